From an optimization exercise on the open Yosys and OpenROAD flow, aimed at small area; shortcuts taken in it are not production practice. Where RTL was checked, it was by simulation tests only, not by an equivalence proof against the original. Order is by start time. A run may have started before the one above it ended, and the first run may already hold edits. Some runs may be left out. An edit can pass the tests and still lose a function that they never use. For runs 2 to 4, only the layout was checked, not whether the RTL still works.

==> design.v <==
module D_ff(
    input D,
    input clk,
    input reset,
    output reg Q
    );
    always @ (posedge clk or posedge reset) begin
     if(reset==1'b1)begin
        Q <= 1'b0; 
     end
     else begin
       Q <= D; 
     end
    end 
endmodule
module T_FF(
    input T,
    input clk,
    input reset,
    input enable,
    output reg Q
    );
    always @ (posedge clk or posedge reset) begin
     if(reset==1'b1)begin
        Q <= 1'b0; 
     end
     else begin
        if (T == 1'b1 & enable == 1'b1) begin
            Q <= ~Q;
        end
        else begin
            Q <= Q;
        end 
     end
    end 
endmodule
module decoder(
    input [2:0] F,
    output [6:0] O
    );
    assign O[0] = ~F[2] & ~F[1] & ~F[0];
    assign O[1] = ~F[2] & ~F[1] & F[0];
    assign O[2] = ~F[2] & F[1] & ~F[0];
    assign O[3] = ~F[2] & F[1] & F[0];
    assign O[4] = F[2] & ~F[1] & ~F[0];
    assign O[5] = F[2] & ~F[1] & F[0];
    assign O[6] = F[2] & F[1] & ~F[0];
endmodule
module cell_selector(
    input F,
    input E,
    input D,
    input C,
    input B,
    input A,
    output [2:0] X
    );
    assign X[0] = ~F | (~D & E) | (~B & C);
    assign X[1] = (~D & F) | (~A &  B);
    assign X[2] = ~A & D;
endmodule
module cell_fsm(
    input column,
    input cell_,
    input change,
    input player_colour,
    input clk,
    input reset,
    input [1:0] win,
    output [1:0] cell_colour
    );
    wire col_cel_change;
    assign col_cel_change = column & cell_ & change;
    wire D2;
    wire D1;
    assign D2 = col_cel_change | cell_colour[1] | win[1];
    D_ff ff2(D2, clk, reset, cell_colour[1]);
    D_ff ff1(D1, clk, reset, cell_colour[0]);
    assign D1 = (win[1] & win[0]) | (cell_colour[0] & ~win[1]) | (~cell_colour[1] & player_colour & col_cel_change & ~win[1]);
endmodule
module column(
    input column_,
    input player_colour,
    input change,
    input [1:0] win,
    input clk,
    input reset,
    output [11:0] column_vector
    );
    wire [2:0] X;
    wire [6:0] O;
    wire [5:0] cell_occupied;
    assign cell_occupied[5] = column_vector[11];
    assign cell_occupied[4] = column_vector[9];
    assign cell_occupied[3] = column_vector[7];
    assign cell_occupied[2] = column_vector[5];
    assign cell_occupied[1] = column_vector[3];
    assign cell_occupied[0] = column_vector[1];
    cell_fsm c0(column_, O[1], change, player_colour, clk, reset, win, column_vector[1:0]);
    cell_fsm c1(column_, O[2], change, player_colour, clk, reset, win, column_vector[3:2]);
    cell_fsm c2(column_, O[3], change, player_colour, clk, reset, win, column_vector[5:4]);
    cell_fsm c3(column_, O[4], change, player_colour, clk, reset, win, column_vector[7:6]);
    cell_fsm c4(column_, O[5], change, player_colour, clk, reset, win, column_vector[9:8]);
    cell_fsm c5(column_, O[6], change, player_colour, clk, reset, win, column_vector[11:10]);
    cell_selector sel(cell_occupied[0], cell_occupied[1], cell_occupied[2], cell_occupied[3], cell_occupied[4], cell_occupied[5], X);
    decoder d1(X, O);
endmodule
module matrix(
    input [6:0] O,
    input player_colour,
    input change,
    input clk,
    input reset,
    input [1:0] win,
    output [11:0] col1,
    output [11:0] col2,
    output [11:0] col3,
    output [11:0] col4,
    output [11:0] col5,
    output [11:0] col6,
    output [11:0] col7
    );
    column c1(O[0], player_colour, change, win, clk, reset, col1);
    column c2(O[1], player_colour, change, win, clk, reset, col2);
    column c3(O[2], player_colour, change, win, clk, reset, col3);
    column c4(O[3], player_colour, change, win, clk, reset, col4);
    column c5(O[4], player_colour, change, win, clk, reset, col5);
    column c6(O[5], player_colour, change, win, clk, reset, col6);
    column c7(O[6], player_colour, change, win, clk, reset, col7);
endmodule
module column_choosing_FSM(
    input right,
    input left,
    input reset,
    input clk,
    input sel_column,
    output [2:0] A
    );
    wire t0;
    wire t1;
    wire t2;
    assign t0 = (~A[2] & right & ~left) | (~A[1] & right & ~left) | (A[0] & ~right & left) | (A[1] & ~right & left) | (A[2] & ~right & left);
    assign t1 = (~A[0] & ~right & left) | (A[0] & right & ~left) | (A[2] & A[1] & right & ~left);
    assign t2 = (~A[1] & ~A[0] & ~right & left) | (A[1] & A[0] & right & ~left) | (A[2] & A[1] & right & ~left);
    T_FF tff0(t0, clk, reset, sel_column, A[0]);
    T_FF tff1(t1, clk, reset, sel_column, A[1]);
    T_FF tff2(t2, clk, reset, sel_column, A[2]);
endmodule
module cell_check(
    input [1:0] c1,
    input [1:0] c2,
    input [1:0] c3,
    input [1:0] c4,
    output [1:0] win
    );
    wire blue_win;
    wire red_win;
    reg [1:0] win_;
    and g1(red_win, c1[1], c2[1], c3[1], c4[1], c1[0], c2[0], c3[0], c4[0]);
    and g2(blue_win, c1[1], c2[1], c3[1], c4[1], ~c1[0], ~c2[0], ~c3[0], ~c4[0]);
    always @ (*) begin
        if (blue_win) begin
            win_ = 2'b10;  
        end
        else if (red_win) begin
            win_ = 2'b11;
        end
        else begin
            win_ = 2'b00;
        end 
    end
    assign win = win_;
endmodule
module win_check(
    input [11:0] col1,
    input [11:0] col2,
    input [11:0] col3,
    input [11:0] col4,
    input [11:0] col5,
    input [11:0] col6,
    input [11:0] col7,
    input clk,
    output [1:0]win
    );
    wire [1:0] win_c [68:0];
    reg [1:0] m_ [41:0];
    always @ (*) begin
        m_[0] = col1[1:0];
        m_[1] = col1[3:2];
        m_[2] = col1[5:4];
        m_[3] = col1[7:6];
        m_[4] = col1[9:8];
        m_[5] = col1[11:10];
        m_[6] = col2[1:0];
        m_[7] = col2[3:2];
        m_[8] = col2[5:4];
        m_[9] = col2[7:6];
        m_[10] = col2[9:8];
        m_[11] = col2[11:10];
        m_[12] = col3[1:0];
        m_[13] = col3[3:2];
        m_[14] = col3[5:4];
        m_[15] = col3[7:6];
        m_[16] = col3[9:8];
        m_[17] = col3[11:10];
        m_[18] = col4[1:0];
        m_[19] = col4[3:2];
        m_[20] = col4[5:4];
        m_[21] = col4[7:6];
        m_[22] = col4[9:8];
        m_[23] = col4[11:10];
        m_[24] = col5[1:0];
        m_[25] = col5[3:2];
        m_[26] = col5[5:4];
        m_[27] = col5[7:6];
        m_[28] = col5[9:8];
        m_[29] = col5[11:10];
        m_[30] = col6[1:0];
        m_[31] = col6[3:2];
        m_[32] = col6[5:4];
        m_[33] = col6[7:6];
        m_[34] = col6[9:8];
        m_[35] = col6[11:10];
        m_[36] = col7[1:0];
        m_[37] = col7[3:2];
        m_[38] = col7[5:4];
        m_[39] = col7[7:6];
        m_[40] = col7[9:8];
        m_[41] = col7[11:10];
    end
    cell_check m0(m_[0], m_[1], m_[2], m_[3], win_c[0]);
    cell_check m1(m_[1], m_[2], m_[3], m_[4], win_c[1]);
    cell_check m2(m_[2], m_[3], m_[4], m_[5], win_c[2]);
    cell_check m3(m_[6], m_[7], m_[8], m_[9], win_c[3]);
    cell_check m4(m_[7], m_[8], m_[9], m_[10], win_c[4]);
    cell_check m5(m_[8], m_[9], m_[10], m_[11], win_c[5]);
    cell_check m6(m_[12], m_[13], m_[14], m_[15], win_c[6]);
    cell_check m7(m_[13], m_[14], m_[15], m_[16], win_c[7]);
    cell_check m8(m_[14], m_[15], m_[16], m_[17], win_c[8]);
    cell_check m9(m_[18], m_[19], m_[20], m_[21], win_c[9]);
    cell_check m10(m_[19], m_[20], m_[21], m_[22], win_c[10]);
    cell_check m11(m_[20], m_[21], m_[22], m_[23], win_c[11]);
    cell_check m12(m_[24], m_[25], m_[26], m_[27], win_c[12]);
    cell_check m13(m_[25], m_[26], m_[27], m_[28], win_c[13]);
    cell_check m14(m_[26], m_[27], m_[28], m_[29], win_c[14]);
    cell_check m15(m_[30], m_[31], m_[32], m_[33], win_c[15]);
    cell_check m16(m_[31], m_[32], m_[33], m_[34], win_c[16]);
    cell_check m17(m_[32], m_[33], m_[34], m_[35], win_c[17]);
    cell_check m18(m_[36], m_[37], m_[38], m_[39], win_c[18]);
    cell_check m19(m_[37], m_[38], m_[39], m_[40], win_c[19]);
    cell_check m20(m_[38], m_[39], m_[40], m_[41], win_c[20]);
    cell_check m21(m_[0], m_[6], m_[12], m_[18], win_c[21]);
    cell_check m22(m_[6], m_[12], m_[18], m_[24], win_c[22]);
    cell_check m23(m_[12], m_[18], m_[24], m_[30], win_c[23]);
    cell_check m24(m_[18], m_[24], m_[30], m_[36], win_c[24]);
    cell_check m25(m_[1], m_[7], m_[13], m_[19], win_c[25]);
    cell_check m26(m_[7], m_[13], m_[19], m_[25], win_c[26]);
    cell_check m27(m_[13], m_[19], m_[25], m_[31], win_c[27]);
    cell_check m28(m_[19], m_[25], m_[31], m_[37], win_c[28]);
    cell_check m29(m_[2], m_[8], m_[14], m_[20], win_c[29]);
    cell_check m30(m_[8], m_[14], m_[20], m_[26], win_c[30]);
    cell_check m31(m_[14], m_[20], m_[26], m_[32], win_c[31]);
    cell_check m32(m_[20], m_[26], m_[32], m_[38], win_c[32]);
    cell_check m33(m_[3], m_[9], m_[15], m_[21], win_c[33]);
    cell_check m34(m_[9], m_[15], m_[21], m_[27], win_c[34]);
    cell_check m35(m_[15], m_[21], m_[27], m_[33], win_c[35]);
    cell_check m36(m_[21], m_[27], m_[33], m_[39], win_c[36]);
    cell_check m37(m_[4], m_[10], m_[16], m_[22], win_c[37]);
    cell_check m38(m_[10], m_[16], m_[22], m_[28], win_c[38]);
    cell_check m39(m_[16], m_[22], m_[28], m_[34], win_c[39]);
    cell_check m40(m_[22], m_[28], m_[34], m_[40], win_c[40]);
    cell_check m41(m_[5], m_[11], m_[17], m_[23], win_c[41]);
    cell_check m42(m_[11], m_[17], m_[23], m_[29], win_c[42]);
    cell_check m43(m_[17], m_[23], m_[29], m_[35], win_c[43]);
    cell_check m44(m_[23], m_[29], m_[35], m_[41], win_c[44]);
    cell_check m45(m_[2], m_[9], m_[16], m_[23], win_c[45]);
    cell_check m46(m_[1], m_[8], m_[15], m_[22], win_c[46]);
    cell_check m47(m_[8], m_[15], m_[22], m_[29], win_c[47]);
    cell_check m48(m_[0], m_[7], m_[14], m_[21], win_c[48]);
    cell_check m49(m_[7], m_[14], m_[21], m_[28], win_c[49]);
    cell_check m50(m_[14], m_[21], m_[28], m_[35], win_c[50]);
    cell_check m51(m_[6], m_[13], m_[20], m_[27], win_c[51]);
    cell_check m52(m_[13], m_[20], m_[27], m_[34], win_c[52]);
    cell_check m53(m_[20], m_[27], m_[34], m_[41], win_c[53]);
    cell_check m54(m_[12], m_[19], m_[26], m_[33], win_c[54]);
    cell_check m55(m_[19], m_[26], m_[33], m_[40], win_c[55]);
    cell_check m56(m_[18], m_[25], m_[32], m_[39], win_c[56]);
    cell_check m57(m_[3], m_[8], m_[13], m_[18], win_c[57]);
    cell_check m58(m_[4], m_[9], m_[14], m_[19], win_c[58]);
    cell_check m59(m_[9], m_[14], m_[19], m_[24], win_c[59]);
    cell_check m60(m_[5], m_[10], m_[15], m_[20], win_c[60]);
    cell_check m61(m_[10], m_[15], m_[20], m_[25], win_c[61]);
    cell_check m62(m_[15], m_[20], m_[25], m_[30], win_c[62]);
    cell_check m63(m_[11], m_[16], m_[21], m_[26], win_c[63]);
    cell_check m64(m_[16], m_[21], m_[26], m_[31], win_c[64]);
    cell_check m65(m_[21], m_[26], m_[31], m_[36], win_c[65]);
    cell_check m66(m_[17], m_[22], m_[27], m_[32], win_c[66]);
    cell_check m67(m_[22], m_[27], m_[32], m_[37], win_c[67]);
    cell_check m68(m_[23], m_[28], m_[33], m_[38], win_c[68]);
    assign win[0] = win_c[0][0] || 
                    win_c[1][0] || 
                    win_c[2][0] || 
                    win_c[3][0] || 
                    win_c[4][0] || 
                    win_c[5][0] || 
                    win_c[6][0] || 
                    win_c[7][0] || 
                    win_c[8][0] || 
                    win_c[9][0] || 
                    win_c[10][0] || 
                    win_c[11][0] || 
                    win_c[12][0] || 
                    win_c[13][0] || 
                    win_c[14][0] || 
                    win_c[15][0] || 
                    win_c[16][0] || 
                    win_c[17][0] || 
                    win_c[18][0] || 
                    win_c[19][0] || 
                    win_c[20][0] || 
                    win_c[21][0] || 
                    win_c[22][0] || 
                    win_c[23][0] || 
                    win_c[24][0] || 
                    win_c[25][0] || 
                    win_c[26][0] || 
                    win_c[27][0] || 
                    win_c[28][0] || 
                    win_c[29][0] || 
                    win_c[30][0] || 
                    win_c[31][0] || 
                    win_c[32][0] || 
                    win_c[33][0] || 
                    win_c[34][0] || 
                    win_c[35][0] || 
                    win_c[36][0] || 
                    win_c[37][0] || 
                    win_c[38][0] || 
                    win_c[39][0] || 
                    win_c[40][0] || 
                    win_c[41][0] || 
                    win_c[42][0] || 
                    win_c[43][0] || 
                    win_c[44][0] || 
                    win_c[45][0] || 
                    win_c[46][0] || 
                    win_c[47][0] || 
                    win_c[48][0] || 
                    win_c[49][0] || 
                    win_c[50][0] || 
                    win_c[51][0] || 
                    win_c[52][0] || 
                    win_c[53][0] || 
                    win_c[54][0] || 
                    win_c[55][0] || 
                    win_c[56][0] || 
                    win_c[57][0] || 
                    win_c[58][0] || 
                    win_c[59][0] || 
                    win_c[60][0] || 
                    win_c[61][0] || 
                    win_c[62][0] || 
                    win_c[63][0] || 
                    win_c[64][0] || 
                    win_c[65][0] || 
                    win_c[66][0] || 
                    win_c[67][0] || 
                    win_c[68][0];
    assign win[1] = win_c[0][1] || 
                    win_c[1][1] || 
                    win_c[2][1] || 
                    win_c[3][1] || 
                    win_c[4][1] || 
                    win_c[5][1] || 
                    win_c[6][1] || 
                    win_c[7][1] || 
                    win_c[8][1] || 
                    win_c[9][1] || 
                    win_c[10][1] || 
                    win_c[11][1] || 
                    win_c[12][1] || 
                    win_c[13][1] || 
                    win_c[14][1] || 
                    win_c[15][1] || 
                    win_c[16][1] || 
                    win_c[17][1] || 
                    win_c[18][1] || 
                    win_c[19][1] || 
                    win_c[20][1] || 
                    win_c[21][1] || 
                    win_c[22][1] || 
                    win_c[23][1] || 
                    win_c[24][1] || 
                    win_c[25][1] || 
                    win_c[26][1] || 
                    win_c[27][1] || 
                    win_c[28][1] || 
                    win_c[29][1] || 
                    win_c[30][1] || 
                    win_c[31][1] || 
                    win_c[32][1] || 
                    win_c[33][1] || 
                    win_c[34][1] || 
                    win_c[35][1] || 
                    win_c[36][1] || 
                    win_c[37][1] || 
                    win_c[38][1] || 
                    win_c[39][1] || 
                    win_c[40][1] || 
                    win_c[41][1] || 
                    win_c[42][1] || 
                    win_c[43][1] || 
                    win_c[44][1] || 
                    win_c[45][1] || 
                    win_c[46][1] || 
                    win_c[47][1] || 
                    win_c[48][1] || 
                    win_c[49][1] || 
                    win_c[50][1] || 
                    win_c[51][1] || 
                    win_c[52][1] || 
                    win_c[53][1] || 
                    win_c[54][1] || 
                    win_c[55][1] || 
                    win_c[56][1] || 
                    win_c[57][1] || 
                    win_c[58][1] || 
                    win_c[59][1] || 
                    win_c[60][1] || 
                    win_c[61][1] || 
                    win_c[62][1] || 
                    win_c[63][1] || 
                    win_c[64][1] || 
                    win_c[65][1] || 
                    win_c[66][1] || 
                    win_c[67][1] || 
                    win_c[68][1];
endmodule
module update_and_check_win(
    input player_colour,
    input change,
    input sel_column,
    input right,
    input left,
    input clk,
    input reset,
    output [1:0] win,
    output [11:0] col1,
    output [11:0] col2,
    output [11:0] col3,
    output [11:0] col4,
    output [11:0] col5,
    output [11:0] col6,
    output [11:0] col7,
    output [2:0] A
    );
    wire [6:0] O;
    column_choosing_FSM FSM(right, left, reset, clk, sel_column, A);
    decoder d2(A, O);
    matrix m(O, player_colour, change, clk, reset, win, col1, col2, col3, col4, col5, col6, col7);
    win_check wc(col1, col2, col3, col4, col5, col6, col7, clk, win);
endmodule
module game_FSM(
    input clk,
    input reset,
    input enter,
    input [1:0] win,
    output change,
    output sel_column
    );
    wire q2;
    wire q1;
    wire d2;
    wire d1;
    wire won;
    assign won = win[1];
    assign d1 = (~q1 & enter) | (q1 & ~enter) | (q2 & ~q1);
    assign d2 = (~q2 & q1 & enter) | (q2 & ~q1 & won) | (q2 & q1 & ~enter);
    D_ff ff1(d1, clk, reset, q1);
    D_ff ff2(d2, clk, reset, q2);
    assign change = q2 & ~q1;
    assign sel_column = ~q2 & q1;
endmodule
module game(
    input clk,
    input reset,
    input right,
    input left,
    input enter,
    output [11:0] col1,
    output [11:0] col2,
    output [11:0] col3,
    output [11:0] col4,
    output [11:0] col5,
    output [11:0] col6,
    output [11:0] col7,
    output [2:0] A,
    output player_colour,
    output change,
    output sel_column,
    output [1:0] win
    );
    T_FF player(change, clk, reset, change, player_colour);
    game_FSM mainfsm(clk, reset, enter, win, change, sel_column);
    update_and_check_win checker_u(player_colour, change, sel_column, right, left, clk, reset, win, col1, col2, col3, col4, col5, col6, col7, A);
endmodule
module clk_div(clk,reset,pix_en);
  parameter div_value=1;
  input clk;
  input reset;
  output pix_en;
  reg clk_d;
  reg count;
  always @(posedge clk or posedge reset)
    begin
      if (reset)
        count<=0;
      else if (count==div_value)
        count<=0;
      else
        count<=count+1;
    end
  always @(posedge clk or posedge reset)
    begin
      if (reset)
        clk_d<=0;
      else if (count==div_value)
        clk_d<=~clk_d;
    end
  assign pix_en = (count==div_value) & ~clk_d;
endmodule
module Counter_10bit(clk,reset,en,h_count,trig_v);
  input clk;
  input reset;
  input en;
  output [9:0] h_count;
  output trig_v;
  reg [9:0] h_count;
  reg trig_v;
  always @ (posedge clk or posedge reset)
    begin 
      if (reset)
        begin
          h_count<=0;
          trig_v<=0;
        end
      else if (en)
        begin
          if (h_count <799)
            begin
              h_count<=h_count+1;
              trig_v<=0;
            end
          else
            begin
              h_count<=0;
              trig_v<=1;
            end
        end
    end
endmodule
module v_Counter(clk,reset,en,v_enable,v_count);
  input clk;
  input reset;
  input en;
  input v_enable;
  output [9:0] v_count;
  reg [9:0] v_count;
  always @ (posedge clk or posedge reset)
    begin 
      if (reset)
        v_count<=0;
      else if (en && v_enable == 1) 
        begin
          if (v_count<524)
            begin
              v_count<=v_count+1;
            end
          else
            begin
              v_count<=0;
            end
        end
    end
endmodule
module vga_sync(
  input [9:0] h_count,
  input [9:0] v_count,
  output h_sync,
  output v_sync,
  output video_on,
  output [9:0] x_loc,
  output [9:0] y_loc);
  localparam HD = 640;
  localparam HF = 16;
  localparam HB = 48;
  localparam HR = 96;
  localparam VD = 480;
  localparam VF = 10;
  localparam VB = 33;
  localparam VR = 2;
  assign video_on = (h_count<640 && v_count<480);
  assign h_sync = ~(h_count>=656 && h_count<752) ;
  assign v_sync = ~(v_count>=490 && v_count<492) ;
  assign x_loc = h_count;
  assign y_loc = v_count;
endmodule
module pixel_gen(
  input clk,
  input reset,
  input en,
  input [9:0] pixel_x,
  input [9:0] pixel_y,
  input video_on,
  input [11:0] col1,
  input [11:0] col2,
  input [11:0] col3,
  input [11:0] col4,
  input [11:0] col5,
  input [11:0] col6,
  input [11:0] col7,
  input [2:0] A,
  input player_colour,
  output reg [3:0] red,
  output reg [3:0] green,
  output reg [3:0] blue
);
    wire [11:0] col [6:0];
    assign col[6] = col7;
    assign col[5] = col6;
    assign col[4] = col5;
    assign col[3] = col4;
    assign col[2] = col3;
    assign col[1] = col2;
    assign col[0] = col1;
    integer col_num;
    integer row_num1;
    integer row_num2;
    reg occupied;
    reg colour;
    reg [3:0] red_n;
    reg [3:0] green_n;
    reg [3:0] blue_n;
  always @(posedge clk or posedge reset) begin
    if (reset) begin
      red <= 4'h0;
      green <= 4'h0;
      blue <= 4'h0;
    end
    else if (en) begin
      red <= red_n;
      green <= green_n;
      blue <= blue_n;
    end
  end
  always @(*) begin
    occupied = 1'b0;
    colour = 1'b0;
    if (pixel_x >=1 && pixel_x <=90)
        col_num = 0;
    else if (pixel_x >=93 && pixel_x <=181)
        col_num = 1;
    else if (pixel_x >=184 && pixel_x <=273)
        col_num = 2;
    else if (pixel_x >=276 && pixel_x <=364)
        col_num = 3;
    else if (pixel_x >=367 && pixel_x <=456)
        col_num = 4;
    else if (pixel_x >=459 && pixel_x <=547)
        col_num = 5;
    else if (pixel_x >=550 && pixel_x <=638)
        col_num = 6;
    else
        col_num = -1;
    if (pixel_y >=1 && pixel_y <= 67) begin
        row_num1 = 0;
        row_num2 = 1;
    end
    else if (pixel_y >=70 && pixel_y <= 136) begin
        row_num1 = 2;
        row_num2 = 3;
    end
    else if (pixel_y >=139 && pixel_y <= 204) begin
        row_num1 = 4;
        row_num2 = 5;
    end
    else if (pixel_y >=207 && pixel_y <= 273) begin
        row_num1 = 6;
        row_num2 = 7;
    end
    else if (pixel_y >=276 && pixel_y <= 341) begin
        row_num1 = 8;
        row_num2 = 9;
    end
    else if (pixel_y >=344 && pixel_y <= 410) begin
        row_num1 = 10;
        row_num2 = 11;
    end
    else begin
        row_num1 = -1;
        row_num2 = -1;
    end
    if (
    (pixel_x ==0) || (pixel_x ==639) ||
    (((pixel_x ==91) || (pixel_x ==92) ||
    (pixel_x ==182) || (pixel_x ==183) ||
    (pixel_x ==274) || (pixel_x ==275) ||
    (pixel_x ==365) || (pixel_x ==366) ||
    (pixel_x ==457) || (pixel_x ==458) ||
    (pixel_x ==548) || (pixel_x ==549)) && (pixel_y >=69)) ||
    (pixel_y ==0) || (pixel_y ==479) ||
    (pixel_y ==68) || (pixel_y ==69) ||
    (pixel_y ==137) || (pixel_y ==138) ||
    (pixel_y ==205) || (pixel_y ==206) ||
    (pixel_y ==274) || (pixel_y ==275) ||
    (pixel_y ==342) || (pixel_y ==343) ||
    (pixel_y ==411) || (pixel_y ==412)
    ) 
      begin
      	red_n = 4'hF;
      	green_n = 4'hF;
      	blue_n = 4'hF;
      end
    else if (video_on && (col_num >= 0 && row_num1 >= 0 && row_num2 >= 0))
      begin
        occupied = col[col_num][row_num2];
        colour = col[col_num][row_num1];
        if (occupied == 1'b0) begin
            red_n = (4'h0);
            green_n = (4'h0);
            blue_n = (4'h0);
        end
        else if (colour == 1'b0) begin
            red_n = (4'h0);
            green_n = (4'h0);
            blue_n = (4'hF);
        end
        else begin
            red_n = (4'hF);
            green_n = (4'h0);
            blue_n = (4'h0);
        end
      end
    else if ((col_num == 0 && A == 3'd0  || col_num == 1 && A == 3'd1 || col_num == 2 && A == 3'd2 || col_num == 3 && A == 3'd3 || col_num == 4 && A == 3'd4 || col_num == 5 && A == 3'd5 || col_num == 6 && A == 3'd6)&& video_on) begin
        if (player_colour) begin
            red_n = (4'hF);
            green_n = (4'h0);
            blue_n = (4'h0);
        end
        else begin
            red_n = (4'h0);
            green_n = (4'h0);
            blue_n = (4'hF);
        end
    end
    else
      begin
        red_n = (4'h0);
        green_n = (4'h0);
        blue_n = (4'h0);
      end
  end
endmodule
module vga_controller(clk, reset, A, player_colour, col1, col2, col3, col4, col5, col6, col7, h_sync,v_sync,red,green,blue);
  input clk;
  input reset;
  input [2:0] A;
  input player_colour;
  input [11:0] col1;
  input [11:0] col2;
  input [11:0] col3;
  input [11:0] col4;
  input [11:0] col5;
  input [11:0] col6;
  input [11:0] col7;
  output h_sync;
  output v_sync;
  output [3:0] red;
  output [3:0] green;
  output [3:0] blue;
  wire [9:0] h_counts;
  wire [9:0] v_counts;
  wire pix_en;
  wire trig_V;
  wire video_ON;
  wire [9:0] X_loc;
  wire [9:0] Y_loc;
  clk_div clock(.clk(clk),.reset(reset),.pix_en(pix_en));
  Counter_10bit h_ct(.clk(clk),.reset(reset),.en(pix_en),.h_count(h_counts),.trig_v(trig_V));
  v_Counter v1(.clk(clk),.reset(reset),.en(pix_en),.v_enable(trig_V),.v_count(v_counts));
  vga_sync vg(.h_count(h_counts),.v_count(v_counts),.h_sync(h_sync),.v_sync(v_sync),.video_on(video_ON),.x_loc(X_loc),.y_loc(Y_loc));
  pixel_gen p1(.clk(clk),.reset(reset),.en(pix_en),.pixel_x(X_loc),.pixel_y(Y_loc),.video_on(video_ON),.red(red),.green(green),.blue(blue), .col1(col1), .col2(col2), .col3(col3), .col4(col4), .col5(col5), .col6(col6), .col7(col7), .A(A), .player_colour(player_colour));
endmodule
module connect4(
    input clk,
    input reset,
    input right,
    input left,
    input enter,
    output h_sync,
    output v_sync,
    output [3:0] red,
    output [3:0] green,
    output [3:0] blue,
    output [1:0] win
    );
    wire [11:0] col1, col2, col3, col4, col5, col6, col7;
    wire [2:0] A;
    wire player_colour;
    wire change;
    wire sel_column;
    game g(clk, reset, right, left, enter, col1, col2, col3, col4, col5, col6, col7, A, player_colour, change, sel_column, win);
    vga_controller vga(clk, reset, A, player_colour, col1, col2, col3, col4, col5, col6, col7, h_sync, v_sync, red, green, blue);
endmodule
==> run.sh <==
#!/bin/bash
# synth_recipe.tcl (not shown) runs the flow's synth.tcl, then flattens the netlist and writes it again
# the make line also repeats each setting of config.mk as NAME=value (left out here)
make -C /OpenROAD-flow-scripts/flow DESIGN_CONFIG=/design/flow/config.mk WORK_HOME=/design/flow/orfs CLKGATE_MAP_FILE= SYNTH_SCRIPT=/design/flow/synth_recipe.tcl finish
==> config.mk <==
export PLATFORM = sky130hd
export DESIGN_NAME = connect4
export DESIGN_NICKNAME = connect4
export VERILOG_FILES = /design/flow/design.v
export SDC_FILE = /design/flow/constraint.sdc
export NUM_CORES = 4
export LEC_CHECK = 0
export CAP_MARGIN = 20
export CORE_MARGIN = 2
export CORE_UTILIZATION = 40
export SLEW_MARGIN = 20
==> constraint.sdc <==
create_clock -name core_clock -period 10.0 [get_ports {clk}]
set_input_delay 2.0000 -clock core_clock [delete_from_list [all_inputs] [get_ports {clk}]]
set_output_delay 2.0000 -clock core_clock [all_outputs]
set_load 0.01 [all_outputs]
==> results of run 1 <==
-- metal layers --
| layer | GRT usage (%) | share of wire, % | wire (um) |
|---|---|---|---|
| met1 | 44.3 | 44 | 16200 |
| met2 | 45.0 | 41 | 15400 |
| met3 | 9.22 | 11 | 3990 |
| met4 | 12.4 | 4.4 | 1620 |
| met5 | 0.828 | 0 | 0 |
-- path summary, 6_finish.rpt --
check | start | to | slack [ns] | cells after the start
min in group asynchronous | reset | vga.v1.v_count[0] | 1.99 | 2
worst min register to register | vga.clock.clk_d | vga.clock.clk_d | 0.49 | 1
worst min-delay path | vga.clock.clk_d | vga.clock.clk_d | 0.49 | 1
worst max register to register | vga.h_ct.h_count[4] | vga.p1.red[2] | 5.98 | 9
worst max-delay path | g.checker_u.m.c5.c2.ff2.Q | win[1] | 4.47 | 8
max in group asynchronous | reset | g.checker_u.m.c6.c4.ff2.Q | 6.68 | 3
-- metrics by stage --
step | hold WS (ns) | util, % | setup WS (ns) | instance area, um^2 | instances
floorplan | 0.451 | - | 4.93 | 9080 | 1183
global placement | 0.468 | 41.0 | 4.90 | 9190 | 1383
detailed placement | 0.479 | 41.0 | 5.03 | 9190 | 1383
CTS | 0.493 | 43.4 | 4.55 | 9730 | 1413
global route | 0.510 | 43.4 | 4.31 | 9730 | 1413
finish | 0.490 | 43.4 | 4.47 | 9730 | 1413
-- cell families after synthesis --
kind of cell	Yosys count	share of synthesized area, %
AOI/OAI and AO/OA	360	28.5
adders and majority gates	9	1.24
xor gates and xnor gates	7	0.675
DFF	116	32.0
muxes	5	0.689
and+or+nand+nor	526	29.3
buffers and inverters	160	7.59
-- critical path, delay by kind of cell (launching register included) --
kind	cells	cell delay [ns]
buffers and inverters	1	0.51
AND/OR/NAND/NOR	5	1.43
AO/OA/AOI/OAI	2	0.57
flip-flops	1	0.59
-- cell usage after synthesis (19+ instances only) --
| cell | n | area [um^2] |
|---|---|---|
| nor2_1 | 138 | 518 |
| dfrtp_1 | 116 | 2900 |
| nand2_1 | 115 | 432 |
| clkbuf_1 | 84 | 315 |
| o21ai_0 | 75 | 375 |
| a21oi_1 | 58 | 290 |
| nand4_1 | 49 | 307 |
| inv_1 | 47 | 176 |
| nor3_1 | 45 | 225 |
| a211o_1 | 31 | 272 |
| nand3_1 | 31 | 155 |
| nor4_1 | 23 | 144 |
| nor2b_1 | 20 | 125 |
| a31oi_1 | 19 | 119 |
-- layout make-up --
cell class	instances	share of cell area, %
clock buffers	21	4.73
inverters	48	1.88
repair buffers	27	2.60
clock inverters	9	0.848
flip-flops and latches	116	29.8
multi-input cells	907	56.5
well taps	285	3.66
==> flow_summary_export.csv, run 1 <==
group,metric,value,unit
job,cap_violations,0,
critical_path,slowest_stage,"dfrtp_1",
floorplanning,pin_count,21,
sta,timing.final.crit_share,55.3,%
cells_and_area,register_area,2900,um^2
floorplanning,die_w,155,um
yosys,synth_nets,1197,
yosys,ys_warn_count,10,
run_status,status,"timing/DRC/antenna clean",
yosys,synth_seq_cells,116,
placed_design,place_congestion,1.10,
floorplanning,die-height,155,um
route,drt_iter0_drc,1579,
cells_and_area,reg_top3,"vga.h_ct.h_count x10, vga.v1.v_count x10",
global_route,track_usage,31.4,%
cts,cts_buffers,17,
placed_design,io_buffers,20,
floorplanning,rows,55,
cts,cts-hold-fix-buffers,0,
yosys,post_synth.cell_area_avg,7.68,um^2
cts,ctsResizeCount,0,
sta,period_needed,5.53,ns
cells_and_area,layout_common_cells,"nor2_1, dfrtp_1, nand2_1, o21ai_0, a21oi_1",
cts,cts.clk_slew.worst_paths,0.05,ns
yosys,synth_cells,1183,
yosys,postSynth.asyncResetShare,100,%
cts,cts_tree,"yes",
sta,timing.setup.tns,0,ns
critical_path,worstPathRequired,8.00,ns
placed_design,hpwl,26.5,mm
sta,finClkSkew,0.0271,ns
critical_path,max_stage_delay,0.59,ns
cells_and_area,multi_input_area,5500,um^2
route,wl_per_cell,26.4,um
sta,fmax,181,MHz
yosys,synth_edf_count,0,
yosys,synth_ff_type,"dfrtp_1",
cells_and_area,fin_nets,1131,
sta,relSlewSlack,42.1,%
sta,maxSlewViolCount,0,
global_route,antenna_found_initial,0,
critical_path,crit_type,"reg2out",
cts,max-clock-path-buffers,2,
cells_and_area,syn2layout_area_growth,7.15,%
sta,setup_viol,0,
critical_path,cp-start-kind,"flop",
cts,clk_latency,0.44,ns
route,vias_per_cell,6.94,
cells_and_area,nFillCells,2292,
cts,htreeDepth,4,
cts,cts_root_buf,"clkbuf_16",
cts,cts_setup_buffers,0,
cells_and_area,antenna_cells,0,
hold_path,hp-class,"reg2reg",
cts,cts_sinks,116,
route,dr.pass1.iters,7,
floorplanning,core_area,22400,um^2
floorplanning,start_util,40.5,%
global_route,grt_pass1_vias,9350,
route,vias,9806,
route,detail-route-antenna-nets,0,
floorplanning,dieArea,23900,um^2
sta,rsz0062_at_grt,"no",
global_route,grt_pass1_wl,57.6,mm
yosys,synth_area,9080,um^2
critical_path,path_max_fanout,14,
global_route,grt_max_degree,86,
critical_path,worst_ep_arrival_time,3.53,ns
sta,hold_violations,0,
global_route,grt_overflow,0,
sta,tightest_slew,0.847,ns
route,drc,0,
yosys,synth.distinct_cells,85,
cells_and_area,final_layout_size_suffix_gt1_share,4.88,%
cells_and_area,final_common_cell,"nor2_1",
critical_path,setup.worst_path.end_class,"primary output",
route,drt_wl_total,37.2,mm
critical_path,crit_chain,"nand2_1, a2111oi_0, nor3_1, nand4_1, a2111oi_0, nand2_1, or3_2, clkdlybuf4s50_1",
yosys,ys_seq_area_share,32.0,%
Power of run 1 is not shown: the default activity estimate is doubtful for this run.
==> inputs of run 2 (changes only) <==
==> design.v (replaced) <==
module connect4(
    input clk,
    input reset,
    input right,
    input left,
    input enter,
    output h_sync,
    output v_sync,
    output [3:0] red,
    output [3:0] green,
    output [3:0] blue,
    output [1:0] win
    );
    integer c, r;
    reg q1, q2;
    wire change = q2 & ~q1;
    wire sel = ~q2 & q1;
    wire won;
    always @(posedge clk or posedge reset)
        if (reset) begin
            q1 <= 1'b0; q2 <= 1'b0;
        end else begin
            q1 <= (~q1 & enter) | (q1 & ~enter) | (q2 & ~q1);
            q2 <= (~q2 & q1 & enter) | (q2 & ~q1 & won) | (q2 & q1 & ~enter);
        end
    reg player;
    always @(posedge clk or posedge reset)
        if (reset) player <= 1'b0;
        else if (change) player <= ~player;
    reg [2:0] A;
    always @(posedge clk or posedge reset)
        if (reset) A <= 3'd0;
        else if (sel) begin
            if (right & ~left) A <= (A == 3'd6) ? 3'd0 : A + 3'd1;
            else if (left & ~right) A <= (A == 3'd0) ? 3'd6 : A - 3'd1;
        end
    reg [6:0] bd [0:6];
    reg F, W;
    reg [5:0] occ [0:6];
    reg [5:0] M [0:6];
    always @(*)
        for (c = 0; c < 7; c = c + 1)
            for (r = 0; r < 6; r = r + 1) begin
                occ[c][r] = |(bd[c] >> (r + 1));
                M[c][r] = occ[c][r] & (bd[c][r] ^ player);
            end
    wire drop = change & ~F;
    always @(posedge clk or posedge reset)
        if (reset) begin
            for (c = 0; c < 7; c = c + 1) bd[c] <= 7'b0000001;
        end else begin
            for (c = 0; c < 7; c = c + 1)
                if (drop && A == c) begin
                    if (~occ[c][0]) bd[c][0] <= player;
                    for (r = 1; r < 6; r = r + 1)
                        if (~occ[c][r]) bd[c][r] <= bd[c][r] ? player : bd[c][r-1];
                    bd[c][6] <= bd[c][6] | bd[c][5];
                end
        end
    reg wm;
    always @(*) begin
        wm = 1'b0;
        for (c = 0; c < 7; c = c + 1)
            for (r = 0; r < 3; r = r + 1)
                wm = wm | (M[c][r] & M[c][r+1] & M[c][r+2] & M[c][r+3]);
        for (c = 0; c < 4; c = c + 1)
            for (r = 0; r < 6; r = r + 1)
                wm = wm | (M[c][r] & M[c+1][r] & M[c+2][r] & M[c+3][r]);
        for (c = 0; c < 4; c = c + 1)
            for (r = 0; r < 3; r = r + 1) begin
                wm = wm | (M[c][r] & M[c+1][r+1] & M[c+2][r+2] & M[c+3][r+3]);
                wm = wm | (M[c][r+3] & M[c+1][r+2] & M[c+2][r+1] & M[c+3][r]);
            end
    end
    assign won = F | wm;
    assign win = {won, F ? W : (wm & ~player)};
    always @(posedge clk or posedge reset)
        if (reset) begin
            F <= 1'b0; W <= 1'b0;
        end else if (~F) begin
            F <= wm; W <= ~player;
        end
    reg [1:0] s;
    wire pe = ~s[1] & s[0];
    reg [2:0] k;
    reg [6:0] o;
    reg [2:0] j;
    reg [6:0] u;
    wire oz = (o == 7'd0);
    wire uz = (u == 7'd0);
    wire hwrap = (k == 3'd7) & oz;
    reg [6:0] ol, ul;
    always @(*) begin
        case (k)
            3'd7, 3'd1, 3'd3: ol = 7'd91;
            3'd0, 3'd2, 3'd4: ol = 7'd90;
            3'd5: ol = 7'd127;
            default: ol = 7'd122;
        endcase
        case (j)
            3'd7, 3'd0, 3'd2, 3'd4: ul = 7'd68;
            3'd1, 3'd3: ul = 7'd67;
            3'd5: ul = 7'd66;
            default: ul = 7'd45;
        endcase
    end
    always @(posedge clk or posedge reset)
        if (reset) begin
            s <= 2'b00; k <= 3'd7; o <= 7'd0; j <= 3'd7; u <= 7'd1;
        end else begin
            s <= {s[0], ~s[1]};
            if (pe) begin
                if (oz) begin
                    k <= k + 3'd1; o <= ol;
                end else
                    o <= o - 7'd1;
                if (hwrap) begin
                    if (uz) begin
                        j <= j + 3'd1; u <= ul;
                    end else
                        u <= u - 7'd1;
                end
            end
        end
    assign h_sync = ~(((k == 3'd6) & (o <= 7'd21)) | ((k == 3'd7) & (o >= 7'd49)));
    assign v_sync = ~((j == 3'd7) & ((u == 7'd34) | (u == 7'd35)));
    wire cellx = ((k <= 3'd5) & (o >= 7'd2)) | ((k == 3'd6) & (o >= 7'd39));
    wire vl = (k <= 3'd5) & (o <= 7'd1);
    wire xb = ((k == 3'd6) & (o == 7'd38)) | hwrap;
    wire hl = ((j <= 3'd5) & (u <= 7'd1)) | ((j >= 3'd6) & uz);
    wire rowon = (j <= 3'd5) & (u >= 7'd2);
    wire cur = (j == 3'd6) & ~uz;
    wire yg = (j != 3'd0);
    reg selb, selo;
    always @(*) begin
        selb = 1'b0; selo = 1'b0;
        for (c = 0; c < 7; c = c + 1)
            for (r = 0; r < 6; r = r + 1)
                if (k == c && j == r) begin
                    selb = bd[c][r];
                    selo = occ[c][r];
                end
    end
    wire curs = cur & cellx & (k == A);
    wire white = xb | (vl & yg) | hl;
    wire cellon = cellx & rowon;
    wire cred = F ? W : (selo & selb);
    wire cblue = F ? ~W : (selo & ~selb);
    wire nR = white | (cellon & cred) | (curs & player);
    wire nB = white | (cellon & cblue) | (curs & ~player);
    reg cR, cB;
    always @(posedge clk or posedge reset)
        if (reset) begin
            cR <= 1'b0; cB <= 1'b0;
        end else if (pe) begin
            cR <= nR; cB <= nB;
        end
    assign red = {4{cR}};
    assign blue = {4{cB}};
    assign green = {4{cR & cB}};
endmodule
==> flow/run.sh (new file) <==
#!/bin/bash
# Standard layout flow, with Yosys's half/full-adder extraction turned off
# (the adder cells are marked don't-use, so synthesis maps all logic with ABC).
set -e
cp standard.sh standard_sh_copy.txt
cp synth_recipe.tcl synth_recipe_copy.txt
cp config.mk config_mk_copy.txt
export DONT_USE_CELLS="sky130_fd_sc_hd__ha_1 sky130_fd_sc_hd__ha_2 sky130_fd_sc_hd__ha_4 sky130_fd_sc_hd__fa_1 sky130_fd_sc_hd__fa_2 sky130_fd_sc_hd__fa_4"
bash standard.sh > standard.log 2>&1
==> standard.sh (new file) <==
#!/bin/bash
# synth_recipe.tcl (not shown) runs the flow's synth.tcl, then flattens the netlist and writes it again
# the make line also repeats each setting of config.mk as NAME=value (left out here)
make -C /OpenROAD-flow-scripts/flow DESIGN_CONFIG=/design/flow/config.mk WORK_HOME=/design/flow/orfs CLKGATE_MAP_FILE= SYNTH_SCRIPT=/design/flow/synth_recipe.tcl "${@:-finish}"
removed: run.sh
==> run 2 against run 1 <==
  * Critical path depth rose by 1
  * Clock-buffer cell count fell by 11
  * Flip-flop and latch count fell by 35
  * Maximum frequency fell by 7.4%
  * Synthesized cell count fell by 16%
  * Clock skew fell by 0.017 ns
  * Non-clock buffer count rose by 2
  * Core utilization fell by 0.12 points
  * Critical path type unchanged
  * Critical endpoint unchanged
==> flow_summary_export.csv, run 2 <==
group,metric,value,unit
sta,timing.setup.tns,0,ns
cells_and_area,antenna_cells,0,
critical_path,slowest_stage,"dfrtp_2",
route,vias,7631,
critical_path,crit_chain,"buf_4, xor2_1, o21ai_0, a2111oi_0, a211oi_1, nand4_1, nor4b_2, nand3_1, clkdlybuf4s50_1",
critical_path,worst_ep_arrival_time,3.97,ns
critical_path,max_stage_delay,0.71,ns
sta,hold_violations,0,
cts,cts_sinks,81,
yosys,yosys.area_share.simple,25.0,%
floorplanning,die_w,143,um
yosys,ys_top_cells_by_count,"nand2_1, o21ai_0, dfrtp_1, nor2_1, a21oi_1",
cts,cts_tree,"yes",
hold_path,hp-class,"reg2reg",
critical_path,setup.worst_path.end_class,"primary output",
sta,fmax,168,MHz
sta,maxSlewViolCount,0,
yosys,post_synth.cell_area_avg,7.80,um^2
cts,cts-hold-fix-buffers,0,
critical_path,crit_type,"reg2out",
yosys,synth_seq_cells,81,
cells_and_area,fin_area,8180,um^2
yosys,synth.distinct_cells,91,
cells_and_area,layout_common_cells,"nand2_1, o21ai_0, dfrtp_1, nor2_1, a21oi_1",
route,drt_wl_total,25.2,mm
critical_path,worstPathRequired,8.00,ns
route,dr.pass1.iters,5,
floorplanning,die-height,143,um
yosys,synthXorXnorAreaFrac,4.96,%
cells_and_area,fin_nets,970,
yosys,yosysTopAreaCellShare,21.6,%
cts,max-clock-path-buffers,2,
cts,cts.clk_slew.worst_paths,0.07,ns
yosys,synth_edf_count,0,
yosys,yosysMostFrequentCell,"nand2_1",
floorplanning,rows,50,
critical_path,critPathBufInv,2,
cts,ctsResizeCount,0,
floorplanning,pin_count,21,
critical_path,path_max_fanout,57,
yosys,synth_top_family_by_area,"compound AO/OA/AOI/OAI gates",
cells_and_area,final_common_cell,"nand2_1",
cells_and_area,nFillCells,1971,
cells_and_area,largest_register_ffs,49,
yosys,synth_nets,1028,
floorplanning,core_area,18900,um^2
yosys,synth-compound-area-share,29.6,%
yosys,synth_cells,995,
sta,finClkSkew,0.00973,ns
cells_and_area,reg_top3,"bd x49, o x7, u x7",
yosys,postSynth.asyncResetShare,100,%
global_route,antenna_found_initial,0,
cts,clk_latency,0.36,ns
route,drt_iter0_drc,950,
route,wl_per_cell,21.0,um
yosys,ys_warn_count,4,
critical_path,cp-start-kind,"flop",
cts,cts_buffers,9,
critical_path,crit_family,"buffers and inverters",
placed_design,io_buffers,20,
placed_design,place_congestion,0.980,
yosys,synth_area,7760,um^2
sta,relSlewSlack,39.8,%
cells_and_area,final_layout_size_suffix_gt1_share,9.13,%
sta,timing.final.crit_share,59.7,%
sta,setup_viol,0,
global_route,grt_overflow,0,
global_route,grt_pass1_wl,40.0,mm
global_route,track_usage,24.9,%
placed_design,postPlaceCellArea,7860,um^2
job,cap_violations,0,
cells_and_area,syn2layout_area_growth,5.32,%
run_status,status,"timing/DRC/antenna clean",
cells_and_area,top_register,"bd",
cts,htreeDepth,3,
sta,rsz0062_at_grt,"no",
floorplanning,start_util,41.1,%
cts,cts_root_buf,"clkbuf_16",
route,drc,0,
yosys,yosys-top-cells-area,"dfrtp_1, dfstp_2, o21ai_0, ha_1, a21oi_1",
yosys,synthMuxAreaShare,1.40,%
yosys,synth_top_area_cell,"dfrtp_1",
yosys,synth_adder_area_share,4.51,%
global_route,grt_pass1_vias,6969,
route,detail-route-antenna-nets,0,
yosys,synth_ff_type,"dfrtp_1",
floorplanning,dieArea,20500,um^2
sta,tightest_slew,0.895,ns
cts,cts_setup_buffers,0,
global_route,grt_max_degree,58,
yosys,ys_seq_area_share,26.3,%
sta,period_needed,5.97,ns
placed_design,hpwl,18.0,mm
route,vias_per_cell,6.35,
run 2: final timing paths:
| check | start | cells after the start | end | slack, ns |
|---|---|---|---|---|
| min in group asynchronous | reset | 2 | A[1] | 2.03 |
| worst max-delay path | player | 9 | win[1] | 4.03 |
| max in group asynchronous | reset | 3 | bd[0][5] | 6.93 |
| worst min register to register | s[0] | 0 | s[1] | 0.40 |
| worst min-delay path | s[0] | 0 | s[1] | 0.40 |
| worst max register to register | j[2] | 10 | cR | 5.84 |
run 2: routing by layer:
layer,up-vias,part of all wire (%),global-route usage [%]
li1,3575,-,-
met1,3647,46,35.7
met2,358,44,37.4
met3,51,6.8,3.93
met4,0,3.5,10.4
met5,-,0,0
run 2: worst register-to-register path, delay by kind of cell (launching register included):
kind | cells | cell delay [ns]
compound gates | 5 | 1.07
fa+ha+maj | 1 | 0.38
buf+inv | 2 | 0.82
flops | 1 | 1.05
simple gates | 2 | 0.75
run 2: through the flow:
step,util (%),setup slack [ns],instances,hold slack (ns)
after floorplan,-,5.75,995,0.367
after global placement,41.6,4.48,1186,0.392
after detailed placement,41.6,4.45,1186,0.391
after CTS,43.3,4.05,1202,0.408
after global routing,43.3,3.75,1202,0.427
final,43.3,4.03,1202,0.403
run 2: kinds of logic after synthesis:
| family | after synthesis |
|---|---|
| AND/OR/NAND/NOR | 362 |
| AO/OA/AOI/OAI | 334 |
| buffers and inverters | 136 |
| flip-flops | 81 |
| XOR/XNOR | 44 |
| adder cells (fa/ha/maj) | 28 |
| multiplexers | 10 |
run 2: final cells by class:
class	count	area, um^2	area share [%]
clock buffers	10	239	2.92
clock inverters	6	73.8	0.903
inverters	38	144	1.76
multi-input cells	778	5080	62.1
flip-flops and latches	81	2050	25.0
well taps	260	325	3.98
repair buffers	29	268	3.28
Power of run 2 is not shown: the default activity estimate is doubtful for this run.
==> inputs of run 3 (changes only) <==
==> flow/run.sh (replaced) <==
#!/bin/bash
# Own layout flow: the standard ORFS flow (standard.sh) with a different
# logic synthesis step:
#  - Yosys's half/full adder extraction is off (ha/fa cells marked don't-use),
#    so all logic is mapped by ABC;
#  - ABC runs the area-oriented script flow/abc_area.script.
# Everything else (floorplan, power grid, placement, CTS, routing) is the
# standard flow unchanged. Each tool's output goes to a log in this folder.
set -euo pipefail
HERE=$(pwd)
FLOWDIR=$HERE/flow

# synthesis script: ORFS's synth.tcl with the ABC script swapped
sed "s|log_cmd abc {\*}\$abc_args|set abc_args [lreplace \$abc_args 1 1 $FLOWDIR/abc_area.script]\n  log_cmd abc {*}\$abc_args|" \
    "$FLOW_HOME/scripts/synth.tcl" > "$HERE/synth_custom.tcl"
grep -q "abc_area.script" "$HERE/synth_custom.tcl"
# wrapper, as synth_recipe.tcl does it (synth -nofsm -noshare, flatten, rename)
sed "s|source \$::env(SCRIPTS_DIR)/synth.tcl|source $HERE/synth_custom.tcl|" synth_recipe.tcl > "$HERE/my_synth.tcl"
grep -q "synth_custom.tcl" "$HERE/my_synth.tcl"

cp config.mk "$HERE/my_config.mk"
echo "export DONT_USE_CELLS = sky130_fd_sc_hd__ha_1 sky130_fd_sc_hd__ha_2 sky130_fd_sc_hd__ha_4 sky130_fd_sc_hd__fa_1 sky130_fd_sc_hd__fa_2 sky130_fd_sc_hd__fa_4" >> "$HERE/my_config.mk"

sed -e "s|DESIGN_CONFIG=[^ ]*|DESIGN_CONFIG=$HERE/my_config.mk|" \
    -e "s|SYNTH_SCRIPT=[^ ]*|SYNTH_SCRIPT=$HERE/my_synth.tcl|" standard.sh > "$HERE/my_standard.sh"
grep -q "my_synth.tcl" "$HERE/my_standard.sh"

bash "$HERE/my_standard.sh" > "$HERE/orfs_flow.log" 2>&1
==> flow/abc_area.script (new file) <==
&get -n
&st
&deepsyn -T 30
&dch -f
&nf -a
&put
topo
stime -c
upsize -c
dnsize -c
==> run 3 against run 2 <==
  * Still clean on timing, DRC and antenna
  * Critical path type unchanged
  * Worst setup slack better by 0.026 ns
  * Critical endpoint is now win[0]
  * Register-to-register slack gained 0.44 ns
  * Highest routed layer unchanged
  * Maximum frequency is 0.43% higher
==> flow_summary_export.csv, run 3 <==
group,metric,value,unit
yosys,yosysTopAreaCellShare,30.2,%
yosys,synthXorXnorAreaFrac,8.35,%
cts,max-clock-path-buffers,2,
yosys,postSynth.asyncResetShare,100,%
sta,timing.final.crit_share,59.4,%
sta,finClkSkew,0.00622,ns
yosys,synth_nets,696,
cells_and_area,reg_top3,"bd x49, o x7, u x7",
route,wl_met3,1.41,mm
yosys,synth_edf_count,0,
placed_design,hpwl,13.9,mm
yosys,synth_adder_area_share,0,%
global_route,track_usage,26.1,%
global_route,grt_pass1_vias,5206,
route,vias_per_cell,6.26,
yosys,synth-compound-area-share,25.6,%
route,drc,0,
cells_and_area,final_common_cell,"nand2_1",
yosys,ys_seq_area_share,36.9,%
cts,cts_setup_buffers,0,
route,highest_layer,"met4",
route,met1_length,8.21,mm
floorplanning,die-height,122,um
critical_path,cp-start-kind,"flop",
cts,cts_buffers,9,
critical_path,worstPathRequired,8.00,ns
cts,cts_tree,"yes",
route,drt_wl_total,18.9,mm
yosys,yosysMostFrequentCell,"nand2_1",
placed_design,io_buffers,20,
global_route,antenna_found_initial,0,
sta,fmax,168,MHz
critical_path,worst_ep_arrival_time,3.94,ns
sta,rsz0062_at_grt,"no",
critical_path,crit_type,"reg2out",
cells_and_area,largest_register_ffs,49,
route,vias,5634,
cells_and_area,fin_nets,720,
critical_path,setup.worst_path.end_class,"primary output",
floorplanning,core_area,13700,um^2
yosys,synth.distinct_cells,57,
cells_and_area,nFillCells,1380,
route,wl_met2,8.82,mm
cts,ctsResizeCount,0,
floorplanning,start_util,40.4,%
sta,setup_viol,0,
critical_path,path_max_fanout,59,
route,detail-route-antenna-nets,0,
yosys,yosys-top-cells-area,"dfrtp_1, dfstp_2, nand2_1, nor2_1, a21oi_1",
sta,tightest_slew,1.02,ns
run_status,status,"timing/DRC/antenna clean",
hold_path,hp-class,"reg2reg",
sta,hold_violations,0,
yosys,synth_area,5540,um^2
global_route,grt_max_degree,60,
yosys,synth_cells,691,
global_route,grt_overflow,0,
yosys,ys_warn_count,4,
job,cap_violations,0,
cts,cts-hold-fix-buffers,0,
yosys,synth_top_family_by_area,"simple AND/OR/NAND/NOR gates",
cells_and_area,final_layout_size_suffix_gt1_share,5.56,%
yosys,post_synth.cell_area_avg,8.02,um^2
cells_and_area,layout_common_cells,"nand2_1, nor2_1, dfrtp_1, a21oi_1, o21ai_0",
cells_and_area,syn2layout_area_growth,13.1,%
cts,htreeDepth,3,
yosys,synth_seq_cells,81,
floorplanning,rows,43,
global_route,grt_pass1_wl,29.3,mm
sta,relSlewSlack,31.5,%
yosys,ys_top_cells_by_count,"nand2_1, nor2_1, dfrtp_1, a21oi_1, o21ai_0",
placed_design,place_congestion,1.02,
floorplanning,dieArea,14800,um^2
yosys,synthMuxAreaShare,0.361,%
route,wl_per_cell,21.0,um
floorplanning,die_w,122,um
yosys,yosys.area_share.simple,26.5,%
route,dr.pass1.iters,5,
cells_and_area,antenna_cells,0,
cts,cts_sinks,81,
floorplanning,pin_count,21,
cts,cts_root_buf,"clkbuf_16",
route,drt_iter0_drc,496,
cts,clk_latency,0.36,ns
yosys,synth_ff_type,"dfrtp_1",
sta,maxSlewViolCount,0,
sta,period_needed,5.94,ns
cts,cts.clk_slew.worst_paths,0.06,ns
yosys,synth_top_area_cell,"dfrtp_1",
cells_and_area,top_register,"bd",
sta,timing.setup.tns,0,ns
## run 3: changes by cell type after synthesis, moves of 12 or more
cell and change:
and2_1 -12, clkbuf_1 -47, ha_1 -28, nor2b_1 -15, nand2_1 +17, o211ai_1 -13
inv_1 -36, o21ai_0 -31, nor2_1 +24, buf_2 -30, nand3_1 -18
## run 3: kinds of logic (layout without fill, tap and decap cells)
| kind of cell | count (synthesis) | count (layout) |
|---|---|---|
| AND/OR/NAND/NOR | 312 | 312 |
| AO/OA/AOI/OAI | 221 | 221 |
| flip-flops | 81 | 81 |
| XOR/XNOR | 52 | 52 |
| buffers and inverters | 23 | 52 |
| multiplexers | 2 | 2 |
## run 3: final cells by class
cell class | count | area, um^2 | area share [%]
clock inverters | 7 | 126 | 2.02
inverters | 11 | 42.5 | 0.679
clock buffers | 9 | 225 | 3.59
repair buffers | 25 | 238 | 3.79
multi-input cells | 587 | 3370 | 53.7
flip-flops and latches | 81 | 2050 | 32.6
well taps | 180 | 225 | 3.59
## run 3: path summary, 6_finish.rpt
check / start / to / slack, ns / cells after the start
max: player / win[0] / 4.06 / 11
min: s[0] / s[1] / 0.39 / 0
max reg2reg: j[0] / cR / 6.28 / 11
min reg2reg: s[0] / s[1] / 0.39 / 0
max in group asynchronous: reset / player / 6.90 / 3
min in group asynchronous: reset / u[5] / 1.97 / 2
## run 3: routing by layer
metal,up-vias,GRT usage [%]
met5,-,0
met4,0,10.1
met3,36,6.04
met2,212,42.0
met1,2752,34.2
li1,2634,-
## run 3: critical path, stage by stage, from the launching register on
cell             delay (ns)
dfrtp_2                0.34
buf_4                  0.65
inv_2                  0.43
nor2_1                 0.21
nor3_1                 0.11
o21ai_0                0.27
a21o_1                 0.17
o2111ai_1              0.10
nor4_1                 0.27
nand4_1                0.30
and2_0                 0.23
clkdlybuf4s50_1        0.47
## run 3: through the flow
step | hold slack, ns | utilization, % | setup WS [ns] | cell area (um^2) | cells
after floorplan | 0.367 | - | 4.75 | 5540 | 691
after global placement | 0.381 | 43.1 | 4.42 | 5920 | 884
after detailed placement | 0.378 | 43.1 | 4.42 | 5920 | 884
after CTS | 0.396 | 45.7 | 4.03 | 6270 | 900
after global routing | 0.414 | 45.7 | 3.86 | 6270 | 900
final | 0.394 | 45.7 | 4.06 | 6270 | 900
Power of run 3 is not shown: the default activity estimate is doubtful for this run.
==> inputs of run 4 (changes only) <==
--- a/config.mk
+++ b/config.mk
@@ -7,5 +7,8 @@
 export LEC_CHECK = 0
 export CAP_MARGIN = 20
 export CORE_MARGIN = 2
-export CORE_UTILIZATION = 40
+export CORE_UTILIZATION = 60
+export CTS_BUF_LIST = sky130_fd_sc_hd__clkbuf_8
+export CTS_CLUSTER_DIAMETER = 100
+export CTS_CLUSTER_SIZE = 20
 export SLEW_MARGIN = 20
==> run 4 against run 3 <==
  * Still clean
  * Via count rose by 1.9%
  * Routed wire length fell by 8.5%
  * Worst setup slack improved by 0.038 ns
  * Global-route usage rose by 9.2 points
  * Flip-flop and latch count did not move
  * Non-clock buffer count fell by 1
  * Clock-buffer cell count rose by 2
  * Critical path depth did not move
  * Maximum frequency rose by 0.64%
  * Critical endpoint unchanged
==> flow_summary_export.csv, run 4 <==
group,metric,value,unit
sta,finClkSkew,0.0113,ns
cts,cts-hold-fix-buffers,0,
route,dr.pass1.iters,6,
yosys,yosys-top-cells-area,"dfrtp_1, dfstp_2, nand2_1, nor2_1, a21oi_1",
yosys,ys_warn_count,4,
cts,clk_latency,0.36,ns
route,met1_length,7.13,mm
yosys,synth_top_area_cell,"dfrtp_1",
job,cap_violations,0,
route,highest_layer,"met4",
cells_and_area,fin_nets,719,
global_route,antenna_found_initial,0,
global_route,grt_overflow,0,
cells_and_area,largest_register_ffs,49,
yosys,synth_ff_type,"dfrtp_1",
route,wl_met2,7.88,mm
floorplanning,rows,35,
cts,cts_tree,"yes",
critical_path,crit_type,"reg2out",
cells_and_area,layout_common_cells,"nand2_1, nor2_1, dfrtp_1, a21oi_1, o21ai_0",
global_route,grt_max_degree,82,
sta,tightest_slew,1.10,ns
hold_path,hp-class,"reg2reg",
cells_and_area,final_layout_size_suffix_gt1_share,5.42,%
critical_path,worst_ep_arrival_time,3.90,ns
floorplanning,die_w,100,um
critical_path,path_max_fanout,45,
route,drt_iter0_drc,636,
placed_design,hpwl,12.7,mm
yosys,synth_seq_cells,81,
cells_and_area,nFillCells,760,
cts,max-clock-path-buffers,2,
cts,cts_setup_buffers,0,
critical_path,setup.worst_path.end_class,"primary output",
cells_and_area,reg_top3,"bd x49, o x7, u x7",
cells_and_area,final_common_cell,"nand2_1",
cts,cts_root_buf,"clkbuf_8",
placed_design,io_buffers,20,
sta,period_needed,5.90,ns
cts,htreeDepth,3,
sta,hold_violations,0,
sta,setup_viol,0,
yosys,yosysMostFrequentCell,"nand2_1",
global_route,grt_pass1_vias,5162,
sta,rsz0062_at_grt,"no",
sta,maxSlewViolCount,0,
route,wl_per_cell,20.9,um
critical_path,cp-start-kind,"flop",
placed_design,place_congestion,0.960,
sta,timing.setup.tns,0,ns
cts,cts_sinks,81,
yosys,synth_cells,691,
yosys,ys_seq_area_share,36.9,%
route,wl_met3,1.57,mm
yosys,yosysTopAreaCellShare,30.2,%
cells_and_area,antenna_cells,0,
yosys,synth.distinct_cells,57,
route,detail-route-antenna-nets,0,
sta,relSlewSlack,26.6,%
sta,fmax,169,MHz
route,drt_wl_total,17.3,mm
route,vias_per_cell,6.92,
yosys,synth_nets,696,
yosys,synth_area,5540,um^2
global_route,track_usage,35.3,%
route,vias,5742,
cells_and_area,top_register,"bd",
yosys,synth_edf_count,0,
global_route,grt_pass1_wl,27.7,mm
cts,ctsResizeCount,0,
floorplanning,start_util,60.9,%
sta,timing.final.crit_share,59.0,%
yosys,postSynth.asyncResetShare,100,%
yosys,ys_top_cells_by_count,"nand2_1, nor2_1, dfrtp_1, a21oi_1, o21ai_0",
cells_and_area,syn2layout_area_growth,8.98,%
critical_path,worstPathRequired,8.00,ns
floorplanning,die-height,100,um
route,drc,0,
cts,cts.clk_slew.worst_paths,0.09,ns
floorplanning,core_area,9110,um^2
floorplanning,pin_count,21,
yosys,post_synth.cell_area_avg,8.02,um^2
run_status,status,"timing/DRC/antenna clean",
floorplanning,dieArea,10000,um^2
cts,cts_buffers,9,
-- run 4: cell types whose count changed in the layout (fill, tap and decap cells not counted), sizes merged --
cell / change
buf: -1
bufinv: -2
clkbuf: +2
clkinv: +2
clkinvlp: -1
inv: -1
-- run 4: final cells by class --
type / count / area [um^2] / share of cell area (%)
multi-input cells: 587 / 3370 / 55.7
inverters: 11 / 42.5 / 0.704
flip-flops and latches: 81 / 2050 / 33.9
well taps: 111 / 139 / 2.30
clock buffers: 11 / 151 / 2.51
clock inverters: 5 / 61.3 / 1.01
repair buffers: 24 / 234 / 3.87
-- run 4: path summary, 6_finish.rpt --
check / start / end / slack [ns] / cells past startpoint
worst max register to register: j[1] / cR / 6.29 / 10
max in group asynchronous: reset / player / 7.31 / 3
worst max-delay path: player / win[0] / 4.10 / 11
min in group asynchronous: reset / bd[1][3] / 2.15 / 3
worst min register to register: s[0] / s[1] / 0.42 / 0
worst min-delay path: s[0] / s[1] / 0.42 / 0
-- run 4: worst max-delay path, cell delays in order (launching register included) --
cell	delay, ns
dfrtp_2	0.58
buf_4	0.60
inv_2	0.38
nor2_1	0.19
nor3_1	0.08
o21ai_0	0.20
a21o_1	0.15
o2111ai_1	0.09
nor4_1	0.25
nand4_1	0.29
and2_0	0.22
clkdlybuf4s50_1	0.47
-- run 4: cell families after synthesis --
family	after synthesis	share of synthesized area (%)
xor+xnor	52	8.35
compound gates	221	25.6
simple gates	312	26.5
buf+inv	23	2.37
flops	81	36.9
mux	2	0.361
-- run 4: per-layer routing --
metal | global-route usage [%] | up-vias
met3 | 5.15 | 59
met5 | 0 | -
met4 | 14.9 | 0
met2 | 54.9 | 333
li1 | - | 2622
met1 | 49.5 | 2728
-- run 4: stage by stage --
step / setup slack (ns) / hold slack (ns) / cell area, um^2 / utilization, % / cells
floorplan: 4.75 / 0.367 / 5540 / - / 691
global placement: 4.65 / 0.379 / 5820 / 63.9 / 814
detailed placement: 4.58 / 0.402 / 5820 / 63.9 / 814
CTS: 4.17 / 0.433 / 6040 / 66.3 / 830
global route: 3.92 / 0.443 / 6040 / 66.3 / 830
finish: 4.10 / 0.421 / 6040 / 66.3 / 830
Power of run 4 is not shown: the default activity estimate is doubtful for this run.
==> inputs of run 5 (changes only) <==
--- a/design.v
+++ b/design.v
@@ -131,15 +131,18 @@
     wire rowon = (j <= 3'd5) & (u >= 7'd2);
     wire cur = (j == 3'd6) & ~uz;
     wire yg = (j != 3'd0);
+    reg [6:0] kc;
     reg selb, selo;
     always @(*) begin
+        kc = 7'd0;
+        for (c = 0; c < 7; c = c + 1)
+            kc = kc | ({7{k == c}} & bd[c]);
         selb = 1'b0; selo = 1'b0;
-        for (c = 0; c < 7; c = c + 1)
-            for (r = 0; r < 6; r = r + 1)
-                if (k == c && j == r) begin
-                    selb = bd[c][r];
-                    selo = occ[c][r];
-                end
+        for (r = 0; r < 6; r = r + 1)
+            if (j == r) begin
+                selb = kc[r];
+                selo = |(kc >> (r + 1));
+            end
     end
     wire curs = cur & cellx & (k == A);
     wire white = xb | (vl & yg) | hl;
--- a/flow/run.sh
+++ b/flow/run.sh
@@ -3,7 +3,9 @@
 # logic synthesis step:
 #  - Yosys's half/full adder extraction is off (ha/fa cells marked don't-use),
 #    so all logic is mapped by ABC;
-#  - ABC runs the area-oriented script flow/abc_area.script.
+#  - ABC runs the area-oriented script flow/abc_area.script;
+#  - no insbuf buffers between output ports; clock tree of clkbuf_8 without
+#    dummy loads.
 # Everything else (floorplan, power grid, placement, CTS, routing) is the
 # standard flow unchanged. Each tool's output goes to a log in this folder.
 set -euo pipefail
@@ -20,6 +22,11 @@
 
 cp config.mk "$HERE/my_config.mk"
 echo "export DONT_USE_CELLS = sky130_fd_sc_hd__ha_1 sky130_fd_sc_hd__ha_2 sky130_fd_sc_hd__ha_4 sky130_fd_sc_hd__fa_1 sky130_fd_sc_hd__fa_2 sky130_fd_sc_hd__fa_4" >> "$HERE/my_config.mk"
+# no buffers between output ports that carry the same signal (each port still
+# gets its own port buffer at placement)
+echo "export SYNTH_INSBUF = 0" >> "$HERE/my_config.mk"
+# clock tree: clkbuf_8 buffers, no dummy loads
+echo "export CTS_ARGS = -sink_clustering_enable -repair_clock_nets -buf_list sky130_fd_sc_hd__clkbuf_8 -root_buf sky130_fd_sc_hd__clkbuf_8 -dont_use_dummy_load" >> "$HERE/my_config.mk"
 
 sed -e "s|DESIGN_CONFIG=[^ ]*|DESIGN_CONFIG=$HERE/my_config.mk|" \
     -e "s|SYNTH_SCRIPT=[^ ]*|SYNTH_SCRIPT=$HERE/my_synth.tcl|" standard.sh > "$HERE/my_standard.sh"
--- a/config.mk
+++ b/config.mk
@@ -7,8 +7,6 @@
 export LEC_CHECK = 0
 export CAP_MARGIN = 20
 export CORE_MARGIN = 2
-export CORE_UTILIZATION = 60
-export CTS_BUF_LIST = sky130_fd_sc_hd__clkbuf_8
-export CTS_CLUSTER_DIAMETER = 100
-export CTS_CLUSTER_SIZE = 20
+export CORE_UTILIZATION = 65
+export PLACE_DENSITY = 0.75
 export SLEW_MARGIN = 20
==> run 5 against run 4 <==
  * Via count shrank 7.9%
  * Worst setup slack lost 0.10 ns
  * Routed wire length shrank 9.6%
  * First-iteration DRC count shrank 20%
  * Critical path type unchanged
==> flow_summary_export.csv, run 5 <==
group,metric,value,unit
cells_and_area,largest_register_ffs,49,
placed_design,io_buffers,20,
route,wl_met3,1.76,mm
yosys,synth_top_area_cell,"dfrtp_1",
yosys,postSynth.asyncResetShare,100,%
yosys,post_synth.cell_area_avg,8.61,um^2
cells_and_area,antenna_cells,0,
cells_and_area,nFillCells,575,
global_route,antenna_found_initial,0,
run_status,status,"timing/DRC/antenna clean",
cts,htreeDepth,3,
sta,rsz0062_at_grt,"no",
yosys,synth_seq_cells,81,
route,wl_per_cell,21.4,um
sta,maxSlewViolCount,0,
route,wl_met2,6.97,mm
route,drt_wl_total,15.7,mm
global_route,grt_pass1_vias,4843,
cts,cts_buffers,9,
sta,timing.setup.tns,0,ns
sta,finClkSkew,0.0308,ns
sta,setup_viol,0,
route,met1_length,6.21,mm
global_route,grt_overflow,0,
yosys,synth_cells,598,
critical_path,setup.worst_path.end_class,"primary output",
sta,layout_setup_ws,3.99,ns
yosys,yosysTopAreaCellShare,32.6,%
route,vias,5288,
sta,tightest_slew,1.09,ns
global_route,grt_max_degree,82,
cts,cts-hold-fix-buffers,0,
placed_design,post-place-ws,4.54,ns
job,cap_violations,0,
critical_path,cp-start-kind,"flop",
global_route,track_usage,37.5,%
floorplanning,pin_count,21,
floorplanning,start_util,67.0,%
cts,cts_tree,"yes",
yosys,synth_nets,603,
placed_design,place_congestion,1.07,
placed_design,hpwl,11.5,mm
critical_path,path_max_fanout,58,
yosys,yosys-top-cells-area,"dfrtp_1, dfstp_2, xor2_1, nand2_1, a21oi_1",
cells_and_area,reg_top3,"bd x49, o x7, u x7",
cts,cts_sinks,81,
route,drt_iter0_drc,509,
cells_and_area,final_layout_size_suffix_gt1_share,4.92,%
critical_path,worst_ep_arrival_time,4.01,ns
cts,cts.clk_slew.worst_paths,0.10,ns
sta,fmax,166,MHz
floorplanning,rows,32,
cts,cts_root_buf,"clkbuf_8",
sta,relSlewSlack,26.7,%
route,dr.pass1.iters,9,
yosys,ys_top_cells_by_count,"nand2_1, dfrtp_1, nor2_1, a21oi_1",
floorplanning,core_area,7690,um^2
cells_and_area,fin_nets,637,
cts,clk_latency,0.37,ns
route,detail-route-antenna-nets,0,
route,vias_per_cell,7.22,
cells_and_area,final_common_cell,"nand2_1",
cts,cts_setup_buffers,0,
yosys,synth_ff_type,"dfrtp_1",
critical_path,crit_type,"reg2out",
yosys,ys_warn_count,4,
yosys,yosysMostFrequentCell,"nand2_1",
cts,ctsResizeCount,0,
floorplanning,die-height,93.0,um
sta,timing.final.crit_share,60.1,%
cells_and_area,syn2layout_area_growth,9.33,%
route,highest_layer,"met4",
global_route,grt_pass1_wl,25.1,mm
floorplanning,dieArea,8650,um^2
route,drc,0,
sta,hold_violations,0,
cells_and_area,top_register,"bd",
yosys,synth_edf_count,0,
yosys,ys_seq_area_share,39.7,%
critical_path,worstPathRequired,8.00,ns
cts,max-clock-path-buffers,2,
cells_and_area,layout_common_cells,"nand2_1, dfrtp_1, nor2_1, a21oi_1",
floorplanning,die_w,93.0,um
hold_path,hp-class,"reg2reg",
yosys,synth.distinct_cells,51,
sta,period_needed,6.01,ns
yosys,synth_area,5150,um^2
run 5: changes by cell type in the layout (fill, tap and decap cells not counted), moves of 5 or more:
cell,change
o22ai_1,-6
a211oi_1,+8
a21oi_1,-14
and3_1,+11
nor3_1,+7
nor2_1,-43
nand3_1,-9
nand2_1,-19
a31oi_1,-13
or2_0,-5
xor2_1,+8
run 5: layout make-up:
class	count	area, um^2	share of cell area, %
tap	102	128	2.27
timing repair buffer	23	226	4.02
multi-input combinational	505	3060	54.4
clock buffer	9	124	2.20
inverter	12	46.3	0.822
sequential	81	2050	36.3
run 5: final timing paths:
kind,from,to,slack (ns),cells after the start
worst max-delay path,player,win[0],3.99,10
worst min-delay path,s[0],s[1],0.41,0
worst max register to register,o[3],u[3],6.72,8
worst min register to register,s[0],s[1],0.41,0
max in group asynchronous,reset,bd[4][1],7.31,3
min in group asynchronous,reset,o[4],2.15,3
run 5: critical path: stages, from the launching register on:
cell	delay (ns)
dfrtp_2	0.44
buf_4	0.69
xor2_1	0.21
o21ai_1	0.36
a2111oi_2	0.15
o21ai_1	0.15
o21ai_0	0.11
nor4_1	0.42
nand4_1	0.32
and2_0	0.26
clkdlybuf4s50_1	0.48
run 5: logic make-up after synthesis:
family	count (synthesis)	synth area share (%)
AND/OR/NAND/NOR	248	23.9
buffers and inverters	12	0.875
XOR/XNOR	58	10.0
flip-flops	81	39.7
AO/OA/AOI/OAI	196	24.9
multiplexers	3	0.632
run 5: through the flow:
stage          hold slack, ns  instance area (um^2)  util, %  cells
2_1_floorplan           0.368                  5150        -    598
3_3_place_gp            0.381                  5500     71.6    723
3_5_place_dp            0.394                  5500     71.6    723
4_1_cts                 0.415                  5630     73.2    732
5_1_grt                 0.426                  5630     73.2    732
6_report                0.413                  5630     73.2    732
run 5: routing by layer:
metal  up-vias  track usage, %
met5         -               0
met4         0            15.8
met3        79            9.02
met2       362            55.7
met1      2503            52.8
li1       2344               -
Power of run 5 is not shown: the default activity estimate is doubtful for this run.
==> inputs of run 6 (changes only) <==
--- a/config.mk
+++ b/config.mk
@@ -7,6 +7,5 @@
 export LEC_CHECK = 0
 export CAP_MARGIN = 20
 export CORE_MARGIN = 2
-export CORE_UTILIZATION = 65
-export PLACE_DENSITY = 0.75
+export CORE_UTILIZATION = 60
 export SLEW_MARGIN = 20
==> run 6 against run 5 <==
  * First-iteration DRC count up 18%
  * Cell count up 0.27%
  * Worst hold slack worse by 0.0070 ns
  * Worst setup slack better by 0.0031 ns
  * Register-to-register slack worse by 0.04 ns
  * Global-route usage down 4.8 points
  * Core utilization down 5.1 points
  * Critical endpoint unchanged
==> flow_summary_export.csv, run 6 <==
group,metric,value,unit
cts,cts_sinks,81,
critical_path,path_max_fanout,7,
cts,cts_buffers,9,
cells_and_area,final_common_cell,"nand2_1",
cells_and_area,final_layout_size_suffix_gt1_share,4.77,%
floorplanning,core_area,8260,um^2
global_route,track_usage,32.6,%
cts,htreeDepth,3,
cells_and_area,multi_input_area,3060,um^2
floorplanning,die-height,96.6,um
yosys,synth_top_area_cell,"dfrtp_1",
floorplanning,pin_count,21,
critical_path,cp-start-kind,"flop",
floorplanning,rows,33,
yosys,synth_edf_count,0,
placed_design,io_buffers,20,
sta,hold_violations,0,
cts,cts_tree,"yes",
route,vias_per_cell,7.01,
yosys,postSynth.asyncResetShare,100,%
floorplanning,dieArea,9340,um^2
route,dr.pass1.iters,9,
route,drc,0,
cells_and_area,syn2layout_area_growth,9.26,%
global_route,grt_pass1_wl,24.7,mm
cells_and_area,fin_nets,636,
placed_design,post-place-ws,4.48,ns
job,cap_violations,0,
sta,timing.final.crit_share,60.0,%
cts,max-clock-path-buffers,2,
critical_path,setup.worst_path.end_class,"primary output",
yosys,ys_warn_count,4,
route,vias,5143,
critical_path,crit_type,"reg2out",
cells_and_area,largest_register_ffs,49,
global_route,grt_overflow,0,
yosys,synth_area,5150,um^2
sta,layout_setup_ws,4.00,ns
cells_and_area,nFillCells,664,
hold_path,hp-class,"reg2reg",
route,drt_iter0_drc,602,
run_status,status,"timing/DRC/antenna clean",
yosys,yosys-top-cells-area,"dfrtp_1, dfstp_2, xor2_1, nand2_1, a21oi_1",
global_route,grt_pass1_vias,4722,
yosys,yosysTopAreaCellShare,32.6,%
yosys,synth_ff_type,"dfrtp_1",
floorplanning,die_w,96.6,um
cells_and_area,fin_cells,734,
cts,ctsResizeCount,0,
yosys,synth_nets,603,
cts,cts-hold-fix-buffers,0,
global_route,grt_max_degree,82,
global_route,antenna_found_initial,0,
cells_and_area,antenna_cells,0,
yosys,ys_top_cells_by_count,"nand2_1, dfrtp_1, nor2_1, a21oi_1",
sta,period_needed,6.00,ns
cts,cts_setup_buffers,0,
cts,cts_root_buf,"clkbuf_8",
route,wl_per_cell,20.8,um
sta,timing.setup.tns,0,ns
route,detail-route-antenna-nets,0,
cts,clk_latency,0.34,ns
sta,relSlewSlack,33.8,%
sta,maxSlewViolCount,0,
yosys,synth_seq_cells,81,
yosys,ys_seq_area_share,39.7,%
floorplanning,start_util,62.4,%
critical_path,worst_ep_arrival_time,4.00,ns
yosys,yosysMostFrequentCell,"nand2_1",
cells_and_area,reg_top3,"bd x49, o x7, u x7",
critical_path,reg2reg_slack,6.68,ns
sta,finClkSkew,0.0226,ns
critical_path,worstPathRequired,8.00,ns
placed_design,hpwl,11.3,mm
yosys,synth_cells,598,
placed_design,dpl.cell_count,725,
yosys,post_synth.cell_area_avg,8.61,um^2
route,drt_wl_total,15.3,mm
sta,tightest_slew,0.985,ns
cells_and_area,top_register,"bd",
sta,rsz0062_at_grt,"no",
sta,fmax,167,MHz
placed_design,place_congestion,1.02,
cells_and_area,layout_common_cells,"nand2_1, dfrtp_1, nor2_1, a21oi_1",
yosys,synth.distinct_cells,51,
cts,cts.clk_slew.worst_paths,0.09,ns
sta,setup_viol,0,
cells_and_area,register_area,2050,um^2
run 6: cell count changes in the layout (fill, tap and decap cells not counted):
cell   delta
buf_4     -1
run 6: critical path: stages, from the launching register on:
cell and delay (ns):
dfrtp_1 0.46, or4_1 0.64, o21ai_0 0.60, nor3_1 0.19, nor4_1 0.30, o21ai_0 0.13, nor4_1 0.27, nand4_1 0.32
and2_0 0.28, clkdlybuf4s50_1 0.47
run 6: worst paths after layout:
kind / startpoint / to / cells past startpoint
hold / removal: s[0] / s[1] / 0
min in group asynchronous: reset / o[4] / 3
setup / recovery: bd[4][4] / win[0] / 9
max in group asynchronous: reset / player / 3
hold reg to reg: s[0] / s[1] / 0
setup reg to reg: bd[4][4] / q2 / 8
run 6: area by class of cell:
| type | count | area share [%] |
|---|---|---|
| Multi-Input combinational cell | 505 | 54.4 |
| Sequential cell | 81 | 36.4 |
| Timing Repair Buffer | 22 | 3.89 |
| Tap cell | 105 | 2.33 |
| Clock buffer | 9 | 2.20 |
| Inverter | 12 | 0.823 |
run 6: stage by stage:
stage	instance area, um^2	hold WS, ns	utilization (%)
finish	5630	0.406	68.1
floorplan	5150	0.368	-
global placement	5500	0.382	66.6
detailed placement	5500	0.388	66.6
CTS	5620	0.408	68.1
global route	5630	0.417	68.1
run 6: layer usage:
layer  GRT usage, %  wire length (um)
met4           11.7               450
met5              0                 0
met1           47.9              6580
met3           5.49              1340
met2           49.0              6920
run 6: cell families (layout without fill, tap and decap cells):
logic type      after synthesis  count (layout)  synth area share [%]
flops                        81              81                  39.7
mux                           3               3                 0.632
xor+xnor                     58              58                  10.0
compound gates              196             196                  24.9
buf+inv                      12              43                 0.875
simple gates                248             248                  23.9
Power of run 6 is not shown: the default activity estimate is doubtful for this run.
==> inputs of run 7 (changes only) <==
==> flow/abc_area.script (replaced) <==
&get -n
&st
&deepsyn -T 60
&dch -f
&nf -a -R 1000
&put
==> run 7 against run 6 <==
  * Final area down 0.27%
  * First-iteration DRC count grew 28%
  * Global-route usage grew 2.5 points
  * Critical path type unchanged
==> flow_summary_export.csv, run 7 <==
group,metric,value,unit
cells_and_area,largest_register_ffs,49,
sta,tightest_slew,1.01,ns
cells_and_area,syn2layout_area_growth,9.77,%
cts,cts_tree,"yes",
route,vias_per_cell,7.06,
global_route,track_usage,35.1,%
cts,cts_setup_buffers,0,
yosys,ys_seq_area_share,40.0,%
global_route,antenna_found_initial,0,
yosys,synth_top_area_cell,"dfrtp_1",
critical_path,crit_chain,"buf_4, clkinv_1, nand4_1, o311ai_0, nand3_1, a22oi_1, nor3_1, nand3_1, nor4_1, nand4_1, and2_0, clkdlybuf4s50_1",
route,wl_per_cell,21.4,um
route,drt_wl_total,16.0,mm
critical_path,worst_ep_arrival_time,4.61,ns
run_status,status,"timing/DRC/antenna clean",
yosys,synth_ff_type,"dfrtp_1",
critical_path,worstPathRequired,8.00,ns
yosys,synth_nets,612,
cts,cts-hold-fix-buffers,0,
route,wl_met3,1.81,mm
route,wl_met2,7.12,mm
cts,cts_root_buf,"clkbuf_8",
yosys,ys_warn_count,4,
cts,htreeDepth,3,
yosys,synth_edf_count,0,
placed_design,dpl.cell_count,737,
yosys,postSynth.asyncResetShare,100,%
cts,ctsResizeCount,0,
cts,cts.clk_slew.worst_paths,0.10,ns
cells_and_area,antenna_cells,0,
cells_and_area,fin_nets,648,
cells_and_area,top_register,"bd",
placed_design,io_buffers,20,
yosys,yosysTopAreaCellShare,32.8,%
sta,finClkSkew,0.0348,ns
floorplanning,start_util,61.9,%
hold_path,whs_path_depth,0,
global_route,grt_pass1_vias,4698,
yosys,synth.distinct_cells,51,
placed_design,post-place-ws,3.83,ns
route,highest_layer,"met4",
floorplanning,die_w,96.3,um
sta,hold_slack,0.411,ns
route,met1_length,6.51,mm
cells_and_area,nFillCells,644,
yosys,synth_cells,607,
yosys,synth_seq_cells,81,
cells_and_area,fin_cells,746,
floorplanning,pin_count,21,
yosys,yosysMostFrequentCell,"nand2_1",
sta,period_needed,6.61,ns
sta,layout_setup_ws,3.39,ns
route,drt_iter0_drc,773,
critical_path,max_stage_delay,0.87,ns
yosys,ys_top_cells_by_count,"nand2_1, nor2_1, dfrtp_1, a21oi_1, xor2_1",
yosys,post_synth.cell_area_avg,8.42,um^2
global_route,grt_overflow,0,
sta,relSlewSlack,32.4,%
yosys,synth_area,5110,um^2
global_route,grt_max_degree,82,
floorplanning,rows,33,
cells_and_area,final_common_cell,"nand2_1",
critical_path,worstRegToRegCells,12,
route,dr.pass1.iters,7,
sta,setup_viol,0,
critical_path,cp-start-kind,"flop",
yosys,yosys-top-cells-area,"dfrtp_1, dfstp_2, xor2_1, nand2_1, nor2_1",
cells_and_area,final_layout_size_suffix_gt1_share,4.68,%
job,cap_violations,0,
floorplanning,core_area,8260,um^2
sta,hold_violations,0,
sta,timing.final.crit_share,66.1,%
route,vias,5268,
route,drc,0,
floorplanning,dieArea,9270,um^2
critical_path,path_max_fanout,35,
global_route,grt_pass1_wl,24.5,mm
sta,maxSlewViolCount,0,
cts,max-clock-path-buffers,2,
placed_design,place_congestion,0.977,
sta,fmax,151,MHz
placed_design,hpwl,11.8,mm
cts,cts_buffers,9,
cells_and_area,reg_top3,"bd x49, o x7, u x7",
cells_and_area,layout_common_cells,"nand2_1, nor2_1, dfrtp_1, a21oi_1, xor2_1",
critical_path,slowest_stage,"dfrtp_2",
sta,timing.setup.tns,0,ns
critical_path,setup.worst_path.end_class,"primary output",
cts,clk_latency,0.36,ns
cts,cts_sinks,81,
sta,rsz0062_at_grt,"no",
hold_path,hp-class,"reg2reg",
route,detail-route-antenna-nets,0,
critical_path,crit_type,"reg2out",
floorplanning,die-height,96.3,um
## run 7: area by class of cell
| class | instances | area (um^2) | share of cell area [%] |
|---|---|---|---|
| multi-input cells | 515 | 3030 | 53.9 |
| clock buffers | 9 | 124 | 2.21 |
| inverters | 11 | 42.5 | 0.758 |
| flip-flops and latches | 81 | 2050 | 36.5 |
| well taps | 105 | 131 | 2.34 |
| repair buffers | 25 | 241 | 4.30 |
## run 7: kinds of logic after synthesis
group	share of synthesized area [%]
AND/OR/NAND/NOR	25.2
AO/OA/AOI/OAI	23.1
flip-flops	40.0
XOR/XNOR	10.1
buffers and inverters	0.808
multiplexers	0.857
## run 7: per-stage QoR
step	cell area [um^2]	utilization, %
6_report	5610	68.0
5_1_grt	5610	68.0
4_1_cts	5610	67.9
3_5_place_dp	5480	66.4
3_3_place_gp	5480	66.4
2_1_floorplan	5110	-
## run 7: worst max-delay path: cells and delay by family (launching register included)
| family | cells | cell delay (ns) |
|---|---|---|
| AOI/OAI and AO/OA | 2 | 0.24 |
| buffers and inverters | 3 | 1.67 |
| DFF | 1 | 0.87 |
| and+or+nand+nor | 7 | 1.45 |
## run 7: layer usage
layer | vias up | track usage [%]
li1 | 2330 | -
met1 | 2513 | 49.7
met2 | 370 | 53.6
met3 | 55 | 6.73
met4 | 0 | 12.6
met5 | - | 0
## run 7: path summary, 6_finish.rpt
path	start	endpoint	slack, ns
max	player	win[0]	3.39
min	s[0]	s[1]	0.41
max reg2reg	player	q2	6.15
min reg2reg	s[0]	s[1]	0.41
max in group asynchronous	reset	player	7.32
min in group asynchronous	reset	bd[6][6]	2.17
Power of run 7 is not shown: the default activity estimate is doubtful for this run.
==> inputs of run 8 (changes only) <==
--- a/flow/run.sh
+++ b/flow/run.sh
@@ -26,7 +26,7 @@
 # gets its own port buffer at placement)
 echo "export SYNTH_INSBUF = 0" >> "$HERE/my_config.mk"
 # clock tree: clkbuf_8 buffers, no dummy loads
-echo "export CTS_ARGS = -sink_clustering_enable -repair_clock_nets -buf_list sky130_fd_sc_hd__clkbuf_8 -root_buf sky130_fd_sc_hd__clkbuf_8 -dont_use_dummy_load" >> "$HERE/my_config.mk"
+echo "export CTS_ARGS = -sink_clustering_enable -repair_clock_nets -sink_clustering_size 30 -sink_clustering_max_diameter 200 -buf_list sky130_fd_sc_hd__clkbuf_8 -root_buf sky130_fd_sc_hd__clkbuf_8 -dont_use_dummy_load"
 
 sed -e "s|DESIGN_CONFIG=[^ ]*|DESIGN_CONFIG=$HERE/my_config.mk|" \
     -e "s|SYNTH_SCRIPT=[^ ]*|SYNTH_SCRIPT=$HERE/my_synth.tcl|" standard.sh > "$HERE/my_standard.sh"
==> run 8 against run 7 <==
  * Critical path depth did not move
  * Final area up 1.5%
  * Clock-buffer cell count unchanged
  * Routed wire length is 1.5% higher
  * Global-route usage grew 0.46 points
  * Non-clock buffer count unchanged
  * Highest routed layer unchanged
==> flow_summary_export.csv, run 8 <==
group,metric,value,unit
placed_design,io_buffers,20,
route,detail-route-antenna-nets,0,
global_route,grt_pass1_wl,24.7,mm
cells_and_area,top_register,"bd",
cells_and_area,final_layout_size_suffix_gt1_share,5.71,%
floorplanning,die-height,96.3,um
cts,htreeDepth,3,
yosys,synth_area,5110,um^2
sta,period_needed,6.67,ns
yosys,ys_warn_count,4,
cts,cts.clk_slew.worst_paths,0.10,ns
cts,cts_root_buf,"clkbuf_8",
floorplanning,die_w,96.3,um
global_route,grt_max_degree,82,
floorplanning,dieArea,9270,um^2
route,wl_per_cell,21.5,um
critical_path,slowest_stage,"dfrtp_2",
cells_and_area,antenna_cells,0,
cells_and_area,fin_nets,648,
yosys,synthXorXnorAreaFrac,10.1,%
yosys,ys_top_cells_by_count,"nand2_1, nor2_1, dfrtp_1, a21oi_1, xor2_1",
critical_path,max_stage_delay,0.88,ns
cts,cts-hold-fix-buffers,0,
yosys,synth_nets,612,
route,dr.pass1.iters,9,
floorplanning,start_util,61.9,%
critical_path,crit_chain,"buf_4, clkinv_1, nand4_1, o311ai_0, nand3_1, a22oi_1, nor3_1, nand3_1, nor4_1, nand4_1, and2_0, clkdlybuf4s50_1",
yosys,synth_adder_area_share,0,%
global_route,antenna_found_initial,0,
sta,hold_violations,0,
global_route,track_usage,35.6,%
sta,setup_viol,0,
sta,maxSlewViolCount,0,
yosys,yosysMostFrequentCell,"nand2_1",
yosys,yosysTopAreaCellShare,32.8,%
yosys,synth_top_family_by_area,"simple AND/OR/NAND/NOR gates",
cells_and_area,final_common_cell,"nand2_1",
floorplanning,core_area,8260,um^2
yosys,synth.distinct_cells,51,
yosys,synth-compound-area-share,23.1,%
critical_path,crit_type,"reg2out",
placed_design,post-place-ws,3.83,ns
route,vias_per_cell,7.07,
cts,max-clock-path-buffers,2,
critical_path,critPathBufInv,3,
yosys,synth_edf_count,0,
cts,ctsResizeCount,0,
run_status,status,"timing/DRC/antenna clean",
cts,cts_buffers,9,
placed_design,hpwl,11.8,mm
cells_and_area,fin_area,5690,um^2
placed_design,place_congestion,0.977,
route,drc,0,
yosys,synthMuxAreaShare,0.857,%
yosys,synth_seq_cells,81,
sta,rsz0062_at_grt,"no",
cts,cts_sinks,81,
sta,timing.setup.tns,0,ns
sta,layout_setup_ws,3.33,ns
yosys,yosys.area_share.simple,25.2,%
global_route,grt_overflow,0,
critical_path,path_max_fanout,35,
yosys,ys_seq_area_share,40.0,%
cells_and_area,reg_top3,"bd x49, o x7, u x7",
sta,relSlewSlack,33.3,%
cts,clk_latency,0.36,ns
cells_and_area,layout_common_cells,"nand2_1, nor2_1, dfrtp_1, a21oi_1, xor2_1",
global_route,grt_pass1_vias,4739,
cells_and_area,syn2layout_area_growth,11.4,%
yosys,post_synth.cell_area_avg,8.42,um^2
critical_path,worst_ep_arrival_time,4.67,ns
cells_and_area,largest_register_ffs,49,
critical_path,setup.worst_path.end_class,"primary output",
cts,cts_tree,"yes",
yosys,yosys-top-cells-area,"dfrtp_1, dfstp_2, xor2_1, nand2_1, nor2_1",
sta,timing.final.crit_share,66.7,%
floorplanning,pin_count,21,
yosys,postSynth.asyncResetShare,100,%
critical_path,crit_family,"buffers and inverters",
yosys,synth_top_area_cell,"dfrtp_1",
cts,cts_setup_buffers,0,
yosys,synth_cells,607,
placed_design,postPlaceCellArea,5480,um^2
route,vias,5324,
hold_path,hp-class,"reg2reg",
route,drt_iter0_drc,692,
sta,tightest_slew,0.992,ns
yosys,synth_ff_type,"dfrtp_1",
route,drt_wl_total,16.2,mm
critical_path,cp-start-kind,"flop",
sta,fmax,150,MHz
floorplanning,rows,33,
job,cap_violations,0,
critical_path,worstPathRequired,8.00,ns
sta,finClkSkew,0.0156,ns
-- run 8: cell counts after synthesis --
No cell type changed its count.
-- run 8: final timing paths --
kind	start	depth (start not counted)	to	slack [ns]
setup / recovery	player	12	win[0]	3.33
hold / removal	s[0]	0	s[1]	0.42
setup reg to reg	player	12	q2	6.10
hold reg to reg	s[0]	0	s[1]	0.42
max in group asynchronous	reset	3	player	7.30
min in group asynchronous	reset	3	bd[6][4]	2.13
-- run 8: cell type report --
type                       count  area, um^2
timing repair buffer          25         241
clock inverter                 7        82.6
clock buffer                   9         124
tap                          105         131
sequential                    81        2050
fill                         636        2560
inverter                      11        42.5
multi-input combinational    515        3030
-- run 8: through the flow --
stage / utilization, % / cells / hold slack (ns)
5_1_grt: 69.0 / 753 / 0.426
4_1_cts: 68.9 / 753 / 0.419
6_report: 69.0 / 753 / 0.417
3_5_place_dp: 66.4 / 737 / 0.390
2_1_floorplan: - / 607 / 0.367
3_3_place_gp: 66.4 / 737 / 0.380
-- run 8: kinds of logic (layout without fill, tap and decap cells) --
kind of cell / count (synthesis) / in the layout
AO/OA/AOI/OAI: 178 / 178
buffers and inverters: 11 / 52
AND/OR/NAND/NOR: 274 / 274
flip-flops: 81 / 81
multiplexers: 4 / 4
XOR/XNOR: 59 / 59
-- run 8: per-layer routing --
layer	vias to the layer above	GRT usage, %	part of all wire (%)
li1	2337	-	-
met1	2537	49.9	40
met2	391	54.3	45
met3	59	7.52	11
met4	0	12.8	3.3
met5	-	0	0
Power of run 8 is not shown: the default activity estimate is doubtful for this run.
==> inputs of run 9 (changes only) <==
--- a/flow/run.sh
+++ b/flow/run.sh
@@ -5,7 +5,7 @@
 #    so all logic is mapped by ABC;
 #  - ABC runs the area-oriented script flow/abc_area.script;
 #  - no insbuf buffers between output ports; clock tree of clkbuf_8 without
-#    dummy loads.
+#    dummy loads; port buffers are buf_1.
 # Everything else (floorplan, power grid, placement, CTS, routing) is the
 # standard flow unchanged. Each tool's output goes to a log in this folder.
 set -euo pipefail
@@ -25,8 +25,10 @@
 # no buffers between output ports that carry the same signal (each port still
 # gets its own port buffer at placement)
 echo "export SYNTH_INSBUF = 0" >> "$HERE/my_config.mk"
+# port buffers: one buf_1 on every input and output port
+echo "export BUFFER_PORTS_ARGS = -inputs -outputs -buffer_cell sky130_fd_sc_hd__buf_1" >> "$HERE/my_config.mk"
 # clock tree: clkbuf_8 buffers, no dummy loads
-echo "export CTS_ARGS = -sink_clustering_enable -repair_clock_nets -sink_clustering_size 30 -sink_clustering_max_diameter 200 -buf_list sky130_fd_sc_hd__clkbuf_8 -root_buf sky130_fd_sc_hd__clkbuf_8 -dont_use_dummy_load"
+echo "export CTS_ARGS = -sink_clustering_enable -repair_clock_nets -buf_list sky130_fd_sc_hd__clkbuf_8 -root_buf sky130_fd_sc_hd__clkbuf_8 -dont_use_dummy_load" >> "$HERE/my_config.mk"
 
 sed -e "s|DESIGN_CONFIG=[^ ]*|DESIGN_CONFIG=$HERE/my_config.mk|" \
     -e "s|SYNTH_SCRIPT=[^ ]*|SYNTH_SCRIPT=$HERE/my_synth.tcl|" standard.sh > "$HERE/my_standard.sh"
==> run 9 against run 8 <==
  * Synthesized cell count stayed put
  * Core utilization decreased by 2.7 points
  * Maximum frequency up 7.6%
  * Die area stayed put
  * Routed wire length is essentially flat
==> flow_summary_export.csv, run 9 <==
group,metric,value,unit
run_status,status,"timing/DRC/antenna clean",
global_route,grt_max_degree,82,
sta,setup_viol,0,
yosys,synth_nets,612,
sta,hold_violations,0,
floorplanning,die_w,96.3,um
route,wl_per_cell,21.8,um
sta,tightest_slew,1.11,ns
floorplanning,dieArea,9270,um^2
yosys,synth_cells,607,
yosys,synth_edf_count,0,
cts,cts_setup_buffers,0,
route,vias,5213,
global_route,antenna_found_initial,0,
cts,max-clock-path-buffers,2,
cts,cts.clk_slew.worst_paths,0.09,ns
critical_path,worstPathRequired,8.00,ns
cells_and_area,final_common_cell,"nand2_1",
yosys,ys_top_cells_by_count,"nand2_1, nor2_1, dfrtp_1, a21oi_1, xor2_1",
sta,layout_setup_ws,3.80,ns
global_route,grt_overflow,0,
cells_and_area,antenna_cells,0,
route,dr.pass1.iters,6,
placed_design,place_congestion,0.965,
cells_and_area,nFillCells,690,
sta,maxSlewViolCount,0,
sta,finClkSkew,0.0268,ns
global_route,grt_pass1_wl,25.1,mm
cts,htreeDepth,3,
floorplanning,pin_count,21,
cells_and_area,reg_top3,"bd x49, o x7, u x7",
floorplanning,start_util,61.9,%
cts,cts-hold-fix-buffers,0,
route,detail-route-antenna-nets,0,
yosys,synth_area,5110,um^2
cells_and_area,register_area,2050,um^2
yosys,post_synth.cell_area_avg,8.42,um^2
cts,cts_buffers,9,
cts,cts_root_buf,"clkbuf_8",
cts,ctsResizeCount,0,
placed_design,hpwl,12.2,mm
critical_path,worst_ep_arrival_time,4.20,ns
cts,cts_tree,"yes",
critical_path,cp-start-kind,"flop",
floorplanning,core_area,8260,um^2
sta,relSlewSlack,25.6,%
critical_path,crit_type,"reg2out",
cells_and_area,layout_common_cells,"nand2_1, nor2_1, dfrtp_1, a21oi_1, xor2_1",
sta,period_needed,6.20,ns
yosys,synth_top_area_cell,"dfrtp_1",
placed_design,io_buffers,20,
cells_and_area,fin_nets,646,
sta,rsz0062_at_grt,"no",
sta,fmax,161,MHz
cells_and_area,final_layout_size_suffix_gt1_share,4.38,%
cells_and_area,syn2layout_area_growth,7.02,%
cells_and_area,largest_register_ffs,49,
cells_and_area,multi_input_area,3030,um^2
critical_path,reg2reg_slack,6.22,ns
yosys,yosysTopAreaCellShare,32.8,%
floorplanning,rows,33,
cts,clk_latency,0.36,ns
route,drc,0,
sta,timing.final.crit_share,62.0,%
hold_path,hp-class,"reg2reg",
sta,timing.setup.tns,0,ns
cells_and_area,top_register,"bd",
cts,cts_sinks,81,
placed_design,post-place-ws,4.31,ns
yosys,postSynth.asyncResetShare,100,%
yosys,yosys-top-cells-area,"dfrtp_1, dfstp_2, xor2_1, nand2_1, nor2_1",
yosys,ys_seq_area_share,40.0,%
yosys,yosysMostFrequentCell,"nand2_1",
critical_path,setup.worst_path.end_class,"primary output",
job,cap_violations,0,
floorplanning,die-height,96.3,um
route,drt_wl_total,16.2,mm
yosys,synth.distinct_cells,51,
yosys,synth_seq_cells,81,
yosys,synth_ff_type,"dfrtp_1",
critical_path,path_max_fanout,66,
global_route,track_usage,36.2,%
yosys,ys_warn_count,4,
route,vias_per_cell,7.01,
route,drt_iter0_drc,829,
global_route,grt_pass1_vias,4553,
[run 9: cell count changes in the layout (fill, tap and decap cells not counted)]
cell,delta
clkdlybuf4s50_1,-20
buf_1,+20
inv_8,-1
clkinvlp_4,-2
inv_6,-3
bufinv_16,-1
buf_4,-2
[run 9: logic make-up after synthesis]
kind of cell	share of synthesized area (%)
AOI/OAI and AO/OA	23.1
and+or+nand+nor	25.2
xor gates and xnor gates	10.1
muxes	0.857
buffers and inverters	0.808
DFF	40.0
[run 9: area by class of cell]
class / count / area share (%)
multi-input combinational: 515 / 55.3
sequential: 81 / 37.4
tap: 105 / 2.40
clock buffer: 9 / 2.26
timing repair buffer: 23 / 1.85
inverter: 11 / 0.777
[run 9: worst paths after layout]
path / startpoint / to / cells past startpoint
min in group asynchronous: reset / bd[5][3] / 3
max in group asynchronous: reset / player / 3
max reg2reg: player / q2 / 12
max: player / win[0] / 12
min: s[0] / s[1] / 0
min reg2reg: s[0] / s[1] / 0
[run 9: layer usage]
layer / global-route usage, % / vias up / wire length [um]
met5: 0 / - / 0
met4: 11.9 / 0 / 488
met3: 5.72 / 48 / 1700
met2: 55.1 / 359 / 7270
met1: 52.6 / 2480 / 6750
li1: - / 2326 / -
[run 9: stage by stage]
| step | hold WS [ns] | util (%) | std cells | instance area [um^2] |
|---|---|---|---|---|
| 6_report | 0.427 | 66.3 | 744 | 5470 |
| 5_1_grt | 0.446 | 66.3 | 744 | 5470 |
| 4_1_cts | 0.427 | 66.2 | 744 | 5470 |
| 3_5_place_dp | 0.389 | 64.7 | 735 | 5340 |
| 3_3_place_gp | 0.378 | 64.7 | 735 | 5340 |
| 2_1_floorplan | 0.367 | - | 607 | 5110 |
[run 9: critical path: stages (launching register included)]
cell and delay (ns):
dfrtp_2 0.35, buf_4 0.70, clkinv_1 0.83, nand4_1 0.23, o311ai_0 0.16, nand3_1 0.13
a22oi_1 0.09, nor3_1 0.27, nand3_1 0.10, nor4_1 0.19, nand4_1 0.35, and2_0 0.28
buf_1 0.12
Power of run 9 is not shown: the default activity estimate is doubtful for this run.
==> inputs of run 10 (changes only) <==
--- a/flow/run.sh
+++ b/flow/run.sh
@@ -28,7 +28,7 @@
 # port buffers: one buf_1 on every input and output port
 echo "export BUFFER_PORTS_ARGS = -inputs -outputs -buffer_cell sky130_fd_sc_hd__buf_1" >> "$HERE/my_config.mk"
 # clock tree: clkbuf_8 buffers, no dummy loads
-echo "export CTS_ARGS = -sink_clustering_enable -repair_clock_nets -buf_list sky130_fd_sc_hd__clkbuf_8 -root_buf sky130_fd_sc_hd__clkbuf_8 -dont_use_dummy_load" >> "$HERE/my_config.mk"
+echo "export CTS_ARGS = -repair_clock_nets -buf_list sky130_fd_sc_hd__clkbuf_8 -root_buf sky130_fd_sc_hd__clkbuf_8 -dont_use_dummy_load" >> "$HERE/my_config.mk"
 
 sed -e "s|DESIGN_CONFIG=[^ ]*|DESIGN_CONFIG=$HERE/my_config.mk|" \
     -e "s|SYNTH_SCRIPT=[^ ]*|SYNTH_SCRIPT=$HERE/my_synth.tcl|" standard.sh > "$HERE/my_standard.sh"
==> run 10 against run 9 <==
  * Cell count is the same
  * Clock-buffer cell count stayed put
  * Worst setup slack unchanged
  * Die area did not move
  * Critical endpoint unchanged
  * Highest routed layer unchanged
==> flow_summary_export.csv, run 10 <==
group,metric,value,unit
run_status,status,"timing/DRC/antenna clean",
yosys,synth_top_area_cell,"dfrtp_1",
yosys,synthXorXnorAreaFrac,10.1,%
yosys,synth_edf_count,0,
yosys,ys_warn_count,4,
sta,maxSlewViolCount,0,
route,wl_per_cell,21.8,um
yosys,ys_seq_area_share,40.0,%
yosys,synth_top_family_by_area,"simple AND/OR/NAND/NOR gates",
sta,period_needed,6.20,ns
floorplanning,core_area,8260,um^2
cts,max-clock-path-buffers,2,
floorplanning,die-height,96.3,um
placed_design,place_congestion,0.965,
global_route,grt_pass1_wl,25.1,mm
cts,cts_sinks,81,
yosys,synth_area,5110,um^2
job,cap_violations,0,
yosys,synth_cells,607,
global_route,grt_overflow,0,
global_route,grt_pass1_vias,4553,
route,dr.pass1.iters,6,
cells_and_area,antenna_cells,0,
yosys,synthMuxAreaShare,0.857,%
critical_path,critPathBufInv,3,
cells_and_area,final_common_cell,"nand2_1",
sta,finClkSkew,0.0268,ns
floorplanning,dieArea,9270,um^2
hold_path,min-delay-start,"s[0]",
cells_and_area,largest_register_ffs,49,
yosys,yosys.area_share.simple,25.2,%
cts,htreeDepth,3,
floorplanning,die_w,96.3,um
cells_and_area,nFillCells,690,
yosys,synth-compound-area-share,23.1,%
cts,cts_buffers,9,
yosys,synth_ff_type,"dfrtp_1",
sta,timing.setup.tns,0,ns
critical_path,crit_family,"buffers and inverters",
critical_path,crit_type,"reg2out",
cts,clk_latency,0.36,ns
hold_path,hp-class,"reg2reg",
route,drt_iter0_drc,829,
critical_path,setup.worst_path.end_class,"primary output",
yosys,synth_seq_cells,81,
sta,setup_viol,0,
placed_design,io_buffers,20,
critical_path,max_stage_delay,0.83,ns
cells_and_area,layout_common_cells,"nand2_1, nor2_1, dfrtp_1, a21oi_1, xor2_1",
sta,fmax,161,MHz
critical_path,crit_chain,"buf_4, clkinv_1, nand4_1, o311ai_0, nand3_1, a22oi_1, nor3_1, nand3_1, nor4_1, nand4_1, and2_0, buf_1",
yosys,ys_top_cells_by_count,"nand2_1, nor2_1, dfrtp_1, a21oi_1, xor2_1",
route,drc,0,
global_route,track_usage,36.2,%
critical_path,rr_startpoint,"player",
critical_path,worstRegToRegCells,12,
critical_path,worst_ep_arrival_time,4.20,ns
cts,cts_setup_buffers,0,
sta,hold_violations,0,
floorplanning,pin_count,21,
yosys,yosys-top-cells-area,"dfrtp_1, dfstp_2, xor2_1, nand2_1, nor2_1",
yosys,yosysTopAreaCellShare,32.8,%
cells_and_area,final_layout_size_suffix_gt1_share,4.38,%
cells_and_area,fin_nets,646,
placed_design,hpwl,12.2,mm
cells_and_area,syn2layout_area_growth,7.02,%
cells_and_area,top_register,"bd",
cts,cts.clk_slew.worst_paths,0.09,ns
yosys,yosysMostFrequentCell,"nand2_1",
route,vias_per_cell,7.01,
route,vias,5213,
yosys,synth_adder_area_share,0,%
critical_path,reg2reg_slack,6.22,ns
critical_path,slowest_stage,"clkinv_1",
sta,rsz0062_at_grt,"no",
cells_and_area,reg_top3,"bd x49, o x7, u x7",
sta,tightest_slew,1.11,ns
floorplanning,rows,33,
critical_path,worstPathRequired,8.00,ns
route,detail-route-antenna-nets,0,
critical_path,timing.rr.end,"q2",
yosys,synth.distinct_cells,51,
cts,ctsResizeCount,0,
sta,hold_slack,0.427,ns
floorplanning,start_util,61.9,%
cts,cts_tree,"yes",
cts,cts_root_buf,"clkbuf_8",
yosys,postSynth.asyncResetShare,100,%
cts,cts-hold-fix-buffers,0,
yosys,post_synth.cell_area_avg,8.42,um^2
route,drt_wl_total,16.2,mm
critical_path,cp-start-kind,"flop",
critical_path,path_max_fanout,66,
sta,timing.final.crit_share,62.0,%
yosys,synth_nets,612,
global_route,grt_max_degree,82,
hold_path,whs_path_depth,0,
global_route,antenna_found_initial,0,
hold_path,min_to,"s[1]",
sta,relSlewSlack,25.6,%
==> run 10: cell type report <==
class	count	area (um^2)	area share (%)
Multi-Input combinational cell	515	3030	55.3
Sequential cell	81	2050	37.4
Tap cell	105	131	2.40
Clock buffer	9	124	2.26
Timing Repair Buffer	23	101	1.85
Inverter	11	42.5	0.777
==> run 10: layer usage <==
metal | GRT usage, % | vias to the layer above | wire length, um
met5 | 0 | - | 0
met2 | 55.1 | 359 | 7270
met1 | 52.6 | 2480 | 6750
met4 | 11.9 | 0 | 488
li1 | - | 2326 | -
met3 | 5.72 | 48 | 1700
==> run 10: logic make-up after synthesis <==
group	count (synthesis)
xor gates and xnor gates	59
DFF	81
buffers and inverters	11
muxes	4
and+or+nand+nor	274
AOI/OAI and AO/OA	178
==> run 10: metrics by stage <==
stage	util [%]	cells	setup WS, ns	area (um^2)
2_1_floorplan	-	607	3.89	5110
3_3_place_gp	64.7	735	4.32	5340
3_5_place_dp	64.7	735	4.31	5340
4_1_cts	66.2	744	3.90	5470
5_1_grt	66.3	744	3.56	5470
6_report	66.3	744	3.80	5470
==> run 10: worst max path at each step <==
stage	startpoint	end	slack, ns	cells after the start
floorplan	player	win[0]	3.89	10
global placement	player	win[0]	4.32	12
detailed placement	player	win[0]	4.31	12
CTS	player	win[0]	3.90	12
global route	player	win[0]	3.56	12
finish	player	win[0]	3.80	12
Power of run 10 is not shown: the default activity estimate is doubtful for this run.
==> inputs of run 11 (changes only) <==
--- a/flow/run.sh
+++ b/flow/run.sh
@@ -28,7 +28,7 @@
 # port buffers: one buf_1 on every input and output port
 echo "export BUFFER_PORTS_ARGS = -inputs -outputs -buffer_cell sky130_fd_sc_hd__buf_1" >> "$HERE/my_config.mk"
 # clock tree: clkbuf_8 buffers, no dummy loads
-echo "export CTS_ARGS = -repair_clock_nets -buf_list sky130_fd_sc_hd__clkbuf_8 -root_buf sky130_fd_sc_hd__clkbuf_8 -dont_use_dummy_load" >> "$HERE/my_config.mk"
+echo "export CTS_ARGS = -sink_clustering_enable -repair_clock_nets -buf_list sky130_fd_sc_hd__clkbuf_4 -root_buf sky130_fd_sc_hd__clkbuf_8 -dont_use_dummy_load" >> "$HERE/my_config.mk"
 
 sed -e "s|DESIGN_CONFIG=[^ ]*|DESIGN_CONFIG=$HERE/my_config.mk|" \
     -e "s|SYNTH_SCRIPT=[^ ]*|SYNTH_SCRIPT=$HERE/my_synth.tcl|" standard.sh > "$HERE/my_standard.sh"
==> flow/abc_area.script (replaced) <==
&get -n
&st
&deepsyn -J 100 -T 600
&dch -f
&nf -a -R 1000 -F 16 -A 16 -C 32
&put
==> run 11 against run 10 <==
  * Register-to-register slack better by 0.14 ns
  * Clock-buffer cell count is the same
  * Non-clock buffer count grew 1
  * Final area decreased by 1.1%
  * Sequential share of layout area rose by 0.43 points
==> flow_summary_export.csv, run 11 <==
group,metric,value,unit
run_status,status,"timing/DRC/antenna clean",
critical_path,crit_family,"simple AND/OR/NAND/NOR gates",
critical_path,reg2reg_slack,6.36,ns
cts,htreeDepth,3,
route,wl_per_cell,20.5,um
sta,finClkSkew,0.0214,ns
floorplanning,die-height,95.7,um
cells_and_area,fin_nets,626,
global_route,grt_pass1_vias,4530,
floorplanning,rows,33,
global_route,grt_overflow,0,
cts,cts.clk_slew.worst_paths,0.08,ns
cts,cts_buffers,9,
route,vias_per_cell,6.83,
yosys,ys_warn_count,4,
critical_path,slowest_stage,"dfrtp_2",
floorplanning,start_util,61.7,%
placed_design,place_congestion,0.992,
yosys,synth_ff_type,"dfrtp_1",
floorplanning,pin_count,21,
sta,timing.setup.tns,0,ns
sta,fmax,165,MHz
route,drc,0,
sta,setup_viol,0,
cts,ctsResizeCount,0,
cts,cts-hold-fix-buffers,0,
critical_path,crit_chain,"buf_4, xor2_1, o21ai_0, nor2_1, nand2_1, a21oi_1, a41oi_1, a21oi_1, or4_1, nor4_1, nand3_1, and2_0, buf_1",
floorplanning,core_area,8180,um^2
global_route,track_usage,34.1,%
yosys,ys_seq_area_share,40.5,%
critical_path,crit_type,"reg2out",
cells_and_area,register_area,2050,um^2
global_route,antenna_found_initial,0,
sta,period_needed,6.06,ns
cells_and_area,largest_register_ffs,49,
yosys,synth_edf_count,0,
placed_design,postPlaceCellArea,5280,um^2
global_route,grt_pass1_wl,23.5,mm
route,vias,4942,
critical_path,rr_startpoint,"player",
cells_and_area,final_layout_size_suffix_gt1_share,4.68,%
cells_and_area,syn2layout_area_growth,7.27,%
critical_path,worst_ep_arrival_time,4.06,ns
cells_and_area,multi_input_area,2940,um^2
cts,cts_setup_buffers,0,
route,detail-route-antenna-nets,0,
floorplanning,die_w,95.7,um
cells_and_area,final_common_cell,"nand2_1",
yosys,synth_area,5040,um^2
hold_path,hp-class,"reg2reg",
job,cap_violations,0,
sta,tightest_slew,0.969,ns
cts,max-clock-path-buffers,2,
yosys,synth_nets,591,
yosys,synth_cells,586,
critical_path,worstRegToRegCells,13,
global_route,grt_max_degree,82,
yosys,synth.distinct_cells,53,
critical_path,crit_path_frequent_cell,"a21oi_1",
yosys,yosysMostFrequentCell,"nand2_1",
sta,hold_violations,0,
route,drt_wl_total,14.9,mm
yosys,postSynth.asyncResetShare,100,%
critical_path,worstPathRequired,8.00,ns
cells_and_area,antenna_cells,0,
cells_and_area,nFillCells,666,
hold_path,min_to,"s[1]",
hold_path,min-delay-start,"s[0]",
yosys,post_synth.cell_area_avg,8.60,um^2
cts,clk_latency,0.37,ns
sta,maxSlewViolCount,0,
critical_path,path_max_fanout,37,
sta,timing.final.crit_share,60.6,%
critical_path,timing.rr.end,"q2",
cells_and_area,fin_area,5410,um^2
critical_path,max_stage_delay,0.78,ns
yosys,ys_top_cells_by_count,"nand2_1, dfrtp_1, nor2_1, xor2_1, o21ai_0",
cts,cts_tree,"yes",
route,dr.pass1.iters,5,
yosys,synth_top_area_cell,"dfrtp_1",
cts,cts_sinks,81,
placed_design,hpwl,11.0,mm
hold_path,whs_path_depth,0,
sta,rsz0062_at_grt,"no",
placed_design,io_buffers,20,
critical_path,cp-start-kind,"flop",
yosys,yosys-top-cells-area,"dfrtp_1, xor2_1, dfstp_2, nand2_1, o21ai_0",
cells_and_area,top_register,"bd",
floorplanning,dieArea,9150,um^2
cells_and_area,reg_top3,"bd x49, o x7, u x7",
cts,cts_root_buf,"clkbuf_8",
route,drt_iter0_drc,593,
sta,relSlewSlack,35.3,%
critical_path,path_depth,13,
critical_path,setup.worst_path.end_class,"primary output",
cells_and_area,layout_common_cells,"nand2_1, dfrtp_1, nor2_1, xor2_1, o21ai_0",
yosys,synth_seq_cells,81,
yosys,yosysTopAreaCellShare,33.3,%
critical_path,critPathBufInv,2,
-- run 11: per-stage QoR --
| stage | worst slack, ns | cells | hold WS, ns | utilization (%) |
|---|---|---|---|---|
| 3_3_place_gp | 4.44 | 715 | 0.366 | 64.6 |
| 5_1_grt | 3.59 | 724 | 0.406 | 66.2 |
| 6_report | 3.94 | 724 | 0.391 | 66.2 |
| 3_5_place_dp | 4.29 | 715 | 0.368 | 64.6 |
| 4_1_cts | 3.92 | 724 | 0.393 | 66.1 |
| 2_1_floorplan | 3.54 | 586 | 0.354 | - |
-- run 11: cell families after synthesis --
| family | count (synthesis) | share of synthesized area, % |
|---|---|---|
| AO/OA/AOI/OAI | 191 | 25.1 |
| buffers and inverters | 15 | 1.12 |
| XOR/XNOR | 57 | 9.90 |
| AND/OR/NAND/NOR | 238 | 22.5 |
| flip-flops | 81 | 40.5 |
| multiplexers | 4 | 0.868 |
-- run 11: worst max-delay path by stage --
stage	end	from	slack, ns
after floorplan	win[0]	player	3.54
after global placement	win[0]	player	4.44
after detailed placement	win[0]	player	4.29
after CTS	win[0]	player	3.92
after global routing	win[0]	bd[3][6]	3.59
final	win[0]	player	3.94
-- run 11: final cells by class --
class | count | share of cell area (%)
clock buffer | 9 | 2.29
inverter | 15 | 1.06
timing repair buffer | 24 | 2.01
multi-input combinational | 490 | 54.4
tap | 105 | 2.43
sequential | 81 | 37.8
-- run 11: per-layer routing --
metal | vias to the layer above | routed length [um] | global-route usage, %
met1 | 2356 | 6490 | 47.8
met4 | 0 | 537 | 16.2
met5 | - | 0 | 0
li1 | 2288 | - | -
met2 | 248 | 6640 | 50.3
met3 | 50 | 1190 | 6.88
-- run 11: worst register-to-register path, stage by stage, from the launching register on --
cell	delay (ns)
dfrtp_2	0.78
buf_4	0.57
xor2_1	0.16
o21ai_0	0.28
nor2_1	0.11
nand2_1	0.09
a21oi_1	0.04
a41oi_1	0.20
a21oi_1	0.06
or4_1	0.51
nor4_1	0.26
nand3_1	0.29
nor2_1	0.16
nor2_1	0.06
Power of run 11 is not shown: the default activity estimate is doubtful for this run.
==> inputs of run 12 (changes only) <==
--- a/flow/run.sh
+++ b/flow/run.sh
@@ -28,7 +28,7 @@
 # port buffers: one buf_1 on every input and output port
 echo "export BUFFER_PORTS_ARGS = -inputs -outputs -buffer_cell sky130_fd_sc_hd__buf_1" >> "$HERE/my_config.mk"
 # clock tree: clkbuf_8 buffers, no dummy loads
-echo "export CTS_ARGS = -sink_clustering_enable -repair_clock_nets -buf_list sky130_fd_sc_hd__clkbuf_4 -root_buf sky130_fd_sc_hd__clkbuf_8 -dont_use_dummy_load" >> "$HERE/my_config.mk"
+echo "export CTS_ARGS = -sink_clustering_enable -repair_clock_nets -buf_list sky130_fd_sc_hd__clkbuf_8 -root_buf sky130_fd_sc_hd__clkbuf_8 -dont_use_dummy_load" >> "$HERE/my_config.mk"
 
 sed -e "s|DESIGN_CONFIG=[^ ]*|DESIGN_CONFIG=$HERE/my_config.mk|" \
     -e "s|SYNTH_SCRIPT=[^ ]*|SYNTH_SCRIPT=$HERE/my_synth.tcl|" standard.sh > "$HERE/my_standard.sh"
==> run 12 against run 11 <==
  * Sequential share of layout area is the same
  * Clock-buffer cell count is the same
  * Critical path depth is the same
  * Highest routed layer unchanged
  * Worst setup slack is the same
  * Maximum frequency is the same
  * Synthesized cell count is the same
  * Clock skew is the same
  * Global-route usage is the same
  * Final area is the same
  * Die area is the same
==> flow_summary_export.csv, run 12 <==
group,metric,value,unit
cts,cts_sinks,81,
cells_and_area,antenna_cells,0,
sta,rsz0062_at_grt,"no",
cells_and_area,reg_top3,"bd x49, o x7, u x7",
placed_design,hpwl,11.0,mm
route,wl_per_cell,20.5,um
cells_and_area,fin_area,5410,um^2
route,detail-route-antenna-nets,0,
cts,cts_root_buf,"clkbuf_8",
cts,cts-hold-fix-buffers,0,
cts,clk_latency,0.37,ns
global_route,grt_overflow,0,
sta,maxSlewViolCount,0,
sta,finClkSkew,0.0214,ns
cells_and_area,largest_register_ffs,49,
yosys,synth_ff_type,"dfrtp_1",
cts,htreeDepth,3,
cells_and_area,fin_nets,626,
yosys,synth.distinct_cells,53,
route,vias,4942,
cells_and_area,final_common_cell,"nand2_1",
placed_design,dpl.cell_count,715,
route,drt_iter0_drc,593,
route,drc,0,
critical_path,crit_family,"simple AND/OR/NAND/NOR gates",
placed_design,io_buffers,20,
critical_path,cp-start-kind,"flop",
critical_path,worstPathRequired,8.00,ns
critical_path,max_stage_delay,0.78,ns
cells_and_area,layout_common_cells,"nand2_1, dfrtp_1, nor2_1, xor2_1, o21ai_0",
run_status,status,"timing/DRC/antenna clean",
placed_design,place_congestion,0.992,
job,cap_violations,0,
cells_and_area,top_register,"bd",
cts,cts_setup_buffers,0,
global_route,track_usage,34.1,%
yosys,synth_edf_count,0,
yosys,synth_area,5040,um^2
route,drt_wl_total,14.9,mm
global_route,grt_pass1_vias,4530,
yosys,postSynth.asyncResetShare,100,%
yosys,ys_warn_count,4,
placed_design,postPlaceCellArea,5280,um^2
global_route,grt_max_degree,82,
critical_path,crit_type,"reg2out",
critical_path,crit_path_frequent_cell,"a21oi_1",
cts,ctsResizeCount,0,
critical_path,crit_chain,"buf_4, xor2_1, o21ai_0, nor2_1, nand2_1, a21oi_1, a41oi_1, a21oi_1, or4_1, nor4_1, nand3_1, and2_0, buf_1",
critical_path,worst_ep_arrival_time,4.06,ns
floorplanning,core_area,8180,um^2
critical_path,setup.worst_path.end_class,"primary output",
floorplanning,die_w,95.7,um
global_route,grt_pass1_wl,23.5,mm
yosys,synth_top_area_cell,"dfrtp_1",
yosys,ys_top_cells_by_count,"nand2_1, dfrtp_1, nor2_1, xor2_1, o21ai_0",
yosys,yosysTopAreaCellShare,33.3,%
sta,fmax,165,MHz
yosys,synth_cells,586,
critical_path,critPathBufInv,2,
floorplanning,pin_count,21,
cts,max-clock-path-buffers,2,
sta,tightest_slew,0.969,ns
hold_path,hp-class,"reg2reg",
route,dr.pass1.iters,5,
sta,hold_violations,0,
floorplanning,start_util,61.7,%
floorplanning,rows,33,
cells_and_area,final_layout_size_suffix_gt1_share,4.68,%
yosys,post_synth.cell_area_avg,8.60,um^2
global_route,antenna_found_initial,0,
yosys,synth_nets,591,
sta,timing.setup.tns,0,ns
cells_and_area,fin_cells,724,
sta,relSlewSlack,35.3,%
sta,hold_slack,0.391,ns
critical_path,slowest_stage,"dfrtp_2",
yosys,synth_seq_cells,81,
floorplanning,dieArea,9150,um^2
cells_and_area,syn2layout_area_growth,7.27,%
cts,cts_tree,"yes",
yosys,yosysMostFrequentCell,"nand2_1",
sta,timing.final.crit_share,60.6,%
floorplanning,die-height,95.7,um
sta,setup_viol,0,
yosys,ys_seq_area_share,40.5,%
yosys,yosys-top-cells-area,"dfrtp_1, xor2_1, dfstp_2, nand2_1, o21ai_0",
cts,cts.clk_slew.worst_paths,0.08,ns
critical_path,path_max_fanout,37,
cts,cts_buffers,9,
route,vias_per_cell,6.83,
sta,period_needed,6.06,ns
-- run 12: final cells by class --
class / count / area (um^2)
inverter: 15 / 57.6
sequential: 81 / 2050
timing repair buffer: 24 / 109
tap: 105 / 131
multi-input combinational: 490 / 2940
fill: 666 / 2770
clock buffer: 9 / 124
-- run 12: cell families after synthesis --
family                    after synthesis  synth area share, %
muxes                                   4                0.868
AOI/OAI and AO/OA                     191                 25.1
and+or+nand+nor                       238                 22.5
buffers and inverters                  15                 1.12
DFF                                    81                 40.5
xor gates and xnor gates               57                 9.90
-- run 12: worst paths after layout --
kind | start | to | slack, ns | cells past startpoint
worst max-delay path | player | win[0] | 3.94 | 13
worst min-delay path | s[0] | s[1] | 0.39 | 0
worst max register to register | player | q2 | 6.36 | 13
worst min register to register | s[0] | s[1] | 0.39 | 0
max in group asynchronous | reset | player | 7.67 | 3
min in group asynchronous | reset | bd[6][2] | 1.81 | 3
-- run 12: through the flow --
stage / util (%) / worst slack (ns)
4_1_cts: 66.1 / 3.92
3_3_place_gp: 64.6 / 4.44
6_report: 66.2 / 3.94
5_1_grt: 66.2 / 3.59
2_1_floorplan: - / 3.54
3_5_place_dp: 64.6 / 4.29
-- run 12: routing by layer --
layer  track usage [%]  share of wire [%]  up-vias
li1                  -                  -     2288
met4              16.2                3.6        0
met3              6.88                8.0       50
met2              50.3                 45      248
met1              47.8                 44     2356
met5                 0                  0        -
Power of run 12 is not shown: the default activity estimate is doubtful for this run.
==> inputs of run 13 (changes only) <==
--- a/config.mk
+++ b/config.mk
@@ -5,7 +5,7 @@
 export SDC_FILE = /design/flow/constraint.sdc
 export NUM_CORES = 4
 export LEC_CHECK = 0
-export CAP_MARGIN = 20
+export CAP_MARGIN = 0
 export CORE_MARGIN = 2
 export CORE_UTILIZATION = 60
-export SLEW_MARGIN = 20
+export SLEW_MARGIN = 0
==> run 13 against run 12 <==
  * Highest routed layer unchanged
  * Die area unchanged
  * Clock-buffer cell count unchanged
  * Worst hold slack unchanged
  * Flip-flop and latch count unchanged
  * Sequential share of layout area about the same
  * Critical path type unchanged
  * Global-route usage unchanged
  * Still clean on timing, DRC and antenna
==> flow_summary_export.csv, run 13 <==
group,metric,value,unit
cts,cts_setup_buffers,0,
route,wl_met3,1.19,mm
global_route,grt_pass1_wl,23.5,mm
yosys,postSynth.asyncResetShare,100,%
cells_and_area,layout_common_cells,"nand2_1, dfrtp_1, nor2_1, xor2_1, o21ai_0",
sta,setup_viol,0,
critical_path,crit_start,"player",
yosys,ys_seq_area_share,40.5,%
critical_path,rr_startpoint,"player",
sta,timing.final.crit_share,60.6,%
route,vias_per_cell,6.83,
yosys,synth_edf_count,0,
critical_path,worstPathRequired,8.00,ns
route,wl_per_cell,20.5,um
floorplanning,rows,33,
cts,cts_tree,"yes",
cts,cts_sinks,81,
placed_design,place_congestion,0.992,
route,dr.pass1.iters,5,
critical_path,setup.worst_path.end_class,"primary output",
hold_path,hp-class,"reg2reg",
route,detail-route-antenna-nets,0,
cells_and_area,final_common_cell,"nand2_1",
critical_path,timing.rr.end,"q2",
cells_and_area,reg_top3,"bd x49, o x7, u x7",
yosys,synth_cells,586,
floorplanning,die_w,95.7,um
route,drt_wl_total,14.9,mm
floorplanning,die-height,95.7,um
floorplanning,start_util,61.7,%
route,met1_length,6.49,mm
global_route,grt_overflow,0,
global_route,grt_pass1_vias,4530,
cts,ctsResizeCount,0,
critical_path,reg2reg_slack,6.36,ns
global_route,grt_max_degree,82,
cells_and_area,multi_input_area,2940,um^2
sta,fmax,165,MHz
job,cap_violations,0,
cts,cts-hold-fix-buffers,0,
critical_path,worst_ep_arrival_time,4.06,ns
floorplanning,dieArea,9150,um^2
route,wl_met2,6.65,mm
sta,relSlewSlack,32.9,%
sta,rsz0062_at_grt,"no",
yosys,post_synth.cell_area_avg,8.60,um^2
floorplanning,core_area,8180,um^2
global_route,track_usage,34.1,%
critical_path,path_max_fanout,37,
sta,timing.setup.tns,0,ns
critical_path,crit_path_frequent_cell,"a21oi_1",
yosys,synth_ff_type,"dfrtp_1",
critical_path,slowest_stage,"dfrtp_2",
sta,hold_violations,0,
cells_and_area,top_register,"bd",
critical_path,path_depth,13,
cells_and_area,fin_nets,626,
critical_path,max_stage_delay,0.78,ns
critical_path,crit_type,"reg2out",
yosys,synth_area,5040,um^2
run_status,status,"timing/DRC/antenna clean",
cts,cts_root_buf,"clkbuf_8",
critical_path,cp-start-kind,"flop",
placed_design,io_buffers,20,
cells_and_area,antenna_cells,0,
yosys,yosysTopAreaCellShare,33.3,%
cells_and_area,register_area,2050,um^2
yosys,yosysMostFrequentCell,"nand2_1",
placed_design,hpwl,11.0,mm
sta,finClkSkew,0.0214,ns
critical_path,endpoint,"win[0]",
route,drc,0,
cells_and_area,largest_register_ffs,49,
route,highest_layer,"met4",
yosys,synth.distinct_cells,53,
cells_and_area,final_layout_size_suffix_gt1_share,4.68,%
critical_path,crit_chain,"buf_4, xor2_1, o21ai_0, nor2_1, nand2_1, a21oi_1, a41oi_1, a21oi_1, or4_1, nor4_1, nand3_1, and2_0, buf_1",
route,drt_iter0_drc,593,
global_route,antenna_found_initial,0,
cells_and_area,nFillCells,667,
yosys,yosys-top-cells-area,"dfrtp_1, xor2_1, dfstp_2, nand2_1, o21ai_0",
cts,max-clock-path-buffers,2,
cells_and_area,syn2layout_area_growth,7.20,%
critical_path,critPathBufInv,2,
cts,cts.clk_slew.worst_paths,0.08,ns
yosys,ys_top_cells_by_count,"nand2_1, dfrtp_1, nor2_1, xor2_1, o21ai_0",
critical_path,crit_family,"simple AND/OR/NAND/NOR gates",
sta,period_needed,6.06,ns
critical_path,worstRegToRegCells,13,
sta,tightest_slew,1.01,ns
cts,cts_buffers,9,
yosys,synth_nets,591,
yosys,ys_warn_count,4,
yosys,synth_top_area_cell,"dfrtp_1",
cts,htreeDepth,3,
sta,maxSlewViolCount,0,
floorplanning,pin_count,21,
route,vias,4942,
cts,clk_latency,0.37,ns
yosys,synth_seq_cells,81,
run 13: metrics by stage:
stage / hold WS (ns) / instance area (um^2) / utilization (%) / std cells / worst slack, ns
after floorplan: 0.354 / 5040 / - / 586 / 3.54
after global placement: 0.366 / 5280 / 64.6 / 715 / 4.44
after detailed placement: 0.368 / 5280 / 64.6 / 715 / 4.29
after CTS: 0.393 / 5410 / 66.1 / 724 / 3.92
after global routing: 0.406 / 5410 / 66.1 / 724 / 3.59
final: 0.391 / 5410 / 66.1 / 724 / 3.94
run 13: kinds of logic (layout without fill, tap and decap cells):
group	count (synthesis)	after routing	share of synthesized area [%]
buffers and inverters	15	48	1.12
flip-flops	81	81	40.5
AO/OA/AOI/OAI	191	191	25.1
multiplexers	4	4	0.868
AND/OR/NAND/NOR	238	238	22.5
XOR/XNOR	57	57	9.90
run 13: routing by layer:
metal / global-route usage [%] / vias up
met3: 6.88 / 50
met5: 0 / -
li1: - / 2288
met4: 16.2 / 0
met2: 50.3 / 248
met1: 47.8 / 2356
run 13: layout make-up:
cell class	count	share of cell area, %
Clock buffer	9	2.29
Timing Repair Buffer	24	1.94
Multi-Input combinational cell	490	54.4
Tap cell	105	2.43
Sequential cell	81	37.8
Inverter	15	1.06
run 13: worst min path at each step:
stage | startpoint | to | slack, ns | depth (start not counted)
4_1_cts | s[0] | s[1] | 0.39 | 0
2_1_floorplan | s[0] | s[1] | 0.35 | 0
3_3_place_gp | s[0] | s[1] | 0.37 | 0
3_5_place_dp | s[0] | s[1] | 0.37 | 0
6_report | s[0] | s[1] | 0.39 | 0
5_1_grt | s[0] | s[1] | 0.41 | 0
Power of run 13 is not shown: the default activity estimate is doubtful for this run.
==> inputs of run 14 (changes only) <==
--- a/flow/run.sh
+++ b/flow/run.sh
@@ -28,7 +28,7 @@
 # port buffers: one buf_1 on every input and output port
 echo "export BUFFER_PORTS_ARGS = -inputs -outputs -buffer_cell sky130_fd_sc_hd__buf_1" >> "$HERE/my_config.mk"
 # clock tree: clkbuf_8 buffers, no dummy loads
-echo "export CTS_ARGS = -sink_clustering_enable -repair_clock_nets -buf_list sky130_fd_sc_hd__clkbuf_8 -root_buf sky130_fd_sc_hd__clkbuf_8 -dont_use_dummy_load" >> "$HERE/my_config.mk"
+echo "export CTS_ARGS = -sink_clustering_enable -sink_buffer_max_cap_derate 1.0 -repair_clock_nets -buf_list sky130_fd_sc_hd__clkbuf_8 -root_buf sky130_fd_sc_hd__clkbuf_8 -dont_use_dummy_load"
 
 sed -e "s|DESIGN_CONFIG=[^ ]*|DESIGN_CONFIG=$HERE/my_config.mk|" \
     -e "s|SYNTH_SCRIPT=[^ ]*|SYNTH_SCRIPT=$HERE/my_synth.tcl|" standard.sh > "$HERE/my_standard.sh"
--- a/config.mk
+++ b/config.mk
@@ -5,7 +5,7 @@
 export SDC_FILE = /design/flow/constraint.sdc
 export NUM_CORES = 4
 export LEC_CHECK = 0
-export CAP_MARGIN = 0
+export CAP_MARGIN = 20
 export CORE_MARGIN = 2
 export CORE_UTILIZATION = 60
-export SLEW_MARGIN = 0
+export SLEW_MARGIN = 20
==> run 14 against run 13 <==
  * Critical endpoint unchanged
  * Sequential share of layout area is 0.55 points lower
  * Cell count rose by 0.97%
  * Final area rose by 1.5%
  * Worst hold slack better by 0.0038 ns
  * Maximum frequency decreased by 0.81%
  * Global-route usage rose by 0.34 points
  * Critical path type unchanged
  * Critical path depth did not move
  * Routed wire length up 0.72%
  * First-iteration DRC count down 7.8%
==> flow_summary_export.csv, run 14 <==
group,metric,value,unit
job,cap_violations,0,
global_route,antenna_found_initial,0,
yosys,synth_top_area_cell,"dfrtp_1",
critical_path,cp-start-kind,"flop",
critical_path,path_max_fanout,37,
floorplanning,core_area,8180,um^2
critical_path,critPathBufInv,2,
route,vias_per_cell,6.85,
sta,tightest_slew,0.992,ns
floorplanning,pin_count,21,
yosys,synth_ff_type,"dfrtp_1",
sta,timing.setup.tns,0,ns
cts,cts_root_buf,"clkbuf_8",
critical_path,slowest_stage,"dfrtp_2",
critical_path,rr_startpoint,"player",
floorplanning,rows,33,
critical_path,setup.worst_path.end_class,"primary output",
route,vias,5010,
placed_design,hpwl,11.0,mm
hold_path,hp-class,"reg2reg",
critical_path,crit_type,"reg2out",
cells_and_area,antenna_cells,0,
route,wl_per_cell,20.5,um
cts,ctsResizeCount,0,
cts,cts.clk_slew.worst_paths,0.09,ns
cts,htreeDepth,3,
cells_and_area,syn2layout_area_growth,8.78,%
yosys,post_synth.cell_area_avg,8.60,um^2
cts,cts_tree,"yes",
critical_path,crit_path_frequent_cell,"a21oi_1",
yosys,synth_cells,586,
yosys,yosysTopAreaCellShare,33.3,%
cells_and_area,top_register,"bd",
sta,rsz0062_at_grt,"no",
sta,fmax,164,MHz
sta,setup_viol,0,
yosys,ys_warn_count,4,
route,drc,0,
route,drt_wl_total,15.0,mm
route,drt_iter0_drc,547,
route,detail-route-antenna-nets,0,
sta,hold_violations,0,
sta,maxSlewViolCount,0,
cts,cts-hold-fix-buffers,0,
cells_and_area,fin_nets,626,
floorplanning,die_w,95.7,um
critical_path,worstPathRequired,8.00,ns
critical_path,reg2reg_slack,6.31,ns
floorplanning,start_util,61.7,%
yosys,postSynth.asyncResetShare,100,%
cells_and_area,final_common_cell,"nand2_1",
critical_path,max_stage_delay,0.79,ns
global_route,grt_pass1_vias,4547,
global_route,track_usage,34.4,%
run_status,status,"timing/DRC/antenna clean",
floorplanning,die-height,95.7,um
yosys,yosys-top-cells-area,"dfrtp_1, xor2_1, dfstp_2, nand2_1, o21ai_0",
yosys,yosysMostFrequentCell,"nand2_1",
floorplanning,dieArea,9150,um^2
yosys,synth_seq_cells,81,
critical_path,worst_ep_arrival_time,4.11,ns
yosys,ys_top_cells_by_count,"nand2_1, dfrtp_1, nor2_1, xor2_1, o21ai_0",
global_route,grt_max_degree,82,
placed_design,place_congestion,0.992,
cts,cts_sinks,81,
cts,max-clock-path-buffers,2,
critical_path,crit_family,"simple AND/OR/NAND/NOR gates",
cells_and_area,reg_top3,"bd x49, o x7, u x7",
global_route,grt_overflow,0,
cells_and_area,layout_common_cells,"nand2_1, dfrtp_1, nor2_1, xor2_1, o21ai_0",
cts,cts_buffers,9,
critical_path,timing.rr.end,"q2",
sta,period_needed,6.11,ns
yosys,synth_nets,591,
cts,clk_latency,0.37,ns
yosys,synth.distinct_cells,53,
yosys,ys_seq_area_share,40.5,%
cells_and_area,largest_register_ffs,49,
sta,relSlewSlack,33.8,%
route,dr.pass1.iters,5,
global_route,grt_pass1_wl,23.7,mm
sta,finClkSkew,0.0111,ns
yosys,synth_area,5040,um^2
critical_path,crit_chain,"buf_4, xor2_1, o21ai_0, nor2_1, nand2_1, a21oi_1, a41oi_1, a21oi_1, or4_1, nor4_1, nand3_1, and2_0, buf_1",
hold_path,min-delay-start,"s[0]",
sta,timing.final.crit_share,61.1,%
hold_path,whs_path_depth,0,
placed_design,io_buffers,20,
hold_path,min_to,"s[1]",
yosys,synth_edf_count,0,
critical_path,worstRegToRegCells,13,
cts,cts_setup_buffers,0,
cells_and_area,final_layout_size_suffix_gt1_share,5.75,%
[run 14: cell counts after synthesis]
No cell type changed its count.
[run 14: metrics by stage]
stage / cells / instance area [um^2] / setup WS, ns / hold WS, ns / util [%]
floorplan: 586 / 5040 / 3.54 / 0.354 / -
global placement: 715 / 5280 / 4.44 / 0.366 / 64.6
detailed placement: 715 / 5280 / 4.29 / 0.368 / 64.6
CTS: 731 / 5480 / 3.89 / 0.395 / 67.0
global route: 731 / 5490 / 3.57 / 0.408 / 67.1
finish: 731 / 5490 / 3.89 / 0.395 / 67.1
[run 14: metal layers]
| metal | up-vias | GRT usage (%) | wire, um | part of all wire (%) |
|---|---|---|---|---|
| li1 | 2294 | - | - | - |
| met1 | 2403 | 48.5 | 6490 | 43 |
| met2 | 257 | 50.5 | 6560 | 44 |
| met3 | 56 | 6.01 | 1270 | 8.5 |
| met4 | 0 | 18.0 | 650 | 4.3 |
| met5 | - | 0 | 0 | 0 |
[run 14: cell families (layout without fill, tap and decap cells)]
family                    after synthesis  count (layout)  share of synthesized area, %
buffers and inverters                  15              55                          1.12
and+or+nand+nor                       238             238                          22.5
AOI/OAI and AO/OA                     191             191                          25.1
xor gates and xnor gates               57              57                          9.90
muxes                                   4               4                         0.868
DFF                                    81              81                          40.5
[run 14: area by class of cell]
cell class	instances	area, um^2
Timing Repair Buffer	24	109
Clock buffer	9	124
Multi-Input combinational cell	490	2940
Clock inverter	7	76.3
Fill cell	658	2690
Sequential cell	81	2050
Tap cell	105	131
Inverter	15	57.6
[run 14: worst max-delay path by stage]
stage / start / endpoint / slack [ns] / depth (start not counted)
2_1_floorplan: player / win[0] / 3.54 / 9
3_3_place_gp: player / win[0] / 4.44 / 13
3_5_place_dp: player / win[0] / 4.29 / 13
4_1_cts: player / win[0] / 3.89 / 13
6_report: player / win[0] / 3.89 / 13
5_1_grt: bd[3][6] / win[0] / 3.57 / 11
[run 14: worst register-to-register path, delay by kind of cell (launching register included)]
family | cells | cell delay, ns
XOR/XNOR | 1 | 0.17
AO/OA/AOI/OAI | 4 | 0.58
AND/OR/NAND/NOR | 7 | 1.49
flip-flops | 1 | 0.79
buffers and inverters | 1 | 0.57
Power of run 14 is not shown: the default activity estimate is doubtful for this run.
==> inputs of run 15 (changes only) <==
--- a/flow/run.sh
+++ b/flow/run.sh
@@ -28,7 +28,7 @@
 # port buffers: one buf_1 on every input and output port
 echo "export BUFFER_PORTS_ARGS = -inputs -outputs -buffer_cell sky130_fd_sc_hd__buf_1" >> "$HERE/my_config.mk"
 # clock tree: clkbuf_8 buffers, no dummy loads
-echo "export CTS_ARGS = -sink_clustering_enable -sink_buffer_max_cap_derate 1.0 -repair_clock_nets -buf_list sky130_fd_sc_hd__clkbuf_8 -root_buf sky130_fd_sc_hd__clkbuf_8 -dont_use_dummy_load"
+echo "export CTS_ARGS = -sink_clustering_enable -sink_clustering_size 40 -sink_clustering_max_diameter 400 -sink_clustering_buffer sky130_fd_sc_hd__clkbuf_8 -repair_clock_nets -buf_list sky130_fd_sc_hd__clkbuf_8 -root_buf sky130_fd_sc_hd__clkbuf_8 -dont_use_dummy_load"
 
 sed -e "s|DESIGN_CONFIG=[^ ]*|DESIGN_CONFIG=$HERE/my_config.mk|" \
     -e "s|SYNTH_SCRIPT=[^ ]*|SYNTH_SCRIPT=$HERE/my_synth.tcl|" standard.sh > "$HERE/my_standard.sh"
==> run 15 against run 14 <==
  * Still clean
  * Cell count did not move
  * Clock skew did not move
  * Via count did not move
  * Global-route usage did not move
  * Clock-buffer cell count did not move
  * Critical path depth did not move
  * Synthesized cell count did not move
  * Critical path type unchanged
  * Largest cell class unchanged
==> flow_summary_export.csv, run 15 <==
group,metric,value,unit
placed_design,hpwl,11.0,mm
job,cap_violations,0,
critical_path,crit_type,"reg2out",
sta,fmax,164,MHz
route,drc,0,
critical_path,rr_startpoint,"player",
floorplanning,rows,33,
yosys,synth_ff_type,"dfrtp_1",
route,vias_per_cell,6.85,
critical_path,setup.worst_path.end_class,"primary output",
sta,setup_viol,0,
cts,cts_setup_buffers,0,
placed_design,place_congestion,0.992,
sta,maxSlewViolCount,0,
global_route,antenna_found_initial,0,
global_route,grt_util_met2,50.5,%
route,drt_iter0_drc,547,
sta,hold_violations,0,
route,vias,5010,
cts,max-clock-path-buffers,2,
critical_path,timing.rr.end,"q2",
critical_path,cp-start-kind,"flop",
cts,cts_buffers,9,
critical_path,reg2reg_slack,6.31,ns
hold_path,whs_path_depth,0,
floorplanning,dieArea,9150,um^2
global_route,use_met1,48.5,%
yosys,synth_edf_count,0,
yosys,synth.distinct_cells,53,
critical_path,worstRegToRegCells,13,
route,wl_per_cell,20.5,um
global_route,grt_max_degree,82,
route,detail-route-antenna-nets,0,
yosys,ys_warn_count,4,
yosys,ys_seq_area_share,40.5,%
yosys,yosysMostFrequentCell,"nand2_1",
hold_path,min-delay-start,"s[0]",
cts,htreeDepth,3,
sta,tightest_slew,0.992,ns
cells_and_area,fin_nets,626,
cells_and_area,reg_top3,"bd x49, o x7, u x7",
cts,cts_tree,"yes",
route,drt_wl_total,15.0,mm
sta,timing.final.crit_share,61.1,%
global_route,grt_pass1_vias,4547,
floorplanning,start_util,61.7,%
cells_and_area,antenna_cells,0,
sta,period_needed,6.11,ns
cts,cts_root_buf,"clkbuf_8",
cells_and_area,top_register,"bd",
yosys,yosysTopAreaCellShare,33.3,%
yosys,postSynth.asyncResetShare,100,%
sta,finClkSkew,0.0111,ns
global_route,grt_pass1_wl,23.7,mm
global_route,use_met3,6.01,%
cts,cts-hold-fix-buffers,0,
critical_path,path_max_fanout,37,
run_status,status,"timing/DRC/antenna clean",
global_route,grt_overflow,0,
global_route,grt_busiest_layer,"met2",
cells_and_area,syn2layout_area_growth,8.78,%
cts,cts_sinks,81,
sta,timing.setup.tns,0,ns
floorplanning,pin_count,21,
hold_path,hp-class,"reg2reg",
yosys,synth_top_area_cell,"dfrtp_1",
yosys,post_synth.cell_area_avg,8.60,um^2
hold_path,min_to,"s[1]",
yosys,yosys-top-cells-area,"dfrtp_1, xor2_1, dfstp_2, nand2_1, o21ai_0",
cells_and_area,largest_register_ffs,49,
sta,rsz0062_at_grt,"no",
critical_path,worstPathRequired,8.00,ns
cells_and_area,layout_common_cells,"nand2_1, dfrtp_1, nor2_1, xor2_1, o21ai_0",
critical_path,worst_ep_arrival_time,4.11,ns
yosys,ys_top_cells_by_count,"nand2_1, dfrtp_1, nor2_1, xor2_1, o21ai_0",
floorplanning,core_area,8180,um^2
yosys,synth_area,5040,um^2
cells_and_area,final_common_cell,"nand2_1",
yosys,synth_seq_cells,81,
cts,clk_latency,0.37,ns
cells_and_area,final_layout_size_suffix_gt1_share,5.75,%
sta,relSlewSlack,33.8,%
global_route,track_usage,34.4,%
cts,cts.clk_slew.worst_paths,0.09,ns
yosys,synth_nets,591,
floorplanning,die_w,95.7,um
floorplanning,die-height,95.7,um
cts,ctsResizeCount,0,
yosys,synth_cells,586,
route,dr.pass1.iters,5,
placed_design,io_buffers,20,
-- run 15: cell counts after synthesis --
No cell type changed its count.
-- run 15: layout make-up --
class                   instances  area, um^2
clock inverters                 7        76.3
inverters                      15        57.6
multi-input cells             490        2940
well taps                     105         131
repair buffers                 24         109
fillers                       658        2690
flip-flops and latches         81        2050
clock buffers                   9         124
-- run 15: cell families after synthesis --
| group | count (synthesis) | synth area share [%] |
|---|---|---|
| and+or+nand+nor | 238 | 22.5 |
| AOI/OAI and AO/OA | 191 | 25.1 |
| DFF | 81 | 40.5 |
| xor gates and xnor gates | 57 | 9.90 |
| buffers and inverters | 15 | 1.12 |
| muxes | 4 | 0.868 |
-- run 15: worst max-delay path, cell delays in order (launching register included) --
cell	delay, ns
dfrtp_2	0.79
buf_4	0.57
xor2_1	0.16
o21ai_0	0.28
nor2_1	0.11
nand2_1	0.09
a21oi_1	0.04
a41oi_1	0.20
a21oi_1	0.06
or4_1	0.51
nor4_1	0.27
nand3_1	0.29
and2_0	0.24
buf_1	0.12
-- run 15: routing by layer --
| layer | vias up | wire length (um) |
|---|---|---|
| met1 | 2403 | 6490 |
| met4 | 0 | 650 |
| met3 | 56 | 1270 |
| met2 | 257 | 6560 |
| li1 | 2294 | - |
| met5 | - | 0 |
-- run 15: worst max path at each step --
stage | slack [ns] | end | startpoint
3_3_place_gp | 4.44 | win[0] | player
6_report | 3.89 | win[0] | player
2_1_floorplan | 3.54 | win[0] | player
4_1_cts | 3.89 | win[0] | player
5_1_grt | 3.57 | win[0] | bd[3][6]
3_5_place_dp | 4.29 | win[0] | player
-- run 15: stage by stage --
stage	worst slack [ns]	instance area (um^2)	utilization (%)	std cells	hold WS (ns)
6_report	3.89	5490	67.1	731	0.395
2_1_floorplan	3.54	5040	-	586	0.354
5_1_grt	3.57	5490	67.1	731	0.408
4_1_cts	3.89	5480	67.0	731	0.395
3_3_place_gp	4.44	5280	64.6	715	0.366
3_5_place_dp	4.29	5280	64.6	715	0.368
Power of run 15 is not shown: the default activity estimate is doubtful for this run.
==> inputs of run 16 (changes only) <==
--- a/flow/run.sh
+++ b/flow/run.sh
@@ -28,7 +28,7 @@
 # port buffers: one buf_1 on every input and output port
 echo "export BUFFER_PORTS_ARGS = -inputs -outputs -buffer_cell sky130_fd_sc_hd__buf_1" >> "$HERE/my_config.mk"
 # clock tree: clkbuf_8 buffers, no dummy loads
-echo "export CTS_ARGS = -sink_clustering_enable -sink_clustering_size 40 -sink_clustering_max_diameter 400 -sink_clustering_buffer sky130_fd_sc_hd__clkbuf_8 -repair_clock_nets -buf_list sky130_fd_sc_hd__clkbuf_8 -root_buf sky130_fd_sc_hd__clkbuf_8 -dont_use_dummy_load"
+echo "export CTS_ARGS = -sink_clustering_enable -repair_clock_nets -buf_list sky130_fd_sc_hd__clkbuf_8 -root_buf sky130_fd_sc_hd__clkbuf_8 -dont_use_dummy_load" >> "$HERE/my_config.mk"
 
 sed -e "s|DESIGN_CONFIG=[^ ]*|DESIGN_CONFIG=$HERE/my_config.mk|" \
     -e "s|SYNTH_SCRIPT=[^ ]*|SYNTH_SCRIPT=$HERE/my_synth.tcl|" standard.sh > "$HERE/my_standard.sh"
--- a/config.mk
+++ b/config.mk
@@ -5,7 +5,8 @@
 export SDC_FILE = /design/flow/constraint.sdc
 export NUM_CORES = 4
 export LEC_CHECK = 0
-export CAP_MARGIN = 20
+export CAP_MARGIN = 0
 export CORE_MARGIN = 2
 export CORE_UTILIZATION = 60
-export SLEW_MARGIN = 20
+export GPL_TIMING_DRIVEN = 0
+export SLEW_MARGIN = 0
==> run 16 against run 15 <==
  * Register-to-register slack got worse by 0.70 ns
  * First-iteration DRC count increased by 1.3%
  * Via count decreased by 0.56%
  * Clock skew increased by 0.017 ns
  * Core utilization decreased by 0.98 points
==> flow_summary_export.csv, run 16 <==
group,metric,value,unit
cells_and_area,syn2layout_area_growth,7.20,%
sta,period_needed,6.82,ns
floorplanning,rows,33,
global_route,grt_pass1_vias,4341,
floorplanning,die-height,95.7,um
yosys,ys_top_cells_by_count,"nand2_1, dfrtp_1, nor2_1, xor2_1, o21ai_0",
placed_design,io_buffers,20,
critical_path,setup.worst_path.end_class,"primary output",
cts,htreeDepth,3,
sta,layout_setup_ws,3.18,ns
cells_and_area,reg_top3,"bd x49, o x7, u x7",
yosys,synth_nets,591,
sta,rsz0062_at_grt,"no",
hold_path,hp-class,"reg2reg",
yosys,yosys-top-cells-area,"dfrtp_1, xor2_1, dfstp_2, nand2_1, o21ai_0",
cts,cts-hold-fix-buffers,0,
run_status,status,"timing/DRC/antenna clean",
route,detail-route-antenna-nets,0,
global_route,use_met1,47.8,%
sta,finClkSkew,0.0277,ns
cts,cts_root_buf,"clkbuf_8",
route,vias,4982,
global_route,antenna_found_initial,0,
yosys,ys_warn_count,4,
critical_path,crit_type,"reg2out",
route,drt_wl_total,14.8,mm
yosys,synth_ff_type,"dfrtp_1",
cts,max-clock-path-buffers,2,
sta,maxSlewViolCount,0,
cts,cts_setup_buffers,0,
sta,relSlewSlack,31.8,%
sta,fmax,147,MHz
cells_and_area,largest_register_ffs,49,
sta,timing.final.crit_share,68.2,%
cells_and_area,top_register,"bd",
yosys,ys_seq_area_share,40.5,%
yosys,yosysMostFrequentCell,"nand2_1",
cts,cts_tree,"yes",
cts,cts_sinks,81,
yosys,synth_top_area_cell,"dfrtp_1",
floorplanning,core_area,8180,um^2
cells_and_area,final_common_cell,"nand2_1",
cells_and_area,fin_nets,623,
global_route,grt_pass1_wl,23.0,mm
route,dr.pass1.iters,6,
floorplanning,dieArea,9150,um^2
sta,setup_viol,0,
cts,ctsResizeCount,0,
placed_design,hpwl,10.9,mm
floorplanning,die_w,95.7,um
placed_design,place_congestion,0.970,
route,wl_per_cell,20.5,um
cells_and_area,layout_common_cells,"nand2_1, dfrtp_1, nor2_1, xor2_1, o21ai_0",
yosys,synth_seq_cells,81,
global_route,track_usage,33.4,%
sta,timing.setup.tns,0,ns
route,vias_per_cell,6.91,
global_route,use_met3,6.72,%
critical_path,path_max_fanout,64,
yosys,synth_area,5040,um^2
floorplanning,start_util,61.7,%
cts,cts.clk_slew.worst_paths,0.09,ns
global_route,grt_max_degree,65,
yosys,synth.distinct_cells,53,
sta,tightest_slew,1.01,ns
yosys,synth_edf_count,0,
route,drt_iter0_drc,554,
critical_path,worstPathRequired,8.00,ns
route,drc,0,
sta,hold_violations,0,
critical_path,worst_ep_arrival_time,4.82,ns
cts,cts_buffers,9,
placed_design,post-place-ws,3.69,ns
yosys,postSynth.asyncResetShare,100,%
global_route,grt_util_met2,51.2,%
yosys,post_synth.cell_area_avg,8.60,um^2
cts,clk_latency,0.37,ns
cells_and_area,final_layout_size_suffix_gt1_share,4.22,%
yosys,yosysTopAreaCellShare,33.3,%
job,cap_violations,0,
yosys,synth_cells,586,
critical_path,cp-start-kind,"flop",
global_route,grt_overflow,0,
cells_and_area,antenna_cells,0,
global_route,grt_busiest_layer,"met2",
floorplanning,pin_count,21,
run 16: cell types whose count changed in the layout (fill, tap and decap cells not counted), sizes merged:
cell      change
clkinvlp      -2
bufinv        -1
inv           -3
buf           -3
clkinv        -1
run 16: final timing paths:
check / from / to / slack (ns) / depth (start not counted)
hold / removal: s[0] / s[1] / 0.40 / 0
max in group asynchronous: reset / bd[4][0] / 7.68 / 3
setup / recovery: player / win[0] / 3.18 / 10
min in group asynchronous: reset / player / 1.64 / 2
hold reg to reg: s[0] / s[1] / 0.40 / 0
setup reg to reg: player / q2 / 5.61 / 10
run 16: cell type report:
type | instances | area (um^2)
multi-input combinational | 490 | 2940
fill | 693 | 2770
sequential | 81 | 2050
tap | 105 | 131
clock buffer | 9 | 124
timing repair buffer | 21 | 103
inverter | 15 | 57.6
run 16: metal layers:
| metal | wire length, um | vias up | share of wire (%) |
|---|---|---|---|
| li1 | - | 2282 | - |
| met1 | 6540 | 2429 | 44 |
| met2 | 6730 | 228 | 45 |
| met3 | 1150 | 43 | 7.8 |
| met4 | 392 | 0 | 2.6 |
| met5 | 0 | - | 0 |
run 16: metrics by stage:
stage	utilization (%)	hold slack, ns	instances	cell area [um^2]
finish	66.1	0.400	721	5410
global route	66.1	0.400	721	5410
CTS	66.1	0.395	721	5410
detailed placement	64.6	0.376	712	5280
global placement	64.2	0.365	711	5250
floorplan	-	0.354	586	5040
run 16: logic make-up after synthesis:
logic type,after synthesis,share of synthesized area [%]
compound gates,191,25.1
flops,81,40.5
xor+xnor,57,9.90
mux,4,0.868
simple gates,238,22.5
buf+inv,15,1.12
run 16: critical path, stage by stage, from the launching register on:
cell and delay [ns]:
dfrtp_4 1.04, clkinv_1 0.99, nand4_1 0.26, o311ai_0 0.15
a41oi_1 0.25, a21oi_1 0.07, or4_1 0.52, nor4_1 0.42
nand3_1 0.31, and2_0 0.26, buf_1 0.13
Power of run 16 is not shown: the default activity estimate is doubtful for this run.
==> inputs of run 17 (changes only) <==
==> config.mk (replaced) <==
export PLATFORM = sky130hd
export DESIGN_NAME = connect4
export DESIGN_NICKNAME = connect4
export VERILOG_FILES = /design/flow/design.v
export SDC_FILE = /design/flow/constraint.sdc
export NUM_CORES = 4
export LEC_CHECK = 0
export CAP_MARGIN = 20
export CORE_MARGIN = 2
export CORE_UTILIZATION = 70
export SLEW_MARGIN = 20
==> run 17 against run 16 <==
  * Still clean
  * Synthesized cell count stayed put
  * Die area is 14% lower
  * Routed wire length is 3.9% lower
  * Worst hold slack worse by 0.011 ns
  * Clock skew is 0.0082 ns higher
  * Non-clock buffer count is 1 higher
  * Flip-flop and latch count stayed put
  * Core utilization is 12 points higher
  * Register-to-register slack better by 0.37 ns
  * Global-route usage is 5.0 points higher
  * Cell count is 1.1% lower
  * Maximum frequency is 5.9% higher
==> flow_summary_export.csv, run 17 <==
group,metric,value,unit
global_route,track_usage,38.4,%
yosys,synth_seq_cells,81,
critical_path,reg2reg_slack,5.98,ns
yosys,yosysMostFrequentCell,"nand2_1",
floorplanning,rows,30,
cells_and_area,utilization,78.4,%
critical_path,worstPathRequired,8.00,ns
cells_and_area,reg_top3,"bd x49, o x7, u x7",
route,drt_wl_total,14.2,mm
floorplanning,start_util,73.4,%
cts,cts_sinks,81,
cts,cts-hold-fix-buffers,0,
placed_design,hpwl,10.4,mm
yosys,synth_edf_count,0,
cells_and_area,syn2layout_area_growth,6.75,%
floorplanning,core_area,6870,um^2
yosys,synth.distinct_cells,53,
cells_and_area,antenna_cells,0,
sta,period_needed,6.44,ns
floorplanning,die_w,88.9,um
sta,relSlewSlack,37.1,%
floorplanning,pin_count,21,
cells_and_area,layout_common_cells,"nand2_1, dfrtp_1, nor2_1, xor2_1, o21ai_0",
sta,hold_slack,0.389,ns
cts,max-clock-path-buffers,2,
yosys,yosysTopAreaCellShare,33.3,%
cells_and_area,final_common_cell,"nand2_1",
sta,timing.final.crit_share,64.4,%
critical_path,timing.rr.end,"q2",
yosys,ys_warn_count,4,
job,cap_violations,0,
yosys,synth_nets,591,
cts,cts_tree,"yes",
yosys,synth_top_area_cell,"dfrtp_1",
hold_path,min_to,"s[1]",
yosys,post_synth.cell_area_avg,8.60,um^2
cells_and_area,fin_cells,713,
sta,setup_viol,0,
cts,cts.clk_slew.worst_paths,0.10,ns
global_route,grt_pass1_vias,4611,
route,vias_per_cell,7.09,
placed_design,place_congestion,1.08,
sta,timing.setup.tns,0,ns
route,drc,0,
sta,rsz0062_at_grt,"no",
route,dr.pass1.iters,7,
yosys,yosys-top-cells-area,"dfrtp_1, xor2_1, dfstp_2, nand2_1, o21ai_0",
yosys,postSynth.asyncResetShare,100,%
sta,maxSlewViolCount,0,
floorplanning,die-height,88.9,um
global_route,grt_overflow,0,
yosys,synth_cells,586,
sta,fmax,155,MHz
run_status,status,"timing/DRC/antenna clean",
cts,ctsResizeCount,0,
yosys,synth_area,5040,um^2
yosys,ys_top_cells_by_count,"nand2_1, dfrtp_1, nor2_1, xor2_1, o21ai_0",
hold_path,min-delay-start,"s[0]",
critical_path,cp-start-kind,"flop",
sta,finClkSkew,0.0358,ns
yosys,ys_seq_area_share,40.5,%
yosys,synth_ff_type,"dfrtp_1",
cells_and_area,fin_nets,624,
global_route,antenna_found_initial,0,
cts,cts_root_buf,"clkbuf_8",
global_route,grt_pass1_wl,23.2,mm
cells_and_area,nFillCells,479,
critical_path,worstRegToRegCells,11,
placed_design,io_buffers,20,
hold_path,hp-class,"reg2reg",
critical_path,worst_ep_arrival_time,4.44,ns
sta,hold_violations,0,
route,vias,5056,
floorplanning,dieArea,7900,um^2
cts,clk_latency,0.38,ns
route,wl_per_cell,20.0,um
placed_design,dpl.cell_count,704,
global_route,grt_max_degree,82,
hold_path,whs_path_depth,0,
critical_path,rr_startpoint,"player",
critical_path,path_max_fanout,64,
cells_and_area,top_register,"bd",
critical_path,setup.worst_path.end_class,"primary output",
sta,tightest_slew,0.933,ns
critical_path,crit_type,"reg2out",
cells_and_area,largest_register_ffs,49,
cts,cts_setup_buffers,0,
cts,cts_buffers,9,
cells_and_area,final_layout_size_suffix_gt1_share,4.38,%
route,detail-route-antenna-nets,0,
cts,htreeDepth,3,
route,drt_iter0_drc,733,
==> run 17: cell counts after synthesis <==
No cell type changed its count.
==> run 17: stage by stage <==
stage / setup WS [ns] / area (um^2)
2_1_floorplan: 3.54 / 5040
3_3_place_gp: 4.11 / 5260
4_1_cts: 3.64 / 5380
5_1_grt: 3.32 / 5380
6_report: 3.56 / 5380
3_5_place_dp: 4.06 / 5260
==> run 17: kinds of logic (layout without fill, tap and decap cells) <==
| group | count (synthesis) | after routing | share of synthesized area (%) |
|---|---|---|---|
| AND/OR/NAND/NOR | 238 | 238 | 22.5 |
| buffers and inverters | 15 | 46 | 1.12 |
| XOR/XNOR | 57 | 57 | 9.90 |
| multiplexers | 4 | 4 | 0.868 |
| AO/OA/AOI/OAI | 191 | 191 | 25.1 |
| flip-flops | 81 | 81 | 40.5 |
==> run 17: metal layers <==
layer,share of wire [%],vias to the layer above,GRT usage (%)
li1,-,2282,-
met1,40,2402,52.6
met2,45,310,57.6
met3,11,62,10.4
met4,4.2,0,16.3
met5,0,-,0
==> run 17: critical path, cell delays in order (launching register included) <==
cell and delay [ns]:
dfrtp_2 0.36, buf_4 0.66, clkinv_1 0.88, nand4_1 0.25, o311ai_0 0.15, a41oi_1 0.25, a21oi_1 0.07, or4_1 0.51
nor4_1 0.26, nand3_1 0.30, and2_0 0.24, buf_1 0.12
==> run 17: worst max-delay path by stage <==
stage,startpoint,slack (ns),end
global placement,player,4.11,win[0]
floorplan,player,3.54,win[0]
CTS,player,3.64,win[0]
global route,player,3.32,win[0]
detailed placement,player,4.06,win[0]
finish,player,3.56,win[0]
==> run 17: layout make-up <==
type | count | area (um^2) | share of cell area (%)
inverter | 15 | 57.6 | 1.07
tap | 96 | 120 | 2.23
multi-input combinational | 490 | 2940 | 54.6
clock buffer | 9 | 124 | 2.30
timing repair buffer | 22 | 93.8 | 1.74
sequential | 81 | 2050 | 38.0
Power of run 17 is not shown: the default activity estimate is doubtful for this run.
==> inputs of run 18 (changes only) <==
--- a/config.mk
+++ b/config.mk
@@ -7,5 +7,5 @@
 export LEC_CHECK = 0
 export CAP_MARGIN = 20
 export CORE_MARGIN = 2
-export CORE_UTILIZATION = 70
+export CORE_UTILIZATION = 45
 export SLEW_MARGIN = 20
==> run 18 against run 17 <==
  * First-iteration DRC count decreased by 34%
  * Worst hold slack about the same
  * Die area is 53% higher
  * Non-clock buffer count is 3 higher
  * Worst setup slack improved by 0.25 ns
  * Critical endpoint unchanged
==> flow_summary_export.csv, run 18 <==
group,metric,value,unit
cells_and_area,syn2layout_area_growth,8.21,%
yosys,yosys-top-cells-area,"dfrtp_1, xor2_1, dfstp_2, nand2_1, o21ai_0",
route,drt_wl_total,15.5,mm
placed_design,hpwl,11.7,mm
sta,rsz0062_at_grt,"no",
route,dr.pass1.iters,5,
cells_and_area,reg_top3,"bd x49, o x7, u x7",
yosys,synth_nets,591,
yosys,ys_warn_count,4,
critical_path,timing.rr.end,"q2",
floorplanning,pin_count,21,
global_route,grt_pass1_vias,4536,
sta,period_needed,6.20,ns
yosys,ys_top_cells_by_count,"nand2_1, dfrtp_1, nor2_1, xor2_1, o21ai_0",
sta,maxSlewViolCount,0,
critical_path,slowest_stage,"o21ai_0",
critical_path,path_max_fanout,9,
route,vias_per_cell,6.37,
yosys,postSynth.asyncResetShare,100,%
cells_and_area,largest_register_ffs,49,
cts,cts_setup_buffers,0,
placed_design,io_buffers,20,
critical_path,crit_start,"bd[3][6]",
cells_and_area,final_layout_size_suffix_gt1_share,4.84,%
cells_and_area,antenna_cells,0,
sta,relSlewSlack,29.0,%
cts,cts_sinks,81,
hold_path,min_to,"s[1]",
route,wl_per_cell,20.4,um
sta,setup_viol,0,
placed_design,place_congestion,0.983,
cells_and_area,fin_nets,627,
cts,cts.clk_slew.worst_paths,0.08,ns
global_route,antenna_found_initial,0,
route,drc,0,
yosys,ys_seq_area_share,40.5,%
sta,fmax,161,MHz
critical_path,reg2reg_slack,6.14,ns
critical_path,worst_ep_arrival_time,4.20,ns
sta,timing.setup.tns,0,ns
floorplanning,core_area,10900,um^2
sta,finClkSkew,0.0266,ns
sta,hold_violations,0,
global_route,track_usage,27.4,%
critical_path,max_stage_delay,0.79,ns
job,cap_violations,0,
cts,ctsResizeCount,0,
cells_and_area,nFillCells,1045,
yosys,synth_cells,586,
cells_and_area,multi_input_area,2940,um^2
cts,htreeDepth,3,
sta,tightest_slew,1.06,ns
critical_path,worstRegToRegCells,11,
route,vias,4844,
critical_path,crit_family,"simple AND/OR/NAND/NOR gates",
yosys,synth.distinct_cells,53,
floorplanning,dieArea,12100,um^2
yosys,synth_seq_cells,81,
route,detail-route-antenna-nets,0,
yosys,synth_top_area_cell,"dfrtp_1",
yosys,yosysTopAreaCellShare,33.3,%
global_route,grt_overflow,0,
hold_path,whs_path_depth,0,
yosys,yosysMostFrequentCell,"nand2_1",
yosys,synth_ff_type,"dfrtp_1",
run_status,status,"timing/DRC/antenna clean",
floorplanning,die_w,110,um
critical_path,worstPathRequired,8.00,ns
critical_path,setup.worst_path.end_class,"primary output",
floorplanning,rows,38,
critical_path,crit_chain,"nor4_1, nand2b_1, o21ai_0, a211oi_1, nand4_1, o21ai_0, or4_1, nor4_1, nand3_1, and2_0, buf_1",
global_route,grt_pass1_wl,24.8,mm
cells_and_area,utilization,50.1,%
cts,max-clock-path-buffers,2,
floorplanning,die-height,110,um
cells_and_area,final_common_cell,"nand2_1",
cells_and_area,register_area,2050,um^2
floorplanning,start_util,46.3,%
hold_path,min-delay-start,"s[0]",
yosys,post_synth.cell_area_avg,8.60,um^2
route,drt_iter0_drc,487,
critical_path,path_depth,11,
cts,cts-hold-fix-buffers,0,
cells_and_area,layout_common_cells,"nand2_1, dfrtp_1, nor2_1, xor2_1, o21ai_0",
cells_and_area,top_register,"bd",
cts,clk_latency,0.38,ns
cts,cts_tree,"yes",
yosys,synth_edf_count,0,
critical_path,critPathBufInv,1,
global_route,grt_max_degree,65,
hold_path,hp-class,"reg2reg",
cts,cts_root_buf,"clkbuf_8",
yosys,synth_area,5040,um^2
critical_path,crit_type,"reg2out",
critical_path,rr_startpoint,"bd[3][6]",
sta,timing.final.crit_share,62.0,%
cts,cts_buffers,9,
critical_path,cp-start-kind,"flop",
-- run 18: cell types whose count changed in the layout (fill, tap and decap cells not counted), sizes merged --
cell	before	now
buf	22	25
-- run 18: how the worst max path moves through the flow --
stage	end	slack [ns]
finish	win[0]	3.80
global placement	win[0]	4.59
floorplan	win[0]	3.54
global route	win[0]	3.69
CTS	win[0]	4.06
detailed placement	win[0]	4.47
-- run 18: cell families after synthesis --
| logic type | Yosys count | synth area share, % |
|---|---|---|
| AND/OR/NAND/NOR | 238 | 22.5 |
| AO/OA/AOI/OAI | 191 | 25.1 |
| flip-flops | 81 | 40.5 |
| XOR/XNOR | 57 | 9.90 |
| buffers and inverters | 15 | 1.12 |
| multiplexers | 4 | 0.868 |
-- run 18: layout make-up --
type / count / area share [%]
clock buffer: 9 / 2.27
inverter: 15 / 1.05
sequential: 81 / 37.5
tap: 140 / 3.21
timing repair buffer: 25 / 2.06
multi-input combinational: 490 / 53.9
-- run 18: metal layers --
layer | GRT usage (%) | part of all wire, %
met1 | 39.9 | 47
met2 | 39.7 | 43
met3 | 5.39 | 7.1
met4 | 10.8 | 2.8
met5 | 0 | 0
-- run 18: stage by stage --
stage / cell area, um^2 / hold slack (ns) / setup WS, ns / cells
after detailed placement: 5330 / 0.370 / 4.47 / 751
after floorplan: 5040 / 0.354 / 3.54 / 586
final: 5460 / 0.389 / 3.80 / 760
after CTS: 5460 / 0.388 / 4.06 / 760
after global placement: 5330 / 0.363 / 4.59 / 751
after global routing: 5460 / 0.407 / 3.69 / 760
Power of run 18 is not shown: the default activity estimate is doubtful for this run.
==> inputs of run 19 (changes only) <==
--- a/flow/run.sh
+++ b/flow/run.sh
@@ -28,7 +28,7 @@
 # port buffers: one buf_1 on every input and output port
 echo "export BUFFER_PORTS_ARGS = -inputs -outputs -buffer_cell sky130_fd_sc_hd__buf_1" >> "$HERE/my_config.mk"
 # clock tree: clkbuf_8 buffers, no dummy loads
-echo "export CTS_ARGS = -sink_clustering_enable -repair_clock_nets -buf_list sky130_fd_sc_hd__clkbuf_8 -root_buf sky130_fd_sc_hd__clkbuf_8 -dont_use_dummy_load" >> "$HERE/my_config.mk"
+echo "export CTS_ARGS = -sink_clustering_enable -repair_clock_nets -buf_list sky130_fd_sc_hd__clkbuf_4 -root_buf sky130_fd_sc_hd__clkbuf_8 -dont_use_dummy_load" >> "$HERE/my_config.mk"
 
 sed -e "s|DESIGN_CONFIG=[^ ]*|DESIGN_CONFIG=$HERE/my_config.mk|" \
     -e "s|SYNTH_SCRIPT=[^ ]*|SYNTH_SCRIPT=$HERE/my_synth.tcl|" standard.sh > "$HERE/my_standard.sh"
--- a/config.mk
+++ b/config.mk
@@ -7,5 +7,5 @@
 export LEC_CHECK = 0
 export CAP_MARGIN = 20
 export CORE_MARGIN = 2
-export CORE_UTILIZATION = 45
+export CORE_UTILIZATION = 75
 export SLEW_MARGIN = 20
==> run 19 against run 18 <==
  * Die area shrank 39%
  * Worst setup slack improved by 0.13 ns
  * Cell count decreased by 8.7%
  * Area after synthesis is the same
  * Largest cell class unchanged
  * Non-clock buffer count fell by 3
==> flow_summary_export.csv, run 19 <==
group,metric,value,unit
yosys,yosys-top-cells-area,"dfrtp_1, xor2_1, dfstp_2, nand2_1, o21ai_0",
yosys,yosysMostFrequentCell,"nand2_1",
sta,timing.setup.tns,0,ns
route,detail-route-antenna-nets,0,
critical_path,worstRegToRegCells,11,
yosys,post_synth.cell_area_avg,8.60,um^2
cts,cts_setup_buffers,0,
critical_path,worst_ep_arrival_time,4.06,ns
route,drc,0,
critical_path,critPathBufInv,1,
global_route,grt_pass1_wl,23.0,mm
yosys,yosysTopAreaCellShare,33.3,%
cells_and_area,fin_area,5360,um^2
global_route,grt_pass1_vias,4660,
sta,tightest_slew,0.977,ns
cts,cts-hold-fix-buffers,0,
cells_and_area,fin_cells,694,
cells_and_area,layout_common_cells,"nand2_1, dfrtp_1, nor2_1, xor2_1, o21ai_0",
sta,timing.final.crit_share,60.6,%
critical_path,crit_type,"reg2out",
yosys,synth_ff_type,"dfrtp_1",
job,cap_violations,0,
critical_path,crit_chain,"nor4_1, nand2b_1, o21ai_0, a211oi_1, nand4_1, o21ai_0, or4_1, nor4_1, nand3_1, and2_0, buf_1",
sta,rsz0062_at_grt,"no",
global_route,antenna_found_initial,0,
placed_design,io_buffers,20,
yosys,postSynth.asyncResetShare,100,%
cells_and_area,syn2layout_area_growth,6.20,%
sta,fmax,165,MHz
critical_path,timing.rr.end,"q2",
global_route,grt_max_degree,82,
yosys,synth_nets,591,
critical_path,reg2reg_slack,6.29,ns
sta,finClkSkew,0.0225,ns
hold_path,min-delay-start,"s[0]",
route,vias,5100,
yosys,ys_top_cells_by_count,"nand2_1, dfrtp_1, nor2_1, xor2_1, o21ai_0",
critical_path,crit_family,"simple AND/OR/NAND/NOR gates",
yosys,synth_cells,586,
cells_and_area,antenna_cells,0,
route,dr.pass1.iters,14,
placed_design,hpwl,9.98,mm
route,vias_per_cell,7.35,
critical_path,slowest_stage,"o21ai_0",
hold_path,whs_path_depth,0,
floorplanning,die_w,86.0,um
sta,period_needed,6.06,ns
cts,cts_sinks,81,
route,wl_per_cell,19.9,um
critical_path,max_stage_delay,0.69,ns
critical_path,path_depth,11,
cts,cts_tree,"yes",
cells_and_area,reg_top3,"bd x49, o x7, u x7",
hold_path,hp-class,"reg2reg",
cts,cts_root_buf,"clkbuf_8",
critical_path,path_max_fanout,9,
critical_path,cp-start-kind,"flop",
yosys,synth.distinct_cells,53,
placed_design,place_congestion,1.26,
floorplanning,dieArea,7400,um^2
yosys,synth_edf_count,0,
yosys,synth_area,5040,um^2
placed_design,postPlaceCellArea,5230,um^2
critical_path,rr_startpoint,"bd[3][6]",
global_route,grt_overflow,0,
run_status,status,"timing/DRC/antenna clean",
cells_and_area,final_layout_size_suffix_gt1_share,4.38,%
floorplanning,pin_count,21,
cts,cts_buffers,9,
sta,relSlewSlack,34.7,%
cells_and_area,nFillCells,402,
cts,cts.clk_slew.worst_paths,0.07,ns
critical_path,worstPathRequired,8.00,ns
yosys,synth_seq_cells,81,
sta,setup_viol,0,
cells_and_area,largest_register_ffs,49,
cts,ctsResizeCount,0,
floorplanning,rows,29,
cells_and_area,fin_nets,624,
yosys,synth_top_area_cell,"dfrtp_1",
cells_and_area,top_register,"bd",
cells_and_area,final_common_cell,"nand2_1",
placed_design,dpl.cell_count,685,
yosys,ys_warn_count,4,
route,drt_wl_total,13.8,mm
route,drt_iter0_drc,958,
floorplanning,start_util,78.5,%
global_route,track_usage,39.5,%
yosys,ys_seq_area_share,40.5,%
sta,hold_slack,0.393,ns
floorplanning,core_area,6420,um^2
cts,htreeDepth,3,
cts,max-clock-path-buffers,2,
sta,maxSlewViolCount,0,
floorplanning,die-height,86.0,um
critical_path,setup.worst_path.end_class,"primary output",
sta,hold_violations,0,
hold_path,min_to,"s[1]",
cts,clk_latency,0.35,ns
-- run 19: changes by cell type in the layout (fill, tap and decap cells not counted), sizes merged --
| cell | delta |
|---|---|
| buf | -3 |
-- run 19: how the worst max path moves through the flow --
stage / from / end
4_1_cts: bd[3][6] / win[0]
2_1_floorplan: player / win[0]
5_1_grt: bd[3][6] / win[0]
3_5_place_dp: bd[3][6] / win[0]
3_3_place_gp: bd[3][6] / win[0]
6_report: bd[3][6] / win[0]
-- run 19: metal layers --
metal  GRT usage (%)  vias to the layer above  wire, um
li1                -                     2277         -
met1            55.4                     2308      5560
met2            57.1                      416      5970
met3            10.8                       99      1600
met4            18.5                        0       706
met5               0                        -         0
-- run 19: kinds of logic (layout without fill, tap and decap cells) --
group / Yosys count / in the layout / synth area share, %
AOI/OAI and AO/OA: 191 / 191 / 25.1
muxes: 4 / 4 / 0.868
buffers and inverters: 15 / 46 / 1.12
xor gates and xnor gates: 57 / 57 / 9.90
DFF: 81 / 81 / 40.5
and+or+nand+nor: 238 / 238 / 22.5
-- run 19: area by class of cell --
cell class / count / area (um^2) / area share [%]
multi-input cells: 490 / 2940 / 54.9
flip-flops and latches: 81 / 2050 / 38.2
clock buffers: 9 / 124 / 2.31
well taps: 77 / 96.3 / 1.80
repair buffers: 22 / 90.1 / 1.68
inverters: 15 / 57.6 / 1.07
-- run 19: per-stage QoR --
stage | setup slack, ns | util [%]
2_1_floorplan | 3.54 | -
5_1_grt | 3.69 | 83.4
3_5_place_dp | 4.58 | 81.5
4_1_cts | 4.19 | 83.4
3_3_place_gp | 4.77 | 81.5
6_report | 3.94 | 83.4
Power of run 19 is not shown: the default activity estimate is doubtful for this run.
==> inputs of run 20 (changes only) <==
--- a/flow/run.sh
+++ b/flow/run.sh
@@ -28,7 +28,7 @@
 # port buffers: one buf_1 on every input and output port
 echo "export BUFFER_PORTS_ARGS = -inputs -outputs -buffer_cell sky130_fd_sc_hd__buf_1" >> "$HERE/my_config.mk"
 # clock tree: clkbuf_8 buffers, no dummy loads
-echo "export CTS_ARGS = -sink_clustering_enable -repair_clock_nets -buf_list sky130_fd_sc_hd__clkbuf_4 -root_buf sky130_fd_sc_hd__clkbuf_8 -dont_use_dummy_load" >> "$HERE/my_config.mk"
+echo "export CTS_ARGS = -sink_clustering_enable -repair_clock_nets -buf_list sky130_fd_sc_hd__clkbuf_8 -root_buf sky130_fd_sc_hd__clkbuf_8 -dont_use_dummy_load" >> "$HERE/my_config.mk"
 
 sed -e "s|DESIGN_CONFIG=[^ ]*|DESIGN_CONFIG=$HERE/my_config.mk|" \
     -e "s|SYNTH_SCRIPT=[^ ]*|SYNTH_SCRIPT=$HERE/my_synth.tcl|" standard.sh > "$HERE/my_standard.sh"
==> run 20 against run 19 <==
  * Critical path depth is the same
  * Clock-buffer cell count unchanged
  * Non-clock buffer count unchanged
  * Cell count unchanged
  * Area after synthesis did not move
  * Flip-flop and latch count unchanged
  * Critical path type unchanged
  * Critical endpoint unchanged
  * Highest routed layer unchanged
==> flow_summary_export.csv, run 20 <==
group,metric,value,unit
yosys,ys_warn_count,4,
cells_and_area,largest_register_ffs,49,
yosys,synth_nets,591,
yosys,postSynth.asyncResetShare,100,%
yosys,synth_edf_count,0,
sta,relSlewSlack,34.7,%
critical_path,crit_type,"reg2out",
floorplanning,die_w,86.0,um
yosys,synth_top_area_cell,"dfrtp_1",
global_route,grt_max_degree,82,
sta,setup_viol,0,
critical_path,setup.worst_path.end_class,"primary output",
critical_path,path_max_fanout,9,
route,met1_length,5.56,mm
route,vias_per_cell,7.35,
route,vias,5100,
cells_and_area,reg_top3,"bd x49, o x7, u x7",
route,detail-route-antenna-nets,0,
sta,hold_violations,0,
yosys,ys_top_cells_by_count,"nand2_1, dfrtp_1, nor2_1, xor2_1, o21ai_0",
cells_and_area,top_register,"bd",
cts,max-clock-path-buffers,2,
route,wl_met3,1.60,mm
global_route,track_usage,39.5,%
cts,clk_latency,0.35,ns
yosys,synth_ff_type,"dfrtp_1",
route,drt_wl_total,13.8,mm
floorplanning,start_util,78.5,%
placed_design,io_buffers,20,
route,wl_per_cell,19.9,um
route,wl_met2,5.97,mm
sta,timing.setup.tns,0,ns
sta,fmax,165,MHz
cells_and_area,antenna_cells,0,
route,highest_layer,"met4",
critical_path,crit_chain,"nor4_1, nand2b_1, o21ai_0, a211oi_1, nand4_1, o21ai_0, or4_1, nor4_1, nand3_1, and2_0, buf_1",
yosys,synth_area,5040,um^2
yosys,ys_seq_area_share,40.5,%
sta,period_needed,6.06,ns
critical_path,worst_ep_arrival_time,4.06,ns
global_route,grt_pass1_vias,4660,
floorplanning,pin_count,21,
global_route,grt_overflow,0,
sta,timing.final.crit_share,60.6,%
critical_path,worstPathRequired,8.00,ns
yosys,yosys-top-cells-area,"dfrtp_1, xor2_1, dfstp_2, nand2_1, o21ai_0",
critical_path,max_stage_delay,0.69,ns
run_status,status,"timing/DRC/antenna clean",
cells_and_area,utilization,83.4,%
hold_path,hp-class,"reg2reg",
cells_and_area,final_common_cell,"nand2_1",
cells_and_area,final_layout_size_suffix_gt1_share,4.38,%
yosys,yosysMostFrequentCell,"nand2_1",
cells_and_area,syn2layout_area_growth,6.20,%
cts,cts_setup_buffers,0,
global_route,antenna_found_initial,0,
cts,cts_tree,"yes",
sta,rsz0062_at_grt,"no",
route,drt_iter0_drc,958,
placed_design,place_congestion,1.26,
cells_and_area,fin_nets,624,
sta,maxSlewViolCount,0,
yosys,synth.distinct_cells,53,
placed_design,hpwl,9.98,mm
cts,htreeDepth,3,
route,drc,0,
cts,cts_sinks,81,
global_route,grt_pass1_wl,23.0,mm
sta,tightest_slew,0.977,ns
cts,ctsResizeCount,0,
job,cap_violations,0,
yosys,yosysTopAreaCellShare,33.3,%
sta,finClkSkew,0.0225,ns
route,dr.pass1.iters,14,
floorplanning,die-height,86.0,um
cts,cts.clk_slew.worst_paths,0.07,ns
cts,cts_root_buf,"clkbuf_8",
yosys,synth_seq_cells,81,
cts,cts_buffers,9,
cells_and_area,layout_common_cells,"nand2_1, dfrtp_1, nor2_1, xor2_1, o21ai_0",
critical_path,cp-start-kind,"flop",
yosys,post_synth.cell_area_avg,8.60,um^2
cts,cts-hold-fix-buffers,0,
critical_path,slowest_stage,"o21ai_0",
floorplanning,rows,29,
floorplanning,core_area,6420,um^2
floorplanning,dieArea,7400,um^2
yosys,synth_cells,586,
-- run 20: cells by family after synthesis --
| kind of cell | share of synthesized area [%] |
|---|---|
| buffers and inverters | 1.12 |
| xor gates and xnor gates | 9.90 |
| AOI/OAI and AO/OA | 25.1 |
| and+or+nand+nor | 22.5 |
| muxes | 0.868 |
| DFF | 40.5 |
-- run 20: final cells by class --
type                            instances  area, um^2
Fill cell                             402        1070
Inverter                               15        57.6
Tap cell                               77        96.3
Timing Repair Buffer                   22        90.1
Sequential cell                        81        2050
Multi-Input combinational cell        490        2940
Clock buffer                            9         124
-- run 20: per-stage QoR --
step	hold WS (ns)	instance area [um^2]	setup WS [ns]	cells
after floorplan	0.354	5040	3.54	586
after global placement	0.364	5230	4.77	685
after detailed placement	0.365	5230	4.58	685
after CTS	0.393	5360	4.19	694
after global routing	0.400	5360	3.69	694
final	0.393	5360	3.94	694
-- run 20: final timing paths --
check | startpoint | endpoint | slack [ns] | cells after the start
min in group asynchronous | reset | bd[6][2] | 1.93 | 3
hold reg to reg | s[0] | s[1] | 0.39 | 0
setup / recovery | bd[3][6] | win[0] | 3.94 | 11
hold / removal | s[0] | s[1] | 0.39 | 0
max in group asynchronous | reset | player | 7.39 | 3
setup reg to reg | bd[3][6] | q2 | 6.29 | 11
-- run 20: critical path: cells and delay by family, from the launching register on --
kind,cells,cell delay [ns]
AOI/OAI and AO/OA,3,0.96
buffers and inverters,1,0.13
DFF,1,0.47
and+or+nand+nor,7,2.15
-- run 20: routing by layer --
layer / track usage [%] / up-vias
met3: 10.8 / 99
met4: 18.5 / 0
met2: 57.1 / 416
li1: - / 2277
met5: 0 / -
met1: 55.4 / 2308
Power of run 20 is not shown: the default activity estimate is doubtful for this run.
==> inputs of run 21 (changes only) <==
--- a/design.v
+++ b/design.v
@@ -57,21 +57,32 @@
                     bd[c][6] <= bd[c][6] | bd[c][5];
                 end
         end
-    reg wm;
-    always @(*) begin
-        wm = 1'b0;
-        for (c = 0; c < 7; c = c + 1)
-            for (r = 0; r < 3; r = r + 1)
-                wm = wm | (M[c][r] & M[c][r+1] & M[c][r+2] & M[c][r+3]);
-        for (c = 0; c < 4; c = c + 1)
-            for (r = 0; r < 6; r = r + 1)
-                wm = wm | (M[c][r] & M[c+1][r] & M[c+2][r] & M[c+3][r]);
-        for (c = 0; c < 4; c = c + 1)
-            for (r = 0; r < 3; r = r + 1) begin
-                wm = wm | (M[c][r] & M[c+1][r+1] & M[c+2][r+2] & M[c+3][r+3]);
-                wm = wm | (M[c][r+3] & M[c+1][r+2] & M[c+2][r+1] & M[c+3][r]);
-            end
-    end
+    wire wm =
+        (M[0][2] & M[0][3] & ((M[0][1] & (M[0][0] | M[0][4])) | (M[0][4] & M[0][5]))) |
+        (M[1][2] & M[1][3] & ((M[1][1] & (M[1][0] | M[1][4])) | (M[1][4] & M[1][5]))) |
+        (M[2][2] & M[2][3] & ((M[2][1] & (M[2][0] | M[2][4])) | (M[2][4] & M[2][5]))) |
+        (M[3][2] & M[3][3] & ((M[3][1] & (M[3][0] | M[3][4])) | (M[3][4] & M[3][5]))) |
+        (M[4][2] & M[4][3] & ((M[4][1] & (M[4][0] | M[4][4])) | (M[4][4] & M[4][5]))) |
+        (M[5][2] & M[5][3] & ((M[5][1] & (M[5][0] | M[5][4])) | (M[5][4] & M[5][5]))) |
+        (M[6][2] & M[6][3] & ((M[6][1] & (M[6][0] | M[6][4])) | (M[6][4] & M[6][5]))) |
+        (M[3][0] & ((M[2][0] & ((M[1][0] & (M[0][0] | M[4][0])) | (M[4][0] & M[5][0]))) | (M[4][0] & M[5][0] & M[6][0]))) |
+        (M[3][1] & ((M[2][1] & ((M[1][1] & (M[0][1] | M[4][1])) | (M[4][1] & M[5][1]))) | (M[4][1] & M[5][1] & M[6][1]))) |
+        (M[3][2] & ((M[2][2] & ((M[1][2] & (M[0][2] | M[4][2])) | (M[4][2] & M[5][2]))) | (M[4][2] & M[5][2] & M[6][2]))) |
+        (M[3][3] & ((M[2][3] & ((M[1][3] & (M[0][3] | M[4][3])) | (M[4][3] & M[5][3]))) | (M[4][3] & M[5][3] & M[6][3]))) |
+        (M[3][4] & ((M[2][4] & ((M[1][4] & (M[0][4] | M[4][4])) | (M[4][4] & M[5][4]))) | (M[4][4] & M[5][4] & M[6][4]))) |
+        (M[3][5] & ((M[2][5] & ((M[1][5] & (M[0][5] | M[4][5])) | (M[4][5] & M[5][5]))) | (M[4][5] & M[5][5] & M[6][5]))) |
+        (M[0][2] & M[1][3] & M[2][4] & M[3][5]) |
+        (M[1][2] & M[2][3] & M[3][4] & (M[0][1] | M[4][5])) |
+        (M[2][2] & M[3][3] & ((M[1][1] & (M[0][0] | M[4][4])) | (M[4][4] & M[5][5]))) |
+        (M[3][2] & M[4][3] & ((M[2][1] & (M[1][0] | M[5][4])) | (M[5][4] & M[6][5]))) |
+        (M[3][1] & M[4][2] & M[5][3] & (M[2][0] | M[6][4])) |
+        (M[3][0] & M[4][1] & M[5][2] & M[6][3]) |
+        (M[0][3] & M[1][2] & M[2][1] & M[3][0]) |
+        (M[1][3] & M[2][2] & M[3][1] & (M[0][4] | M[4][0])) |
+        (M[2][3] & M[3][2] & ((M[1][4] & (M[0][5] | M[4][1])) | (M[4][1] & M[5][0]))) |
+        (M[3][3] & M[4][2] & ((M[2][4] & (M[1][5] | M[5][1])) | (M[5][1] & M[6][0]))) |
+        (M[3][4] & M[4][3] & M[5][2] & (M[2][5] | M[6][1])) |
+        (M[3][5] & M[4][4] & M[5][3] & M[6][2]);
     assign won = F | wm;
     assign win = {won, F ? W : (wm & ~player)};
     always @(posedge clk or posedge reset)
==> run 21 against run 20 <==
  * Still clean on timing, DRC and antenna
  * Non-clock buffer count rose by 2
  * Clock skew rose by 0.012 ns
  * Clock-buffer cell count unchanged
  * Flip-flop and latch count unchanged
  * Area after synthesis down 0.69%
  * Global-route usage fell by 0.17 points
  * Critical endpoint unchanged
==> flow_summary_export.csv, run 21 <==
group,metric,value,unit
placed_design,place_congestion,1.15,
global_route,grt_pass1_wl,22.7,mm
route,drt_wl_total,13.5,mm
job,cap_violations,0,
route,drt_iter0_drc,1011,
global_route,track_usage,39.3,%
route,detail-route-antenna-nets,0,
route,dr.pass1.iters,12,
critical_path,worst_ep_arrival_time,3.83,ns
critical_path,crit_type,"reg2out",
critical_path,worstRegToRegCells,8,
yosys,synth.distinct_cells,48,
yosys,synth_seq_cells,81,
sta,timing.final.crit_share,58.3,%
sta,tightest_slew,0.909,ns
critical_path,rr_startpoint,"o[0]",
cells_and_area,layout_common_cells,"nand2_1, dfrtp_1, nor2_1, xor2_1, o21ai_0",
sta,fmax,172,MHz
cts,cts_buffers,9,
global_route,grt_max_degree,82,
yosys,ys_top_cells_by_count,"nand2_1, dfrtp_1, nor2_1, xor2_1, o21ai_0",
cts,max-clock-path-buffers,2,
route,vias,5045,
cts,cts.clk_slew.worst_paths,0.08,ns
global_route,grt_util_met2,56.1,%
global_route,use_met1,55.1,%
cts,htreeDepth,3,
global_route,use_met3,11.9,%
yosys,synth_edf_count,0,
yosys,ys_warn_count,4,
yosys,synth_nets,588,
floorplanning,dieArea,7350,um^2
hold_path,min-delay-start,"s[0]",
sta,relSlewSlack,39.3,%
yosys,yosys-top-cells-area,"dfrtp_1, dfstp_2, xor2_1, nand2_1, o21ai_0",
route,wl_per_cell,19.6,um
placed_design,postPlaceCellArea,5200,um^2
global_route,grt_overflow,0,
yosys,yosysTopAreaCellShare,33.5,%
cells_and_area,nFillCells,397,
sta,setup_viol,0,
yosys,postSynth.asyncResetShare,100,%
cells_and_area,top_register,"bd",
placed_design,hpwl,9.82,mm
cts,cts_root_buf,"clkbuf_8",
sta,period_needed,5.83,ns
run_status,status,"timing/DRC/antenna clean",
sta,rsz0062_at_grt,"no",
yosys,yosysMostFrequentCell,"nand2_1",
global_route,grt_busiest_layer,"met2",
yosys,synth_cells,583,
critical_path,setup.worst_path.end_class,"primary output",
yosys,synth_top_area_cell,"dfrtp_1",
cells_and_area,fin_nets,623,
global_route,grt_pass1_vias,4598,
yosys,ys_seq_area_share,40.8,%
cells_and_area,final_common_cell,"nand2_1",
route,drc,0,
hold_path,hp-class,"reg2reg",
sta,timing.setup.tns,0,ns
floorplanning,core_area,6390,um^2
cells_and_area,reg_top3,"bd x49, o x7, u x7",
hold_path,whs_path_depth,0,
cells_and_area,multi_input_area,2900,um^2
floorplanning,die_w,85.7,um
cts,ctsResizeCount,0,
cts,cts-hold-fix-buffers,0,
cts,cts_setup_buffers,0,
floorplanning,start_util,78.4,%
cells_and_area,fin_area,5360,um^2
sta,maxSlewViolCount,0,
cells_and_area,largest_register_ffs,49,
yosys,post_synth.cell_area_avg,8.59,um^2
sta,finClkSkew,0.0346,ns
critical_path,worstPathRequired,8.00,ns
floorplanning,pin_count,21,
sta,hold_violations,0,
critical_path,crit_start,"bd[1][6]",
yosys,synth_area,5010,um^2
placed_design,io_buffers,20,
cells_and_area,syn2layout_area_growth,6.95,%
yosys,synth_ff_type,"dfrtp_1",
cells_and_area,final_layout_size_suffix_gt1_share,4.71,%
floorplanning,die-height,85.7,um
cells_and_area,register_area,2050,um^2
cells_and_area,antenna_cells,0,
global_route,antenna_found_initial,0,
cts,cts_sinks,81,
critical_path,cp-start-kind,"flop",
cts,cts_tree,"yes",
route,vias_per_cell,7.28,
critical_path,path_max_fanout,7,
cts,clk_latency,0.36,ns
floorplanning,rows,29,
## run 21: stage by stage
stage          std cells  util, %  hold WS, ns  worst slack, ns
6_report             693     83.9        0.414             4.17
5_1_grt              693     83.9        0.426             4.00
4_1_cts              692     83.4        0.412             4.39
3_5_place_dp         683     81.5        0.381             4.77
3_3_place_gp         683     81.5        0.383             4.82
2_1_floorplan        583        -        0.367             4.52
## run 21: kinds of logic after synthesis
family,synth area share (%)
muxes,0.225
DFF,40.8
AOI/OAI and AO/OA,26.5
xor gates and xnor gates,9.62
and+or+nand+nor,21.6
buffers and inverters,1.20
## run 21: metal layers
metal	wire (um)	share of wire [%]
met5	0	0
met4	766	5.7
met3	1640	12
met2	5750	42
met1	5400	40
## run 21: worst max-delay path: stages (launching register included)
cell and delay [ns]:
dfrtp_1 0.46, or4_1 0.61, or2_0 0.29, o21ai_0 0.53
a21oi_1 0.16, a221oi_1 0.40, o221ai_1 0.20, a31oi_1 0.22
o211ai_1 0.25, and2_0 0.22, buf_1 0.13
## run 21: worst paths after layout
| path | endpoint | slack [ns] |
|---|---|---|
| setup reg to reg | u[6] | 6.31 |
| hold / removal | s[1] | 0.41 |
| min in group asynchronous | bd[5][1] | 1.70 |
| hold reg to reg | s[1] | 0.41 |
| max in group asynchronous | bd[2][0] | 7.67 |
| setup / recovery | win[0] | 4.17 |
## run 21: final cells by class
cell class / instances / share of cell area (%)
Timing Repair Buffer: 24 / 2.34
Multi-Input combinational cell: 486 / 54.2
Inverter: 16 / 1.14
Clock buffer: 9 / 2.31
Sequential cell: 81 / 38.2
Tap cell: 77 / 1.80
Power of run 21 is not shown: the default activity estimate is doubtful for this run.
==> inputs of run 22 (changes only) <==
--- a/config.mk
+++ b/config.mk
@@ -7,5 +7,5 @@
 export LEC_CHECK = 0
 export CAP_MARGIN = 20
 export CORE_MARGIN = 2
-export CORE_UTILIZATION = 75
+export CORE_UTILIZATION = 60
 export SLEW_MARGIN = 20
==> run 22 against run 21 <==
  * Worst setup slack got worse by 0.060 ns
  * Critical path type unchanged
  * Maximum frequency fell by 1.0%
  * Worst hold slack improved by 0.014 ns
  * Die area rose by 24%
  * Sequential share of layout area fell by 0.24 points
  * Still clean on timing, DRC and antenna
  * Largest cell class unchanged
==> flow_summary_export.csv, run 22 <==
group,metric,value,unit
yosys,synth_ff_type,"dfrtp_1",
yosys,yosysTopAreaCellShare,33.5,%
route,vias,4891,
yosys,synth_seq_cells,81,
route,drt_iter0_drc,462,
yosys,synthMuxAreaShare,0.225,%
cells_and_area,utilization,66.3,%
sta,relSlewSlack,34.4,%
yosys,yosys-top-cells-area,"dfrtp_1, dfstp_2, xor2_1, nand2_1, o21ai_0",
cells_and_area,top_register,"bd",
placed_design,dpl.cell_count,714,
cells_and_area,antenna_cells,0,
yosys,synth-compound-area-share,26.5,%
yosys,synth_edf_count,0,
route,detail-route-antenna-nets,0,
sta,hold_violations,0,
yosys,ys_seq_area_share,40.8,%
sta,timing.setup.tns,0,ns
sta,maxSlewViolCount,0,
cells_and_area,syn2layout_area_growth,7.62,%
critical_path,worstPathRequired,8.00,ns
route,vias_per_cell,6.76,
cts,cts_buffers,9,
yosys,yosys.area_share.simple,21.6,%
cts,cts_tree,"yes",
placed_design,hpwl,10.9,mm
global_route,grt_max_degree,82,
floorplanning,die-height,95.4,um
global_route,grt_overflow,0,
floorplanning,die_w,95.4,um
floorplanning,start_util,61.6,%
cts,cts_setup_buffers,0,
sta,tightest_slew,0.976,ns
floorplanning,core_area,8130,um^2
sta,fmax,170,MHz
critical_path,path_max_fanout,8,
global_route,track_usage,34.6,%
floorplanning,pin_count,21,
yosys,postSynth.asyncResetShare,100,%
critical_path,crit_type,"reg2out",
cts,cts-hold-fix-buffers,0,
cells_and_area,final_layout_size_suffix_gt1_share,5.02,%
hold_path,hp-class,"reg2reg",
yosys,synth_top_area_cell,"dfrtp_1",
critical_path,setup.worst_path.end_class,"primary output",
cts,cts_root_buf,"clkbuf_8",
sta,setup_viol,0,
cells_and_area,final_common_cell,"nand2_1",
route,dr.pass1.iters,6,
cts,cts_sinks,81,
yosys,yosysMostFrequentCell,"nand2_1",
job,cap_violations,0,
sta,finClkSkew,0.0258,ns
yosys,ys_warn_count,4,
cts,cts.clk_slew.worst_paths,0.09,ns
cells_and_area,fin_cells,723,
global_route,grt_pass1_vias,4420,
cts,max-clock-path-buffers,2,
yosys,synth_cells,583,
cts,htreeDepth,3,
cells_and_area,reg_top3,"bd x49, o x7, u x7",
cells_and_area,fin_nets,625,
placed_design,io_buffers,20,
floorplanning,dieArea,9090,um^2
yosys,synth_adder_area_share,0,%
critical_path,worst_ep_arrival_time,3.89,ns
sta,period_needed,5.89,ns
yosys,synth_nets,588,
cells_and_area,largest_register_ffs,49,
yosys,synth.distinct_cells,48,
sta,timing.final.crit_share,58.9,%
run_status,status,"timing/DRC/antenna clean",
route,drc,0,
placed_design,place_congestion,1.03,
critical_path,cp-start-kind,"flop",
yosys,synth_area,5010,um^2
global_route,antenna_found_initial,0,
global_route,grt_pass1_wl,23.4,mm
route,drt_wl_total,14.8,mm
cells_and_area,layout_common_cells,"nand2_1, dfrtp_1, nor2_1, xor2_1, o21ai_0",
cts,clk_latency,0.35,ns
floorplanning,rows,33,
yosys,synthXorXnorAreaFrac,9.62,%
cts,ctsResizeCount,0,
route,wl_per_cell,20.5,um
sta,rsz0062_at_grt,"no",
yosys,post_synth.cell_area_avg,8.59,um^2
yosys,ys_top_cells_by_count,"nand2_1, dfrtp_1, nor2_1, xor2_1, o21ai_0",
yosys,synth_top_family_by_area,"compound AO/OA/AOI/OAI gates",
## run 22: cell counts after synthesis
No cell type changed its count.
## run 22: final cells by class
cell class	count	area (um^2)
Multi-Input combinational cell	486	2900
Inverter	16	61.3
Timing Repair Buffer	26	124
Clock buffer	9	124
Fill cell	666	2750
Tap cell	105	131
Sequential cell	81	2050
## run 22: critical path, cell delays in order, from the launching register on
cell       delay (ns)
dfrtp_1          0.48
or4_1            0.58
or2_0            0.27
o21ai_0          0.49
a22oi_1          0.15
a211oi_1         0.30
nor3_1           0.08
a2111oi_0        0.49
o211ai_1         0.35
and2_0           0.23
buf_1            0.12
## run 22: cell families (layout without fill, tap and decap cells)
kind of cell / Yosys count / after routing
muxes: 1 / 1
xor gates and xnor gates: 55 / 55
buffers and inverters: 16 / 51
and+or+nand+nor: 231 / 231
DFF: 81 / 81
AOI/OAI and AO/OA: 199 / 199
## run 22: worst paths after layout
path | from | slack, ns | to | cells past startpoint
hold reg to reg | s[0] | 0.43 | s[1] | 0
hold / removal | s[0] | 0.43 | s[1] | 0
setup / recovery | bd[4][4] | 4.11 | win[0] | 10
max in group asynchronous | reset | 7.65 | player | 3
min in group asynchronous | reset | 1.81 | bd[6][5] | 3
setup reg to reg | o[0] | 6.25 | u[6] | 8
## run 22: per-stage QoR
stage,setup slack [ns],hold WS [ns],instance area (um^2)
finish,4.11,0.427,5390
floorplan,4.52,0.367,5010
detailed placement,4.49,0.399,5260
global route,3.85,0.428,5390
global placement,4.51,0.382,5260
CTS,4.13,0.424,5390
## run 22: metal layers
metal  GRT usage (%)  part of all wire (%)  vias to the layer above
li1                -                     -                     2264
met1            49.2                    44                     2354
met2            52.2                    45                      234
met3            6.72                   8.8                       39
met4            12.9                   2.7                        0
met5               0                     0                        -
Power of run 22 is not shown: the default activity estimate is doubtful for this run.

## afterwards: timing with drivers on the ports
No port has a modelled driver above. Below, the same layouts with a new extraction and two added sets of constraints. Step 1 sets driving cells, clkbuf_16 on the clock port and buf_2 on the other inputs (assumed; they add their load-dependent delay and slew). Step 2 adds t to the input delays and takes it off the output delays; t is the mean of the earliest and latest rising clock arrival at the registers after step 1. Input paths then give back, and output paths get back, about the clock's delay inside the block. Slacks: ideal / step 1 / step 2; pairs: ideal / step 1.
run	shift t [ns]	setup slack, ns	clock arrival spread, ns
run 1	0.472	4.475 / 4.428 / 4.900	0.027 / 0.027
run 2	0.402	4.032 / 3.988 / 4.390	0.012 / 0.012
run 3	0.397	4.058 / 4.016 / 4.413	0.006 / 0.006
run 4	0.392	4.096 / 4.061 / 4.453	0.011 / 0.011
run 5	0.394	3.992 / 3.954 / 4.348	0.031 / 0.031
run 6	0.368	3.995 / 3.960 / 4.328	0.022 / 0.023
run 7	0.372	3.386 / 3.352 / 3.725	0.034 / 0.035
run 8	0.390	3.327 / 3.293 / 3.683	0.016 / 0.016
run 9	0.387	3.801 / 3.764 / 4.151	0.027 / 0.027
run 10	0.387	3.801 / 3.764 / 4.151	0.027 / 0.027
run 11	0.394	3.942 / 3.905 / 4.298	0.021 / 0.021
run 12	0.394	3.942 / 3.905 / 4.298	0.021 / 0.021
run 13	0.394	3.941 / 3.904 / 4.298	0.022 / 0.021
run 14	0.402	3.892 / 3.857 / 4.260	0.012 / 0.011
run 15	0.402	3.892 / 3.857 / 4.260	0.012 / 0.011
run 16	0.388	3.177 / 3.142 / 3.529	0.028 / 0.029
run 17	0.395	3.556 / 3.523 / 3.918	0.036 / 0.036
run 18	0.402	3.805 / 3.770 / 4.172	0.026 / 0.026
run 19	0.370	3.937 / 3.904 / 4.274	0.023 / 0.023
run 20	0.370	3.937 / 3.904 / 4.274	0.023 / 0.023
run 21	0.370	4.172 / 4.140 / 4.510	0.034 / 0.034
run 22	0.375	4.111 / 4.073 / 4.448	0.025 / 0.026
After both steps every run listed still meets setup and hold.
